What follows belongs to an exercise in optimizing a design on an open flow for small area; a production flow would make more cautious choices. RTL that was checked went through simulation tests only; none was proved equivalent to the original. Order is by start time. A run may have started before the one above it ended, and the first run may already hold edits. The series may have gaps, and a smaller design here may also do less where the tests do not look. Only the layout flow was run in run 11; the RTL was not checked for function there. The flow treats the clock pin as an ideal source. Dropping or thinning the clock tree relies on that and would not hold on a real chip. Power and IR drop assume default switching activity.

<file path="design/flow/run.sh">
#!/bin/bash
# synth_recipe.tcl (not shown) runs the flow's synth.tcl, then flattens the netlist and writes it again
# the make line also repeats each setting of config.mk as NAME=value (left out here)
make -C /OpenROAD-flow-scripts/flow DESIGN_CONFIG=/design/flow/config.mk WORK_HOME=/design/flow/orfs CLKGATE_MAP_FILE= SYNTH_SCRIPT=/design/flow/synth_recipe.tcl finish
</file>
<file path="design/flow/config.mk">
export PLATFORM = sky130hd
export DESIGN_NAME = top
export DESIGN_NICKNAME = top
export VERILOG_FILES = /design/flow/design.v
export SDC_FILE = /design/flow/constraint.sdc
export NUM_CORES = 4
export LEC_CHECK = 0
export CAP_MARGIN = 20
export CORE_MARGIN = 2
export CORE_UTILIZATION = 40
export SLEW_MARGIN = 20
</file>
<file path="design/flow/constraint.sdc">
create_clock -name core_clock -period 10.0 [get_ports {clock}]
set_input_delay 2.0000 -clock core_clock [delete_from_list [all_inputs] [get_ports {clock}]]
set_output_delay 2.0000 -clock core_clock [all_outputs]
set_load 0.01 [all_outputs]
</file>
<file path="design/flow/design.v">
module SEQ1(
    input [3:0] address,
    output reg [3:0] output_reg
);
always @(address) begin
    case (address)
        4'b0000: output_reg = 4'b0001;
        4'b0001: output_reg = 4'b0001;
        4'b0010: output_reg = 4'b0001;
        4'b0011: output_reg = 4'b0001;
        4'b0100: output_reg = 4'b0001;
        4'b0101: output_reg = 4'b0001;
        4'b0110: output_reg = 4'b0001;
        4'b0111: output_reg = 4'b0001;
        4'b1000: output_reg = 4'b0001;
        4'b1001: output_reg = 4'b0001;
        4'b1010: output_reg = 4'b0001;
        4'b1011: output_reg = 4'b0001;
        4'b1100: output_reg = 4'b0001;
        4'b1101: output_reg = 4'b0001;
        4'b1110: output_reg = 4'b0001;
        4'b1111: output_reg = 4'b0001;
        default: output_reg = 4'b0001;   
    endcase
end
endmodule
module SEQ2(
    input [3:0] address,
    output reg [3:0] output_reg
);
always @(address) begin
    case (address)
        4'b0000: output_reg = 4'b0001;
        4'b0001: output_reg = 4'b0100;
        4'b0010: output_reg = 4'b0010;
        4'b0011: output_reg = 4'b1000;
        4'b0100: output_reg = 4'b0001;
        4'b0101: output_reg = 4'b1000;
        4'b0110: output_reg = 4'b0100;
        4'b0111: output_reg = 4'b1000;
        4'b1000: output_reg = 4'b0010;
        4'b1001: output_reg = 4'b1000;
        4'b1010: output_reg = 4'b0001;
        4'b1011: output_reg = 4'b0010;
        4'b1100: output_reg = 4'b1000;
        4'b1101: output_reg = 4'b0001;
        4'b1110: output_reg = 4'b0100;
        4'b1111: output_reg = 4'b0010;
        default: output_reg = 4'b0000;   
    endcase
end
endmodule
module SEQ3(
    input [3:0] address,
    output reg [3:0] output_reg
);
always @(address) begin
    case (address)
        4'b0000: output_reg = 4'b0001;
        4'b0001: output_reg = 4'b0100;
        4'b0010: output_reg = 4'b0010;
        4'b0011: output_reg = 4'b1000;
        4'b0100: output_reg = 4'b0001;
        4'b0101: output_reg = 4'b1000;
        4'b0110: output_reg = 4'b0100;
        4'b0111: output_reg = 4'b1000;
        4'b1000: output_reg = 4'b0010;
        4'b1001: output_reg = 4'b1000;
        4'b1010: output_reg = 4'b0001;
        4'b1011: output_reg = 4'b0010;
        4'b1100: output_reg = 4'b1000;
        4'b1101: output_reg = 4'b0001;
        4'b1110: output_reg = 4'b0100;
        4'b1111: output_reg = 4'b0010;
        default: output_reg = 4'b0000;   
    endcase
end
endmodule
module SEQ4(
    input [3:0] address,
    output reg [3:0] output_reg
);
always @(address) begin
    case (address)
        4'b0000: output_reg = 4'b0001;
        4'b0001: output_reg = 4'b1000;
        4'b0010: output_reg = 4'b0100;
        4'b0011: output_reg = 4'b1000;
        4'b0100: output_reg = 4'b0001;
        4'b0101: output_reg = 4'b0010;
        4'b0110: output_reg = 4'b0100;
        4'b0111: output_reg = 4'b1000;
        4'b1000: output_reg = 4'b0001;
        4'b1001: output_reg = 4'b0010;
        4'b1010: output_reg = 4'b1000;
        4'b1011: output_reg = 4'b0010;
        4'b1100: output_reg = 4'b0001;
        4'b1101: output_reg = 4'b1000;
        4'b1110: output_reg = 4'b0100;
        4'b1111: output_reg = 4'b0010;
        default: output_reg = 4'b0000;   
    endcase
end
endmodule
module dec7seg (
    G_i,
    O_o
);
   localparam BCD_SIZE = 4;
	localparam SEG_SIZE = 7;
    input  wire [BCD_SIZE - 1:0] G_i;
    output reg  [SEG_SIZE - 1:0] O_o;
    always @(G_i) begin
        case (G_i)
            4'h0 : O_o = ~7'b011_1111;   
				4'h1 : O_o = ~7'b000_0110;   
				4'h2 : O_o = ~7'b101_1011;
				4'h3 : O_o = ~7'b100_1111;
				4'h4 : O_o = ~7'b110_0110;
				4'h5 : O_o = ~7'b110_1101;
				4'h6 : O_o = ~7'b111_1101;
				4'h7 : O_o = ~7'b000_0111;
				4'h8 : O_o = ~7'b111_1111;
				4'h9 : O_o = ~7'b110_1111;
				4'hA : O_o = ~7'b111_0111;
				4'hB : O_o = ~7'b111_1100;
				4'hC : O_o = ~7'b011_1001;
				4'hD : O_o = ~7'b101_1110;
				4'hE : O_o = ~7'b111_1001;
				4'hF : O_o = ~7'b111_0001;
         default: O_o = ~7'b100_0000;
        endcase
    end 
endmodule
module mux2x1 (
	ENT0_i,
	ENT1_i,
	SEL_i,
	output_o
);
	localparam WIDTH = 7;
	localparam SEL = 1;
	input wire  [WIDTH - 1:0] ENT0_i;
	input wire  [WIDTH - 1:0] ENT1_i;
	input wire  [SEL   - 1:0] SEL_i;
	output reg  [WIDTH - 1:0] output_o;
	always @(ENT0_i or ENT1_i or SEL_i)
	begin
		if (SEL_i==1'b1)
			output_o <= ENT1_i;
		else output_o <= ENT0_i;
	end
endmodule
module mux4x1_1b (
	CL0_i,
	CL1_i,
	CL2_i,
	CL3_i,
	level_i,
	CLKHZ_o
);
	input wire   CL0_i;
	input wire   CL1_i;
	input wire   CL2_i;
	input wire   CL3_i;
	input wire  [1:0] level_i;
	output reg   CLKHZ_o;
	always @(CL0_i or CL1_i or CL2_i or CL3_i or level_i)
	begin
		case (level_i)
			2'b00: CLKHZ_o = CL0_i;
			2'b01: CLKHZ_o = CL1_i;
			2'b10: CLKHZ_o = CL2_i;
			default: CLKHZ_o = CL3_i;
		endcase
	end
endmodule
module mux4x1_4b (
	ENT0_i,
	ENT1_i,
	ENT2_i,
	ENT3_i,
	SEL_i,
	output_o
);
	localparam WIDTH = 4;
	localparam SEL = 2;
	input wire  [WIDTH - 1:0] ENT0_i;
	input wire  [WIDTH - 1:0] ENT1_i;
	input wire  [WIDTH - 1:0] ENT2_i;
	input wire  [WIDTH - 1:0] ENT3_i;
	input wire  [SEL   - 1:0] SEL_i;
	output reg  [WIDTH - 1:0] output_o;
	always @(ENT0_i or ENT1_i or ENT2_i or ENT3_i or SEL_i)
	begin
		case (SEL_i)
			2'b00: output_o = ENT0_i;
			2'b01: output_o = ENT1_i;
			2'b10: output_o = ENT2_i;
			default: output_o = ENT3_i;
		endcase
	end
endmodule
module Logica(
	REG_SetupLEVEL, round, REG_SetupMAPA, points
);
input wire [1:0] REG_SetupLEVEL, REG_SetupMAPA;
input wire [3:0] round;
output wire[7:0] points;
assign points = {REG_SetupLEVEL, round, REG_SetupMAPA};
endmodule
module ButtonSync (
	KEY0, KEY1, KEY2, KEY3, CLK, RST,
	BTN0, BTN1, BTN2, BTN3
);
input wire  KEY0, KEY1, KEY2, KEY3, CLK, RST;
output reg	BTN0, BTN1, BTN2, BTN3;
reg [1:0] btn0state, btn1state, btn2state, btn3state;
reg [1:0] btn0next, btn1next, btn2next, btn3next;
localparam EsperaApertar = 2'b00, SaidaAtiva = 2'b01, EsperaSoltar = 2'b10;
always@(posedge CLK)
begin
	if (RST == 1'b1) begin
	btn0state <= EsperaApertar;
	btn1state <= EsperaApertar;
	btn2state <= EsperaApertar;
	btn3state <= EsperaApertar;
	end
	else begin
	btn0state <= btn0next;
	btn1state <= btn1next;
	btn2state <= btn2next;
	btn3state <= btn3next;
	end
end
always @ (*) begin
	case (btn0state)
		EsperaApertar: begin
			if (KEY0 == 0) btn0next = SaidaAtiva; 
			else	btn0next = EsperaApertar;
		end
		SaidaAtiva:begin
			if (KEY0 == 0) btn0next = EsperaSoltar; 
			else btn0next = EsperaApertar; 
		end
		EsperaSoltar:begin
			if (KEY0 == 0) btn0next = EsperaSoltar;	
			else btn0next = EsperaApertar;
		end		
		default: btn0next = EsperaApertar;
	endcase
end	
always @ (*) begin
	case (btn0state)
		EsperaApertar:
			BTN0 = 1'b1;
		SaidaAtiva:
			BTN0 = 1'b0;
		EsperaSoltar:
			BTN0 = 1'b1;
		default:
			BTN0 = 1'b1;
	endcase
end	
always @ (*) begin
	case (btn1state)
		EsperaApertar: begin
			if (KEY1 == 0) btn1next = SaidaAtiva; 
			else	btn1next = EsperaApertar;
		end
		SaidaAtiva:begin
			if (KEY1 == 0) btn1next = EsperaSoltar; 
			else btn1next = EsperaApertar; 
		end
		EsperaSoltar:begin
			if (KEY1 == 0) btn1next = EsperaSoltar;	
			else btn1next = EsperaApertar;
		end		
		default: btn1next = EsperaApertar;
	endcase
end	
always @ (*) begin
	case (btn1state)
		EsperaApertar:
			BTN1 = 1'b1;
		SaidaAtiva:
			BTN1 = 1'b0;
		EsperaSoltar:
			BTN1 = 1'b1;
		default:
			BTN1 = 1'b1;
	endcase
end
always @ (*) begin
	case (btn2state)
		EsperaApertar: begin
			if (KEY2 == 0) btn2next = SaidaAtiva; 
			else	btn2next = EsperaApertar;
		end
		SaidaAtiva:begin
			if (KEY2 == 0) btn2next = EsperaSoltar; 
			else btn2next = EsperaApertar; 
		end
		EsperaSoltar:begin
			if (KEY2 == 0) btn2next = EsperaSoltar;	
			else btn2next = EsperaApertar;
		end		
		default: btn2next = EsperaApertar;
	endcase
end	
always @ (*) begin
	case (btn2state)
		EsperaApertar:
			BTN2 = 1'b1;
		SaidaAtiva:
			BTN2 = 1'b0;
		EsperaSoltar:
			BTN2 = 1'b1;
		default:
			BTN2 = 1'b1;
	endcase
end
always @ (*) begin
	case (btn3state)
		EsperaApertar: begin
			if (KEY3 == 0) btn3next = SaidaAtiva; 
			else	btn3next = EsperaApertar;
		end
		SaidaAtiva:begin
			if (KEY3 == 0) btn3next = EsperaSoltar; 
			else btn3next = EsperaApertar; 
		end
		EsperaSoltar:begin
			if (KEY3 == 0) btn3next = EsperaSoltar;	
			else btn3next = EsperaApertar;
		end		
		default: btn3next = EsperaApertar;
	endcase
end	
always @ (*) begin
	case (btn3state)
		EsperaApertar:
			BTN3 = 1'b1;
		SaidaAtiva:
			BTN3 = 1'b0;
		EsperaSoltar:
			BTN3 = 1'b1;
		default:
			BTN3 = 1'b1;
	endcase
end
endmodule
module FSM_clock(
	clk_i, 
	rst_i,
	tick_5, tick_3, tick_2, tick_1
);
input  wire clk_i, rst_i;
output wire tick_5, tick_3, tick_2, tick_1;
reg clk_5, clk_3, clk_2, clk_1;
reg [27:0] c1, c2, c3, c5;
wire hit5 = (c5 + 28'd1 == 28'd10);
wire hit3 = (c3 + 28'd1 == 28'd166);
wire hit2 = (c2 + 28'd1 == 28'd250);
wire hit1 = (c1 + 28'd1 == 28'd500);
assign tick_5 = hit5 & ~clk_5;
assign tick_3 = hit3 & ~clk_3;
assign tick_2 = hit2 & ~clk_2;
assign tick_1 = hit1 & ~clk_1;
always@(posedge clk_i) 
begin
if (rst_i == 1'b1)begin
	c1<=0;
	c2<=0;
	c3<=0; 
	c5<=0; 
	clk_5<=1'b0;
	clk_3<=1'b0;
	clk_2<=1'b0;
	clk_1<=1'b0;  end
else begin
	  c1 <= hit1 ? 28'd0 : c1 + 1'b1;
	  c2 <= hit2 ? 28'd0 : c2 + 1'b1;
	  c3 <= hit3 ? 28'd0 : c3 + 1'b1;
	  c5 <= hit5 ? 28'd0 : c5 + 1'b1;
	  if(hit5) clk_5 <= ~clk_5;  
	  if(hit3) clk_3 <= ~clk_3;  
	  if(hit2) clk_2 <= ~clk_2;  
	  if(hit1) clk_1 <= ~clk_1;  
	  end
end
endmodule
module Counter_time
(
	clk, CE, R, E,
	tempo, end_time
);
input  wire  clk, CE, R, E;
output reg [3:0] tempo;				 
output reg end_time;
always @ (posedge clk) begin
	if (R == 1'b1) begin
		tempo <= 4'b0000;
		end_time <= 1'b0;
	end
	else begin
		if (CE == 1'b1 && E == 1'b1) begin  
			if (tempo + 1'b1 == 4'b1001)begin
				tempo <= 4'b0000; 
				end_time <= 1'b1;		
			end
			else begin
				tempo <= tempo + 1'b1;
				end_time <= 1'b0;
			end
		end
	end
end
endmodule
module Counter_round
(
	clk, 
	R,
	data,
	E,
	tc_o,
	ROUND
);
input wire  clk, R, E;
input wire  [3:0] data;
output wire tc_o;
output reg [3:0] ROUND;
assign tc_o = (ROUND == data);
always@(posedge clk)begin
	if (R==1'b1)
		ROUND <= 4'b0001;
	else if (E==1'b1 && tc_o==1'b0)
		ROUND <= ROUND + 1'b1;
end
endmodule
module Counter_fpga(
	clk, 
	CE,
	R,
	E,
	data,
	SEQFPGA,
	tc
);
input wire 	clk; 
input wire 	CE; 
input wire 	R;
input wire 	E;
input wire [3:0] data;
output wire [3:0] SEQFPGA;
output reg tc;
reg [3:0] total;
assign SEQFPGA = total;
always@(posedge clk)begin
if(R == 1'b1)begin
	 total <= 4'b0000;
	 tc <= 1'b0; end
  else begin 
		if (CE == 1'b1 && E == 1'b1 && tc == 1'b0) begin  
		total <= total + 1'b1;
		tc <= (total + 1'b1 == data);
		end
	end
end	
endmodule
module Counter_user(
	clk, 
	R,
	E,
	data,
	tc	
);
input wire  clk, R, E; 
input wire [3:0] data;
output reg tc;
reg [3:0] total;
always@(posedge clk)begin
if(R == 1'b1)begin
	 total <= 4'b0000;
	 tc <= 1'b0; end
else if (E == 1'b1 && tc == 1'b0) begin  
		total <= total + 1'b1;
		tc <= (total + 1'b1 == data);
		end
	end
endmodule
module REG_fpga 
#(parameter N = 64)
(
	data,
	CLK,
	R,
	E,
	q_o
);
input wire [N-1:0] data;
input wire 	CLK, R, E; 
output reg [N-1:0] q_o;
always@(posedge CLK)
begin
	if (R == 1'b1) begin
		q_o <= 0;
	end
	else begin
		if (E == 1'b1) begin
			q_o <= data;
		end
	end
end
endmodule
module REG_user
#(parameter N = 64)
(
	data,
	CLK,
	R,
	E,
	q_o
);
input wire 	CLK, R, E; 
input wire [N-1:0] data;
output reg [N-1:0] q_o;
always@(posedge CLK)
begin
	if (R == 1'b1)
		q_o <= 0;
	else if (E == 1'b1)
			q_o <= data;
		else 
		   q_o <= q_o;
end
endmodule
module REG_setup 
(
	SW,
	CLK,
	R,
	E,
	setup
);
input wire 	CLK, R, E; 
input wire [7:0] SW;
output reg [7:0] setup;
always@(posedge CLK)
begin
	if (R == 1'b1)
		setup <= 8'b0000_0000;
	else
		if (E == 1'b1)
			setup <= SW;
		else 
		   setup <= setup;
end
endmodule
module Datapath(
	clock, KEY_i, SW_i, R1_i, R2_i, E1_i, E2_i, E3_i, E4_i, SEL_i, 
	LEDR_o, end_FPGA_o, end_User_o, end_time_o, win_o, match_o,
	HEX0_o, HEX1_o, HEX2_o, HEX3_o, HEX4_o, HEX5_o
);
 input wire clock, R1_i, R2_i, E1_i, E2_i, E3_i, E4_i, SEL_i;
 input wire [3:0] KEY_i;
 input wire [7:0] SW_i;
 output wire [9:0] LEDR_o;  
 output wire  end_FPGA_o, end_User_o, end_time_o, win_o, match_o;
 output wire [6:0] HEX0_o, HEX1_o, HEX2_o, HEX3_o, HEX4_o, HEX5_o;
 wire w_match_o, w_win, w_end_FPGA_o, w_end_time_o, w_end_User_o;
 assign win_o = w_win;
 assign end_FPGA_o = w_end_FPGA_o;
 assign end_time_o = w_end_time_o;
 assign end_User_o = w_end_User_o;
 assign match_o = w_match_o;
 wire w_clk5,w_clk3,w_clk2,w_clk1,CLKHZ,w_tick1;
 assign w_tick1 = w_clk1;
 wire [3:0] TIME, ROUND, SEQ_FPGA, BTN, NBTN;
 wire [7:0] POINTS, SETUP;
 wire [63:0] OUT_FPGA, OUT_user;
Logica U_L(
	.REG_SetupLEVEL(SETUP[7:6]), .round(ROUND), .REG_SetupMAPA(SETUP[5:4]), .points(POINTS)
);
Counter_time U0_CT(
	.clk(clock), .CE(w_tick1),	.R(R2_i), .E(E2_i),
	.tempo(TIME), .end_time(w_end_time_o)
);
Counter_round U1_CR(
	.clk(clock), 
	.R(R1_i),
	.data(SETUP[3:0]),
	.E(E4_i),
	.tc_o(w_win),
	.ROUND(ROUND)
);
wire [3:0] sq_fpga;
Counter_fpga U2_CF(
	.clk(clock), 
	.CE(CLKHZ),
	.R(R2_i),
	.E(E3_i),
	.data(ROUND),
	.SEQFPGA(sq_fpga),
	.tc(w_end_FPGA_o)
);
wire [3:0] w_seq1_mux, w_seq2_mux, w_seq3_mux, w_seq4_mux;
SEQ1 U21_CF(
    .address(sq_fpga),
    .output_reg(w_seq1_mux)
);
SEQ2 U22_CF(
    .address(sq_fpga),
    .output_reg(w_seq2_mux)
);
SEQ3 U23_CF(
    .address(sq_fpga),
    .output_reg(w_seq3_mux)
);
SEQ4 U24_CF(
    .address(sq_fpga),
    .output_reg(w_seq4_mux)
);
mux4x1_4b U25_CF(
	.ENT0_i(w_seq1_mux),
	.ENT1_i(w_seq2_mux),
	.ENT2_i(w_seq3_mux),
	.ENT3_i(w_seq4_mux),
	.SEL_i(SETUP[5:4]),
	.output_o(SEQ_FPGA)
);
wire EU3,andin1;
or U31_CU(andin1,NBTN[0],NBTN[1],NBTN[2],NBTN[3]);
and U32_CU(EU3, andin1, E2_i, ~w_end_User_o);
Counter_user U3_CU(
	.clk(clock), 
	.R(R2_i),
	.E(EU3),
	.data(ROUND),
	.tc(w_end_User_o)	
);
FSM_clock U4_FSM(
	.clk_i(clock), 
	.rst_i(R1_i),
	.tick_5(w_clk5), .tick_3(w_clk3), .tick_2(w_clk2), .tick_1(w_clk1)
);
mux4x1_1b U41_FSM_MUX(
	.CL0_i(w_clk5),
	.CL1_i(w_clk1),
	.CL2_i(w_clk2),
	.CL3_i(w_clk3),
	.level_i(SETUP[7:6]),
	.CLKHZ_o(CLKHZ)
);
REG_setup U5_REGS(
	.SW(SW_i),
	.CLK(clock),
	.R(R1_i),
	.E(E1_i),
	.setup(SETUP)
);
REG_fpga U6_REGF(
	.data({SEQ_FPGA,OUT_FPGA[63:4]}),
	.CLK(clock),
	.R(R2_i),
	.E(CLKHZ & E3_i & ~w_end_FPGA_o),
	.q_o(OUT_FPGA)
);
wire carry1,w_and1;
or U71(carry1,NBTN[0],NBTN[1],NBTN[2],NBTN[3]);
and U72(w_and1,carry1,E2_i,~w_end_User_o);
REG_user U7_REGU(
	.data({NBTN[3:0],OUT_user[63:4]}),
	.CLK(clock),
	.R(R2_i),
	.E(w_and1),
	.q_o(OUT_user)
);
ButtonSync U8_BTS(
		.KEY0(KEY_i[0]), .KEY1(KEY_i[1]), .KEY2(KEY_i[2]), .KEY3(KEY_i[3]), .CLK(clock), .RST(R1_i),
		.BTN0(BTN[0]), .BTN1(BTN[1]), .BTN2(BTN[2]), .BTN3(BTN[3])
	);
not U80(NBTN[0],BTN[0]); 
not U81(NBTN[1],BTN[1]);
not U82(NBTN[2],BTN[2]);
not U83(NBTN[3],BTN[3]);
assign LEDR_o[3:0] = E3_i ? OUT_FPGA[63:60] : 4'b0000;
assign LEDR_o[4] = E3_i;
assign LEDR_o[5] = E2_i;
assign LEDR_o[9:6] = E2_i ? OUT_user[63:60] : 4'b0000;
assign w_match_o = (OUT_FPGA == OUT_user) & w_end_User_o ? 1'b1:1'b0;
wire [6:0] w_mux0_mux1;
mux2x1 MUX0(
	.ENT0_i(7'b111_0001),  
	.ENT1_i(7'b011_1110),  
	.SEL_i(w_win),
	.output_o(w_mux0_mux1)
);
mux2x1 MUX1(
	.ENT0_i(7'b011_1000),  
	.ENT1_i(w_mux0_mux1),  
	.SEL_i(SEL_i),
	.output_o(HEX5_o)
);
wire [6:0] w_mux2_mux3, w_dec0_mux3;
dec7seg DEC0(
    .G_i({2'b00, SETUP[7:6]}),
    .O_o(w_dec0_mux3)
);
mux2x1 MUX2(
	.ENT0_i(7'b111_0001),  
	.ENT1_i(7'b110_1101),  
	.SEL_i(w_win),
	.output_o(w_mux2_mux3)
);
mux2x1 MUX3(
	.ENT0_i(w_dec0_mux3),  
	.ENT1_i(w_mux2_mux3),  
	.SEL_i(SEL_i),
	.output_o(HEX4_o)
);
wire [6:0] w_mux4_mux5;
mux2x1 MUX4(
	.ENT0_i(7'b1101_111),  
	.ENT1_i(7'b1111_001),  
	.SEL_i(w_win),
	.output_o(w_mux4_mux5)
);
mux2x1 MUX5(
	.ENT0_i(7'b1111_000),  
	.ENT1_i(w_mux4_mux5),  
	.SEL_i(SEL_i),
	.output_o(HEX3_o)
);
wire [6:0] w_mux6_mux7,w_dec1_mux7;
dec7seg DEC1(
    .G_i(TIME),
    .O_o(w_dec1_mux7)
);
mux2x1 MUX6(
	.ENT0_i(7'b1110_111),  
	.ENT1_i(7'b1010_000),  
	.SEL_i(w_win),
	.output_o(w_mux6_mux7)
);
mux2x1 MUX7(
	.ENT0_i(w_dec1_mux7),  
	.ENT1_i(w_mux6_mux7),  
	.SEL_i(SEL_i),
	.output_o(HEX2_o)
);
wire [6:0] w_dec2_mux8;
dec7seg DEC2(
    .G_i(POINTS[7:4]),
    .O_o(w_dec2_mux8)
);
mux2x1 MUX8(
	.ENT0_i(7'b1010_000),  
	.ENT1_i(w_dec2_mux8),  
	.SEL_i(SEL_i),
	.output_o(HEX1_o)
);
wire [6:0] w_dec3_mux9,w_dec4_mux9;
dec7seg DEC3(
    .G_i(ROUND),
    .O_o(w_dec3_mux9)
);
dec7seg DEC4(
    .G_i(POINTS[3:0]),
    .O_o(w_dec4_mux9)
);
mux2x1 MUX9(
	.ENT0_i(w_dec3_mux9),  
	.ENT1_i(w_dec4_mux9),  
	.SEL_i(SEL_i),
	.output_o(HEX0_o)
);
endmodule
module Controle(
	R1_o, R2_o, E1_o, E2_o, E3_o, E4_o, SEL_o, 
	clock, end_FPGA_i, end_User_i, end_time_i, win_i, match_i, reset_i, enter_i
);
	input wire reset_i, enter_i, clock, end_FPGA_i, end_User_i, end_time_i, win_i, match_i;
   output reg R1_o, R2_o, E1_o, E2_o, E3_o, E4_o, SEL_o;
localparam [2:0]	Init=3'b000, Setup=3'b001, Play_FPGA=2,  Play_User=3'h3, Check=3'b100,  Next_Round=3'b101, Result=3'b110;  
reg [2:0] state, next_state;
always@(posedge clock)begin
	if(reset_i == 1'b1)
	state<= Init;
	else
	state<= next_state;
end
always@(*)
begin
	next_state = state;
	case (state)
		Init: next_state = Setup;
		Setup: 
					if(enter_i==1'b1)
						next_state = Play_FPGA;
					else next_state = Setup; 
		Play_FPGA:
					if(end_FPGA_i == 1'b1) 
						next_state = Play_User;
					else next_state = Play_FPGA; 
		Play_User:
					if(end_User_i == 1'b1) 
							next_state = Check;
					else 
					if(end_time_i==1'b1) 
							next_state = Result;
					else next_state = Play_User;
		Check: 	
					if(match_i == 1'b1) 
							next_state = Next_Round;
					else next_state = Result;
		Next_Round: 
					if(win_i == 1'b1) 
							next_state = Result;
					else next_state = Play_FPGA;
		Result: next_state = Result;
		default: next_state = Init;
	endcase
end
always @ (*) 
begin
	R1_o=1'b0; R2_o=1'b0; E1_o=1'b0; E2_o=1'b0; E3_o=1'b0; E4_o=1'b0; SEL_o=1'b0;
	case (state)
		Init: begin
					R1_o=1'b1; 
					R2_o=1'b1;			
				end
		Setup: begin
					E1_o=1'b1; 
				end 
		Play_FPGA: begin
					E3_o=1'b1;
				end
		Play_User:	begin
					E2_o=1'b1;			
				end
		Check: begin
				end
		Next_Round: begin
					R2_o=1'b1;			
					E4_o=1'b1;			
				end 
		Result: begin
					SEL_o=1'b1;			
				end
		default: ;
	endcase
end
endmodule
module top(
	clock, KEY,
	SW, LEDR_o,
	HEX0_o, HEX1_o, HEX2_o, HEX3_o, HEX4_o, HEX5_o
);
	input wire clock; 
	input wire [3:0]KEY;
	input wire [9:0] SW;
	output wire [9:0]LEDR_o;
	output wire [6:0] HEX0_o, HEX1_o, HEX2_o, HEX3_o, HEX4_o, HEX5_o;
	wire w_R1, w_R2, w_E1, w_E2, w_E3, w_E4, w_SEL, w_end_time, w_end_FPGA, w_end_User, w_win, w_match;
Datapath U0_DP(
	.clock(clock), .KEY_i(KEY), .SW_i(SW[9:2]), .R1_i(w_R1), .R2_i(w_R2), .E1_i(w_E1), .E2_i(w_E2), .E3_i(w_E3), .E4_i(w_E4), .SEL_i(w_SEL), 
	.LEDR_o(LEDR_o), .end_FPGA_o(w_end_FPGA), .end_User_o(w_end_User), .end_time_o(w_end_time), .win_o(w_win), .match_o(w_match),
	.HEX0_o(HEX0_o), .HEX1_o(HEX1_o), .HEX2_o(HEX2_o), .HEX3_o(HEX3_o), .HEX4_o(HEX4_o), .HEX5_o(HEX5_o)
);
Controle U1_CT(
	.R1_o(w_R1), .R2_o(w_R2), .E1_o(w_E1), .E2_o(w_E2), .E3_o(w_E3), .E4_o(w_E4), .SEL_o(w_SEL), 
	.clock(clock), .enter_i(SW[0]), .reset_i(SW[1]),  
	.end_FPGA_i(w_end_FPGA), .end_User_i(w_end_User), .end_time_i(w_end_time), .win_i(w_win), .match_i(w_match)
);
endmodule
</file>
==> flow_metrics.py, run 1 <==
metrics = {
    "worst_setup_path": {
        "cp_top_family": "simple AND/OR/NAND/NOR gates",
        "cp.arrival_ns": 5.77,
        "crit_top_cell": "mux2i_1",
        "crit_path_end_kind": "flip-flop",
        "critical_path_required_ns": 10.41,
        "slowest_delay_ns": 0.86,
        "critical_path.reg2reg.endpoint": "U0_DP.U25_CF.ENT3_i[3]",
        "cp-endpoint": "U0_DP.U25_CF.ENT3_i[3]",
        "cp_slowest_cell": "buf_4",
        "crit_start": "U0_DP.U4_FSM.c5[0]",
        "reg2reg_depth": 13,
        "critPathKind": "reg2reg",
        "path_cells": "ha_1, nand3_1, or3_1, nor2_4, and3_1, a21oi_1, or4_4, o32a_4, a21oi_4, buf_4, mux2_2, mux2i_1, mux2i_1",
        "cp.depth": 13,
        "reg2reg_slack_ns": 4.64,
        "r2r-start": "U0_DP.U4_FSM.c5[0]",
        "cp_max_fo": 62,
        "crit_buf_inv": 1,
        "startpoint_type": "flip-flop",
    },
    "logic_synthesis": {
        "synth_seq_cells": 309,
        "netlist_instances": 1959,
        "syn_area_mm2": 0.0161,
        "avgSynthCellArea_um2": 8.24,
        "synth_enable_flop_cells": 0,
        "synth.cells.most_frequent": "309 x dfxtp_1, 282 x nor2_1, 247 x nand2_1, 113 x a21oi_1, 107 x xnor2_1",
        "synth_top_area_share": 0.383,
        "ys_types": 83,
        "seq_area_frac_synth": 0.383,
        "synth_most_common_cell": "dfxtp_1",
        "yosys_warnings": 18,
        "synth_area_leader_cell": "dfxtp_1",
        "synth_area_leaders": "dfxtp_1 38%, nor2_1 6.6%, xnor2_1 5.8%, nand2_1 5.7%, xor2_1 5.1%",
        "synthArstFlopShare": 0,
        "ys.flop_type": "dfxtp_1",
    },
    "pwr": {
        "p_per_area_mw_per_mm2": 157,
        "swShare": 0.236,
        "power.share.clock": 0.487,
        "ir_drop_uv": 151,
        "switchingPower_mw": 0.674,
        "p_int_mw": 2.18,
        "p_comb_frac": 0.061,
        "p_leak_nw": 6.60,
        "p_total_mw": 2.85,
        "p_seq_frac": 0.452,
    },
    "cts": {
        "clock_latency_ns": 0.54,
        "ctsHoldBuffers": 0,
        "clock-root-buffer": "clkbuf_16",
        "cts_tree": "built",
        "cts_made_buffers": 35,
        "cts_setup_buffers": 0,
        "cts_htree_levels": 2,
        "clk_pin_slew_ns": 0.06,
        "cts.sinks": 309,
        "clk_path_buf_depth": 3,
        "post_cts_resize_count": 0,
    },
    "floorplanning": {
        "initial_core_util": 0.405,
        "dieHeight_um": 205,
        "die_area_mm2": 0.0420,
        "coreArea_mm2": 0.0398,
        "boundaryPins": 67,
        "dieWidth_um": 205,
        "std_cell_rows": 73,
    },
    "global_route": {
        "antenna_found_initial": 1,
        "grt_pass1_wl_um": 61300,
        "grt_overflow_total": 0,
        "grt_pass1_vias": 12400,
        "grt_max_degree": 87,
        "grt.total_usage": 0.176,
    },
    "routing": {
        "first_iter_violations": 729,
        "firstDrtPassIters": 5,
        "vias": 13000,
        "post_drt_via_cell_ratio": 5.21,
        "drc_errors": 0,
        "routed_wl_um": 37100,
        "ant_nets": 0,
        "routedWlPerCell_um": 14.9,
    },
    "sta": {
        "fin_crit_ns": 5.36,
        "holdWs_ns": 0.455,
        "fmax_mhz": 187,
        "slew_violations": 0,
        "skew_ns": 0.0212,
        "min_period_over_period": 0.536,
        "max_slew.worst_pin.slew_ns": 1.05,
        "tns_ns": 0,
        "setup_viol": 0,
        "slew_headroom": 0.291,
        "finalHoldViolCount": 0,
        "grt_setup_unrepaired": "no",
        "postLayoutSetupSlackWorst_ns": 4.64,
    },
    "layout": {
        "final_nets": 2008,
        "fill_cells": 3948,
        "drive_above_1_share": 0.0539,
        "syn_to_final_growth_pct": 12.5,
    },
    "outcome": {
        "status": "no timing/DRC/antenna violations",
    },
    "placed_design": {
        "gp_congestion": 0.866,
        "post-place-ws_ns": 4.66,
        "dp.final_hpwl_um": 25400,
        "port_buffers": 60,
    },
    "run": {
        "maxCapViolations": 0,
    },
    "min_path": {
        "hold_path.class": "reg2reg",
    },
}
==> flip-flops by register name, summed over array words and instances (netlist names), 4 cells and up <==
name	flops
U0_DP.U3_CU.total	4
U0_DP.U4_FSM.c1	28
U0_DP.U1_CR.ROUND	4
U0_DP.U7_REGU.q_o	64
U0_DP.U0_CT.tempo	4
U0_DP.U25_CF.ENT2_i	4
U0_DP.U4_FSM.c2	28
U0_DP.U25_CF.ENT3_i	4
U0_DP.U4_FSM.c5	28
U0_DP.U2_CF.total	4
U0_DP.U5_REGS.setup	8
U0_DP.U6_REGF.q_o	64
U0_DP.MUX3.ENT0_i	5
U0_DP.MUX7.ENT0_i	7
U0_DP.MUX9.ENT0_i	7
U0_DP.U4_FSM.c3	28
==> metrics by stage <==
step / utilization / cell area [µm²] / instances
global placement: 0.424 / 16900 / 2430
global route: 0.456 / 18200 / 2491
CTS: 0.456 / 18200 / 2491
floorplan: - / 16200 / 1963
finish: 0.456 / 18200 / 2492
detailed placement: 0.424 / 16900 / 2430
==> power groups by stage <==
stage	combinational [mW]	clock [mW]	sequential (mW)
CTS	0.174	1.43	1.29
detailed placement	0.174	0	1.32
finish	0.173	1.39	1.29
floorplan	0.134	0	1.30
global placement	0.171	0	1.31
global route	0.193	1.48	1.29
==> worst min-delay path: stages (launching register included) <==
cell and delay [ns]:
dfxtp_1 0.31, nand2_1 0.05, a21oi_1 0.05
==> worst min path at each step <==
stage | depth (start not counted) | start | slack (ns) | end
after CTS | 2 | U0_DP.U7_REGU.q_o[3] | 0.46 | U0_DP.U7_REGU.q_o[3]
final | 2 | U0_DP.U7_REGU.q_o[3] | 0.46 | U0_DP.U7_REGU.q_o[3]
after global placement | 2 | U0_DP.U7_REGU.q_o[3] | 0.44 | U0_DP.U7_REGU.q_o[3]
after global routing | 2 | U0_DP.U7_REGU.q_o[3] | 0.48 | U0_DP.U7_REGU.q_o[3]
after floorplan | 2 | U0_DP.U7_REGU.q_o[3] | 0.44 | U0_DP.U7_REGU.q_o[3]
after detailed placement | 2 | U0_DP.U7_REGU.q_o[3] | 0.45 | U0_DP.U7_REGU.q_o[3]
==> placed cells by master (no fill, tap or decap), types with 57 or more instances in the layout <==
cell type	n
xor2_1	94
inv_1	65
dfxtp_1	309
xnor2_1	107
nor2_1	280
clkdlybuf4s50_1	60
nand3_1	57
a21oi_1	112
nand2_1	247
mux2i_1	74
==> area by class of cell <==
type	count	area, µm²	area share
sequential	309	6190	0.341
clock buffer	46	998	0.0550
inverter	66	260	0.0143
clock inverter	15	253	0.0139
timing repair buffer	70	676	0.0372
tap	525	657	0.0362
antenna	1	2.50	0.000138
multi-input combinational	1460	9130	0.503
==> logic make-up (layout without fill, tap and decap cells) <==
| group | after synthesis | count (layout) | synth area share |
|---|---|---|---|
| AOI/OAI and AO/OA | 279 | 279 | 0.110 |
| xor gates and xnor gates | 201 | 201 | 0.109 |
| adders and majority gates | 51 | 51 | 0.0395 |
| buffers and inverters | 194 | 197 | 0.0550 |
| DFF | 309 | 309 | 0.383 |
| muxes | 84 | 84 | 0.0543 |
| other | 2 | 7 | 0.000465 |
| and+or+nand+nor | 839 | 839 | 0.248 |
==> routing by layer <==
layer  track usage  wire, µm  share of wire
met5             0        13        0.00035
met4        0.0537       814          0.022
met3        0.0310      1590          0.043
met2         0.300     17200           0.46
met1         0.227     17500           0.47
==> inputs of run 2 (changes only) <==
==> design/flow/design.v (replaced) <==
module top(
	clock, KEY,
	SW, LEDR_o,
	HEX0_o, HEX1_o, HEX2_o, HEX3_o, HEX4_o, HEX5_o
);
	input wire clock;
	input wire [3:0] KEY;
	input wire [9:0] SW;
	output wire [9:0] LEDR_o;
	output wire [6:0] HEX0_o, HEX1_o, HEX2_o, HEX3_o, HEX4_o, HEX5_o;
	function [6:0] dec7;
		input [3:0] g;
		reg [111:0] t;
		begin
			t = 112'h1c190c60620800f0089196093cc0;
			dec7 = t[g*7 +: 7];
		end
	endfunction
	function [6:0] dect;
		input [3:0] g;
		reg [111:0] t;
		begin
			t = 112'h1c190c60622000f0089196093cc0;
			dect = t[g*7 +: 7];
		end
	endfunction
	function [3:0] rom;
		input [1:0] m;
		input [3:0] a;
		reg [63:0] t;
		begin
			case (m)
				2'd0: t = 64'h1111_1111_1111_1111;
				2'd3: t = 64'h2481_2821_8421_8481;
				default: t = 64'h2418_2182_8481_8241;
			endcase
			rom = t[a*4 +: 4];
		end
	endfunction
	localparam [2:0] S_INIT = 3'd0, S_SETUP = 3'd1, S_PF = 3'd2, S_PU = 3'd3,
	                 S_CHK = 3'd4, S_NR = 3'd5, S_RES = 3'd6;
	reg [2:0] state, next_state;
	wire st_init = (state == S_INIT);
	wire st_setup = (state == S_SETUP);
	wire st_pf = (state == S_PF);
	wire st_pu = (state == S_PU);
	wire st_nr = (state == S_NR);
	wire st_res = (state == S_RES);
	wire r2 = st_init | st_nr;
	reg [1:0] level;
	reg [1:0] map;
	reg [3:0] target;
	reg [3:0] round;
	reg [3:0] tempo;
	reg [3:0] cnt;
	reg done;
	reg mism;
	reg [3:0] last;
	reg [3:0] k1, k2;
	reg [1:0] q;
	reg [2:0] m5;
	reg [5:0] m50;
	reg [6:0] m83;
	wire win = (round == target);
	wire tend = (tempo == 4'd9);
	always @(*) begin
		case (state)
			S_INIT: next_state = S_SETUP;
			S_SETUP: next_state = SW[0] ? S_PF : S_SETUP;
			S_PF: next_state = done ? S_PU : S_PF;
			S_PU: next_state = done ? S_CHK : (tend ? S_RES : S_PU);
			S_CHK: next_state = mism ? S_RES : S_NR;
			S_NR: next_state = win ? S_RES : S_PF;
			S_RES: next_state = S_RES;
			default: next_state = S_INIT;
		endcase
	end
	always @(posedge clock)
		if (SW[1]) state <= S_INIT;
		else state <= next_state;
	wire q3 = (q == 2'd3);
	wire q1 = (q == 2'd1);
	wire m5w = (m5 == 3'd4);
	wire tick5 = q1 & (m5 == 3'd2);
	wire tick2 = tick5 & ((m50 == 6'd12) | (m50 == 6'd37));
	wire tick1 = q3 & m5w & (m50 == 6'd24);
	wire tick3 = q1 & (m83 == 7'd41);
	always @(posedge clock) begin
		if (st_init) begin
			q <= 2'd0;
			m5 <= 3'd0;
			m50 <= 6'd0;
			m83 <= 7'd0;
		end else begin
			q <= q + 2'd1;
			if (q3) begin
				m5 <= m5w ? 3'd0 : m5 + 3'd1;
				if (m5w) m50 <= (m50 == 6'd49) ? 6'd0 : m50 + 6'd1;
				m83 <= (m83 == 7'd82) ? 7'd0 : m83 + 7'd1;
			end
		end
	end
	reg speed;
	always @(*)
		case (level)
			2'd0: speed = tick5;
			2'd1: speed = tick1;
			2'd2: speed = tick2;
			default: speed = tick3;
		endcase
	always @(posedge clock) begin
		if (st_init) level <= 2'd0;
		else if (st_setup) level <= SW[9:8];
		if (st_init | st_setup) begin
			map <= SW[7:6];
			target <= SW[5:2];
		end
	end
	always @(posedge clock) begin
		k1 <= ~KEY;
		k2 <= k1;
	end
	wire [3:0] nbtn = k1 & ~k2;
	wire press = |nbtn;
	always @(posedge clock)
		if (st_init) round <= 4'd1;
		else if (st_nr & ~win) round <= round + 4'd1;
	always @(posedge clock)
		if (r2) tempo <= 4'd0;
		else if (st_pu & tick1) tempo <= tempo + 4'd1;
	wire [3:0] sym = rom(map, cnt);
	wire step_f = st_pf & speed & ~done;
	wire step_u = st_pu & press & ~done;
	wire step = step_f | step_u;
	wire [3:0] cnt1 = cnt + 4'd1;
	always @(posedge clock) begin
		if (r2 | (st_pf & done)) begin
			cnt <= 4'd0;
			done <= 1'b0;
		end else if (step) begin
			cnt <= cnt1;
			done <= (cnt1 == round);
		end
		if (step) last <= st_pf ? sym : nbtn;
		if (r2) mism <= 1'b0;
		else if (step_u & (nbtn != sym)) mism <= 1'b1;
	end
	wire has = done | (cnt != 4'd0);
	assign LEDR_o[3:0] = (st_pf & has) ? last : 4'b0000;
	assign LEDR_o[4] = st_pf;
	assign LEDR_o[5] = st_pu;
	assign LEDR_o[9:6] = (st_pu & has) ? last : 4'b0000;
	assign HEX5_o = st_res ? (win ? 7'b011_1110 : 7'b111_0001) : 7'b011_1000;
	assign HEX4_o = st_res ? (win ? 7'b110_1101 : 7'b111_0001) : dec7({2'b00, level});
	assign HEX3_o = st_res ? (win ? 7'b111_1001 : 7'b110_1111) : 7'b111_1000;
	assign HEX2_o = st_res ? (win ? 7'b101_0000 : 7'b111_0111) : dect(tempo);
	assign HEX1_o = st_res ? dec7({level, round[3:2]}) : 7'b101_0000;
	assign HEX0_o = dec7(st_res ? {round[1:0], map} : round);
endmodule
==> flow_metrics.py, run 2 <==
metrics = {
    "worst_setup_path": {
        "critPathKind": "reg2out",
        "critical_path.reg2reg.endpoint": "tempo[3]",
        "cp-endpoint": "HEX0_o[3]",
        "critical_path_required_ns": 8.00,
        "crit_path_end_kind": "output pin",
        "reg2reg_depth": 7,
        "cp_max_fo": 23,
        "cp.arrival_ns": 3.98,
        "startpoint_type": "flip-flop",
        "r2r-start": "q[0]",
        "reg2reg_slack_ns": 7.82,
        "crit_start": "state[2]",
    },
    "global_route": {
        "grt.total_usage": 0.159,
        "grt_pass1_wl_um": 13700,
        "grt_max_degree": 24,
        "antenna_found_initial": 0,
        "grt_overflow_total": 0,
        "grt_pass1_vias": 2959,
    },
    "floorplanning": {
        "dieHeight_um": 103,
        "coreArea_mm2": 0.00964,
        "dieWidth_um": 103,
        "boundaryPins": 67,
        "die_area_mm2": 0.0106,
        "initial_core_util": 0.405,
        "std_cell_rows": 36,
    },
    "cts": {
        "cts_htree_levels": 2,
        "clock_latency_ns": 0.32,
        "cts.sinks": 55,
        "clk_pin_slew_ns": 0.11,
        "cts_tree": "built",
        "cts_setup_buffers": 0,
        "clk_path_buf_depth": 2,
        "clock-root-buffer": "clkbuf_8",
        "ctsHoldBuffers": 0,
        "cts_made_buffers": 5,
        "post_cts_resize_count": 0,
    },
    "sta": {
        "fmax_mhz": 167,
        "tns_ns": 0,
        "finalHoldViolCount": 0,
        "slew_headroom": 0.462,
        "skew_ns": 0.0159,
        "setup_viol": 0,
        "grt_setup_unrepaired": "no",
        "postLayoutSetupSlackWorst_ns": 4.02,
        "min_period_over_period": 0.598,
        "slew_violations": 0,
        "fin_crit_ns": 5.98,
        "max_slew.worst_pin.slew_ns": 0.806,
    },
    "logic_synthesis": {
        "avgSynthCellArea_um2": 8.11,
        "synthArstFlopShare": 0,
        "yosys.area_share.simple": 0.225,
        "synthAdderAreaFrac": 0.112,
        "synth.cells.most_frequent": "58 x nor2_1, 45 x dfxtp_1, 41 x nand2_1, 35 x ha_1, 34 x inv_1",
        "synth_area_leaders": "dfxtp_1 23%, ha_1 11%, edfxtp_1 7.7%, nor2_1 5.6%, xnor2_1 4.5%",
        "synth_top_family_by_area": "simple AND/OR/NAND/NOR gates",
        "seq_area_frac_synth": 0.308,
        "syn_area_mm2": 0.00390,
        "synth_enable_flop_cells": 10,
        "synth_area_leader_cell": "dfxtp_1",
        "synthXorXnorAreaFrac": 0.0673,
        "yosys_warnings": 1,
        "synth_most_common_cell": "nor2_1",
        "synth_seq_cells": 55,
        "synth_compound_area_frac": 0.162,
        "netlist_instances": 481,
        "synth_top_area_share": 0.231,
        "ys.flop_type": "dfxtp_1",
        "synth_mux_area_frac": 0.0346,
        "ys_types": 59,
    },
    "layout": {
        "final_nets": 562,
        "final_cell_mix": "60 x clkdlybuf4s50_1, 58 x nor2_1, 45 x dfxtp_1",
        "antenna_cells": 0,
        "utilization": 0.475,
        "largest_reg_flops": 7,
        "reg_top3": "m83 x7, m50 x6",
        "top_register": "m83",
        "drive_above_1_share": 0.0370,
        "fill_cells": 962,
        "fin_area_mm2": 0.00457,
        "layout_commonest_cell": "clkdlybuf4s50_1",
        "syn_to_final_growth_pct": 17.2,
    },
    "routing": {
        "post_drt_via_cell_ratio": 5.04,
        "routed_wl_um": 8160,
        "drc_errors": 0,
        "routedWlPerCell_um": 12.6,
        "first_iter_violations": 143,
        "vias": 3258,
        "firstDrtPassIters": 4,
        "ant_nets": 0,
    },
    "placed_design": {
        "post-place-ws_ns": 4.38,
        "gp_congestion": 0.840,
        "port_buffers": 60,
        "dpl-instance-area_mm2": 0.00447,
        "dp.final_hpwl_um": 6250,
    },
    "outcome": {
        "status": "no timing/DRC/antenna violations",
    },
    "min_path": {
        "hold_path.class": "reg2reg",
    },
    "pwr": {
        "ir_drop_uv": 55.5,
        "p_per_area_mw_per_mm2": 103,
        "p_leak_nw": 1.77,
        "p_total_mw": 0.473,
    },
    "run": {
        "maxCapViolations": 0,
    },
}
-- run 2: power by group --
| group | internal [mW] | switching (mW) | leakage [nW] | total (mW) |
|---|---|---|---|---|
| logic | 0.0362 | 0.0411 | 1.25 | 0.0773 |
| registers | 0.237 | 0.0164 | 0.466 | 0.254 |
| clock network | 0.0658 | 0.0760 | 0.0540 | 0.142 |
-- run 2: logic make-up (layout without fill, tap and decap cells) --
| group | count (synthesis) | count (layout) |
|---|---|---|
| and+or+nand+nor | 173 | 173 |
| AOI/OAI and AO/OA | 99 | 99 |
| buffers and inverters | 75 | 103 |
| DFF | 55 | 55 |
| adders and majority gates | 35 | 35 |
| xor gates and xnor gates | 30 | 30 |
| muxes | 12 | 12 |
| other | 2 | 6 |
-- run 2: area by class of cell --
cell class              count  area (µm²)  area share
flip-flops and latches     55        1200       0.263
clock inverters             1        8.76     0.00191
inverters                  35         131      0.0287
well taps                 133         166      0.0364
repair buffers             60         601       0.131
clock buffers               7        97.6      0.0213
multi-input cells         355        2370       0.518
-- run 2: worst min path at each step --
stage / startpoint / cells after the start / end
2_1_floorplan: k1[0] / 0 / k2[0]
3_3_place_gp: k1[3] / 0 / k2[3]
3_5_place_dp: k1[1] / 0 / k2[1]
4_1_cts: k1[1] / 0 / k2[1]
5_1_grt: k1[0] / 0 / k2[0]
6_report: k1[1] / 0 / k2[1]
-- run 2: per-layer routing --
layer  track usage  part of all wire  up-vias
met4        0.0334            0.0089        0
met1         0.222              0.49     1500
li1              -                 -     1686
met2         0.262              0.46       63
met5             0                 0        -
met3        0.0258             0.038        9
-- run 2: critical path: stages, from the launching register on --
cell             delay, ns
dfxtp_1               0.86
nand3b_1              0.63
inv_2                 0.42
nand2_1               0.08
o21ai_1               0.25
inv_1                 0.15
ha_1                  0.30
inv_1                 0.05
mux4_2                0.44
clkdlybuf4s50_1       0.49
-- run 2: per-stage QoR --
step	cells	hold slack, ns
floorplan	485	0.324
global placement	638	0.331
detailed placement	638	0.336
CTS	646	0.357
global route	646	0.361
finish	646	0.354
==> inputs of run 3 (changes only) <==
--- a/design/flow/design.v
+++ b/design/flow/design.v
@@ -11,16 +11,8 @@
 	function [6:0] dec7;
 		input [3:0] g;
-		reg [111:0] t;
+		reg [127:0] t;
 		begin
-			t = 112'h1c190c60620800f0089196093cc0;
-			dec7 = t[g*7 +: 7];
-		end
-	endfunction
-	function [6:0] dect;
-		input [3:0] g;
-		reg [111:0] t;
-		begin
-			t = 112'h1c190c60622000f0089196093cc0;
-			dect = t[g*7 +: 7];
+			t = 128'h0e062146030810007802121930247940;
+			dec7 = t[{g, 3'b000} +: 7];
 		end
 	endfunction
@@ -35,14 +27,14 @@
 				default: t = 64'h2418_2182_8481_8241;
 			endcase
-			rom = t[a*4 +: 4];
+			rom = t[{a, 2'b00} +: 4];
 		end
 	endfunction
-	localparam [2:0] S_INIT = 3'd0, S_SETUP = 3'd1, S_PF = 3'd2, S_PU = 3'd3,
-	                 S_CHK = 3'd4, S_NR = 3'd5, S_RES = 3'd6;
+	localparam [2:0] S_INIT = 3'b000, S_SETUP = 3'b001, S_PF = 3'b010, S_PU = 3'b011,
+	                 S_NR = 3'b100, S_RES = 3'b101, S_CHK = 3'b110, S_PUE = 3'b111;
 	reg [2:0] state, next_state;
 	wire st_init = (state == S_INIT);
 	wire st_setup = (state == S_SETUP);
 	wire st_pf = (state == S_PF);
-	wire st_pu = (state == S_PU);
+	wire st_pu = (state == S_PU) | (state == S_PUE);
 	wire st_nr = (state == S_NR);
 	wire st_res = (state == S_RES);
@@ -58,10 +50,16 @@
 	reg [3:0] last;
 	reg [3:0] k1, k2;
-	reg [1:0] q;
-	reg [2:0] m5;
-	reg [5:0] m50;
-	reg [6:0] m83;
+	reg [2:0] c8;
+	reg [2:0] c5;
+	reg [4:0] c25;
+	reg [6:0] c83;
 	wire win = (round == target);
-	wire tend = (tempo == 4'd9);
+	wire w25 = (c25 == 5'b10100);
+	wire w83 = (c83 == 7'b0010100);
+	wire p4is1 = ~c8[1] & c8[0];
+	wire tick5 = p4is1 & c5[2];
+	wire tick2 = tick5 & w25;
+	wire tick1 = ~c8[2] & c8[1] & c8[0] & c5[2] & w25;
+	wire tick3 = p4is1 & w83;
 	always @(*) begin
 		case (state)
@@ -69,9 +67,9 @@
 			S_SETUP: next_state = SW[0] ? S_PF : S_SETUP;
 			S_PF: next_state = done ? S_PU : S_PF;
-			S_PU: next_state = done ? S_CHK : (tend ? S_RES : S_PU);
+			S_PU: next_state = done ? S_CHK : ((tick1 & tempo[3]) ? S_PUE : S_PU);
+			S_PUE: next_state = done ? S_CHK : S_RES;
 			S_CHK: next_state = mism ? S_RES : S_NR;
 			S_NR: next_state = win ? S_RES : S_PF;
-			S_RES: next_state = S_RES;
-			default: next_state = S_INIT;
+			default: next_state = S_RES;
 		endcase
 	end
@@ -79,24 +77,15 @@
 		if (SW[1]) state <= S_INIT;
 		else state <= next_state;
-	wire q3 = (q == 2'd3);
-	wire q1 = (q == 2'd1);
-	wire m5w = (m5 == 3'd4);
-	wire tick5 = q1 & (m5 == 3'd2);
-	wire tick2 = tick5 & ((m50 == 6'd12) | (m50 == 6'd37));
-	wire tick1 = q3 & m5w & (m50 == 6'd24);
-	wire tick3 = q1 & (m83 == 7'd41);
 	always @(posedge clock) begin
 		if (st_init) begin
-			q <= 2'd0;
-			m5 <= 3'd0;
-			m50 <= 6'd0;
-			m83 <= 7'd0;
+			c8 <= 3'd0;
+			c5 <= 3'd0;
+			c25 <= 5'd0;
+			c83 <= 7'd0;
 		end else begin
-			q <= q + 2'd1;
-			if (q3) begin
-				m5 <= m5w ? 3'd0 : m5 + 3'd1;
-				if (m5w) m50 <= (m50 == 6'd49) ? 6'd0 : m50 + 6'd1;
-				m83 <= (m83 == 7'd82) ? 7'd0 : m83 + 7'd1;
-			end
+			c8 <= c8 + 3'd1;
+			c5 <= {c5[1] & c5[0], c5[1] ^ c5[0], ~c5[0] & ~c5[2]};
+			if (c5[2]) c25 <= w25 ? 5'd0 : {c25[3:0], ~(c25[4] ^ c25[2])};
+			c83 <= w83 ? 7'd0 : {c83[5:0], ~(c83[6] ^ c83[5])};
 		end
 	end
@@ -128,5 +117,5 @@
 	always @(posedge clock)
 		if (r2) tempo <= 4'd0;
-		else if (st_pu & tick1) tempo <= tempo + 4'd1;
+		else if (st_pu & tick1) tempo <= tempo[3] ? 4'd0 : tempo + 4'd1;
 	wire [3:0] sym = rom(map, cnt);
 	wire step_f = st_pf & speed & ~done;
@@ -154,6 +143,7 @@
 	assign HEX4_o = st_res ? (win ? 7'b110_1101 : 7'b111_0001) : dec7({2'b00, level});
 	assign HEX3_o = st_res ? (win ? 7'b111_1001 : 7'b110_1111) : 7'b111_1000;
-	assign HEX2_o = st_res ? (win ? 7'b101_0000 : 7'b111_0111) : dect(tempo);
-	assign HEX1_o = st_res ? dec7({level, round[3:2]}) : 7'b101_0000;
+	wire [6:0] d12 = dec7(st_res ? {level, round[3:2]} : tempo);
+	assign HEX2_o = st_res ? (win ? 7'b101_0000 : 7'b111_0111) : d12;
+	assign HEX1_o = st_res ? d12 : 7'b101_0000;
 	assign HEX0_o = dec7(st_res ? {round[1:0], map} : round);
 endmodule
==> design/flow/flow/run.sh (new file) <==
#!/bin/bash
# Layout flow: the standard flow, with two changes.
#  1. Synthesis is the standard synthesis, except that ABC maps the logic
#     with flow/abc_area.script (area-only mapping, no buffering or upsizing)
#     and the adder step (extract_fa) is skipped. Registers are mapped by the
#     same dfflibmap step as in the standard synthesis, so they keep their
#     names and cell types.
#  2. Port buffering uses sky130_fd_sc_hd__buf_1 (every port still gets
#     its own buffer).
# Each step's full output goes to a log file in this folder.
set -euo pipefail
W=$(pwd)
rm -rf "$W/synth_scripts"
cp -r "$FLOW_HOME/scripts" "$W/synth_scripts"
cp "$W/flow/abc_area.script" "$W/synth_scripts/abc_area.script"
bash "$W/standard.sh" SCRIPTS_DIR="$W/synth_scripts" ADDER_MAP_FILE= synth > "$W/synth.log" 2>&1
export BUFFER_PORTS_ARGS="-buffer_cell sky130_fd_sc_hd__buf_1"
bash "$W/standard.sh" "BUFFER_PORTS_ARGS=$BUFFER_PORTS_ARGS" finish > "$W/layout.log" 2>&1
==> design/flow/flow/abc_area.script (new file) <==
strash
dch
map -a
topo
dnsize -c
==> design/flow/standard.sh (new file) <==
#!/bin/bash
# synth_recipe.tcl (not shown) runs the flow's synth.tcl, then flattens the netlist and writes it again
# the make line also repeats each setting of config.mk as NAME=value (left out here)
make -C /OpenROAD-flow-scripts/flow DESIGN_CONFIG=/design/flow/config.mk WORK_HOME=/design/flow/orfs CLKGATE_MAP_FILE= SYNTH_SCRIPT=/design/flow/synth_recipe.tcl "${@:-finish}"
--- a/design/flow/config.mk
+++ b/design/flow/config.mk
@@ -6,4 +6,5 @@
 export NUM_CORES = 4
 export LEC_CHECK = 0
+export ABC_AREA = 1
 export CAP_MARGIN = 20
 export CORE_MARGIN = 2
removed: design/flow/run.sh
==> flow_metrics.py, run 3 <==
metrics = {
    "floorplanning": {
        "initial_core_util": 0.408,
        "coreArea_mm2": 0.00718,
        "die_area_mm2": 0.00801,
        "std_cell_rows": 31,
        "boundaryPins": 67,
        "dieWidth_um": 89.5,
        "dieHeight_um": 89.5,
    },
    "worst_setup_path": {
        "critPathKind": "reg2out",
        "r2r-start": "state[2]",
        "crit_path_end_kind": "output pin",
        "reg2reg_slack_ns": 7.16,
        "cp_max_fo": 30,
        "reg2reg_depth": 4,
        "critical_path.reg2reg.endpoint": "state[0]",
        "path_cells": "clkinv_1, nor3_1, clkinv_1, o21ai_0, clkinv_1, nor2_1, nor2_1, o311ai_0, o21ai_0, buf_1",
        "crit_top_cell": "clkinv_1",
        "startpoint_type": "flip-flop",
        "critical_path_required_ns": 8.00,
        "slowest_delay_ns": 0.93,
        "cp_slowest_cell": "clkinv_1",
        "cp.arrival_ns": 4.71,
    },
    "routing": {
        "ant_nets": 0,
        "routed_wl_um": 6430,
        "drc_errors": 0,
        "vias": 2816,
        "firstDrtPassIters": 4,
        "first_iter_violations": 119,
        "routedWlPerCell_um": 11.0,
        "post_drt_via_cell_ratio": 4.84,
    },
    "outcome": {
        "status": "no timing/DRC/antenna violations",
    },
    "sta": {
        "tns_ns": 0,
        "min_period_over_period": 0.671,
        "finalHoldViolCount": 0,
        "slew_headroom": 0.287,
        "slew_violations": 0,
        "fmax_mhz": 149,
        "setup_viol": 0,
        "fin_crit_ns": 6.71,
        "max_slew.worst_pin.slew_ns": 1.06,
        "grt_setup_unrepaired": "no",
        "skew_ns": 0.0134,
    },
    "placed_design": {
        "port_buffers": 60,
        "gp_congestion": 0.834,
        "dp_cells": 574,
        "dpl-instance-area_mm2": 0.00319,
        "dp.final_hpwl_um": 5150,
    },
    "logic_synthesis": {
        "synthArstFlopShare": 0,
        "seq_area_frac_synth": 0.411,
        "synth.cells.most_frequent": "85 x nor2_1, 72 x clkinv_1, 61 x nand2_1, 45 x dfxtp_1, 36 x o21ai_0",
        "ys_types": 28,
        "synth_most_common_cell": "nor2_1",
        "ys.flop_type": "dfxtp_1",
        "synth_top_area_share": 0.308,
        "netlist_instances": 424,
        "syn_area_mm2": 0.00293,
        "yosys_warnings": 1,
        "synth_area_leader_cell": "dfxtp_1",
        "avgSynthCellArea_um2": 6.90,
        "synth_area_leaders": "dfxtp_1 31%, nor2_1 11%, edfxtp_1 10%, clkinv_1 9.2%, nand2_1 7.8%",
        "synth_enable_flop_cells": 10,
        "synth_seq_cells": 55,
    },
    "global_route": {
        "grt_pass1_vias": 2421,
        "grt_pass1_wl_um": 10600,
        "grt.total_usage": 0.168,
        "antenna_found_initial": 0,
        "grt_overflow_total": 0,
        "grt_max_degree": 31,
    },
    "cts": {
        "post_cts_resize_count": 0,
        "clock-root-buffer": "clkbuf_8",
        "ctsHoldBuffers": 0,
        "cts_htree_levels": 2,
        "cts_setup_buffers": 0,
        "clk_path_buf_depth": 2,
        "clock_latency_ns": 0.31,
        "clk_pin_slew_ns": 0.10,
        "cts_tree": "built",
        "cts_made_buffers": 5,
        "cts.sinks": 55,
    },
    "pwr": {
        "p_int_mw": 0.329,
        "switchingPower_mw": 0.140,
        "p_seq_frac": 0.549,
        "p_total_mw": 0.469,
        "ir_drop_uv": 77.9,
        "p_per_area_mw_per_mm2": 143,
        "p_comb_frac": 0.173,
        "p_leak_nw": 1.16,
        "power.share.clock": 0.278,
        "swShare": 0.299,
    },
    "layout": {
        "largest_reg_flops": 7,
        "reg_top3": "c83 x7, c25 x5",
        "final_nets": 497,
        "antenna_cells": 0,
        "syn_to_final_growth_pct": 12.5,
        "final_cell_mix": "85 x nor2_1, 72 x clkinv_1, 61 x nand2_1",
        "top_register": "c83",
        "fin_cells": 582,
        "layout_commonest_cell": "nor2_1",
        "fill_cells": 777,
        "fin_area_mm2": 0.00329,
        "drive_above_1_share": 0.0269,
    },
    "min_path": {
        "worstHoldStart": "k1[0]",
        "min_to": "k2[0]",
        "min_path_cells": 0,
        "hold_path.class": "reg2reg",
    },
    "run": {
        "maxCapViolations": 0,
    },
}
-- run 3: power by group through the flow --
stage | clock network [mW] | registers [mW] | logic [mW]
after floorplan | 0 | 0.260 | 0.0625
after detailed placement | 0 | 0.263 | 0.0817
final | 0.130 | 0.258 | 0.0813
after CTS | 0.136 | 0.258 | 0.0821
after global routing | 0.146 | 0.261 | 0.0942
after global placement | 0 | 0.263 | 0.0811
-- run 3: how the worst max path moves through the flow --
| stage | slack [ns] | start | end | cells past startpoint |
|---|---|---|---|---|
| 2_1_floorplan | 4.76 | state[2] | HEX2_o[0] | 9 |
| 3_3_place_gp | 3.88 | state[2] | HEX2_o[0] | 10 |
| 3_5_place_dp | 3.72 | state[2] | HEX2_o[0] | 10 |
| 4_1_cts | 3.34 | state[2] | HEX2_o[0] | 10 |
| 5_1_grt | 2.75 | state[2] | HEX2_o[0] | 10 |
| 6_report | 3.29 | state[2] | HEX2_o[0] | 10 |
-- run 3: cells by family after synthesis --
kind of cell | count (synthesis) | synth area share
flops | 55 | 0.411
xor+xnor | 10 | 0.0299
other cells | 2 | 0.00257
simple gates | 184 | 0.257
buf+inv | 86 | 0.128
compound gates | 87 | 0.171
-- run 3: metrics by stage --
| stage | setup slack [ns] | utilization | hold WS, ns |
|---|---|---|---|
| after floorplan | 4.76 | - | 0.338 |
| after global placement | 3.88 | 0.445 | 0.340 |
| after detailed placement | 3.72 | 0.445 | 0.345 |
| after CTS | 3.34 | 0.459 | 0.362 |
| after global routing | 2.75 | 0.459 | 0.372 |
| final | 3.29 | 0.459 | 0.359 |
-- run 3: routing by layer --
layer,vias to the layer above,global-route usage,part of all wire
met1,1266,0.212,0.48
met4,0,0.0475,0.014
li1,1501,-,-
met3,8,0.0351,0.031
met5,-,0,0
met2,41,0.289,0.47
-- run 3: area by class of cell --
type	count	area [µm²]	area share
Clock inverter	2	17.5	0.00532
Inverter	72	270	0.0821
Sequential cell	55	1200	0.365
Tap cell	99	124	0.0376
Timing Repair Buffer	61	233	0.0707
Clock buffer	6	82.6	0.0251
Multi-Input combinational cell	287	1360	0.414
-- run 3: critical path: cells and delay by family, from the launching register on --
family	cells	cell delay, ns
AO/OA/AOI/OAI	3	1.38
buffers and inverters	4	1.48
flip-flops	1	0.45
AND/OR/NAND/NOR	3	1.09
==> inputs of run 4 (changes only) <==
--- a/design/flow/flow/run.sh
+++ b/design/flow/flow/run.sh
@@ -16,3 +16,4 @@
 bash "$W/standard.sh" SCRIPTS_DIR="$W/synth_scripts" ADDER_MAP_FILE= synth > "$W/synth.log" 2>&1
 export BUFFER_PORTS_ARGS="-buffer_cell sky130_fd_sc_hd__buf_1"
-bash "$W/standard.sh" "BUFFER_PORTS_ARGS=$BUFFER_PORTS_ARGS" finish > "$W/layout.log" 2>&1
+export CTS_ARGS="-sink_clustering_enable -repair_clock_nets -dont_use_dummy_load -buf_list sky130_fd_sc_hd__clkbuf_8 -root_buf sky130_fd_sc_hd__clkbuf_8 -sink_clustering_size 60 -sink_clustering_max_diameter 500"
+bash "$W/standard.sh" "CTS_ARGS=$CTS_ARGS" "BUFFER_PORTS_ARGS=$BUFFER_PORTS_ARGS" finish > "$W/layout.log" 2>&1
==> flow_metrics.py, run 4 <==
metrics = {
    "routing": {
        "firstDrtPassIters": 4,
        "vias": 2809,
        "drc_errors": 0,
        "ant_nets": 0,
        "routedWlPerCell_um": 11.1,
        "post_drt_via_cell_ratio": 4.85,
        "first_iter_violations": 126,
        "routed_wl_um": 6400,
    },
    "worst_setup_path": {
        "cp_max_fo": 30,
        "critical_path_required_ns": 8.00,
        "cp.arrival_ns": 4.72,
        "reg2reg_slack_ns": 7.14,
        "critical_path.reg2reg.endpoint": "state[0]",
        "reg2reg_depth": 4,
        "critPathKind": "reg2out",
        "crit_path_end_kind": "output pin",
        "startpoint_type": "flip-flop",
        "r2r-start": "state[2]",
    },
    "pwr": {
        "p_total_mw": 0.446,
        "p_per_area_mw_per_mm2": 137,
        "ir_drop_uv": 77.2,
        "p_leak_nw": 1.15,
    },
    "sta": {
        "grt_setup_unrepaired": "no",
        "skew_ns": 0.0305,
        "fmax_mhz": 149,
        "finalHoldViolCount": 0,
        "slew_headroom": 0.285,
        "max_slew.worst_pin.slew_ns": 1.06,
        "tns_ns": 0,
        "fin_crit_ns": 6.72,
        "min_period_over_period": 0.672,
        "holdWs_ns": 0.358,
        "setup_viol": 0,
        "postLayoutSetupSlackWorst_ns": 3.28,
        "slew_violations": 0,
    },
    "layout": {
        "largest_reg_flops": 7,
        "fin_area_mm2": 0.00326,
        "top_register": "c83",
        "fill_cells": 775,
        "drive_above_1_share": 0.0208,
        "final_cell_mix": "85 x nor2_1, 72 x clkinv_1, 61 x nand2_1",
        "antenna_cells": 0,
        "layout_commonest_cell": "nor2_1",
        "syn_to_final_growth_pct": 11.5,
        "reg_top3": "c83 x7, c25 x5",
        "final_nets": 497,
    },
    "global_route": {
        "antenna_found_initial": 0,
        "grt_pass1_vias": 2421,
        "gr-usage-met1": 0.210,
        "grt_max_degree": 31,
        "grtUsageMet2": 0.288,
        "grt.total_usage": 0.167,
        "busiest_layer": "met2",
        "globalRouteMet3Util": 0.0351,
        "grt_overflow_total": 0,
        "grt_pass1_wl_um": 10500,
    },
    "logic_synthesis": {
        "synth_seq_cells": 55,
        "synth_top_area_share": 0.308,
        "yosys_warnings": 1,
        "synthXorXnorAreaFrac": 0.0299,
        "synth_area_leaders": "dfxtp_1 31%, nor2_1 11%, edfxtp_1 10%, clkinv_1 9.2%, nand2_1 7.8%",
        "synthArstFlopShare": 0,
        "netlist_instances": 424,
        "avgSynthCellArea_um2": 6.90,
        "synth_area_leader_cell": "dfxtp_1",
        "syn_area_mm2": 0.00293,
        "synth_top_family_by_area": "simple AND/OR/NAND/NOR gates",
        "yosys.area_share.simple": 0.257,
        "ys.flop_type": "dfxtp_1",
        "synth.cells.most_frequent": "85 x nor2_1, 72 x clkinv_1, 61 x nand2_1, 45 x dfxtp_1, 36 x o21ai_0",
        "synth_mux_area_frac": 0,
        "seq_area_frac_synth": 0.411,
        "synthAdderAreaFrac": 0,
        "synth_enable_flop_cells": 10,
        "synth_most_common_cell": "nor2_1",
        "synth_compound_area_frac": 0.171,
        "ys_types": 28,
    },
    "min_path": {
        "worstHoldStart": "k1[0]",
        "min_to": "k2[0]",
        "min_path_cells": 0,
        "hold_path.class": "reg2reg",
    },
    "outcome": {
        "status": "no timing/DRC/antenna violations",
    },
    "cts": {
        "cts_tree": "built",
        "clock_latency_ns": 0.31,
        "cts_setup_buffers": 0,
        "cts_htree_levels": 2,
        "ctsHoldBuffers": 0,
        "post_cts_resize_count": 0,
        "cts_made_buffers": 5,
        "cts.sinks": 55,
        "clk_pin_slew_ns": 0.10,
        "clk_path_buf_depth": 2,
        "clock-root-buffer": "clkbuf_8",
    },
    "floorplanning": {
        "boundaryPins": 67,
        "std_cell_rows": 31,
        "dieWidth_um": 89.5,
        "die_area_mm2": 0.00801,
        "coreArea_mm2": 0.00718,
        "dieHeight_um": 89.5,
        "initial_core_util": 0.408,
    },
    "run": {
        "maxCapViolations": 0,
    },
    "placed_design": {
        "post-place-ws_ns": 3.72,
        "dpl-instance-area_mm2": 0.00319,
        "dp.final_hpwl_um": 5150,
        "port_buffers": 60,
        "gp_congestion": 0.834,
    },
}
run 4: cell families (layout without fill, tap and decap cells):
| family | after synthesis | in the layout |
|---|---|---|
| buffers and inverters | 86 | 138 |
| AOI/OAI and AO/OA | 87 | 87 |
| xor gates and xnor gates | 10 | 10 |
| other | 2 | 6 |
| DFF | 55 | 55 |
| and+or+nand+nor | 184 | 184 |
run 4: critical path, cell delays in order, from the launching register on:
cell	delay, ns
dfxtp_1	0.46
clkinv_1	0.14
nor3_1	0.87
clkinv_1	0.93
o21ai_0	0.87
clkinv_1	0.24
nor2_1	0.17
nor2_1	0.06
o311ai_0	0.38
o21ai_0	0.13
buf_1	0.17
run 4: metrics by stage:
| step | utilization | std cells |
|---|---|---|
| finish | 0.454 | 579 |
| global route | 0.454 | 579 |
| CTS | 0.454 | 579 |
| detailed placement | 0.445 | 574 |
| global placement | 0.445 | 574 |
| floorplan | - | 428 |
run 4: routing by layer:
metal,part of all wire,wire length (µm)
met1,0.48,3080
met4,0.016,104
met5,0,0
met2,0.47,3020
met3,0.030,194
run 4: cell type report:
type,instances,area [µm²],area share
clock buffer,5,68.8,0.0211
inverter,72,270,0.0829
multi-input combinational,287,1360,0.418
sequential,55,1200,0.368
tap,99,124,0.0380
timing repair buffer,61,233,0.0714
run 4: how the worst max path moves through the flow:
stage | from | end | slack (ns)
final | state[2] | HEX2_o[0] | 3.28
after global routing | state[2] | HEX2_o[0] | 2.75
after CTS | state[2] | HEX2_o[0] | 3.34
after detailed placement | state[2] | HEX2_o[0] | 3.72
after global placement | state[2] | HEX2_o[0] | 3.88
after floorplan | state[2] | HEX2_o[0] | 4.76
run 4: power by group:
| part | switching (mW) | internal [mW] | total [mW] |
|---|---|---|---|
| registers | 0.0130 | 0.245 | 0.258 |
| logic | 0.0551 | 0.0261 | 0.0812 |
| clock network | 0.0617 | 0.0453 | 0.107 |
==> inputs of run 5 (changes only) <==
==> design/flow/flow/run.sh (replaced) <==
#!/bin/bash
# Layout flow: the standard flow (standard.sh), with these changes.
#  1. Synthesis is the standard synthesis, except that ABC maps the logic
#     with flow/abc_area.script (area-oriented: deepsyn, then area mapping,
#     no buffering or upsizing) and the adder step (extract_fa) is skipped.
#     Registers come from the same dfflibmap step as in the standard
#     synthesis, so they keep their names and cell types.
#  2. Port buffering uses sky130_fd_sc_hd__buf_1 (every port still gets
#     its own buffer).
#  3. CTS uses clkbuf_8 for the root and the tree and inserts no dummy loads.
# Each step's full output goes to a log file in this folder.
set -euo pipefail
W=$(pwd)
rm -rf "$W/synth_scripts"
cp -r "$FLOW_HOME/scripts" "$W/synth_scripts"
cp "$W/flow/abc_area.script" "$W/synth_scripts/abc_area.script"
bash "$W/standard.sh" SCRIPTS_DIR="$W/synth_scripts" ADDER_MAP_FILE= synth > "$W/synth.log" 2>&1
export BUFFER_PORTS_ARGS="-buffer_cell sky130_fd_sc_hd__buf_1"
export CTS_ARGS="-sink_clustering_enable -repair_clock_nets -dont_use_dummy_load -buf_list sky130_fd_sc_hd__clkbuf_8 -root_buf sky130_fd_sc_hd__clkbuf_8"
bash "$W/standard.sh" "CTS_ARGS=$CTS_ARGS" "BUFFER_PORTS_ARGS=$BUFFER_PORTS_ARGS" finish > "$W/layout.log" 2>&1
==> design/flow/flow/abc_area.script (replaced) <==
strash
&get -n
&deepsyn -T 60
&put
dch -f
amap
topo
dnsize -c
==> flow_metrics.py, run 5 <==
metrics = {
    "outcome": {
        "status": "no timing/DRC/antenna violations",
    },
    "worst_setup_path": {
        "crit_path_end_kind": "output pin",
        "critical_path_required_ns": 8.00,
        "reg2reg_slack_ns": 6.71,
        "slowest_delay_ns": 0.85,
        "startpoint_type": "flip-flop",
        "cp_top_family": "compound AO/OA/AOI/OAI gates",
        "crit_buf_inv": 4,
        "path_cells": "clkinv_1, nor3_2, clkinv_1, o22ai_1, clkinv_1, o21ai_0, o31ai_1, nor2_1, o21ai_0, o21ai_0, buf_1",
        "cp_max_fo": 20,
        "critPathKind": "reg2out",
        "cp_slowest_cell": "nor3_2",
        "cp.arrival_ns": 4.52,
    },
    "logic_synthesis": {
        "yosys.area_share.simple": 0.224,
        "syn_area_mm2": 0.00281,
        "synth_area_leader_cell": "dfxtp_1",
        "netlist_instances": 384,
        "synth_top_family_by_area": "simple AND/OR/NAND/NOR gates",
        "synthArstFlopShare": 0,
        "seq_area_frac_synth": 0.428,
        "synth.cells.most_frequent": "77 x nor2_1, 72 x clkinv_1, 45 x dfxtp_1, 30 x o21ai_0, 28 x nand2_1",
        "synth_area_leaders": "dfxtp_1 32%, edfxtp_1 11%, nor2_1 10%, clkinv_1 9.6%, o21ai_0 5.3%",
        "yosys_warnings": 1,
        "synth_mux_area_frac": 0,
        "synth_top_area_share": 0.321,
        "ys_types": 31,
        "avgSynthCellArea_um2": 7.31,
        "synth_compound_area_frac": 0.212,
        "synth_enable_flop_cells": 10,
        "synth_most_common_cell": "nor2_1",
        "synth_seq_cells": 55,
        "synthXorXnorAreaFrac": 0,
        "ys.flop_type": "dfxtp_1",
        "synthAdderAreaFrac": 0,
    },
    "cts": {
        "cts_htree_levels": 2,
        "cts_tree": "built",
        "ctsHoldBuffers": 0,
        "cts.sinks": 55,
        "post_cts_resize_count": 0,
        "cts_made_buffers": 5,
        "cts_setup_buffers": 0,
        "clk_path_buf_depth": 2,
        "clk_pin_slew_ns": 0.09,
        "clock-root-buffer": "clkbuf_8",
        "clock_latency_ns": 0.31,
    },
    "routing": {
        "routedWlPerCell_um": 11.5,
        "vias": 2634,
        "routed_wl_um": 6140,
        "first_iter_violations": 109,
        "post_drt_via_cell_ratio": 4.92,
        "ant_nets": 0,
        "firstDrtPassIters": 4,
        "drc_errors": 0,
    },
    "placed_design": {
        "dp.final_hpwl_um": 4900,
        "gp_congestion": 0.768,
        "post-place-ws_ns": 3.85,
        "port_buffers": 60,
    },
    "sta": {
        "tns_ns": 0,
        "min_period_over_period": 0.652,
        "skew_ns": 0.0362,
        "slew_headroom": 0.309,
        "fmax_mhz": 153,
        "fin_crit_ns": 6.52,
        "grt_setup_unrepaired": "no",
        "finalHoldViolCount": 0,
        "postLayoutSetupSlackWorst_ns": 3.48,
        "max_slew.worst_pin.slew_ns": 1.03,
        "setup_viol": 0,
        "slew_violations": 0,
    },
    "pwr": {
        "swShare": 0.265,
        "p_comb_frac": 0.136,
        "power.share.clock": 0.260,
        "p_int_mw": 0.305,
        "p_leak_nw": 1.06,
        "ir_drop_uv": 64.1,
        "p_seq_frac": 0.604,
        "switchingPower_mw": 0.110,
        "p_per_area_mw_per_mm2": 133,
    },
    "floorplanning": {
        "dieWidth_um": 87.8,
        "std_cell_rows": 30,
        "initial_core_util": 0.413,
        "coreArea_mm2": 0.00679,
        "die_area_mm2": 0.00771,
        "boundaryPins": 67,
        "dieHeight_um": 87.8,
    },
    "layout": {
        "largest_reg_flops": 7,
        "final_nets": 456,
        "drive_above_1_share": 0.0137,
        "antenna_cells": 0,
        "top_register": "c83",
        "syn_to_final_growth_pct": 11.7,
        "reg_top3": "c83 x7, c25 x5",
        "layout_commonest_cell": "nor2_1",
        "final_cell_mix": "77 x nor2_1, 72 x clkinv_1, 60 x buf_1",
    },
    "global_route": {
        "grt_overflow_total": 0,
        "antenna_found_initial": 0,
        "grt_pass1_wl_um": 9630,
        "grt_pass1_vias": 2141,
        "grt_max_degree": 21,
        "grt.total_usage": 0.156,
    },
    "run": {
        "maxCapViolations": 0,
    },
    "min_path": {
        "hold_path.class": "reg2reg",
    },
}
==> run 5: cells by family (layout without fill, tap and decap cells) <==
kind of cell | after synthesis | after routing
simple gates | 145 | 145
compound gates | 96 | 96
other cells | 2 | 6
buf+inv | 86 | 137
flops | 55 | 55
==> run 5: final timing paths <==
path                 start  depth (start not counted)         to
hold / removal       k1[2]                          0      k2[2]
setup / recovery  state[0]                         11  HEX2_o[1]
setup reg to reg    map[1]                         13       mism
hold reg to reg      k1[2]                          0      k2[2]
==> run 5: per-layer routing <==
metal,track usage,wire length (µm),up-vias,share of wire
met3,0.0330,254,6,0.041
li1,-,-,1399,-
met4,0.0406,73,0,0.012
met1,0.214,2980,1171,0.49
met5,0,0,-,0
met2,0.251,2820,58,0.46
==> run 5: final cells by class <==
| cell class | instances | area (µm²) |
|---|---|---|
| tap | 96 | 120 |
| sequential | 55 | 1200 |
| multi-input combinational | 247 | 1250 |
| clock buffer | 5 | 68.8 |
| inverter | 72 | 270 |
| fill | 717 | 3660 |
| timing repair buffer | 60 | 225 |
==> run 5: metrics by stage <==
step | cell area [µm²] | cells | power (mW) | hold slack, ns | util
after floorplan | 2820 | 388 | 0.297 | 0.324 | -
after global placement | 3070 | 530 | 0.312 | 0.331 | 0.452
after detailed placement | 3070 | 530 | 0.313 | 0.335 | 0.452
after CTS | 3140 | 535 | 0.422 | 0.354 | 0.462
after global routing | 3140 | 535 | 0.440 | 0.362 | 0.462
final | 3140 | 535 | 0.416 | 0.350 | 0.462
==> run 5: power by group through the flow <==
stage	Combinational, mW	Clock [mW]	Sequential (mW)
after floorplan	0.0438	0	0.254
after global placement	0.0563	0	0.256
after detailed placement	0.0567	0	0.256
after CTS	0.0571	0.114	0.251
after global routing	0.0650	0.122	0.253
final	0.0565	0.108	0.251
==> inputs of run 6 (changes only) <==
--- a/design/flow/design.v
+++ b/design/flow/design.v
@@ -48,5 +48,6 @@
 	reg done;
 	reg mism;
-	reg [3:0] last;
+	reg [3:0] nlast;   
+	wire [3:0] last = ~nlast;
 	reg [3:0] k1, k2;
 	reg [2:0] c8;
@@ -55,6 +56,6 @@
 	reg [6:0] c83;
 	wire win = (round == target);
-	wire w25 = (c25 == 5'b10100);
-	wire w83 = (c83 == 7'b0010100);
+	wire w25 = (c25 == 5'b01011);
+	wire w83 = (c83 == 7'b1101011);
 	wire p4is1 = ~c8[1] & c8[0];
 	wire tick5 = p4is1 & c5[2];
@@ -81,11 +82,11 @@
 			c8 <= 3'd0;
 			c5 <= 3'd0;
-			c25 <= 5'd0;
-			c83 <= 7'd0;
+			c25 <= 5'b11111;
+			c83 <= 7'b1111111;
 		end else begin
 			c8 <= c8 + 3'd1;
 			c5 <= {c5[1] & c5[0], c5[1] ^ c5[0], ~c5[0] & ~c5[2]};
-			if (c5[2]) c25 <= w25 ? 5'd0 : {c25[3:0], ~(c25[4] ^ c25[2])};
-			c83 <= w83 ? 7'd0 : {c83[5:0], ~(c83[6] ^ c83[5])};
+			if (c5[2]) c25 <= w25 ? 5'b11111 : {c25[3:0], c25[4] ^ c25[2]};
+			c83 <= w83 ? 7'b1111111 : {c83[5:0], c83[6] ^ c83[5]};
 		end
 	end
@@ -131,5 +132,5 @@
 			done <= (cnt1 == round);
 		end
-		if (step) last <= st_pf ? sym : nbtn;
+		if (step) nlast <= ~(st_pf ? sym : nbtn);
 		if (r2) mism <= 1'b0;
 		else if (step_u & (nbtn != sym)) mism <= 1'b1;
--- a/design/flow/flow/run.sh
+++ b/design/flow/flow/run.sh
@@ -2,5 +2,5 @@
 # Layout flow: the standard flow (standard.sh), with these changes.
 #  1. Synthesis is the standard synthesis, except that ABC maps the logic
-#     with flow/abc_area.script (area-oriented: deepsyn, then area mapping,
+#     with flow/abc_area.script (area-oriented: deepsyn, then area mapping with mux matching,
 #     no buffering or upsizing) and the adder step (extract_fa) is skipped.
 #     Registers come from the same dfflibmap step as in the standard
==> design/flow/flow/abc_area.script (replaced) <==
strash
&get -n
&deepsyn -T 60
&put
dch -f
amap -m
topo
dnsize -c
==> flow_metrics.py, run 6 <==
metrics = {
    "worst_setup_path": {
        "critical_path.reg2reg.endpoint": "cnt[3]",
        "crit_start": "state[0]",
        "reg2reg_slack_ns": 6.89,
        "r2r-start": "c83[5]",
        "cp.arrival_ns": 3.31,
        "critPathKind": "reg2out",
        "cp_max_fo": 14,
        "cp-endpoint": "HEX0_o[2]",
        "reg2reg_depth": 11,
        "crit_path_end_kind": "output pin",
        "critical_path_required_ns": 8.00,
        "startpoint_type": "flip-flop",
    },
    "logic_synthesis": {
        "netlist_instances": 372,
        "ys.flop_type": "dfxtp_1",
        "ys_types": 36,
        "synth_top_area_share": 0.323,
        "synth_most_common_cell": "nor2_1",
        "synthArstFlopShare": 0,
        "synth_area_leader_cell": "dfxtp_1",
        "synth_enable_flop_cells": 10,
        "syn_area_mm2": 0.00279,
        "synth_area_leaders": "dfxtp_1 32%, edfxtp_1 11%, nor2_1 10%, clkinv_1 6.1%, nand2_1 4.7%",
        "synth.cells.most_frequent": "78 x nor2_1, 45 x clkinv_1, 45 x dfxtp_1, 35 x nand2_1, 24 x o21ai_0",
        "avgSynthCellArea_um2": 7.50,
        "seq_area_frac_synth": 0.431,
        "synth_seq_cells": 55,
        "yosys_warnings": 1,
    },
    "run": {
        "maxCapViolations": 0,
    },
    "global_route": {
        "antenna_found_initial": 0,
        "grt.total_usage": 0.167,
        "grt_pass1_vias": 2361,
        "grt_pass1_wl_um": 10200,
        "grt_max_degree": 18,
        "grt_overflow_total": 0,
    },
    "routing": {
        "ant_nets": 0,
        "first_iter_violations": 146,
        "drc_errors": 0,
        "vias": 2672,
        "firstDrtPassIters": 5,
        "post_drt_via_cell_ratio": 5.26,
        "routedWlPerCell_um": 12.3,
        "routed_wl_um": 6270,
    },
    "cts": {
        "clock-root-buffer": "clkbuf_8",
        "cts_htree_levels": 2,
        "cts_made_buffers": 5,
        "cts_setup_buffers": 0,
        "cts_tree": "built",
        "post_cts_resize_count": 0,
        "clk_path_buf_depth": 2,
        "clock_latency_ns": 0.31,
        "clk_pin_slew_ns": 0.09,
        "ctsHoldBuffers": 0,
        "cts.sinks": 55,
    },
    "sta": {
        "finalHoldViolCount": 0,
        "fin_crit_ns": 5.31,
        "holdWs_ns": 0.352,
        "min_period_over_period": 0.531,
        "grt_setup_unrepaired": "no",
        "skew_ns": 0.0196,
        "slew_violations": 0,
        "slew_headroom": 0.390,
        "max_slew.worst_pin.slew_ns": 0.912,
        "tns_ns": 0,
        "setup_viol": 0,
        "fmax_mhz": 188,
    },
    "layout": {
        "syn_to_final_growth_pct": 11.2,
        "drive_above_1_share": 0.0140,
        "reg_top3": "c83 x7, c25 x5",
        "top_register": "c83",
        "seq_area_mm2": 0.00120,
        "largest_reg_flops": 7,
        "antenna_cells": 0,
        "layout_commonest_cell": "nor2_1",
        "final_cell_mix": "78 x nor2_1, 60 x buf_1, 45 x clkinv_1, 45 x dfxtp_1, 35 x nand2_1",
        "multi_input_area_mm2": 0.00133,
        "final_nets": 445,
        "fill_cells": 697,
    },
    "outcome": {
        "status": "no timing/DRC/antenna violations",
    },
    "min_path": {
        "min_path_cells": 0,
        "hold_path.class": "reg2reg",
    },
    "floorplanning": {
        "coreArea_mm2": 0.00676,
        "die_area_mm2": 0.00766,
        "dieWidth_um": 87.5,
        "dieHeight_um": 87.5,
        "boundaryPins": 67,
        "initial_core_util": 0.413,
        "std_cell_rows": 30,
    },
    "pwr": {
        "p_per_area_mw_per_mm2": 159,
        "ir_drop_uv": 84.2,
        "p_leak_nw": 1.08,
    },
    "placed_design": {
        "dp.final_hpwl_um": 4820,
        "gp_congestion": 0.853,
        "port_buffers": 60,
    },
}
==> run 6: worst max-delay path, cell delays in order (launching register included) <==
cell	delay, ns
dfxtp_1	0.46
clkinv_1	0.21
nor3_1	0.22
buf_4	0.22
clkinv_1	0.31
o22ai_1	0.42
clkinv_1	0.21
and3_1	0.19
or2_0	0.22
a21oi_1	0.12
o21bai_1	0.14
a21oi_1	0.06
nor2_1	0.08
buf_1	0.15
==> run 6: report_power, final <==
part           switching, mW  leakage, nW  internal [mW]
Clock                 0.0641       0.0359         0.0454
Combinational         0.0709        0.574         0.0397
Sequential            0.0214        0.466          0.251
Total                  0.156         1.08          0.336
==> run 6: kinds of logic (layout without fill, tap and decap cells) <==
family | count (synthesis) | count (layout) | synth area share
AO/OA/AOI/OAI | 95 | 95 | 0.216
buffers and inverters | 59 | 111 | 0.0982
flip-flops | 55 | 55 | 0.431
other | 2 | 6 | 0.00269
AND/OR/NAND/NOR | 161 | 161 | 0.253
==> run 6: how the worst min path moves through the flow <==
stage	from	end	slack (ns)
after floorplan	k1[0]	k2[0]	0.32
after global placement	k1[0]	k2[0]	0.33
after detailed placement	k1[0]	k2[0]	0.33
after CTS	k1[0]	k2[0]	0.35
after global routing	k1[3]	k2[3]	0.36
final	k1[3]	k2[3]	0.35
==> run 6: routing by layer <==
layer	routed length [µm]	global-route usage
met4	72	0.0490
met2	2950	0.279
met3	346	0.0417
met1	2900	0.213
met5	0	0
==> run 6: cell type report <==
| type | instances | share of cell area |
|---|---|---|
| clock buffer | 5 | 0.0222 |
| inverter | 45 | 0.0545 |
| timing repair buffer | 61 | 0.0751 |
| sequential | 55 | 0.387 |
| multi-input combinational | 262 | 0.429 |
| tap | 80 | 0.0323 |
==> run 6: metrics by stage <==
step / worst slack (ns) / util / instances / area [µm²] / power [mW]
final: 4.69 / 0.459 / 508 / 3100 / 0.493
after global routing: 4.24 / 0.459 / 508 / 3100 / 0.528
after CTS: 4.76 / 0.459 / 508 / 3100 / 0.498
after detailed placement: 5.09 / 0.449 / 503 / 3030 / 0.388
after global placement: 5.23 / 0.449 / 503 / 3030 / 0.388
after floorplan: 4.67 / - / 376 / 2800 / 0.358
==> inputs of run 7 (changes only) <==
--- a/design/flow/design.v
+++ b/design/flow/design.v
@@ -48,6 +48,5 @@
 	reg done;
 	reg mism;
-	reg [3:0] nlast;   
-	wire [3:0] last = ~nlast;
+	reg [3:0] last;
 	reg [3:0] k1, k2;
 	reg [2:0] c8;
@@ -56,6 +55,6 @@
 	reg [6:0] c83;
 	wire win = (round == target);
-	wire w25 = (c25 == 5'b01011);
-	wire w83 = (c83 == 7'b1101011);
+	wire w25 = (c25 == 5'b10100);
+	wire w83 = (c83 == 7'b0010100);
 	wire p4is1 = ~c8[1] & c8[0];
 	wire tick5 = p4is1 & c5[2];
@@ -82,11 +81,11 @@
 			c8 <= 3'd0;
 			c5 <= 3'd0;
-			c25 <= 5'b11111;
-			c83 <= 7'b1111111;
+			c25 <= 5'd0;
+			c83 <= 7'd0;
 		end else begin
 			c8 <= c8 + 3'd1;
 			c5 <= {c5[1] & c5[0], c5[1] ^ c5[0], ~c5[0] & ~c5[2]};
-			if (c5[2]) c25 <= w25 ? 5'b11111 : {c25[3:0], c25[4] ^ c25[2]};
-			c83 <= w83 ? 7'b1111111 : {c83[5:0], c83[6] ^ c83[5]};
+			if (c5[2]) c25 <= w25 ? 5'd0 : {c25[3:0], ~(c25[4] ^ c25[2])};
+			c83 <= w83 ? 7'd0 : {c83[5:0], ~(c83[6] ^ c83[5])};
 		end
 	end
@@ -132,5 +131,5 @@
 			done <= (cnt1 == round);
 		end
-		if (step) nlast <= ~(st_pf ? sym : nbtn);
+		if (step) last <= st_pf ? sym : nbtn;
 		if (r2) mism <= 1'b0;
 		else if (step_u & (nbtn != sym)) mism <= 1'b1;
==> design/flow/flow/run.sh (replaced) <==
#!/bin/bash
# Layout flow: the standard flow (standard.sh), with these changes.
#  1. Synthesis is the standard synthesis, except that ABC maps the logic
#     with an area-oriented script (no buffering or upsizing) and the adder
#     step (extract_fa) is skipped. It is run once per flow/abc_*.script,
#     each in its own folder under trials/, and the run whose netlist has the
#     smallest cell area (buffers left out, as placement removes them) is
#     copied to orfs/ for the rest of the flow. Registers come from the same
#     dfflibmap step as in the standard synthesis in every run, so they keep
#     their names and cell types.
#  2. Port buffering uses sky130_fd_sc_hd__buf_1 (every port still gets
#     its own buffer).
#  3. CTS uses clkbuf_8 for the root and the tree and inserts no dummy loads.
# Each step's full output goes to a log file in this folder (trials/*/synth.log,
# synth_pick.log, layout.log) besides ORFS's own logs.
set -euo pipefail
W=$(pwd)
LIB="$FLOW_HOME/platforms/sky130hd/lib/sky130_fd_sc_hd__tt_025C_1v80.lib"
rm -rf "$W/trials"
mkdir -p "$W/trials"
names=()
for s in "$W"/flow/abc_*.script; do
  n=$(basename "$s" .script)
  names+=("$n")
  T="$W/trials/$n"
  mkdir -p "$T"
  cp -r "$FLOW_HOME/scripts" "$T/scripts"
  cp "$s" "$T/scripts/abc_area.script"
done
run_trial() {
  local T="$W/trials/$1"
  bash "$W/standard.sh" "WORK_HOME=$T/orfs" "SCRIPTS_DIR=$T/scripts" ADDER_MAP_FILE= synth > "$T/synth.log" 2>&1 || true
}
jobs_max=${NUM_CORES:-4}
for n in "${names[@]}"; do
  while (( $(jobs -rp | wc -l) >= jobs_max )); do sleep 2; done
  run_trial "$n" &
done
wait
best=""
best_area=""
: > "$W/synth_pick.log"
for n in "${names[@]}"; do
  v="$W/trials/$n/orfs/results/sky130hd/top/base/1_2_yosys.v"
  o="$W/trials/$n/orfs/results/sky130hd/top/base/1_synth.odb"
  if [[ -f "$v" && -f "$o" ]]; then
    a=$(python3 "$W/flow/area.py" "$LIB" "$v")
    echo "$n $a" >> "$W/synth_pick.log"
    if [[ -z "$best" ]] || python3 -c "import sys; sys.exit(0 if float('$a') < float('$best_area') else 1)"; then
      best="$n"; best_area="$a"
    fi
  else
    echo "$n failed" >> "$W/synth_pick.log"
  fi
done
echo "picked $best $best_area" >> "$W/synth_pick.log"
[[ -n "$best" ]]
rm -rf "$W/orfs"
cp -a "$W/trials/$best/orfs" "$W/orfs"
export BUFFER_PORTS_ARGS="-buffer_cell sky130_fd_sc_hd__buf_1"
export CTS_ARGS="-sink_clustering_enable -repair_clock_nets -dont_use_dummy_load -buf_list sky130_fd_sc_hd__clkbuf_8 -root_buf sky130_fd_sc_hd__clkbuf_8"
bash "$W/standard.sh" "CTS_ARGS=$CTS_ARGS" "BUFFER_PORTS_ARGS=$BUFFER_PORTS_ARGS" finish > "$W/layout.log" 2>&1
==> design/flow/flow/abc_a1.script (new file) <==
strash
&get -n
&deepsyn -T 60 -S 0
&put
dch -f
amap -m
topo
dnsize -c
==> design/flow/flow/abc_a2.script (new file) <==
strash
&get -n
&deepsyn -T 60 -S 0
&put
dch -f
amap
topo
dnsize -c
==> design/flow/flow/abc_a3.script (new file) <==
strash
&get -n
&deepsyn -T 60 -S 1
&put
dch -f
amap -m
topo
dnsize -c
==> design/flow/flow/abc_a4.script (new file) <==
strash
&get -n
&deepsyn -T 60 -S 2
&put
dch -f
amap -m
topo
dnsize -c
==> design/flow/flow/abc_a5.script (new file) <==
strash
&get -n
&deepsyn -T 60 -S 3
&put
dch -f
amap -m
topo
dnsize -c
==> design/flow/flow/abc_a6.script (new file) <==
strash
&get -n
&deepsyn -T 60 -S 4
&put
dch -f
amap
topo
dnsize -c
==> design/flow/flow/abc_a7.script (new file) <==
strash
dch
map -a
topo
dnsize -c
==> design/flow/flow/abc_a8.script (new file) <==
strash
dch
amap
topo
dnsize -c
==> design/flow/flow/area.py (new file) <==
# area.py LIB NETLIST: standard-cell area of a synthesized netlist, leaving out
# buffers (the layout flow removes synthesis buffers before placement).
import re, sys
lib = open(sys.argv[1]).read()
area = {}
for m in re.finditer(r'cell \("(\w+)"\)', lib):
    a = re.compile(r'area : ([\d.]+)').search(lib, m.start())
    area[m.group(1)] = float(a.group(1))
net = open(sys.argv[2]).read()
tot = 0.0
for c in re.findall(r'^\s*(sky130_fd_sc_hd__\w+)\s+\S+\s*\(', net, re.M):
    if re.search(r'__(clk)?buf_\d+$', c):
        continue
    tot += area[c]
print("%.4f" % tot)
removed: design/flow/flow/abc_area.script
==> flow_metrics.py, run 7 <==
metrics = {
    "layout": {
        "largest_reg_flops": 7,
        "fin_area_mm2": 0.00308,
        "final_cell_mix": "80 x nor2_1, 60 x buf_1, 57 x clkinv_1",
        "layout_commonest_cell": "nor2_1",
        "utilization": 0.455,
        "top_register": "c83",
        "reg_top3": "c83 x7, c25 x5",
        "antenna_cells": 0,
        "syn_to_final_growth_pct": 11.3,
        "final_nets": 445,
        "drive_above_1_share": 0.0140,
        "fill_cells": 687,
    },
    "sta": {
        "grt_setup_unrepaired": "no",
        "setup_viol": 0,
        "fin_crit_ns": 5.83,
        "skew_ns": 0.0219,
        "tns_ns": 0,
        "min_period_over_period": 0.583,
        "slew_violations": 0,
        "slew_headroom": 0.326,
        "max_slew.worst_pin.slew_ns": 1.01,
        "fmax_mhz": 172,
        "finalHoldViolCount": 0,
    },
    "logic_synthesis": {
        "synth_seq_cells": 55,
        "synth_top_area_share": 0.326,
        "ys.flop_type": "dfxtp_1",
        "synth.cells.most_frequent": "80 x nor2_1, 57 x clkinv_1, 45 x dfxtp_1, 34 x nand2_1, 21 x o21ai_0",
        "synth_most_common_cell": "nor2_1",
        "synthArstFlopShare": 0,
        "netlist_instances": 372,
        "ys_types": 36,
        "synth_enable_flop_cells": 10,
        "avgSynthCellArea_um2": 7.43,
        "synth_area_leader_cell": "dfxtp_1",
        "synth_area_leaders": "dfxtp_1 33%, edfxtp_1 11%, nor2_1 11%, clkinv_1 7.7%, nand2_1 4.6%",
        "syn_area_mm2": 0.00277,
        "seq_area_frac_synth": 0.434,
        "yosys_warnings": 1,
    },
    "placed_design": {
        "port_buffers": 60,
        "gp_congestion": 0.860,
        "dp.final_hpwl_um": 4880,
        "dpl-instance-area_mm2": 0.00301,
    },
    "cts": {
        "clk_path_buf_depth": 2,
        "post_cts_resize_count": 0,
        "cts.sinks": 55,
        "cts_setup_buffers": 0,
        "cts_htree_levels": 2,
        "cts_made_buffers": 5,
        "clock-root-buffer": "clkbuf_8",
        "clk_pin_slew_ns": 0.10,
        "cts_tree": "built",
        "ctsHoldBuffers": 0,
        "clock_latency_ns": 0.30,
    },
    "worst_setup_path": {
        "crit_start": "state[0]",
        "cp.arrival_ns": 3.83,
        "startpoint_type": "flip-flop",
        "r2r-start": "cnt[0]",
        "cp_max_fo": 22,
        "crit_path_end_kind": "output pin",
        "critical_path_required_ns": 8.00,
        "critPathKind": "reg2out",
        "reg2reg_depth": 13,
    },
    "routing": {
        "first_iter_violations": 110,
        "drc_errors": 0,
        "routedWlPerCell_um": 12.2,
        "firstDrtPassIters": 4,
        "routed_wl_um": 6200,
        "ant_nets": 0,
        "post_drt_via_cell_ratio": 5.00,
        "vias": 2542,
    },
    "global_route": {
        "grt_pass1_wl_um": 10200,
        "grt_pass1_vias": 2310,
        "grt_max_degree": 23,
        "grt_overflow_total": 0,
        "grt.total_usage": 0.166,
        "antenna_found_initial": 0,
    },
    "pwr": {
        "p_leak_nw": 1.09,
        "ir_drop_uv": 93.5,
        "p_total_mw": 0.413,
        "p_per_area_mw_per_mm2": 134,
    },
    "min_path": {
        "hold_path.class": "reg2reg",
        "min_path_cells": 0,
        "worstHoldStart": "k1[0]",
    },
    "floorplanning": {
        "coreArea_mm2": 0.00676,
        "dieHeight_um": 87.1,
        "initial_core_util": 0.409,
        "boundaryPins": 67,
        "dieWidth_um": 87.1,
        "die_area_mm2": 0.00759,
        "std_cell_rows": 30,
    },
    "run": {
        "maxCapViolations": 0,
    },
    "outcome": {
        "status": "no timing/DRC/antenna violations",
    },
}
run 7: metal layers:
layer | vias up | share of wire | GRT usage | routed length [µm]
li1 | 1356 | - | - | -
met4 | 0 | 0.012 | 0.0364 | 74
met1 | 1121 | 0.47 | 0.214 | 2930
met2 | 57 | 0.47 | 0.280 | 2920
met3 | 8 | 0.044 | 0.0445 | 272
met5 | - | 0 | 0 | 0
run 7: critical path, cell delays in order (launching register included):
cell	delay (ns)
dfxtp_1	0.46
clkinv_1	0.17
nor3_1	0.20
buf_4	0.23
clkinv_1	0.48
o22ai_1	0.65
clkinv_1	0.25
nor2_1	0.16
a211oi_1	0.08
nor3_1	0.28
nor2_1	0.10
a32oi_1	0.25
a21oi_1	0.09
buf_1	0.15
run 7: cells by family after synthesis:
family | count (synthesis) | synth area share
and+or+nand+nor | 163 | 0.260
xor gates and xnor gates | 1 | 0.00317
DFF | 55 | 0.434
AOI/OAI and AO/OA | 80 | 0.185
buffers and inverters | 71 | 0.115
other | 2 | 0.00272
run 7: path summary, 6_finish.rpt:
kind,end,slack (ns)
worst max-delay path,HEX2_o[1],4.17
worst min register to register,k2[0],0.35
worst min-delay path,k2[0],0.35
worst max register to register,mism,7.00
run 7: where the power goes:
part	internal, mW	total, mW	switching (mW)
clock	0.0454	0.110	0.0642
combinational	0.0177	0.0527	0.0351
sequential	0.241	0.251	0.0100
total	0.304	0.413	0.109
run 7: cell type report:
class,count,area [µm²],share of cell area
flip-flops and latches,55,1200,0.390
multi-input cells,250,1260,0.410
clock buffers,5,68.8,0.0224
repair buffers,61,233,0.0756
inverters,57,214,0.0695
well taps,80,100,0.0325
run 7: per-stage QoR:
| step | hold WS (ns) | setup slack (ns) | instances |
|---|---|---|---|
| 6_report | 0.355 | 4.17 | 508 |
| 2_1_floorplan | 0.324 | 4.24 | 376 |
| 3_3_place_gp | 0.331 | 4.70 | 503 |
| 5_1_grt | 0.365 | 3.67 | 508 |
| 4_1_cts | 0.357 | 4.23 | 508 |
| 3_5_place_dp | 0.337 | 4.54 | 503 |
==> inputs of run 8 (changes only) <==
--- a/design/flow/design.v
+++ b/design/flow/design.v
@@ -119,7 +119,5 @@
 		else if (st_pu & tick1) tempo <= tempo[3] ? 4'd0 : tempo + 4'd1;
 	wire [3:0] sym = rom(map, cnt);
-	wire step_f = st_pf & speed & ~done;
-	wire step_u = st_pu & press & ~done;
-	wire step = step_f | step_u;
+	wire step = (st_pf & speed) | (st_pu & press);
 	wire [3:0] cnt1 = cnt + 4'd1;
 	always @(posedge clock) begin
@@ -133,5 +131,5 @@
 		if (step) last <= st_pf ? sym : nbtn;
 		if (r2) mism <= 1'b0;
-		else if (step_u & (nbtn != sym)) mism <= 1'b1;
+		else if (st_pu & press & ~done & (nbtn != sym)) mism <= 1'b1;
 	end
 	wire has = done | (cnt != 4'd0);
==> flow_metrics.py, run 8 <==
metrics = {
    "outcome": {
        "status": "no timing/DRC/antenna violations",
    },
    "sta": {
        "min_period_over_period": 0.658,
        "max_slew.worst_pin.slew_ns": 1.08,
        "holdWs_ns": 0.352,
        "setup_viol": 0,
        "tns_ns": 0,
        "skew_ns": 0.0314,
        "fin_crit_ns": 6.58,
        "fmax_mhz": 152,
        "slew_violations": 0,
        "postLayoutSetupSlackWorst_ns": 3.42,
        "slew_headroom": 0.277,
        "grt_setup_unrepaired": "no",
        "finalHoldViolCount": 0,
    },
    "pwr": {
        "swShare": 0.274,
        "p_leak_nw": 1.11,
        "ir_drop_uv": 85.7,
        "p_comb_frac": 0.150,
        "power.share.clock": 0.254,
        "switchingPower_mw": 0.117,
        "p_per_area_mw_per_mm2": 140,
        "p_int_mw": 0.310,
        "p_seq_frac": 0.596,
    },
    "routing": {
        "highest_layer": "met4",
        "firstDrtPassIters": 4,
        "first_iter_violations": 68,
        "drc_errors": 0,
        "vias": 2528,
        "routed_wl_um": 5890,
        "dr_wl_met2_um": 2680,
        "route.met3.wl_um": 291,
        "ant_nets": 0,
        "post_drt_via_cell_ratio": 5.05,
        "met1_length_um": 2850,
        "routedWlPerCell_um": 11.8,
    },
    "logic_synthesis": {
        "synth_seq_cells": 55,
        "synth_compound_area_frac": 0.198,
        "synth_top_family_by_area": "simple AND/OR/NAND/NOR gates",
        "syn_area_mm2": 0.00274,
        "synth_enable_flop_cells": 10,
        "synth_area_leaders": "dfxtp_1 33%, edfxtp_1 11%, nor2_1 11%, clkinv_1 7.8%, o21ai_0 4.2%",
        "ys.flop_type": "dfxtp_1",
        "synth_top_area_share": 0.329,
        "synth.cells.most_frequent": "80 x nor2_1, 57 x clkinv_1, 45 x dfxtp_1, 27 x nand2_1, 23 x o21ai_0",
        "avgSynthCellArea_um2": 7.49,
        "netlist_instances": 366,
        "yosys_warnings": 1,
        "ys_types": 40,
        "synth_most_common_cell": "nor2_1",
        "seq_area_frac_synth": 0.438,
        "synth_mux_area_frac": 0,
        "synthXorXnorAreaFrac": 0,
        "synthAdderAreaFrac": 0,
        "synth_area_leader_cell": "dfxtp_1",
        "yosys.area_share.simple": 0.245,
        "synthArstFlopShare": 0,
    },
    "placed_design": {
        "post-place-ws_ns": 3.81,
        "port_buffers": 60,
        "gp_congestion": 0.831,
        "dp.final_hpwl_um": 4570,
    },
    "layout": {
        "seq_area_mm2": 0.00120,
        "top_register": "c83",
        "antenna_cells": 0,
        "final_cell_mix": "80 x nor2_1, 60 x buf_1, 57 x clkinv_1",
        "largest_reg_flops": 7,
        "syn_to_final_growth_pct": 11.3,
        "reg_top3": "c83 x7, c25 x5",
        "layout_commonest_cell": "nor2_1",
        "fill_cells": 678,
        "drive_above_1_share": 0.0143,
        "final_nets": 438,
        "multi_input_area_mm2": 0.00124,
    },
    "worst_setup_path": {
        "crit_buf_inv": 4,
        "critical_path_required_ns": 8.00,
        "startpoint_type": "flip-flop",
        "cp.arrival_ns": 4.58,
        "critical_path.reg2reg.endpoint": "mism",
        "reg2reg_slack_ns": 7.52,
        "path_cells": "clkinv_1, nor3_2, clkinv_1, o22ai_1, nor2_1, nor2_1, clkinv_1, nor2_1, o21ai_0, o21ai_0, nor2b_1, buf_1",
        "slowest_delay_ns": 0.92,
        "critPathKind": "reg2out",
        "reg2reg_depth": 10,
        "cp_max_fo": 20,
        "crit_path_end_kind": "output pin",
        "cp_slowest_cell": "nor3_2",
        "r2r-start": "map[1]",
        "cp_top_family": "simple AND/OR/NAND/NOR gates",
    },
    "floorplanning": {
        "dieHeight_um": 86.8,
        "dieWidth_um": 86.8,
        "std_cell_rows": 30,
        "coreArea_mm2": 0.00672,
        "boundaryPins": 67,
        "initial_core_util": 0.408,
        "die_area_mm2": 0.00753,
    },
    "min_path": {
        "worstHoldStart": "k1[0]",
        "hold_path.class": "reg2reg",
        "min_path_cells": 0,
        "min_to": "k2[0]",
    },
    "global_route": {
        "grt_max_degree": 21,
        "grt_pass1_vias": 2162,
        "grt.total_usage": 0.161,
        "antenna_found_initial": 0,
        "grt_overflow_total": 0,
        "grt_pass1_wl_um": 9800,
    },
    "cts": {
        "clock_latency_ns": 0.31,
        "cts_tree": "built",
        "cts_made_buffers": 5,
        "clk_pin_slew_ns": 0.10,
        "ctsHoldBuffers": 0,
        "cts_htree_levels": 2,
        "clk_path_buf_depth": 2,
        "clock-root-buffer": "clkbuf_8",
        "post_cts_resize_count": 0,
        "cts_setup_buffers": 0,
        "cts.sinks": 55,
    },
    "run": {
        "maxCapViolations": 0,
    },
}
==> run 8: cell count changes after synthesis, sizes merged, moves of 4 or more <==
cell	before	now
a21oi	11	17
nor2b	11	6
nand2	34	27
a221oi	1	5
==> run 8: cells by family (layout without fill, tap and decap cells) <==
group | Yosys count | in the layout
AOI/OAI and AO/OA | 85 | 85
buffers and inverters | 71 | 122
DFF | 55 | 55
other | 2 | 6
and+or+nand+nor | 153 | 153
==> run 8: final cells by class <==
cell class	instances	share of cell area
timing repair buffer	60	0.0738
inverter	57	0.0701
multi-input combinational	244	0.407
clock buffer	5	0.0226
sequential	55	0.394
tap	80	0.0328
==> run 8: worst max-delay path by stage <==
stage                        start   endpoint  slack [ns]  cells after the start
after global routing      state[0]  HEX1_o[0]        2.99                     12
after floorplan           state[0]  HEX2_o[5]        4.30                     10
after global placement    state[0]  HEX1_o[0]        4.06                     12
after CTS                 state[0]  HEX1_o[0]        3.46                     12
after detailed placement  state[0]  HEX1_o[0]        3.81                     12
final                     state[0]  HEX1_o[0]        3.42                     12
==> run 8: per-layer routing <==
layer,GRT usage,vias up
li1,-,1345
met5,0,-
met3,0.0362,9
met1,0.219,1108
met2,0.260,66
met4,0.0412,0
==> run 8: power groups by stage <==
stage	logic, mW	registers [mW]	clock network (mW)
4_1_cts	0.0648	0.255	0.113
3_3_place_gp	0.0640	0.260	0
2_1_floorplan	0.0498	0.257	0
6_report	0.0640	0.255	0.109
3_5_place_dp	0.0645	0.260	0
5_1_grt	0.0739	0.258	0.122
==> run 8: metrics by stage <==
| step | utilization | instance area [µm²] | instances | total power [mW] |
|---|---|---|---|---|
| CTS | 0.454 | 3050 | 501 | 0.433 |
| detailed placement | 0.444 | 2980 | 496 | 0.324 |
| floorplan | - | 2760 | 370 | 0.307 |
| finish | 0.454 | 3050 | 501 | 0.428 |
| global placement | 0.444 | 2980 | 496 | 0.324 |
| global route | 0.454 | 3050 | 501 | 0.454 |
==> inputs of run 9 (changes only) <==
--- a/design/flow/flow/run.sh
+++ b/design/flow/flow/run.sh
@@ -60,3 +60,3 @@
 export BUFFER_PORTS_ARGS="-buffer_cell sky130_fd_sc_hd__buf_1"
 export CTS_ARGS="-sink_clustering_enable -repair_clock_nets -dont_use_dummy_load -buf_list sky130_fd_sc_hd__clkbuf_8 -root_buf sky130_fd_sc_hd__clkbuf_8"
-bash "$W/standard.sh" "CTS_ARGS=$CTS_ARGS" "BUFFER_PORTS_ARGS=$BUFFER_PORTS_ARGS" finish > "$W/layout.log" 2>&1
+bash "$W/standard.sh" SKIP_REPAIR_TIE_FANOUT=1 "CTS_ARGS=$CTS_ARGS" "BUFFER_PORTS_ARGS=$BUFFER_PORTS_ARGS" finish > "$W/layout.log" 2>&1
--- a/design/flow/config.mk
+++ b/design/flow/config.mk
@@ -7,6 +7,6 @@
 export LEC_CHECK = 0
 export ABC_AREA = 1
-export CAP_MARGIN = 20
+export CAP_MARGIN = 0
 export CORE_MARGIN = 2
 export CORE_UTILIZATION = 40
-export SLEW_MARGIN = 20
+export SLEW_MARGIN = 0
==> flow_metrics.py, run 9 <==
metrics = {
    "pwr": {
        "p_leak_nw": 1.10,
        "p_total_mw": 0.428,
        "p_per_area_mw_per_mm2": 141,
        "ir_drop_uv": 82.1,
    },
    "global_route": {
        "grt_pass1_wl_um": 9580,
        "antenna_found_initial": 0,
        "grt_overflow_total": 0,
        "grt_pass1_vias": 2195,
        "grt_max_degree": 21,
        "grt.total_usage": 0.160,
    },
    "worst_setup_path": {
        "critical_path_required_ns": 8.00,
        "path_cells": "clkinv_1, nor3_2, clkinv_1, o22ai_1, nor2_1, nor2_1, clkinv_1, nor2_1, o21ai_0, o21ai_0, nor2b_1, buf_1",
        "startpoint_type": "flip-flop",
        "slowest_delay_ns": 0.89,
        "cp_max_fo": 20,
        "crit_path_end_kind": "output pin",
        "crit_buf_inv": 4,
        "cp.arrival_ns": 4.50,
        "critPathKind": "reg2out",
        "cp_top_family": "simple AND/OR/NAND/NOR gates",
        "cp_slowest_cell": "nor3_2",
    },
    "cts": {
        "clock_latency_ns": 0.31,
        "cts.sinks": 55,
        "clk_path_buf_depth": 2,
        "clock-root-buffer": "clkbuf_8",
        "cts_setup_buffers": 0,
        "ctsHoldBuffers": 0,
        "cts_tree": "built",
        "cts_htree_levels": 2,
        "cts_made_buffers": 5,
        "clk_pin_slew_ns": 0.10,
        "post_cts_resize_count": 0,
    },
    "sta": {
        "min_period_over_period": 0.650,
        "slew_violations": 0,
        "tns_ns": 0,
        "skew_ns": 0.0288,
        "fmax_mhz": 154,
        "max_slew.worst_pin.slew_ns": 1.05,
        "finalHoldViolCount": 0,
        "slew_headroom": 0.296,
        "grt_setup_unrepaired": "no",
        "setup_viol": 0,
        "fin_crit_ns": 6.50,
    },
    "floorplanning": {
        "dieHeight_um": 86.8,
        "std_cell_rows": 30,
        "dieWidth_um": 86.8,
        "die_area_mm2": 0.00753,
        "boundaryPins": 67,
        "initial_core_util": 0.408,
        "coreArea_mm2": 0.00672,
    },
    "logic_synthesis": {
        "ys_types": 40,
        "syn_area_mm2": 0.00274,
        "synth_top_area_share": 0.329,
        "seq_area_frac_synth": 0.438,
        "avgSynthCellArea_um2": 7.49,
        "synth_seq_cells": 55,
        "synth_most_common_cell": "nor2_1",
        "synth.cells.most_frequent": "80 x nor2_1, 57 x clkinv_1, 45 x dfxtp_1, 27 x nand2_1, 23 x o21ai_0",
        "synthArstFlopShare": 0,
        "synth_enable_flop_cells": 10,
        "ys.flop_type": "dfxtp_1",
        "synth_area_leader_cell": "dfxtp_1",
        "netlist_instances": 366,
        "yosys_warnings": 1,
        "synth_area_leaders": "dfxtp_1 33%, edfxtp_1 11%, nor2_1 11%, clkinv_1 7.8%, o21ai_0 4.2%",
    },
    "layout": {
        "layout_commonest_cell": "nor2_1",
        "syn_to_final_growth_pct": 10.7,
        "reg_top3": "c83 x7, c25 x5",
        "multi_input_area_mm2": 0.00123,
        "top_register": "c83",
        "seq_area_mm2": 0.00120,
        "final_nets": 434,
        "largest_reg_flops": 7,
        "drive_above_1_share": 0.0144,
        "antenna_cells": 0,
        "final_cell_mix": "80 x nor2_1, 60 x buf_1, 57 x clkinv_1",
        "fill_cells": 703,
    },
    "run": {
        "maxCapViolations": 0,
    },
    "placed_design": {
        "port_buffers": 60,
        "dp.final_hpwl_um": 4650,
        "gp_congestion": 0.869,
    },
    "outcome": {
        "status": "no timing/DRC/antenna violations",
    },
    "routing": {
        "ant_nets": 0,
        "post_drt_via_cell_ratio": 5.06,
        "routed_wl_um": 5980,
        "first_iter_violations": 114,
        "vias": 2513,
        "drc_errors": 0,
        "firstDrtPassIters": 4,
        "routedWlPerCell_um": 12.0,
    },
    "min_path": {
        "hold_path.class": "reg2reg",
    },
}
run 9: metrics by stage:
step / hold slack [ns] / util / std cells / cell area, µm² / setup slack, ns
floorplan: 0.324 / - / 366 / 2740 / 4.30
global placement: 0.332 / 0.442 / 492 / 2970 / 4.07
detailed placement: 0.336 / 0.442 / 492 / 2970 / 3.86
CTS: 0.356 / 0.452 / 497 / 3040 / 3.50
global route: 0.364 / 0.452 / 497 / 3040 / 2.98
finish: 0.353 / 0.452 / 497 / 3040 / 3.50
run 9: per-layer routing:
metal	track usage	part of all wire	up-vias
met1	0.202	0.47	1101
li1	-	-	1341
met4	0.0497	0.017	0
met5	0	0	-
met3	0.0324	0.045	10
met2	0.273	0.46	61
run 9: cell type report:
class,instances,share of cell area
repair buffers,60,0.0742
flip-flops and latches,55,0.396
well taps,80,0.0330
inverters,57,0.0705
multi-input cells,240,0.404
clock buffers,5,0.0227
run 9: path summary, 6_finish.rpt:
path              cells after the start   endpoint  startpoint  slack [ns]
setup / recovery                     12  HEX1_o[0]    state[0]        3.50
setup reg to reg                     12   round[3]    round[1]        7.46
hold / removal                        0      k2[0]       k1[0]        0.35
hold reg to reg                       0      k2[0]       k1[0]        0.35
run 9: power breakdown:
part / internal, mW / switching [mW] / total (mW)
Sequential: 0.243 / 0.0114 / 0.255
Clock: 0.0454 / 0.0632 / 0.109
Combinational: 0.0215 / 0.0427 / 0.0642
run 9: logic make-up (layout without fill, tap and decap cells):
kind of cell	Yosys count	after routing	synth area share
flops	55	55	0.438
buf+inv	71	122	0.116
simple gates	153	153	0.245
compound gates	85	85	0.198
other cells	2	2	0.00274
==> inputs of run 10 (changes only) <==
--- a/design/flow/flow/run.sh
+++ b/design/flow/flow/run.sh
@@ -11,5 +11,6 @@
 #  2. Port buffering uses sky130_fd_sc_hd__buf_1 (every port still gets
 #     its own buffer).
-#  3. CTS uses clkbuf_8 for the root and the tree and inserts no dummy loads.
+#  4. Tie cells are not split per load (SKIP_REPAIR_TIE_FANOUT), so constant
+#     outputs share one tie cell per value, as synthesis made them.
 # Each step's full output goes to a log file in this folder (trials/*/synth.log,
 # synth_pick.log, layout.log) besides ORFS's own logs.
@@ -60,3 +61,4 @@
 export BUFFER_PORTS_ARGS="-buffer_cell sky130_fd_sc_hd__buf_1"
 export CTS_ARGS="-sink_clustering_enable -repair_clock_nets -dont_use_dummy_load -buf_list sky130_fd_sc_hd__clkbuf_8 -root_buf sky130_fd_sc_hd__clkbuf_8"
-bash "$W/standard.sh" SKIP_REPAIR_TIE_FANOUT=1 "CTS_ARGS=$CTS_ARGS" "BUFFER_PORTS_ARGS=$BUFFER_PORTS_ARGS" finish > "$W/layout.log" 2>&1
+export POST_CTS_TCL="$W/flow/clock_trim.tcl"
+bash "$W/standard.sh" "POST_CTS_TCL=$POST_CTS_TCL" SKIP_REPAIR_TIE_FANOUT=1 "CTS_ARGS=$CTS_ARGS" "BUFFER_PORTS_ARGS=$BUFFER_PORTS_ARGS" finish > "$W/layout.log" 2>&1
==> design/flow/flow/clock_trim.tcl (new file) <==
proc trim_clock_tree { port_name merge } {
  set block [ord::get_db_block]
  set pnet [[$block findBTerm $port_name] getNet]
  set its [$pnet getITerms]
  if { [llength $its] != 1 } { puts "trim: port drives [llength $its] cells, skipped"; return }
  set root [[lindex $its 0] getInst]
  if { ![string match "*clkbuf*" [[$root getMaster] getName]] } { puts "trim: no root buffer, skipped"; return }
  set rout ""
  foreach it [$root getITerms] { if { [$it isOutputSignal] } { set rout $it } }
  set rnet [$rout getNet]
  set leaves {}
  foreach it [$rnet getITerms] {
    if { [$it getInst] == $root } { continue }
    set inst [$it getInst]
    if { ![string match "*clkbuf*" [[$inst getMaster] getName]] } { puts "trim: root drives a non-buffer, skipped"; return }
    lappend leaves $inst
  }
  if { [llength $leaves] > 4 } { puts "trim: [llength $leaves] leaves, skipped"; return }
  foreach it [$rnet getITerms] {
    if { [$it getInst] == $root } { continue }
    $it disconnect
    $it connect $pnet
  }
  foreach it [$root getITerms] { $it disconnect }
  odb::dbInst_destroy $root
  odb::dbNet_destroy $rnet
  puts "trim: removed root buffer, port drives [llength $leaves] leaf buffers"
  if { !$merge || [llength $leaves] < 2 } { return }
  # leaf with fewest sinks
  set best ""; set bestn 100000
  foreach leaf $leaves {
    foreach it [$leaf getITerms] { if { [$it isOutputSignal] } { set n [llength [[$it getNet] getITerms]] } }
    if { $n < $bestn } { set bestn $n; set best $leaf }
  }
  set bx [lindex [$best getLocation] 0]; set by [lindex [$best getLocation] 1]
  set near ""; set nd 1e18
  foreach leaf $leaves {
    if { $leaf == $best } { continue }
    set d [expr { abs([lindex [$leaf getLocation] 0] - $bx) + abs([lindex [$leaf getLocation] 1] - $by) }]
    if { $d < $nd } { set nd $d; set near $leaf }
  }
  foreach it [$best getITerms] { if { [$it isOutputSignal] } { set bnet [$it getNet] } }
  foreach it [$near getITerms] { if { [$it isOutputSignal] } { set nnet [$it getNet] } }
  foreach it [$bnet getITerms] {
    if { [$it getInst] == $best } { continue }
    $it disconnect
    $it connect $nnet
  }
  foreach it [$best getITerms] { $it disconnect }
  odb::dbInst_destroy $best
  odb::dbNet_destroy $bnet
  puts "trim: merged a leaf with [expr {$bestn - 1}] sinks into [$near getName]"
}

trim_clock_tree clock 0
==> flow_metrics.py, run 10 <==
metrics = {
    "logic_synthesis": {
        "seq_area_frac_synth": 0.438,
        "synth_top_area_share": 0.329,
        "synth_most_common_cell": "nor2_1",
        "ys_types": 40,
        "synthArstFlopShare": 0,
        "synth_area_leader_cell": "dfxtp_1",
        "netlist_instances": 366,
        "synth_enable_flop_cells": 10,
        "synth_area_leaders": "dfxtp_1 33%, edfxtp_1 11%, nor2_1 11%, clkinv_1 7.8%, o21ai_0 4.2%",
        "synth.cells.most_frequent": "80 x nor2_1, 57 x clkinv_1, 45 x dfxtp_1, 27 x nand2_1, 23 x o21ai_0",
        "synth_seq_cells": 55,
        "ys.flop_type": "dfxtp_1",
        "avgSynthCellArea_um2": 7.49,
        "yosys_warnings": 1,
        "syn_area_mm2": 0.00274,
    },
    "layout": {
        "syn_to_final_growth_pct": 10.2,
        "fin_area_mm2": 0.00302,
        "fin_cells": 496,
        "final_cell_mix": "80 x nor2_1, 60 x buf_1, 57 x clkinv_1",
        "layout_commonest_cell": "nor2_1",
        "top_register": "c83",
        "utilization": 0.450,
        "largest_reg_flops": 7,
        "reg_top3": "c83 x7, c25 x5",
        "antenna_cells": 0,
        "final_nets": 433,
        "drive_above_1_share": 0.0120,
    },
    "worst_setup_path": {
        "critical_path_required_ns": 8.00,
        "path_cells": "clkinv_1, nor3_2, clkinv_1, o22ai_1, nor2_1, nor2_1, clkinv_1, nor2_1, o21ai_0, o21ai_0, nor2b_1, buf_1",
        "critPathKind": "reg2out",
        "cp_slowest_cell": "nor3_2",
        "slowest_delay_ns": 0.89,
        "cp_top_family": "simple AND/OR/NAND/NOR gates",
        "startpoint_type": "flip-flop",
        "crit_buf_inv": 4,
        "reg2reg_slack_ns": 7.44,
        "cp_max_fo": 20,
        "cp.arrival_ns": 4.34,
        "crit_path_end_kind": "output pin",
    },
    "routing": {
        "ant_nets": 0,
        "first_iter_violations": 99,
        "drc_errors": 0,
        "routedWlPerCell_um": 12.0,
        "firstDrtPassIters": 4,
        "post_drt_via_cell_ratio": 5.02,
        "vias": 2491,
        "routed_wl_um": 5950,
    },
    "global_route": {
        "grt_pass1_wl_um": 9540,
        "grt_pass1_vias": 2182,
        "grt.total_usage": 0.158,
        "antenna_found_initial": 0,
        "grt_max_degree": 21,
        "grt_overflow_total": 0,
    },
    "sta": {
        "max_slew.worst_pin.slew_ns": 1.04,
        "finalHoldViolCount": 0,
        "min_period_over_period": 0.634,
        "fmax_mhz": 158,
        "tns_ns": 0,
        "grt_setup_unrepaired": "no",
        "postLayoutSetupSlackWorst_ns": 3.66,
        "setup_viol": 0,
        "holdWs_ns": 0.353,
        "slew_violations": 0,
        "slew_headroom": 0.304,
        "fin_crit_ns": 6.34,
        "skew_ns": 0.0263,
    },
    "placed_design": {
        "dpl-instance-area_mm2": 0.00297,
        "port_buffers": 60,
        "dp.final_hpwl_um": 4650,
        "gp_congestion": 0.869,
        "dp_cells": 492,
        "post-place-ws_ns": 3.86,
    },
    "pwr": {
        "ir_drop_uv": 74.5,
        "p_per_area_mw_per_mm2": 135,
        "power.share.clock": 0.221,
        "swShare": 0.263,
        "p_leak_nw": 1.09,
        "p_total_mw": 0.409,
        "p_comb_frac": 0.157,
        "p_seq_frac": 0.623,
        "switchingPower_mw": 0.108,
        "p_int_mw": 0.302,
    },
    "floorplanning": {
        "coreArea_mm2": 0.00672,
        "dieHeight_um": 86.8,
        "std_cell_rows": 30,
        "die_area_mm2": 0.00753,
        "boundaryPins": 67,
        "initial_core_util": 0.408,
        "dieWidth_um": 86.8,
    },
    "min_path": {
        "hold_path.class": "reg2reg",
    },
    "outcome": {
        "status": "no timing/DRC/antenna violations",
    },
    "cts": {
        "clk_pin_slew_ns": 0.10,
        "clock_latency_ns": 0.16,
        "cts.sinks": 55,
    },
    "run": {
        "maxCapViolations": 0,
    },
}
[run 10: cell counts after synthesis]
Identical to the previous run, type by type.
[run 10: path summary, 6_finish.rpt]
path,start,end,cells after the start
setup / recovery,state[0],HEX1_o[0],12
hold reg to reg,k1[0],k2[0],0
setup reg to reg,round[1],round[3],12
hold / removal,k1[0],k2[0],0
[run 10: cell families after synthesis]
family | count (synthesis) | share of synthesized area
and+or+nand+nor | 153 | 0.245
AOI/OAI and AO/OA | 85 | 0.198
buffers and inverters | 71 | 0.116
DFF | 55 | 0.438
other | 2 | 0.00274
[run 10: metal layers]
layer	vias up	routed length, µm	GRT usage
met3	8	262	0.0238
met4	0	76	0.0497
met2	59	2800	0.273
li1	1338	-	-
met5	-	0	0
met1	1086	2810	0.202
[run 10: area by class of cell]
class                   instances  area (µm²)
multi-input cells             240        1230
fillers                       706        3700
inverters                      57         214
flip-flops and latches         55        1200
repair buffers                 60         225
well taps                      80         100
clock buffers                   4        55.1
[run 10: power by group through the flow]
stage          logic [mW]  clock network, mW  registers [mW]
6_report           0.0641             0.0904           0.255
5_1_grt            0.0742              0.103           0.258
3_5_place_dp       0.0647                  0           0.260
3_3_place_gp       0.0641                  0           0.260
2_1_floorplan      0.0498                  0           0.257
==> inputs of run 11 (changes only) <==
--- a/design/flow/design.v
+++ b/design/flow/design.v
@@ -46,5 +46,6 @@
 	reg [3:0] tempo;
 	reg [3:0] cnt;
-	reg done;
+	reg f;   
+	wire done;
 	reg mism;
 	reg [3:0] last;
@@ -124,8 +125,8 @@
 		if (r2 | (st_pf & done)) begin
 			cnt <= 4'd0;
-			done <= 1'b0;
+			f <= 1'b0;
 		end else if (step) begin
 			cnt <= cnt1;
-			done <= (cnt1 == round);
+			f <= 1'b1;
 		end
 		if (step) last <= st_pf ? sym : nbtn;
@@ -133,5 +134,6 @@
 		else if (st_pu & press & ~done & (nbtn != sym)) mism <= 1'b1;
 	end
-	wire has = done | (cnt != 4'd0);
+	wire has = f;
+	assign done = f & (cnt == round);
 	assign LEDR_o[3:0] = (st_pf & has) ? last : 4'b0000;
 	assign LEDR_o[4] = st_pf;
--- a/design/flow/flow/run.sh
+++ b/design/flow/flow/run.sh
@@ -3,5 +3,6 @@
 #  1. Synthesis is the standard synthesis, except that ABC maps the logic
 #     with an area-oriented script (no buffering or upsizing) and the adder
-#     step (extract_fa) is skipped. It is run once per flow/abc_*.script,
+#     step (extract_fa) is skipped. It is run once per entry of trial_list
+#     (a deepsyn seed and a mapper filled into flow/abc_template.script),
 #     each in its own folder under trials/, and the run whose netlist has the
 #     smallest cell area (buffers left out, as placement removes them) is
@@ -21,11 +22,14 @@
 mkdir -p "$W/trials"
 names=()
-for s in "$W"/flow/abc_*.script; do
-  n=$(basename "$s" .script)
+# one trial per (deepsyn seed, mapper) pair, from flow/abc_template.script
+trial_list="0:amap_-m 1:amap_-m 2:amap_-m 3:amap_-m 4:amap_-m 5:amap_-m 6:amap_-m 7:amap_-m 8:amap_-m 9:amap_-m 10:amap_-m 11:amap_-m 0:amap 4:amap 6:amap 9:amap"
+for t in $trial_list; do
+  seed=${t%%:*}; map=${t#*:}; map=${map//_/ }
+  n="s${seed}_${t#*:}"
   names+=("$n")
   T="$W/trials/$n"
   mkdir -p "$T"
   cp -r "$FLOW_HOME/scripts" "$T/scripts"
-  cp "$s" "$T/scripts/abc_area.script"
+  sed -e "s/SEED/$seed/" -e "s/MAP/$map/" "$W/flow/abc_template.script" > "$T/scripts/abc_area.script"
 done
 run_trial() {
==> design/flow/flow/abc_template.script (new file) <==
strash
&get -n
&deepsyn -T 60 -S SEED
&put
dch -f
MAP
topo
dnsize -c
removed: design/flow/flow/abc_a1.script
removed: design/flow/flow/abc_a2.script
removed: design/flow/flow/abc_a3.script
removed: design/flow/flow/abc_a4.script
removed: design/flow/flow/abc_a5.script
removed: design/flow/flow/abc_a6.script
removed: design/flow/flow/abc_a7.script
removed: design/flow/flow/abc_a8.script
==> flow_metrics.py, run 11 <==
metrics = {
    "outcome": {
        "status": "no timing/DRC/antenna violations",
    },
    "layout": {
        "final_nets": 438,
        "syn_to_final_growth_pct": 10.2,
        "antenna_cells": 0,
        "final_cell_mix": "76 x nor2_1, 63 x clkinv_1, 60 x buf_1",
        "reg_top3": "c83 x7, c25 x5",
        "layout_commonest_cell": "nor2_1",
        "drive_above_1_share": 0.0119,
        "top_register": "c83",
        "largest_reg_flops": 7,
        "fill_cells": 692,
    },
    "floorplanning": {
        "coreArea_mm2": 0.00672,
        "die_area_mm2": 0.00755,
        "dieHeight_um": 86.9,
        "std_cell_rows": 30,
        "boundaryPins": 67,
        "initial_core_util": 0.409,
        "dieWidth_um": 86.9,
    },
    "worst_setup_path": {
        "crit_top_cell": "nor2_1",
        "startpoint_type": "flip-flop",
        "critPathKind": "reg2out",
        "cp_top_family": "simple AND/OR/NAND/NOR gates",
        "cp_slowest_cell": "nor3_2",
        "path_cells": "clkinv_1, nor3_2, clkinv_1, o22ai_1, nor2_1, nand2_1, o211ai_1, o21ai_0, nor2_1, nor2_1, buf_1",
        "slowest_delay_ns": 0.81,
        "critical_path_required_ns": 8.00,
        "crit_buf_inv": 3,
        "cp_max_fo": 20,
        "cp.arrival_ns": 3.98,
        "crit_path_end_kind": "output pin",
    },
    "logic_synthesis": {
        "yosys_warnings": 1,
        "syn_area_mm2": 0.00275,
        "synthXorXnorAreaFrac": 0,
        "synthArstFlopShare": 0,
        "ys.flop_type": "dfxtp_1",
        "synth_mux_area_frac": 0,
        "avgSynthCellArea_um2": 7.41,
        "synth_most_common_cell": "nor2_1",
        "ys_types": 34,
        "synth_top_area_share": 0.328,
        "synth.cells.most_frequent": "76 x nor2_1, 63 x clkinv_1, 45 x dfxtp_1, 30 x nand2_1, 26 x o22ai_1",
        "synth_seq_cells": 55,
        "synth_area_leaders": "dfxtp_1 33%, edfxtp_1 11%, nor2_1 10%, clkinv_1 8.6%, o22ai_1 5.9%",
        "synthAdderAreaFrac": 0,
        "synth_compound_area_frac": 0.187,
        "synth_top_family_by_area": "simple AND/OR/NAND/NOR gates",
        "synth_area_leader_cell": "dfxtp_1",
        "yosys.area_share.simple": 0.249,
        "seq_area_frac_synth": 0.437,
        "synth_enable_flop_cells": 10,
        "netlist_instances": 371,
    },
    "sta": {
        "min_period_over_period": 0.598,
        "finalHoldViolCount": 0,
        "slew_headroom": 0.357,
        "slew_violations": 0,
        "fin_crit_ns": 5.98,
        "tns_ns": 0,
        "grt_setup_unrepaired": "no",
        "max_slew.worst_pin.slew_ns": 0.959,
        "fmax_mhz": 167,
        "skew_ns": 0.0309,
        "postLayoutSetupSlackWorst_ns": 4.02,
        "setup_viol": 0,
    },
    "placed_design": {
        "dp.final_hpwl_um": 4580,
        "post-place-ws_ns": 4.22,
        "gp_congestion": 0.861,
        "port_buffers": 60,
    },
    "global_route": {
        "antenna_found_initial": 0,
        "grt_pass1_wl_um": 9680,
        "grt_max_degree": 21,
        "grt_pass1_vias": 2197,
        "grt_overflow_total": 0,
        "grt.total_usage": 0.159,
    },
    "routing": {
        "first_iter_violations": 139,
        "post_drt_via_cell_ratio": 5.09,
        "firstDrtPassIters": 5,
        "vias": 2548,
        "drc_errors": 0,
        "ant_nets": 0,
        "routedWlPerCell_um": 11.7,
        "routed_wl_um": 5870,
    },
    "pwr": {
        "ir_drop_uv": 88.2,
        "p_comb_frac": 0.127,
        "swShare": 0.252,
        "power.share.clock": 0.237,
        "switchingPower_mw": 0.0989,
        "p_seq_frac": 0.635,
        "p_leak_nw": 1.02,
        "p_total_mw": 0.392,
        "p_int_mw": 0.293,
        "p_per_area_mw_per_mm2": 130,
    },
    "min_path": {
        "hold_path.class": "reg2reg",
    },
    "run": {
        "maxCapViolations": 0,
    },
    "cts": {
        "cts.sinks": 55,
        "clock_latency_ns": 0.16,
        "clk_pin_slew_ns": 0.08,
    },
}
[run 11: cell count changes after synthesis, sizes merged, moves of 2 or more]
cell	delta
a221oi	-2
a22oi	-2
or4	-2
nand2	+3
o22ai	+14
and3	-2
clkinv	+6
o21ai	-3
nor2b	+6
nor2	-4
a21oi	-5
[run 11: layout make-up]
type                    instances  area (µm²)  area share
inverters                      63         236      0.0781
clock buffers                   4        55.1      0.0182
repair buffers                 60         225      0.0744
well taps                      80         100      0.0331
multi-input cells             239        1210       0.400
flip-flops and latches         55        1200       0.397
[run 11: stage by stage]
step / utilization / hold slack (ns) / std cells / instance area (µm²)
2_1_floorplan: - / 0.324 / 371 / 2750
3_3_place_gp: 0.442 / 0.331 / 497 / 2970
3_5_place_dp: 0.442 / 0.336 / 497 / 2970
5_1_grt: 0.451 / 0.370 / 501 / 3030
6_report: 0.451 / 0.351 / 501 / 3030
[run 11: worst paths after layout]
path / start / endpoint / slack [ns] / cells past startpoint
max: state[0] / HEX2_o[5] / 4.02 / 11
min: k1[0] / k2[0] / 0.35 / 0
max reg2reg: cnt[0] / mism / 6.81 / 17
min reg2reg: k1[0] / k2[0] / 0.35 / 0
[run 11: logic make-up after synthesis]
kind of cell / Yosys count
AOI/OAI and AO/OA: 82
and+or+nand+nor: 155
DFF: 55
buffers and inverters: 77
other: 2
[run 11: worst register-to-register path: stages, from the launching register on]
cell and delay (ns):
dfxtp_1 0.47, clkinv_1 0.15, nor2_1 0.13, clkinv_1 0.09
a21oi_1 0.25, clkinv_1 0.10, o32ai_1 0.11, a31oi_1 0.08
o21ai_0 0.42, nor4_1 0.11, a31oi_1 0.28, clkinv_1 0.13
nor3_1 0.22, nor2_1 0.07, nor4_1 0.23, nor3_1 0.08
nor2_1 0.10, nor2_1 0.04
[run 11: power by group through the flow]
stage,clock (mW),sequential [mW],combinational (mW)
after global routing,0.105,0.252,0.0576
after detailed placement,0,0.254,0.0499
final,0.0930,0.249,0.0500
after floorplan,0,0.252,0.0390
after global placement,0,0.254,0.0497
[run 11: routing by layer]
layer | vias up | track usage | routed length (µm)
met5 | - | 0 | 0
met4 | 0 | 0.0554 | 76
met3 | 7 | 0.0237 | 257
met2 | 62 | 0.250 | 2530
met1 | 1129 | 0.222 | 3010
li1 | 1350 | - | -
==> inputs of run 12 (changes only) <==
--- a/design/flow/design.v
+++ b/design/flow/design.v
@@ -46,6 +46,5 @@
 	reg [3:0] tempo;
 	reg [3:0] cnt;
-	reg f;   
-	wire done;
+	reg done;
 	reg mism;
 	reg [3:0] last;
@@ -125,8 +124,8 @@
 		if (r2 | (st_pf & done)) begin
 			cnt <= 4'd0;
-			f <= 1'b0;
+			done <= 1'b0;
 		end else if (step) begin
 			cnt <= cnt1;
-			f <= 1'b1;
+			done <= (cnt1 == round);
 		end
 		if (step) last <= st_pf ? sym : nbtn;
@@ -134,6 +133,5 @@
 		else if (st_pu & press & ~done & (nbtn != sym)) mism <= 1'b1;
 	end
-	wire has = f;
-	assign done = f & (cnt == round);
+	wire has = done | (cnt != 4'd0);
 	assign LEDR_o[3:0] = (st_pf & has) ? last : 4'b0000;
 	assign LEDR_o[4] = st_pf;
==> flow_metrics.py, run 12 <==
metrics = {
    "outcome": {
        "status": "no timing/DRC/antenna violations",
    },
    "routing": {
        "first_iter_violations": 140,
        "drc_errors": 0,
        "ant_nets": 0,
        "routedWlPerCell_um": 12.1,
        "post_drt_via_cell_ratio": 5.19,
        "firstDrtPassIters": 4,
        "routed_wl_um": 5870,
        "vias": 2509,
    },
    "floorplanning": {
        "boundaryPins": 67,
        "initial_core_util": 0.407,
        "coreArea_mm2": 0.00672,
        "dieWidth_um": 86.7,
        "dieHeight_um": 86.7,
        "std_cell_rows": 30,
        "die_area_mm2": 0.00752,
    },
    "logic_synthesis": {
        "ys.flop_type": "dfxtp_1",
        "syn_area_mm2": 0.00274,
        "seq_area_frac_synth": 0.439,
        "netlist_instances": 353,
        "synth_seq_cells": 55,
        "synth_top_area_share": 0.329,
        "synth_enable_flop_cells": 10,
        "synth_area_leader_cell": "dfxtp_1",
        "synth_most_common_cell": "clkinv_1",
        "synth.cells.most_frequent": "63 x clkinv_1, 60 x nor2_1, 45 x dfxtp_1, 23 x nand2_1, 20 x o21ai_0",
        "avgSynthCellArea_um2": 7.76,
        "yosys_warnings": 1,
        "synth_area_leaders": "dfxtp_1 33%, edfxtp_1 11%, clkinv_1 8.6%, nor2_1 8.2%, o22ai_1 4.3%",
        "ys_types": 40,
        "synthArstFlopShare": 0,
    },
    "layout": {
        "top_register": "c83",
        "largest_reg_flops": 7,
        "layout_commonest_cell": "clkinv_1",
        "fin_cells": 483,
        "antenna_cells": 0,
        "reg_top3": "c83 x7, c25 x5",
        "utilization": 0.448,
        "final_nets": 420,
        "syn_to_final_growth_pct": 10.1,
        "drive_above_1_share": 0.00993,
        "final_cell_mix": "63 x clkinv_1, 60 x nor2_1, 60 x buf_1",
    },
    "sta": {
        "grt_setup_unrepaired": "no",
        "slew_violations": 0,
        "setup_viol": 0,
        "tns_ns": 0,
        "fmax_mhz": 143,
        "fin_crit_ns": 6.99,
        "max_slew.worst_pin.slew_ns": 0.979,
        "slew_headroom": 0.345,
        "holdWs_ns": 0.351,
        "min_period_over_period": 0.699,
        "finalHoldViolCount": 0,
        "skew_ns": 0.0301,
    },
    "worst_setup_path": {
        "critical_path.reg2reg.endpoint": "done",
        "path_cells": "nand2_1, nor2_1, clkinv_1, o22ai_1, clkinv_1, o32ai_1, nor2_1, a211o_1, o21ai_0, nor3_1, a21oi_1, o221ai_1, o21ai_0, nor2b_1, buf_1",
        "crit_path_end_kind": "output pin",
        "slowest_delay_ns": 0.75,
        "reg2reg_depth": 7,
        "critPathKind": "reg2out",
        "cp_slowest_cell": "nor2_1",
        "cp_max_fo": 21,
        "reg2reg_slack_ns": 7.16,
        "cp.arrival_ns": 4.99,
        "r2r-start": "c25[1]",
        "startpoint_type": "flip-flop",
        "critical_path_required_ns": 8.00,
    },
    "pwr": {
        "p_per_area_mw_per_mm2": 131,
        "p_leak_nw": 0.999,
        "ir_drop_uv": 101,
    },
    "placed_design": {
        "gp_congestion": 0.891,
        "port_buffers": 60,
        "dp.final_hpwl_um": 4630,
        "dp_cells": 479,
    },
    "global_route": {
        "grt_pass1_vias": 2133,
        "grt.total_usage": 0.157,
        "grt_overflow_total": 0,
        "grt_pass1_wl_um": 9600,
        "antenna_found_initial": 0,
        "grt_max_degree": 22,
    },
    "cts": {
        "cts.sinks": 55,
        "clk_pin_slew_ns": 0.10,
        "clock_latency_ns": 0.16,
    },
    "min_path": {
        "min_to": "k2[1]",
        "hold_path.class": "reg2reg",
        "worstHoldStart": "k1[1]",
        "min_path_cells": 0,
    },
    "run": {
        "maxCapViolations": 0,
    },
}
run 12: cell count changes in the layout (fill, tap and decap cells not counted), moves of 2 or more:
cell	before	now
nor2_1	76	60
nand2_1	30	23
o22ai_1	26	19
a211oi_1	3	7
o32ai_1	2	6
nand3_1	2	5
a21oi_1	12	10
a32oi_1	0	2
nor2b_1	12	10
nor4_1	6	4
o21a_1	1	3
o221ai_1	0	2
run 12: logic make-up (layout without fill, tap and decap cells):
kind of cell    Yosys count  in the layout  share of synthesized area
simple gates            130            130                      0.214
compound gates           89             89                      0.219
buf+inv                  77            127                      0.125
flops                    55             55                      0.439
other cells               2              2                    0.00274
run 12: cell type report:
cell class                      instances  area [µm²]
Timing Repair Buffer                   60         225
Sequential cell                        55        1200
Tap cell                               80         100
Fill cell                             681        3710
Clock buffer                            4        55.1
Multi-Input combinational cell        221        1190
Inverter                               63         236
run 12: critical path, delay by kind of cell (launching register included):
kind	cells	cell delay, ns
AOI/OAI and AO/OA	7	1.98
and+or+nand+nor	5	1.18
buffers and inverters	3	1.18
DFF	1	0.50
run 12: how the worst max path moves through the flow:
stage,startpoint,endpoint,slack (ns)
finish,state[0],HEX1_o[2],3.01
global route,state[0],HEX2_o[2],2.38
detailed placement,state[0],HEX1_o[2],3.33
global placement,state[0],HEX2_o[2],3.48
floorplan,state[0],HEX2_o[2],4.22
run 12: metal layers:
| metal | global-route usage | wire (µm) |
|---|---|---|
| met1 | 0.211 | 2740 |
| met3 | 0.0381 | 348 |
| met5 | 0 | 0 |
| met2 | 0.257 | 2760 |
| met4 | 0.0313 | 23 |
run 12: per-stage QoR:
step / power, mW / setup slack [ns] / cell area, µm²
2_1_floorplan: 0.294 / 4.22 / 2740
3_3_place_gp: 0.308 / 3.48 / 2960
3_5_place_dp: 0.308 / 3.33 / 2960
6_report: 0.393 / 3.01 / 3010
5_1_grt: 0.414 / 2.38 / 3010
run 12: where the power goes:
| group | switching [mW] | internal, mW |
|---|---|---|
| logic | 0.0336 | 0.0176 |
| registers | 0.0105 | 0.241 |
| clock network | 0.0539 | 0.0368 |
| total | 0.0980 | 0.295 |
==> inputs of run 13 (changes only) <==
--- a/design/flow/flow/clock_trim.tcl
+++ b/design/flow/flow/clock_trim.tcl
@@ -53,3 +53,31 @@
 }
 
+proc downsize_clock_leaves { port_name small_cell max_slew_ns } {
+  set block [ord::get_db_block]
+  set pnet [[$block findBTerm $port_name] getNet]
+  foreach it [$pnet getITerms] {
+    set inst [$it getInst]
+    set old [[$inst getMaster] getName]
+    if { ![string match "*clkbuf*" $old] || $old == $small_cell } { continue }
+    set name [$inst getName]
+    set sta_inst [get_cells $name]
+    set onet [get_nets -of_objects [get_pins -of_objects $sta_inst -filter "direction==output"]]
+    replace_cell $sta_inst $small_cell
+    estimate_parasitics -placement
+    set w 0
+    foreach p [get_pins -of_objects $onet -filter "direction==input"] {
+      set sl [get_property $p slew_max]
+      if { $sl > $w } { set w $sl }
+    }
+    if { $w > $max_slew_ns } {
+      replace_cell $sta_inst $old
+      puts "downsize: $name stays $old (slew $w with $small_cell)"
+    } else {
+      puts "downsize: $name is now $small_cell (slew $w)"
+    }
+  }
+  estimate_parasitics -placement
+}
+
 trim_clock_tree clock 0
+downsize_clock_leaves clock sky130_fd_sc_hd__clkbuf_4 0.105
==> flow_metrics.py, run 13 <==
metrics = {
    "layout": {
        "final_nets": 420,
        "reg_top3": "c83 x7, c25 x5",
        "fin_area_mm2": 0.00301,
        "top_register": "c83",
        "antenna_cells": 0,
        "drive_above_1_share": 0.00993,
        "fill_cells": 682,
        "largest_reg_flops": 7,
        "syn_to_final_growth_pct": 9.83,
        "layout_commonest_cell": "clkinv_1",
        "final_cell_mix": "63 x clkinv_1, 60 x nor2_1, 60 x buf_1",
    },
    "placed_design": {
        "dp.final_hpwl_um": 4630,
        "port_buffers": 60,
        "dpl-instance-area_mm2": 0.00296,
        "post-place-ws_ns": 3.33,
        "gp_congestion": 0.891,
    },
    "worst_setup_path": {
        "startpoint_type": "flip-flop",
        "crit_start": "state[0]",
        "cp.arrival_ns": 5.01,
        "crit_path_end_kind": "output pin",
        "critical_path_required_ns": 8.00,
        "slowest_delay_ns": 0.76,
        "r2r-start": "c25[1]",
        "critPathKind": "reg2out",
        "cp_slowest_cell": "nor2_1",
        "crit_buf_inv": 3,
        "cp-endpoint": "HEX1_o[2]",
        "cp_max_fo": 21,
        "reg2reg_depth": 7,
        "cp_top_family": "compound AO/OA/AOI/OAI gates",
        "critical_path.reg2reg.endpoint": "cnt[1]",
        "path_cells": "nand2_1, nor2_1, clkinv_1, o22ai_1, clkinv_1, o32ai_1, nor2_1, a211o_1, o21ai_0, nor3_1, a21oi_1, o221ai_1, o21ai_0, nor2b_1, buf_1",
        "cp.depth": 15,
        "reg2reg_slack_ns": 7.17,
    },
    "floorplanning": {
        "initial_core_util": 0.407,
        "die_area_mm2": 0.00752,
        "std_cell_rows": 30,
        "coreArea_mm2": 0.00672,
        "dieWidth_um": 86.7,
        "boundaryPins": 67,
        "dieHeight_um": 86.7,
    },
    "logic_synthesis": {
        "avgSynthCellArea_um2": 7.76,
        "synth_area_leaders": "dfxtp_1 33%, edfxtp_1 11%, clkinv_1 8.6%, nor2_1 8.2%, o22ai_1 4.3%",
        "synthAdderAreaFrac": 0,
        "synth_mux_area_frac": 0,
        "syn_area_mm2": 0.00274,
        "yosys.area_share.simple": 0.214,
        "synth_top_area_share": 0.329,
        "synth_most_common_cell": "clkinv_1",
        "netlist_instances": 353,
        "synth_top_family_by_area": "compound AO/OA/AOI/OAI gates",
        "synthXorXnorAreaFrac": 0,
        "seq_area_frac_synth": 0.439,
        "yosys_warnings": 1,
        "ys.flop_type": "dfxtp_1",
        "synthArstFlopShare": 0,
        "synth_enable_flop_cells": 10,
        "synth_seq_cells": 55,
        "ys_types": 40,
        "synth_area_leader_cell": "dfxtp_1",
        "synth.cells.most_frequent": "63 x clkinv_1, 60 x nor2_1, 45 x dfxtp_1, 23 x nand2_1, 20 x o21ai_0",
        "synth_compound_area_frac": 0.219,
    },
    "cts": {
        "clock_latency_ns": 0.16,
        "cts.sinks": 55,
        "clk_pin_slew_ns": 0.10,
    },
    "outcome": {
        "status": "no timing/DRC/antenna violations",
    },
    "sta": {
        "postLayoutSetupSlackWorst_ns": 2.99,
        "min_period_over_period": 0.701,
        "skew_ns": 0.0206,
        "fmax_mhz": 143,
        "grt_setup_unrepaired": "no",
        "finalHoldViolCount": 0,
        "max_slew.worst_pin.slew_ns": 0.996,
        "slew_headroom": 0.333,
        "fin_crit_ns": 7.01,
        "tns_ns": 0,
        "setup_viol": 0,
        "holdWs_ns": 0.351,
        "slew_violations": 0,
    },
    "pwr": {
        "power.share.clock": 0.222,
        "swShare": 0.252,
        "p_total_mw": 0.389,
        "p_comb_frac": 0.131,
        "switchingPower_mw": 0.0978,
        "ir_drop_uv": 101,
        "p_int_mw": 0.291,
        "p_leak_nw": 0.996,
        "p_per_area_mw_per_mm2": 129,
        "p_seq_frac": 0.647,
    },
    "routing": {
        "routedWlPerCell_um": 12.1,
        "firstDrtPassIters": 4,
        "post_drt_via_cell_ratio": 5.17,
        "vias": 2497,
        "routed_wl_um": 5860,
        "first_iter_violations": 139,
        "ant_nets": 0,
        "drc_errors": 0,
    },
    "global_route": {
        "grt_pass1_wl_um": 9600,
        "grt_max_degree": 22,
        "grt_overflow_total": 0,
        "antenna_found_initial": 0,
        "grt.total_usage": 0.157,
        "grt_pass1_vias": 2133,
    },
    "min_path": {
        "worstHoldStart": "k1[1]",
        "hold_path.class": "reg2reg",
    },
    "run": {
        "maxCapViolations": 0,
    },
}
## run 13: cell counts after synthesis
Identical to the previous run, type by type.
## run 13: metrics by stage
step / cells / utilization
global placement: 479 / 0.440
global route: 483 / 0.447
finish: 483 / 0.447
floorplan: 353 / -
detailed placement: 479 / 0.440
## run 13: worst min path at each step
stage,to,slack (ns),depth (start not counted)
5_1_grt,k2[1],0.36,0
3_3_place_gp,k2[2],0.33,0
3_5_place_dp,k2[1],0.33,0
2_1_floorplan,k2[0],0.32,0
6_report,k2[1],0.35,0
## run 13: power groups by stage
stage / Combinational [mW] / Sequential, mW / Clock (mW)
6_report: 0.0511 / 0.252 / 0.0864
5_1_grt: 0.0586 / 0.254 / 0.0974
3_5_place_dp: 0.0511 / 0.257 / 0
3_3_place_gp: 0.0511 / 0.257 / 0
2_1_floorplan: 0.0401 / 0.254 / 0
## run 13: cells by family (layout without fill, tap and decap cells)
| logic type | Yosys count | after routing |
|---|---|---|
| other cells | 2 | 2 |
| compound gates | 89 | 89 |
| buf+inv | 77 | 127 |
| flops | 55 | 55 |
| simple gates | 130 | 130 |
## run 13: final cells by class
type	instances	area [µm²]	area share
inverters	63	236	0.0787
clock buffers	4	48.8	0.0162
well taps	80	100	0.0333
multi-input cells	221	1190	0.397
repair buffers	60	225	0.0749
flip-flops and latches	55	1200	0.400
## run 13: routing by layer
| metal | GRT usage | part of all wire |
|---|---|---|
| met5 | 0 | 0 |
| met4 | 0.0313 | 0.0039 |
| met3 | 0.0381 | 0.056 |
| met2 | 0.257 | 0.47 |
| met1 | 0.211 | 0.47 |
==> inputs of run 14 (changes only) <==
--- a/design/flow/flow/run.sh
+++ b/design/flow/flow/run.sh
@@ -4,5 +4,5 @@
 #     with an area-oriented script (no buffering or upsizing) and the adder
 #     step (extract_fa) is skipped. It is run once per entry of trial_list
-#     (a deepsyn seed and a mapper filled into flow/abc_template.script),
+#     (deepsyn seeds and a mapper filled into flow/abc_template.script),
 #     each in its own folder under trials/, and the run whose netlist has the
 #     smallest cell area (buffers left out, as placement removes them) is
@@ -22,14 +22,20 @@
 mkdir -p "$W/trials"
 names=()
-# one trial per (deepsyn seed, mapper) pair, from flow/abc_template.script
-trial_list="0:amap_-m 1:amap_-m 2:amap_-m 3:amap_-m 4:amap_-m 5:amap_-m 6:amap_-m 7:amap_-m 8:amap_-m 9:amap_-m 10:amap_-m 11:amap_-m 0:amap 4:amap 6:amap 9:amap"
+# One trial per entry "seeds:mapper". flow/abc_template.script is one pass
+# (deepsyn with the given seed, then mapping); an entry with seeds a-b runs
+# the pass once per seed, each on the previous pass's mapped result.
+trial_list="0:amap_-m 1:amap_-m 2:amap_-m 4:amap_-m 6:amap_-m 8:amap_-m 0:amap 6:amap 6-1:amap_-m 6-3:amap_-m 6-0:amap_-m 6-2:amap_-m 1-6:amap_-m 1-3:amap_-m 1-0:amap_-m 0-6:amap_-m"
 for t in $trial_list; do
-  seed=${t%%:*}; map=${t#*:}; map=${map//_/ }
-  n="s${seed}_${t#*:}"
+  seeds=${t%%:*}; map=${t#*:}; map=${map//_/ }
+  n="s${seeds}_${t#*:}"
   names+=("$n")
   T="$W/trials/$n"
   mkdir -p "$T"
   cp -r "$FLOW_HOME/scripts" "$T/scripts"
-  sed -e "s/SEED/$seed/" -e "s/MAP/$map/" "$W/flow/abc_template.script" > "$T/scripts/abc_area.script"
+  : > "$T/scripts/abc_area.script"
+  for seed in ${seeds//-/ }; do
+    sed -e "s/SEED/$seed/" -e "s/MAP/$map/" "$W/flow/abc_template.script" >> "$T/scripts/abc_area.script"
+  done
+  printf 'topo\ndnsize -c\n' >> "$T/scripts/abc_area.script"
 done
 run_trial() {
==> design/flow/flow/abc_template.script (replaced) <==
strash
&get -n
&deepsyn -T 60 -S SEED
&put
dch -f
MAP
==> flow_metrics.py, run 14 <==
metrics = {
    "run": {
        "maxCapViolations": 0,
    },
    "routing": {
        "first_iter_violations": 108,
        "drc_errors": 0,
        "highest_layer": "met4",
        "dr_wl_met2_um": 2690,
        "ant_nets": 0,
        "vias": 2502,
        "routedWlPerCell_um": 12.0,
        "routed_wl_um": 5890,
        "post_drt_via_cell_ratio": 5.11,
        "met1_length_um": 2950,
        "route.met3.wl_um": 189,
        "firstDrtPassIters": 4,
    },
    "logic_synthesis": {
        "ys_types": 35,
        "yosys_warnings": 1,
        "avgSynthCellArea_um2": 7.59,
        "synth_enable_flop_cells": 10,
        "ys.flop_type": "dfxtp_1",
        "synth_area_leaders": "dfxtp_1 33%, edfxtp_1 11%, nor2_1 9.6%, clkinv_1 8.1%, o22ai_1 5.5%",
        "netlist_instances": 359,
        "synth_area_leader_cell": "dfxtp_1",
        "synthArstFlopShare": 0,
        "seq_area_frac_synth": 0.441,
        "syn_area_mm2": 0.00272,
        "synth_top_area_share": 0.331,
        "synth.cells.most_frequent": "70 x nor2_1, 59 x clkinv_1, 45 x dfxtp_1, 27 x nand2_1, 24 x o22ai_1",
        "synth_seq_cells": 55,
        "synth_most_common_cell": "nor2_1",
    },
    "worst_setup_path": {
        "critical_path_required_ns": 8.00,
        "crit_path_end_kind": "output pin",
        "crit_start": "state[0]",
        "cp.arrival_ns": 4.26,
        "r2r-start": "c25[0]",
        "reg2reg_depth": 9,
        "critPathKind": "reg2out",
        "startpoint_type": "flip-flop",
        "cp_max_fo": 22,
        "critical_path.reg2reg.endpoint": "cnt[3]",
        "cp-endpoint": "HEX2_o[2]",
        "reg2reg_slack_ns": 7.06,
    },
    "cts": {
        "clk_pin_slew_ns": 0.10,
        "cts.sinks": 55,
        "clock_latency_ns": 0.16,
    },
    "layout": {
        "drive_above_1_share": 0.0122,
        "largest_reg_flops": 7,
        "final_nets": 427,
        "syn_to_final_growth_pct": 10.2,
        "fill_cells": 703,
        "reg_top3": "c83 x7, c25 x5",
        "top_register": "c83",
        "final_cell_mix": "70 x nor2_1, 60 x buf_1, 59 x clkinv_1",
        "antenna_cells": 0,
        "layout_commonest_cell": "nor2_1",
    },
    "global_route": {
        "grt.total_usage": 0.157,
        "antenna_found_initial": 0,
        "grt_pass1_vias": 2154,
        "grt_max_degree": 23,
        "grt_pass1_wl_um": 9650,
        "grt_overflow_total": 0,
    },
    "sta": {
        "min_period_over_period": 0.626,
        "fin_crit_ns": 6.26,
        "grt_setup_unrepaired": "no",
        "postLayoutSetupSlackWorst_ns": 3.74,
        "finalHoldViolCount": 0,
        "slew_violations": 0,
        "skew_ns": 0.0210,
        "setup_viol": 0,
        "max_slew.worst_pin.slew_ns": 0.902,
        "fmax_mhz": 160,
        "tns_ns": 0,
        "slew_headroom": 0.397,
    },
    "floorplanning": {
        "die_area_mm2": 0.00749,
        "coreArea_mm2": 0.00668,
        "std_cell_rows": 30,
        "boundaryPins": 67,
        "dieHeight_um": 86.5,
        "dieWidth_um": 86.5,
        "initial_core_util": 0.408,
    },
    "pwr": {
        "p_total_mw": 0.427,
        "p_leak_nw": 1.04,
        "ir_drop_uv": 98.1,
        "p_per_area_mw_per_mm2": 142,
    },
    "placed_design": {
        "dp.final_hpwl_um": 4580,
        "gp_congestion": 0.891,
        "port_buffers": 60,
        "post-place-ws_ns": 3.99,
    },
    "min_path": {
        "min_path_cells": 0,
        "hold_path.class": "reg2reg",
    },
    "outcome": {
        "status": "no timing/DRC/antenna violations",
    },
}
==> run 14: where the power goes <==
group          switching (mW)  internal (mW)  total, mW
Clock                  0.0550         0.0326     0.0876
Sequential             0.0148          0.247      0.262
Combinational          0.0506         0.0272     0.0778
Total                   0.120          0.307      0.427
==> run 14: stage by stage <==
stage | util | cells | area (µm²) | hold slack, ns
2_1_floorplan | - | 359 | 2720 | 0.324
3_3_place_gp | 0.442 | 486 | 2950 | 0.331
3_5_place_dp | 0.442 | 486 | 2950 | 0.336
5_1_grt | 0.449 | 490 | 3000 | 0.364
6_report | 0.449 | 490 | 3000 | 0.353
==> run 14: logic make-up after synthesis <==
| group | after synthesis | share of synthesized area |
|---|---|---|
| AOI/OAI and AO/OA | 87 | 0.206 |
| DFF | 55 | 0.441 |
| other | 2 | 0.00276 |
| buffers and inverters | 73 | 0.120 |
| and+or+nand+nor | 141 | 0.227 |
| xor gates and xnor gates | 1 | 0.00322 |
==> run 14: metal layers <==
| layer | up-vias | global-route usage |
|---|---|---|
| met5 | - | 0 |
| met4 | 0 | 0.0412 |
| met3 | 6 | 0.0257 |
| met2 | 30 | 0.262 |
| met1 | 1131 | 0.213 |
| li1 | 1335 | - |
==> run 14: cell type report <==
cell class,count,area (µm²),share of cell area
flip-flops and latches,55,1200,0.400
multi-input cells,231,1200,0.399
repair buffers,61,233,0.0776
inverters,59,221,0.0738
well taps,80,100,0.0334
clock buffers,4,48.8,0.0163
==> run 14: how the worst min path moves through the flow <==
| stage | startpoint | endpoint | slack [ns] |
|---|---|---|---|
| 5_1_grt | k1[3] | k2[3] | 0.36 |
| 2_1_floorplan | k1[0] | k2[0] | 0.32 |
| 6_report | k1[3] | k2[3] | 0.35 |
| 3_3_place_gp | k1[2] | k2[2] | 0.33 |
| 3_5_place_dp | k1[3] | k2[3] | 0.34 |
==> run 14: worst max-delay path, cell delays in order (launching register included) <==
cell and delay (ns):
dfxtp_1 0.46, clkinv_1 0.22, nor3_1 0.22, buf_4 0.23, clkinv_1 0.48, o22ai_1 0.53, clkinv_1 0.23, o32ai_1 0.34
nor2_1 0.13, a211oi_1 0.24, a21oi_1 0.12, clkinv_1 0.07, o32ai_1 0.09, a211oi_1 0.29, a21oi_1 0.13, a21oi_1 0.17
buf_1 0.17
==> inputs of run 15 (changes only) <==
--- a/design/flow/flow/run.sh
+++ b/design/flow/flow/run.sh
@@ -14,6 +14,4 @@
 #  4. Tie cells are not split per load (SKIP_REPAIR_TIE_FANOUT), so constant
 #     outputs share one tie cell per value, as synthesis made them.
-# Each step's full output goes to a log file in this folder (trials/*/synth.log,
-# synth_pick.log, layout.log) besides ORFS's own logs.
 set -euo pipefail
 W=$(pwd)
@@ -72,3 +70,3 @@
 export CTS_ARGS="-sink_clustering_enable -repair_clock_nets -dont_use_dummy_load -buf_list sky130_fd_sc_hd__clkbuf_8 -root_buf sky130_fd_sc_hd__clkbuf_8"
 export POST_CTS_TCL="$W/flow/clock_trim.tcl"
-bash "$W/standard.sh" "POST_CTS_TCL=$POST_CTS_TCL" SKIP_REPAIR_TIE_FANOUT=1 "CTS_ARGS=$CTS_ARGS" "BUFFER_PORTS_ARGS=$BUFFER_PORTS_ARGS" finish > "$W/layout.log" 2>&1
+bash "$W/standard.sh" "POST_CTS_TCL=$POST_CTS_TCL" SKIP_REPAIR_TIE_FANOUT=1 REMOVE_ABC_BUFFERS=1 "CTS_ARGS=$CTS_ARGS" "BUFFER_PORTS_ARGS=$BUFFER_PORTS_ARGS" finish > "$W/layout.log" 2>&1
--- a/design/flow/config.mk
+++ b/design/flow/config.mk
@@ -10,3 +10,4 @@
 export CORE_MARGIN = 2
 export CORE_UTILIZATION = 40
+export GPL_TIMING_DRIVEN = 0
 export SLEW_MARGIN = 0
==> flow_metrics.py, run 15 <==
metrics = {
    "outcome": {
        "status": "no timing/DRC/antenna violations",
    },
    "logic_synthesis": {
        "ys_types": 35,
        "yosys_warnings": 1,
        "synth_seq_cells": 55,
        "netlist_instances": 359,
        "ys.flop_type": "dfxtp_1",
        "synth.cells.most_frequent": "70 x nor2_1, 59 x clkinv_1, 45 x dfxtp_1, 27 x nand2_1, 24 x o22ai_1",
        "synth_most_common_cell": "nor2_1",
        "synth_area_leader_cell": "dfxtp_1",
        "synth_enable_flop_cells": 10,
        "synth_area_leaders": "dfxtp_1 33%, edfxtp_1 11%, nor2_1 9.6%, clkinv_1 8.1%, o22ai_1 5.5%",
        "synthArstFlopShare": 0,
        "avgSynthCellArea_um2": 7.59,
        "seq_area_frac_synth": 0.441,
        "synth_top_area_share": 0.331,
        "syn_area_mm2": 0.00272,
    },
    "worst_setup_path": {
        "critical_path_required_ns": 8.00,
        "startpoint_type": "flip-flop",
        "critPathKind": "reg2out",
        "crit_path_end_kind": "output pin",
        "cp.arrival_ns": 5.09,
        "cp_max_fo": 22,
    },
    "routing": {
        "vias": 2505,
        "post_drt_via_cell_ratio": 5.12,
        "first_iter_violations": 91,
        "ant_nets": 0,
        "drc_errors": 0,
        "firstDrtPassIters": 4,
        "routed_wl_um": 5810,
        "routedWlPerCell_um": 11.9,
    },
    "layout": {
        "syn_to_final_growth_pct": 10.3,
        "reg_top3": "c83 x7, c25 x5",
        "final_cell_mix": "70 x nor2_1, 60 x buf_1, 59 x clkinv_1",
        "largest_reg_flops": 7,
        "fin_cells": 489,
        "final_nets": 426,
        "layout_commonest_cell": "nor2_1",
        "antenna_cells": 0,
        "drive_above_1_share": 0.0122,
        "top_register": "c83",
    },
    "global_route": {
        "grt_max_degree": 23,
        "grt.total_usage": 0.157,
        "grt_pass1_vias": 2207,
        "grt_pass1_wl_um": 9670,
        "antenna_found_initial": 0,
        "grt_overflow_total": 0,
    },
    "sta": {
        "max_slew.worst_pin.slew_ns": 0.961,
        "slew_violations": 0,
        "holdWs_ns": 0.352,
        "slew_headroom": 0.356,
        "min_period_over_period": 0.709,
        "finalHoldViolCount": 0,
        "fin_crit_ns": 7.09,
        "setup_viol": 0,
        "skew_ns": 0.0248,
        "tns_ns": 0,
        "fmax_mhz": 141,
        "grt_setup_unrepaired": "no",
    },
    "pwr": {
        "swShare": 0.280,
        "p_total_mw": 0.432,
        "p_leak_nw": 1.04,
        "p_per_area_mw_per_mm2": 144,
        "power.share.clock": 0.214,
        "p_comb_frac": 0.180,
        "ir_drop_uv": 68.6,
        "p_int_mw": 0.311,
        "switchingPower_mw": 0.121,
        "p_seq_frac": 0.606,
    },
    "placed_design": {
        "gp_congestion": 0.802,
        "dp.final_hpwl_um": 4410,
        "dp_cells": 485,
        "port_buffers": 60,
    },
    "min_path": {
        "hold_path.class": "reg2reg",
    },
    "floorplanning": {
        "coreArea_mm2": 0.00668,
        "dieHeight_um": 86.5,
        "initial_core_util": 0.408,
        "die_area_mm2": 0.00749,
        "dieWidth_um": 86.5,
        "boundaryPins": 67,
        "std_cell_rows": 30,
    },
    "cts": {
        "clk_pin_slew_ns": 0.10,
        "cts.sinks": 55,
        "clock_latency_ns": 0.16,
    },
    "run": {
        "maxCapViolations": 0,
    },
}
==> run 15: cell counts after synthesis <==
No cell type changed its count.
==> run 15: worst max-delay path: stages, from the launching register on <==
cell	delay [ns]
dfxtp_1	0.49
clkinv_1	0.25
nor3_2	0.82
clkinv_1	0.80
o22ai_1	0.58
clkinv_1	0.23
o32ai_1	0.34
nor2_1	0.14
a211oi_1	0.25
a21oi_1	0.12
clkinv_1	0.06
o32ai_1	0.08
a211oi_1	0.30
a21oi_1	0.14
a21oi_1	0.19
buf_1	0.17
==> run 15: layout make-up <==
class                      instances  area (µm²)
inverter                          59         221
fill                             694        3680
clock buffer                       4        55.1
sequential                        55        1200
multi-input combinational        231        1200
tap                               80         100
timing repair buffer              60         225
==> run 15: path summary, 6_finish.rpt <==
check	startpoint	end	slack (ns)	cells after the start
worst max register to register	c25[1]	cnt[3]	7.02	11
worst max-delay path	state[0]	HEX2_o[2]	2.91	15
worst min register to register	k1[1]	k2[1]	0.35	0
worst min-delay path	k1[1]	k2[1]	0.35	0
==> run 15: through the flow <==
stage / cell area (µm²) / utilization / worst slack (ns)
3_3_place_gp: 2940 / 0.441 / 2.24
6_report: 3000 / 0.450 / 2.91
2_1_floorplan: 2620 / - / 3.53
3_5_place_dp: 2950 / 0.441 / 3.09
5_1_grt: 3000 / 0.450 / 2.22
==> run 15: per-layer routing <==
| layer | part of all wire | track usage | vias up |
|---|---|---|---|
| li1 | - | - | 1328 |
| met1 | 0.50 | 0.218 | 1144 |
| met2 | 0.46 | 0.260 | 30 |
| met3 | 0.030 | 0.0257 | 3 |
| met4 | 0.0060 | 0.0327 | 0 |
| met5 | 0 | 0 | - |
==> run 15: logic make-up (layout without fill, tap and decap cells) <==
group,after synthesis,in the layout,synth area share
xor+xnor,1,1,0.00322
other cells,2,2,0.00276
flops,55,55,0.441
simple gates,141,141,0.227
compound gates,87,87,0.206
buf+inv,73,123,0.120
==> run 15: power groups by stage <==
stage | Combinational (mW) | Clock (mW) | Sequential [mW]
finish | 0.0776 | 0.0927 | 0.262
global route | 0.0897 | 0.103 | 0.266
detailed placement | 0.0781 | 0 | 0.267
global placement | 0.0762 | 0 | 0.267
floorplan | 0.0586 | 0 | 0.263
==> inputs of run 16 (changes only) <==
--- a/design/flow/flow/run.sh
+++ b/design/flow/flow/run.sh
@@ -14,4 +14,6 @@
 #  4. Tie cells are not split per load (SKIP_REPAIR_TIE_FANOUT), so constant
 #     outputs share one tie cell per value, as synthesis made them.
+# Each step's full output goes to a log file in this folder (trials/*/synth.log,
+# synth_pick.log, layout.log) besides ORFS's own logs.
 set -euo pipefail
 W=$(pwd)
@@ -23,5 +25,5 @@
 # (deepsyn with the given seed, then mapping); an entry with seeds a-b runs
 # the pass once per seed, each on the previous pass's mapped result.
-trial_list="0:amap_-m 1:amap_-m 2:amap_-m 4:amap_-m 6:amap_-m 8:amap_-m 0:amap 6:amap 6-1:amap_-m 6-3:amap_-m 6-0:amap_-m 6-2:amap_-m 1-6:amap_-m 1-3:amap_-m 1-0:amap_-m 0-6:amap_-m"
+trial_list="6:amap_-m 1:amap_-m 0:amap 6:amap 6-1:amap_-m 6-3:amap_-m 6-0:amap_-m 1-0:amap_-m 6-4:amap_-m 6-1-0:amap_-m 6-1-3:amap_-m 6-1-6:amap_-m"
 for t in $trial_list; do
   seeds=${t%%:*}; map=${t#*:}; map=${map//_/ }
@@ -70,3 +72,3 @@
 export CTS_ARGS="-sink_clustering_enable -repair_clock_nets -dont_use_dummy_load -buf_list sky130_fd_sc_hd__clkbuf_8 -root_buf sky130_fd_sc_hd__clkbuf_8"
 export POST_CTS_TCL="$W/flow/clock_trim.tcl"
-bash "$W/standard.sh" "POST_CTS_TCL=$POST_CTS_TCL" SKIP_REPAIR_TIE_FANOUT=1 REMOVE_ABC_BUFFERS=1 "CTS_ARGS=$CTS_ARGS" "BUFFER_PORTS_ARGS=$BUFFER_PORTS_ARGS" finish > "$W/layout.log" 2>&1
+bash "$W/standard.sh" "POST_CTS_TCL=$POST_CTS_TCL" SKIP_REPAIR_TIE_FANOUT=1 "CTS_ARGS=$CTS_ARGS" "BUFFER_PORTS_ARGS=$BUFFER_PORTS_ARGS" finish > "$W/layout.log" 2>&1
--- a/design/flow/config.mk
+++ b/design/flow/config.mk
@@ -10,4 +10,3 @@
 export CORE_MARGIN = 2
 export CORE_UTILIZATION = 40
-export GPL_TIMING_DRIVEN = 0
 export SLEW_MARGIN = 0
==> flow_metrics.py, run 16 <==
metrics = {
    "outcome": {
        "status": "no timing/DRC/antenna violations",
    },
    "global_route": {
        "grt_pass1_vias": 2204,
        "grt_pass1_wl_um": 9810,
        "grt_max_degree": 23,
        "grt_overflow_total": 0,
        "antenna_found_initial": 0,
        "grt.total_usage": 0.161,
    },
    "worst_setup_path": {
        "r2r-start": "c25[1]",
        "cp_slowest_cell": "o22ai_1",
        "critical_path_required_ns": 8.00,
        "critPathKind": "reg2out",
        "crit_path_end_kind": "output pin",
        "path_cells": "clkinv_1, nor3_1, buf_4, clkinv_1, o22ai_1, clkinv_1, o32ai_1, nor2_1, a211oi_1, a21oi_1, clkinv_1, o32ai_1, a211oi_1, a21oi_1, a21oi_1, buf_1",
        "startpoint_type": "flip-flop",
        "cp.arrival_ns": 4.27,
        "reg2reg_depth": 11,
        "slowest_delay_ns": 0.53,
        "cp_max_fo": 22,
        "crit_buf_inv": 6,
        "reg2reg_slack_ns": 7.07,
        "crit_top_cell": "clkinv_1",
        "cp.depth": 16,
        "cp_top_family": "compound AO/OA/AOI/OAI gates",
        "critical_path.reg2reg.endpoint": "cnt[3]",
    },
    "sta": {
        "tns_ns": 0,
        "skew_ns": 0.0217,
        "min_period_over_period": 0.627,
        "grt_setup_unrepaired": "no",
        "slew_headroom": 0.419,
        "finalHoldViolCount": 0,
        "fin_crit_ns": 6.27,
        "max_slew.worst_pin.slew_ns": 0.869,
        "postLayoutSetupSlackWorst_ns": 3.73,
        "setup_viol": 0,
        "slew_violations": 0,
        "fmax_mhz": 159,
    },
    "cts": {
        "cts.sinks": 55,
        "clk_pin_slew_ns": 0.09,
        "clock_latency_ns": 0.16,
    },
    "logic_synthesis": {
        "syn_area_mm2": 0.00272,
        "synth_area_leaders": "dfxtp_1 33%, edfxtp_1 11%, nor2_1 9.3%, clkinv_1 8.3%, o22ai_1 5.8%",
        "yosys.area_share.simple": 0.220,
        "synthAdderAreaFrac": 0,
        "synth_area_leader_cell": "dfxtp_1",
        "synth_mux_area_frac": 0,
        "synth_top_family_by_area": "simple AND/OR/NAND/NOR gates",
        "synth_enable_flop_cells": 10,
        "yosys_warnings": 1,
        "seq_area_frac_synth": 0.442,
        "synthXorXnorAreaFrac": 0.00322,
        "synth.cells.most_frequent": "67 x nor2_1, 60 x clkinv_1, 45 x dfxtp_1, 26 x nand2_1, 25 x o22ai_1",
        "ys.flop_type": "dfxtp_1",
        "netlist_instances": 358,
        "ys_types": 35,
        "avgSynthCellArea_um2": 7.59,
        "synth_top_area_share": 0.332,
        "synth_seq_cells": 55,
        "synthArstFlopShare": 0,
        "synth_most_common_cell": "nor2_1",
        "synth_compound_area_frac": 0.210,
    },
    "layout": {
        "top_register": "c83",
        "largest_reg_flops": 7,
        "final_nets": 426,
        "reg_top3": "c83 x7, c25 x5",
        "antenna_cells": 0,
        "layout_commonest_cell": "nor2_1",
        "drive_above_1_share": 0.0122,
        "utilization": 0.449,
        "syn_to_final_growth_pct": 10.4,
        "final_cell_mix": "67 x nor2_1, 60 x clkinv_1, 60 x buf_1",
        "fin_cells": 489,
    },
    "floorplanning": {
        "coreArea_mm2": 0.00668,
        "die_area_mm2": 0.00747,
        "std_cell_rows": 30,
        "dieHeight_um": 86.4,
        "boundaryPins": 67,
        "initial_core_util": 0.407,
        "dieWidth_um": 86.4,
    },
    "min_path": {
        "worstHoldStart": "k1[3]",
        "min_to": "k2[3]",
        "hold_path.class": "reg2reg",
        "min_path_cells": 0,
    },
    "pwr": {
        "p_total_mw": 0.431,
        "ir_drop_uv": 124,
        "p_per_area_mw_per_mm2": 144,
        "p_leak_nw": 1.04,
    },
    "routing": {
        "dr_wl_met2_um": 2700,
        "ant_nets": 0,
        "routedWlPerCell_um": 12.0,
        "highest_layer": "met4",
        "firstDrtPassIters": 4,
        "post_drt_via_cell_ratio": 5.14,
        "vias": 2515,
        "routed_wl_um": 5850,
        "route.met3.wl_um": 300,
        "first_iter_violations": 65,
        "drc_errors": 0,
        "met1_length_um": 2790,
    },
    "placed_design": {
        "gp_congestion": 0.772,
        "dp_cells": 485,
        "post-place-ws_ns": 3.98,
        "dp.final_hpwl_um": 4630,
        "port_buffers": 60,
    },
    "run": {
        "maxCapViolations": 0,
    },
}
## run 16: kinds of logic after synthesis
| kind of cell | after synthesis |
|---|---|
| XOR/XNOR | 1 |
| flip-flops | 55 |
| buffers and inverters | 74 |
| AO/OA/AOI/OAI | 90 |
| other | 2 |
| AND/OR/NAND/NOR | 136 |
## run 16: power breakdown
| part | internal, mW | switching [mW] |
|---|---|---|
| clock network | 0.0368 | 0.0543 |
| logic | 0.0273 | 0.0510 |
| registers | 0.247 | 0.0144 |
## run 16: stage by stage
stage / cell area (µm²) / hold slack [ns]
after floorplan: 2720 / 0.324
after global placement: 2940 / 0.332
after detailed placement: 2940 / 0.337
after global routing: 3000 / 0.364
final: 3000 / 0.352
## run 16: how the worst max path moves through the flow
stage	from	end	slack (ns)
after floorplan	state[0]	HEX2_o[2]	3.75
after global placement	state[0]	HEX2_o[2]	4.10
after detailed placement	state[0]	HEX2_o[2]	3.98
after global routing	state[0]	HEX2_o[2]	3.19
final	state[0]	HEX2_o[2]	3.73
## run 16: cell type report
type / instances / area (µm²)
well taps: 80 / 100
fillers: 691 / 3680
flip-flops and latches: 55 / 1200
multi-input cells: 229 / 1180
clock buffers: 4 / 55.1
repair buffers: 61 / 233
inverters: 60 / 225
## run 16: routing by layer
layer	global-route usage	up-vias
li1	-	1332
met1	0.211	1128
met2	0.273	49
met3	0.0314	6
met4	0.0369	0
met5	0	-

==> separate check: timing with driven ports <==
The results above use ideal ports. As a check the final layouts listed here were re-extracted and re-timed, cells and wires unchanged. Step 1 sets driving cells, clkbuf_16 on the clock port and buf_2 on the other inputs (assumed; they add their load-dependent delay and slew). Step 2 moves the port delays by t, midway between the first and last clock arrival at a register: inputs arrive t later, outputs are due t later. That takes back most of the time a late clock gives input paths. Three values: no drivers, after step 1, after step 2; two values: the first two.
| run | t, ns | setup slack, ns | cell pins on the clock port's net |
|---|---|---|---|
| run 1 | 0.579 | 4.642 / 4.642 / 4.642 | 1 |
| run 2 | 0.338 | 4.016 / 3.986 / 4.324 | 1 |
| run 3 | 0.337 | 3.290 / 3.260 / 3.597 | 1 |
| run 4 | 0.328 | 3.276 / 3.246 / 3.573 | 1 |
| run 5 | 0.322 | 3.477 / 3.447 / 3.769 | 1 |
| run 6 | 0.325 | 4.688 / 4.659 / 4.984 | 1 |
| run 7 | 0.319 | 4.170 / 4.139 / 4.458 | 1 |
| run 8 | 0.319 | 3.415 / 3.386 / 3.704 | 1 |
| run 9 | 0.321 | 3.495 / 3.466 / 3.787 | 1 |
| run 10 | 0.196 | 3.662 / 3.611 / 3.807 | 4 |
| run 11 | 0.204 | 4.020 / 3.966 / 4.169 | 4 |
| run 12 | 0.193 | 3.007 / 2.959 / 3.152 | 4 |
| run 13 | 0.197 | 2.992 / 2.945 / 3.141 | 4 |
| run 14 | 0.202 | 3.736 / 3.684 / 3.886 | 4 |
| run 15 | 0.198 | 2.911 / 2.858 / 3.056 | 4 |
| run 16 | 0.196 | 3.726 / 3.676 / 3.871 | 4 |
After both steps every run listed still meets setup and hold.
